This design comes from an exercise in tuning for small area on the open sky130 flow, not from production work.
The RTL was checked by simulation tests, not by an equivalence proof against the original design.
The runs stand in the order in which they began. Some may have run side by side, so a run need not build on the results above it, and the first need not be the original design.
Some runs may be left out. An edit can pass the tests and still lose a function that they never use.
Power is estimated from default activity; no workload was simulated.

**design/flow/design.v**
```verilog
module alu (a, b, func, c_in, out, neg, zero, ovfl, c_out);
  input [31:0] a;
  input [31:0] b;
  input [3:0] func;
  input c_in;
  output reg c_out;
  output reg [31:0] out;
  output zero, neg, ovfl;
  wire [31:0] sum;
  wire [31:0] bn;
  wire unsigned_op, subtract, add_cout, sgn, unsgn;
  always @ (*) begin
  c_out = 1'b0;
  case(func)
    4'b0000,
    4'b0001,
    4'b0010,
    4'b0011: begin
      out = sum;
      c_out = add_cout;
    end
    4'b0100: begin
      c_out = 0;
      out = a & b;
    end
    4'b0101: begin
      c_out = 0;
      out = a | b;
    end
    4'b0110: begin
      c_out = 0;
      out = a ^ b;
    end
    4'b1010: begin
      {c_out,out} = a << b;
    end
    4'b1000: begin
      out = a >> b;
    end
    4'b1001: begin
      out = a >>> b;
    end
    4'b1011: begin
      out = {a[7:0],a[15:8],a[23:16],a[31:24]};
    end
    4'b1100: begin
      out = {{25{a[7]}}, a[6:0]};
    end
    4'b1101: begin
      out = {{17{a[15]}}, a[14:0]};
    end
    4'b1110: begin
      out = {24'b0, a[7:0]};
    end
    4'b1111: begin
      out = {16'b0, a[15:0]};
    end
    default: begin
      c_out = 0; out = a;
    end
  endcase
  end
  assign subtract = (func == 4'b0010) || (func == 4'b0011);
  assign unsigned_op = (func == 4'b0011) || (func == 4'b0001);
  assign bn = (subtract? ~b: b);
  assign {add_cout, sum} = a+bn+(subtract | c_in);
  assign zero = ~(|sum);
  assign sgn  = (sum[31]? (~a[31])&(~bn[31]): a[31]&bn[31] );
  assign unsgn = add_cout^subtract;
  assign ovfl = (unsigned_op ? unsgn : sgn);
  assign neg = (unsigned_op ? unsgn : sum[31]);
endmodule
module rf(a0, a1, write_reg, data_in, we,q0, q1, clk, rst);
  input [3:0] a0, a1, write_reg;
  input [31:0] data_in;
  output [31:0] q0, q1;
  input clk, rst, we;
  reg [31:0] r[0:14];
  always @ (posedge clk) begin
    if (rst) begin
      r[0] <= 31'b0;
      r[1] <= 31'b0;
      r[2] <= 31'b0;
      r[3] <= 31'b0;
      r[4] <= 31'b0;
      r[5] <= 31'b0;
      r[6] <= 31'b0;
      r[7] <= 31'b0;
      r[8] <= 31'b0;
      r[9] <= 31'b0;
      r[10] <= 31'b0;
      r[11] <= 31'b0;
      r[12] <= 31'b0;
      r[13] <= 31'b0;
      r[14] <= 31'b0;
    end else if (we && write_reg != 4'hf) begin
      r[write_reg] <= data_in;
    end
  end
  assign q0 = (a0 == 4'hf) ? 32'b0 : r[a0];
  assign q1 = (a1 == 4'hf) ? 32'b0 : r[a1];
endmodule
module conditional_branch(instruction_encoding, flags, taken) ;
  input [31:0] instruction_encoding;
  input [3:0] flags;
  output reg taken;
  wire n_flag = flags[3];
  wire z_flag = flags[2];
  wire c_flag = flags[1];
  wire v_flag = flags[0];
always @ (*)
  case (instruction_encoding[11:8])
    4'b0000: begin
      if (z_flag == 1'b1) begin  
        taken = 1;
      end else begin
        taken = 0;
      end
    end
    4'b0001: begin
      if (z_flag == 1'b0) begin  
        taken = 1;
      end else begin
        taken = 0;
      end
    end
    4'b0010: begin
      if (c_flag == 1'b1) begin  
        taken = 1;
      end else begin
        taken = 0;
      end
    end
    4'b0011: begin
      if (c_flag == 1'b0) begin  
        taken = 1;
      end else begin
        taken = 0;
      end
    end
    4'b0100: begin
      if (n_flag == 1'b1) begin  
        taken = 1;
      end else begin
        taken = 0;
      end
    end
    4'b0101: begin
      if (n_flag == 1'b0) begin  
        taken = 1;
      end else begin
        taken = 0;
      end
    end
    4'b0110: begin
      if (v_flag == 1'b1) begin  
        taken = 1;
      end else begin
        taken = 0;
      end
    end
    4'b0111: begin
      if (v_flag == 1'b0) begin  
        taken = 1;
      end else begin
        taken = 0;
      end
    end
    4'b1000: begin
      if ((c_flag == 1'b1) && (z_flag == 1'b0)) begin  
        taken = 1;
      end else begin
        taken = 0;
      end
    end
    4'b1001: begin
      if ((c_flag == 1'b0) || (z_flag == 1'b1)) begin  
        taken = 1;
      end else begin
        taken = 0;
      end
    end
    4'b1010: begin
      if (v_flag == n_flag) begin  
        taken = 1;
      end else begin
        taken = 0;
      end
    end
    4'b1011: begin
      if (v_flag != n_flag) begin  
        taken = 1;
      end else begin
        taken = 0;
      end
    end
    4'b1100: begin
      if ((z_flag == 1'b0) && (v_flag == n_flag)) begin  
        taken = 1;
      end else begin
        taken = 0;
      end
    end
    4'b1101: begin
      if ((z_flag == 1'b1) && (v_flag != n_flag)) begin  
        taken = 1;
      end else begin
        taken = 0;
      end
    end
    4'b1110: begin
        taken = 1;
    end
    4'b1111: begin
        taken = 1;
    end
    default: begin
        taken = 0;
    end
  endcase
endmodule
module push_fsm (clk, rst, active, register_list, base_register, dmem_write_enable, rf_read_0, rf_read_1, rf_write, rf_write_enable, alu_control, alu_input_0, alu_input_1, rf_data_in_select, dmem_byte_enable, done, push_pop, save_new_pc_from_dmem_out);
  parameter IDLE = 7'b0000001, INIT = 7'b0000010, SHIFT_PUSHLIST = 7'b0000100, DEC_SP = 7'b0001000, STOREREG = 7'b0010000,  DONE = 7'b0100000, INC_SP = 7'b1000000;
  input clk, rst, active, push_pop;
  input [15:0] register_list;
  input [3:0] base_register;
  output reg [3:0] rf_read_0, rf_read_1, rf_write;
  output reg [3:0] dmem_byte_enable;
  output reg [2:0] alu_control;
  output reg rf_write_enable, dmem_write_enable;
  output reg [31:0] alu_input_0, alu_input_1;
  output reg [1:0] rf_data_in_select;
  output reg done;
  output reg save_new_pc_from_dmem_out;
  reg [15:0] push_list, new_push_list;
  reg [3:0] reg_num, new_reg_num;
  reg [6:0] state, next_state;
  integer i;
  always @ (*) begin :FSM_COMBO
    case(state)
      IDLE: if(active == 1'b1) begin
              next_state = INIT;
            end else begin
              next_state = IDLE;
            end
      INIT: if (push_list == 16'b0) begin
              next_state = DONE;
            end else if (push_list[0] == 1'b0) begin
              next_state = SHIFT_PUSHLIST;
            end else if (push_list[0] == 1'b1 && push_pop ==1'b1) begin
              next_state = DEC_SP;
            end else begin
              next_state = STOREREG;
            end
      SHIFT_PUSHLIST: if (push_list == 16'b0) begin
                        next_state = DONE;
                      end else if (push_list[0] == 1'b0) begin
                        next_state = SHIFT_PUSHLIST;
                      end else if(push_list[0] == 1'b1 && push_pop == 1'b1) begin
                        next_state = DEC_SP;
                      end else begin
                        next_state = STOREREG;
                      end
      DEC_SP: next_state = STOREREG;
      INC_SP: next_state = SHIFT_PUSHLIST;
      STOREREG: if (push_pop == 1'b1) begin
                  next_state = SHIFT_PUSHLIST;
                end else begin
                  next_state = INC_SP;
                end
      DONE: next_state = IDLE;
      default: next_state = IDLE;
    endcase
  end
  always @ (posedge clk) begin: FSM_SEQ
    if(rst == 1'b1) begin
      state <= IDLE;
      push_list <= 16'b0;
    end else begin
      state <= next_state;
      push_list <= new_push_list;
      reg_num <= new_reg_num;
    end
  end
  always @ (*) begin : OUTPUT_LOGIC
    i = 0;
      case (state)
        IDLE: begin
          new_reg_num = push_pop ? -1 : 0;
          if (push_pop == 1'b1) begin
            new_push_list = register_list;
          end else begin
            for (i = 0; i < 16; i = i+1) begin
              new_push_list[i] = register_list[15-i];  
            end
          end
          dmem_byte_enable = 4'b0;
          rf_read_0 = 4'b0;
          rf_read_1 = 4'b0;
          rf_write = 4'b0;
          alu_control = 3'b0;
          rf_write_enable = 1'b0;
          dmem_write_enable = 1'b0;
          alu_input_0 = 32'b0;
          alu_input_1 = 32'b0;
          rf_data_in_select = 2'b0;
          done = 1'b0;
          save_new_pc_from_dmem_out = 1'b0;
        end
        INIT: begin
          new_reg_num = -1;
          new_push_list = register_list;
          dmem_byte_enable = 4'b0;
          rf_read_0 = 4'b0;
          rf_read_1 = 4'b0;
          rf_write = 4'b0;
          alu_control = 3'b0;
          rf_write_enable = 1'b0;
          dmem_write_enable = 1'b0;
          alu_input_0 = 32'b0;
          alu_input_1 = 32'b0;
          rf_data_in_select = 2'b0;
          done = 1'b0;
          save_new_pc_from_dmem_out = 1'b0;
        end
        SHIFT_PUSHLIST: begin
          new_reg_num = push_pop ? reg_num + 1 : reg_num - 1;
          new_push_list = {1'b0, push_list[15:1]};
          dmem_byte_enable = 4'b0;
          rf_read_0 = 4'b0;
          rf_read_1 = 4'b0;
          rf_write = 4'b0;
          alu_control = 3'b0;
          rf_write_enable = 1'b0;
          dmem_write_enable = 1'b0;
          alu_input_0 = 32'b0;
          alu_input_1 = 32'b0;
          rf_data_in_select = 2'b0;
          done = 1'b0;
          save_new_pc_from_dmem_out = 1'b0;
        end
        DEC_SP: begin
          new_reg_num = reg_num;
          new_push_list = push_list;
          dmem_byte_enable = 4'b0;
          rf_read_0 = base_register;
          rf_read_1 = 4'b0;
          rf_write = base_register;
          alu_control = 4'b0011;
          rf_write_enable = 1'b1;
          dmem_write_enable = 1'b0;
          alu_input_0 = 32'b0;
          alu_input_1 = 32'd4;
          rf_data_in_select = 2'b10;
          done = 1'b0;
          save_new_pc_from_dmem_out = 1'b0;
        end
        INC_SP: begin
          new_reg_num = reg_num;
          new_push_list = push_list;
          dmem_byte_enable = 4'b0;
          rf_read_0 = base_register;
          rf_read_1 = 4'b0;
          rf_write = base_register;
          alu_control = 4'b0001;
          rf_write_enable = 1'b1;
          dmem_write_enable = 1'b0;
          alu_input_0 = 32'b0;
          alu_input_1 = 32'd4;
          rf_data_in_select = 2'b10;
          done = 1'b0;
          save_new_pc_from_dmem_out = 1'b0;
        end
        STOREREG: begin
          new_reg_num = reg_num;
          new_push_list = push_list;
          dmem_byte_enable = 4'hf;
          rf_read_0 = base_register;
          rf_read_1 = reg_num;
          rf_write = push_pop ? 4'bx : reg_num;
          alu_control = 3'b0;
          rf_write_enable = ~push_pop ;  
          dmem_write_enable = push_pop;  
          alu_input_0 = 32'b0;
          alu_input_1 = 32'b0;
          rf_data_in_select = 2'b0;
          done = 1'b0;
          save_new_pc_from_dmem_out = (reg_num == 4'hf) & (push_pop == 1'b0) & (push_list != 0);
        end
        DONE: begin
          new_reg_num = reg_num;
          new_push_list = push_list;
          dmem_byte_enable = 4'b0;
          rf_read_0 = 4'b0;
          rf_read_1 = 4'b0;
          rf_write = 4'b0;
          alu_control = 3'b0;
          rf_write_enable = 1'b0;
          dmem_write_enable = 1'b0;
          alu_input_0 = 32'b0;
          alu_input_1 = 32'b0;
          rf_data_in_select = 2'b0;
          done = 1'b1;
          save_new_pc_from_dmem_out = 1'b0;
        end
        default: begin
          new_reg_num = -1;
          new_push_list = 16'b0;
          dmem_byte_enable = 4'b0;
          rf_read_0 = 4'b0;
          rf_read_1 = 4'b0;
          rf_write = 4'b0;
          alu_control = 3'b0;
          rf_write_enable = 1'b0;
          dmem_write_enable = 1'b0;
          alu_input_0 = 32'b0;
          alu_input_1 = 32'b0;
          rf_data_in_select = 2'b0;
          done = 1'b0;
          save_new_pc_from_dmem_out = 1'b0;
        end
      endcase
  end
endmodule
module control(clk, rst, instruction_encoding, rf_read_0, rf_read_1, rf_write, rf_write_enable, rf_data_in_select, alu_input_0, alu_input_1, alu_control, rf_out_0, rf_out_1, pc, new_pc_select, immediate, dmem_byte_enable, dmem_write_enable, dmem_create_dump, dmem_out_byte_select, force_stall_in_decode, flags, alu_carry_in, save_new_pc_from_dmem_out) ;
  input clk, rst;
  input [3:0] flags;
  input [31:0] instruction_encoding, rf_out_0, rf_out_1, pc;
  output reg [3:0] rf_read_0, rf_read_1, rf_write;
  output reg [3:0] alu_control;
  output reg rf_write_enable, dmem_write_enable, dmem_create_dump;
  output reg [31:0] alu_input_0, alu_input_1, immediate;
  output reg [2:0] new_pc_select;
  output reg [1:0] rf_data_in_select, dmem_out_byte_select;
  output reg [3:0] dmem_byte_enable;
  output reg force_stall_in_decode;
  output reg alu_carry_in;
  output save_new_pc_from_dmem_out;
  reg push_fsm_active, push_fsm_push_pop;
  reg [15:0] push_fsm_register_list;
  reg [3:0] push_fsm_base_register;
  wire push_fsm_dmem_write_enable, push_fsm_rf_write_enable, push_fsm_done, branch_taken;
  wire [3:0] push_fsm_rf_read_0, push_fsm_rf_read_1, push_fsm_rf_write;
  wire [2:0] push_fsm_alu_control;
  wire [31:0] push_fsm_alu_input_0, push_fsm_alu_input_1;
  wire [31:0] push_fsm_new_pc;
  wire [1:0] push_fsm_rf_data_in_select;
  wire [3:0] push_fsm_dmem_byte_enable;
push_fsm pfsm (.clk(clk), .rst(rst), .active(push_fsm_active),
               .register_list(push_fsm_register_list),
               .base_register(push_fsm_base_register),
               .dmem_write_enable(push_fsm_dmem_write_enable),
               .rf_read_0(push_fsm_rf_read_0),
               .rf_read_1(push_fsm_rf_read_1),
               .rf_write(push_fsm_rf_write),
               .rf_write_enable(push_fsm_rf_write_enable),
               .alu_control(push_fsm_alu_control),
               .alu_input_0(push_fsm_alu_input_0),
               .alu_input_1(push_fsm_alu_input_1),
               .rf_data_in_select(push_fsm_rf_data_in_select),
               .dmem_byte_enable(push_fsm_dmem_byte_enable),
               .done(push_fsm_done), 
               .push_pop(push_fsm_push_pop),
               .save_new_pc_from_dmem_out(save_new_pc_from_dmem_out));
conditional_branch branch_decision_logic(.instruction_encoding(instruction_encoding),
                                         .flags(flags), .taken(branch_taken)) ;
  always @ (*) begin
    rf_write = 4'b0;
    alu_control = 4'b0000;
    rf_write_enable = 1'b0;
    alu_input_1 = 32'b0;
    rf_data_in_select = 2'b0;
    casex(instruction_encoding)
      32'bxxxxxxxxxxxxxxxx011xxxxxxxxxxxxx: begin
        push_fsm_base_register = 4'b0;
        alu_carry_in = 1'b0;
        dmem_create_dump = 1'b0;
        push_fsm_register_list = 16'b0;
        push_fsm_active = 1'b0;
        force_stall_in_decode = 1'b0;
        dmem_write_enable = ~instruction_encoding[11];  
        new_pc_select = 3'b000;
        rf_read_0 = {1'b0, instruction_encoding[5:3]};
        rf_read_1 = {1'b0, instruction_encoding[2:0]};
        rf_write = {1'b0,instruction_encoding[2:0]};
        rf_write_enable = instruction_encoding[11];  
        alu_control = 4'b0000;
        alu_input_0 = rf_out_0;
        if(instruction_encoding[12] == 1'b0) begin
          alu_input_1 = {25'b0,instruction_encoding[10:6],2'b0};  
          dmem_byte_enable = 4'hf;
          dmem_out_byte_select = 2'b0;
        end else begin
          alu_input_1 = {27'b0,instruction_encoding[10:6]} & 32'hfffffffc;  
          dmem_byte_enable = (1<<instruction_encoding[7:6]);
          dmem_out_byte_select = instruction_encoding[7:6];
        end
        rf_data_in_select = 2'b0;
        immediate = 32'b0;
        push_fsm_push_pop = 1'b0;
      end
      32'bxxxxxxxxxxxxxxxx01001xxxxxxxxxxx: begin
        push_fsm_base_register = 4'b0;
        alu_carry_in = 1'b0;
        dmem_create_dump = 1'b0;
        push_fsm_register_list = 16'b0;
        push_fsm_active = 1'b0;
        force_stall_in_decode = 1'b0;
        dmem_out_byte_select = 2'b0;
        dmem_write_enable = 0;
        dmem_byte_enable = 4'hf;
        new_pc_select = 3'b000;
        rf_read_0 = 4'b0;
        rf_read_1 = 4'b0;
        rf_write = {1'b0,instruction_encoding[10:8]};
        rf_write_enable = 1;
        alu_control = 4'b0001;
        alu_input_0 = ((pc & 32'hfffffffc) + 32'h4);
        alu_input_1 = {22'b0,instruction_encoding[7:0],2'b0};
        rf_data_in_select = 2'b0;
        immediate = 32'b0;
        push_fsm_push_pop = 1'b0;
        end
      32'bxxxxxxxxxxxxxxxx1011010xxxxxxxxx: begin
        push_fsm_base_register = 4'd13;
        alu_carry_in = 1'b0;
        dmem_create_dump = 1'b0;
        push_fsm_register_list = {1'b0, instruction_encoding[8], 6'b0, instruction_encoding[7:0]};
        push_fsm_active = 1'b1;
        force_stall_in_decode = ~push_fsm_done;
        dmem_out_byte_select = 2'b0;
        dmem_write_enable = push_fsm_dmem_write_enable;
        dmem_byte_enable = push_fsm_dmem_byte_enable;
        new_pc_select = 3'b000;
        rf_read_0 = push_fsm_rf_read_0;
        rf_read_1 = push_fsm_rf_read_1;
        rf_write = push_fsm_rf_write;
        rf_write_enable = push_fsm_rf_write_enable;
        alu_control = push_fsm_alu_control;
        alu_input_0 = rf_out_0;
        alu_input_1 = push_fsm_alu_input_1;
        rf_data_in_select = push_fsm_rf_data_in_select;
        immediate = 32'b0;
        push_fsm_push_pop = 1'b1;
        end
      32'bxxxxxxxxxxxxxxxx1011110xxxxxxxxx: begin
        push_fsm_base_register = 4'd13;
        alu_carry_in = 1'b0;
        dmem_create_dump = 1'b0;
        push_fsm_register_list = {instruction_encoding[8], 7'b0, instruction_encoding[7:0]};
        push_fsm_active = 1'b1;
        force_stall_in_decode = ~push_fsm_done;
        dmem_out_byte_select = 2'b0;
        dmem_write_enable = push_fsm_dmem_write_enable;
        dmem_byte_enable = push_fsm_dmem_byte_enable;
        new_pc_select = instruction_encoding[8] ? 3'b110 :3'b000;
        rf_read_0 = push_fsm_rf_read_0;
        rf_read_1 = push_fsm_rf_read_1;
        rf_write = push_fsm_rf_write;
        rf_write_enable = push_fsm_rf_write_enable;
        alu_control = push_fsm_alu_control;
        alu_input_0 = rf_out_0;
        alu_input_1 = push_fsm_alu_input_1;
        rf_data_in_select = push_fsm_rf_data_in_select;
        immediate = 32'b0;
        push_fsm_push_pop = 1'b0;
        end
      32'bxxxxxxxxxxxxxxxx001xxxxxxxxxxxxx: begin
        push_fsm_base_register = 4'b0;
        alu_carry_in = 1'b0;
        dmem_create_dump = 1'b0;
        push_fsm_register_list = 16'b0;
        push_fsm_active = 1'b0;
        push_fsm_push_pop = 1'b0;
        force_stall_in_decode = 1'b0;
        dmem_out_byte_select = 2'b0;
        dmem_write_enable = 0;
        dmem_byte_enable = 4'b0;
        new_pc_select = 3'b000;
        rf_read_1 = {4'b0};
        rf_read_0 = {1'b0,instruction_encoding[10:8]};
        alu_input_0 = rf_out_0;
        immediate = {24'b0, instruction_encoding[7:0]};
        if (instruction_encoding[12:11] == 2'b00) begin  
          alu_input_1 = 32'b0;
          rf_data_in_select = 2'b11;  
          rf_write = {1'b0,instruction_encoding[10:8]};
          alu_control = 4'b0000;
          rf_write_enable = 1;
        end else if (instruction_encoding[12:11] == 2'b01) begin  
          alu_input_1 = immediate;
          rf_data_in_select = 2'b0;
          rf_write = {4'b0};
          alu_control = 4'b0010;
          rf_write_enable = 0;
        end else if (instruction_encoding[12:11] == 2'b10) begin  
          alu_input_1 = immediate;
          rf_data_in_select = 2'b10;
          rf_write = {1'b0,instruction_encoding[10:8]};
          alu_control = 4'b0000;
          rf_write_enable = 1;
        end else if (instruction_encoding[12:11] == 2'b11) begin  
          alu_input_1 = immediate;
          rf_data_in_select = 2'b10;
          rf_write = {1'b0,instruction_encoding[10:8]};
          alu_control = 4'b0010;
          rf_write_enable = 1;
        end
        end
      32'bxxxxxxxxxxxxxxxx000110xxxxxxxxxx: begin
        push_fsm_base_register = 4'b0;
        alu_carry_in = 1'b0;
        dmem_create_dump = 1'b0;
        push_fsm_register_list = 16'b0;
        push_fsm_active = 1'b0;
        push_fsm_push_pop = 1'b0;
        force_stall_in_decode = 1'b0;
        dmem_out_byte_select = 2'b0;
        dmem_write_enable = 0;
        dmem_byte_enable = 4'b0;
        new_pc_select = 3'b000;
        rf_write = {1'b0,instruction_encoding[2:0]};
        rf_read_1 = {1'b0,instruction_encoding[8:6]};
        rf_read_0 = {1'b0,instruction_encoding[5:3]};
        rf_write_enable = 1;
        alu_input_0 = rf_out_0;
        alu_input_1 = rf_out_1;
        rf_data_in_select = 2'b10;
        immediate = 32'b0;
        if (instruction_encoding[9] == 1'b0) begin  
          alu_control = 4'b0000;
        end else if (instruction_encoding[9] == 1'b1) begin  
          alu_control = 4'b0010;
        end
        end
      32'bxxxxxxxxxxxxxxxx1010xxxxxxxxxxxx: begin
        push_fsm_base_register = 4'b0;
        alu_carry_in = 1'b0;
        dmem_create_dump = 1'b0;
        push_fsm_register_list = 16'b0;
        push_fsm_active = 1'b0;
        push_fsm_push_pop = 1'b0;
        force_stall_in_decode = 1'b0;
        dmem_out_byte_select = 2'b0;
        dmem_write_enable = 0;
        dmem_byte_enable = 4'b0;
        new_pc_select = 3'b000;
        rf_write = {1'b0,instruction_encoding[10:8]};
        rf_read_1 = 4'b0;
        rf_read_0 = 13;
        rf_write_enable = 1;
        alu_input_0 = instruction_encoding[11] ? rf_out_0 : pc;
        alu_input_1 = {22'b0,instruction_encoding[7:0],2'b00};
        rf_data_in_select = 2'b10;
        immediate = 32'b0;
        alu_control = 4'b0000;
        end
      32'bxxxxxxxxxxxxxxxx1001xxxxxxxxxxxx: begin
        push_fsm_base_register = 4'b0;
        alu_carry_in = 1'b0;
        dmem_create_dump = 1'b0;
        push_fsm_register_list = 16'b0;
        push_fsm_active = 1'b0;
        push_fsm_push_pop = 1'b0;
        force_stall_in_decode = 1'b0;
        dmem_out_byte_select = 2'b0;
        dmem_write_enable = ~instruction_encoding[11];
        dmem_byte_enable = 4'hf;
        new_pc_select = 3'b000;
        rf_write = {1'b0,instruction_encoding[10:8]};
        rf_read_1 = {1'b0,instruction_encoding[10:8]};
        rf_read_0 = 13;  
        rf_write_enable = instruction_encoding[11];
        alu_input_0 = rf_out_0;
        alu_input_1 = {22'b0,instruction_encoding[7:0],2'b00};
        rf_data_in_select = 2'b00;
        immediate = 32'b0;
        alu_control = 4'b0001;
      end
      32'bxxxxxxxxxxxxxxxx000111xxxxxxxxxx: begin
        push_fsm_base_register = 4'b0;
        alu_carry_in = 1'b0;
        dmem_create_dump = 1'b0;
        push_fsm_register_list = 16'b0;
        push_fsm_active = 1'b0;
        push_fsm_push_pop = 1'b0;
        force_stall_in_decode = 1'b0;
        dmem_out_byte_select = 2'b0;
        dmem_write_enable = 0;
        dmem_byte_enable = 4'b0;
        new_pc_select = 3'b000;
        rf_write = {1'b0,instruction_encoding[2:0]};
        rf_read_1 = 4'b0;
        rf_read_0 = {1'b0,instruction_encoding[5:3]};
        rf_write_enable = 1;
        alu_input_0 = rf_out_0;
        alu_input_1 = { 29'b0, instruction_encoding[8:6]};
        rf_data_in_select = 2'b10;
        immediate = 32'b0;
        if (instruction_encoding[9] == 1'b0) begin  
          alu_control = 4'b0000;
        end else if (instruction_encoding[9] == 1'b1) begin  
          alu_control = 4'b0010;
        end
        end
      32'bxxxxxxxxxxxxxxxx000xxxxxxxxxxxxx: begin
        push_fsm_base_register = 4'b0;
        push_fsm_push_pop = 1'b0;
        alu_carry_in = 1'b0;
        if(instruction_encoding[12:11] == 2'b00) begin
          dmem_create_dump = 1'b0;
          push_fsm_register_list = 16'b0;
          push_fsm_active = 1'b0;
          force_stall_in_decode = 1'b0;
          dmem_out_byte_select = 2'b0;
          dmem_write_enable = 0;
          dmem_byte_enable = 4'b0;
          new_pc_select = 3'b000;
          rf_read_0 = {1'b0,instruction_encoding[5:3]};
          rf_read_1 = 4'b0;
          rf_write = {1'b0,instruction_encoding[2:0]};
          rf_write_enable = 1;
          alu_control = 4'b1010;
          alu_input_0 = rf_out_0;
          alu_input_1 = {27'b0,instruction_encoding[10:6]};
          rf_data_in_select = 2'b10;
          immediate = 32'b0;
        end else if (instruction_encoding[12:11] == 2'b01) begin
          dmem_create_dump = 1'b0;
          push_fsm_register_list = 16'b0;
          push_fsm_active = 1'b0;
          force_stall_in_decode = 1'b0;
          dmem_out_byte_select = 2'b0;
          dmem_write_enable = 0;
          dmem_byte_enable = 4'b0;
          new_pc_select = 3'b000;
          rf_read_0 = {1'b0,instruction_encoding[5:3]};
          rf_read_1 = 4'b0;
          rf_write = {1'b0,instruction_encoding[2:0]};
          rf_write_enable = 1;
          alu_control = 4'b1000;
          alu_input_0 = rf_out_0;
          alu_input_1 = {27'b0,instruction_encoding[10:6]};
          rf_data_in_select = 2'b10;
          immediate = 32'b0;
        end else if (instruction_encoding[12:11] == 2'b10) begin
          dmem_create_dump = 1'b0;
          push_fsm_register_list = 16'b0;
          push_fsm_active = 1'b0;
          force_stall_in_decode = 1'b0;
          dmem_out_byte_select = 2'b0;
          dmem_write_enable = 0;
          dmem_byte_enable = 4'b0;
          new_pc_select = 3'b000;
          rf_read_0 = {1'b0,instruction_encoding[5:3]};
          rf_read_1 = 4'b0;
          rf_write = {1'b0,instruction_encoding[2:0]};
          rf_write_enable = 1;
          alu_control = 4'b1001;
          alu_input_0 = rf_out_0;
          alu_input_1 = {27'b0,instruction_encoding[10:6]};
          rf_data_in_select = 2'b10;
          immediate = 32'b0;
        end else begin
          dmem_create_dump = 1'b0;
          push_fsm_register_list = 16'b0;
          push_fsm_active = 1'b0;
          force_stall_in_decode = 1'b0;
          dmem_out_byte_select = 2'b0;
          dmem_write_enable = 1'b0;
          dmem_byte_enable = 4'b0;
          new_pc_select = 3'b000;
          rf_read_0 = {1'b0,instruction_encoding[5:3]};
          rf_read_1 = 4'b0;
          rf_write = {1'b0,instruction_encoding[2:0]};
          rf_write_enable = 1'b0;
          alu_control = 4'b1001;
          alu_input_0 = 32'b0;
          alu_input_1 = 32'b0;
          rf_data_in_select = 2'b0;
          immediate = 32'b0;
        end
      end
      32'bxxxxxxxxxxxxxxxx010000xxxxxxxxxx: begin
        push_fsm_base_register = 4'b0;
        alu_carry_in = 1'b0;
        dmem_create_dump = 1'b0;
        push_fsm_register_list = 16'b0;
        push_fsm_active = 1'b0;
        push_fsm_push_pop = 1'b0;
        force_stall_in_decode = 1'b0;
        dmem_out_byte_select = 2'b0;
        dmem_write_enable = 1'b0;
        dmem_byte_enable = 4'b0;
        new_pc_select = 3'b000;
        rf_write = {1'b0,instruction_encoding[2:0]};
        rf_read_0 = {1'b0,instruction_encoding[2:0]};
        rf_read_1 = {1'b0,instruction_encoding[5:3]};
        rf_write_enable = 1'b1;
        alu_input_0 = rf_out_0;
        alu_input_1 = rf_out_1;
        rf_data_in_select = 2'b10;
        immediate = 32'b0;
        alu_control = 4'b0;
        if(instruction_encoding[9:6] == 4'b0000) begin
          alu_control = 4'b0100;
        end else if (instruction_encoding[9:6] == 4'b0001) begin
          alu_control = 4'b0110;
        end else if (instruction_encoding[9:6] == 4'b0010) begin
          alu_control = 4'b1010;
        end else if (instruction_encoding[9:6] == 4'b0011) begin
          alu_control = 4'b1000;
        end else if (instruction_encoding[9:6] == 4'b0100) begin
          alu_control = 4'b1001;
        end else if (instruction_encoding[9:6] == 4'b0101) begin
          alu_carry_in = flags[1];
          alu_control = 4'b0000;
        end else if (instruction_encoding[9:6] == 4'b0110) begin
        end else if (instruction_encoding[9:6] == 4'b0111) begin
        end else if (instruction_encoding[9:6] == 4'b1000) begin
        end else if (instruction_encoding[9:6] == 4'b1001) begin  
          alu_control = 4'b0010;
          alu_input_0 = 32'b0;
          alu_input_1 = rf_out_1;
        end else if (instruction_encoding[9:6] == 4'b1010) begin
          alu_control = 4'b0010;
          rf_write_enable = 1'b0;
        end else if (instruction_encoding[9:6] == 4'b1011) begin
        end else if (instruction_encoding[9:6] == 4'b1100) begin
          alu_control = 4'b0101;
        end else if (instruction_encoding[9:6] == 4'b1101) begin
        end else if (instruction_encoding[9:6] == 4'b1110) begin
        end else if (instruction_encoding[9:6] == 4'b1111) begin
        end
      end
      32'bxxxxxxxxxxxxxxxx01000111xxxxxxxx: begin
        push_fsm_base_register = 4'b0;
        push_fsm_push_pop = 1'b0;
        alu_carry_in = 1'b0;
        dmem_create_dump = 1'b0;
        push_fsm_register_list = 16'b0;
        push_fsm_active = 1'b0;
        force_stall_in_decode = 1'b0;
        dmem_out_byte_select = 2'b0;
        dmem_write_enable = 0;
        dmem_byte_enable = 4'b0;
        rf_read_0 = instruction_encoding[6:3];  
        rf_read_1 = 4'b0;
        rf_write = 4'b0;  
        rf_write_enable = 1'b0;
        alu_control = 4'b0;
        alu_input_0 = 32'b0;
        alu_input_1 = 32'b0;
        rf_data_in_select = 2'b11;
        immediate = (pc + 4) | 1 ;  
        new_pc_select = 3'b010;
      end
      32'bxxxxxxxxxxxxxxxx010001xxxxxxxxxx: begin
        push_fsm_base_register = 4'b0;
        alu_carry_in = 1'b0;
        dmem_create_dump = 1'b0;
        push_fsm_register_list = 16'b0;
        push_fsm_active = 1'b0;
        push_fsm_push_pop = 1'b0;
        force_stall_in_decode = 1'b0;
        dmem_out_byte_select = 2'b0;
        dmem_write_enable = 0;
        dmem_byte_enable = 4'b0;
        new_pc_select = 3'b000;
        rf_write = {instruction_encoding[7],instruction_encoding[2:0]};
        rf_read_0 = instruction_encoding[6:3];
        rf_read_1 = 4'b0;
        immediate = 32'b0;
        if (instruction_encoding[9:8] == 2'b10) begin  
          rf_write_enable = 1'b1;
          alu_control = 4'b0000;
          alu_input_0 = rf_out_0;
          alu_input_1 = rf_out_1;
          rf_data_in_select = 2'b01;
        end else if (instruction_encoding[9:8] == 2'b00) begin  
          rf_read_1 = {instruction_encoding[7],instruction_encoding[2:0]};
          rf_write_enable = 1'b1;
          alu_control = 4'b0000;
          alu_input_0 = rf_out_0;
          alu_input_1 = rf_out_1;
          rf_data_in_select = 2'b10;
        end else if (instruction_encoding[9:8] == 2'b01) begin  
          rf_read_1 = {instruction_encoding[7],instruction_encoding[2:0]};
          rf_write_enable = 1'b0;
          alu_control = 4'b0010;
          alu_input_0 = rf_out_0;
          alu_input_1 = rf_out_1;
          rf_data_in_select = 2'b0;
        end else begin
          rf_read_1 = 4'b0;
          rf_write_enable = 1'b0;
          alu_control = 4'b0010;
          alu_input_0 = 32'b0;
          alu_input_1 = 32'b0;
          rf_data_in_select = 2'b0;
        end
        end
      32'bxxxxxxxxxxxxxxxx10111010xxxxxxxx: begin
        push_fsm_base_register = 4'b0;
        alu_carry_in = 1'b0;
        dmem_create_dump = 1'b0;
        push_fsm_register_list = 16'b0;
        push_fsm_active = 1'b0;
        push_fsm_push_pop = 1'b0;
        force_stall_in_decode = 1'b0;
        dmem_out_byte_select = 2'b0;
        dmem_write_enable = 0;
        dmem_byte_enable = 4'h0;
        new_pc_select = 3'b000;
        rf_read_0 = {1'b0,instruction_encoding[5:3]};
        rf_read_1 = 4'b0;
        rf_write = {1'b0,instruction_encoding[2:0]};
        rf_write_enable = 1'b1;
        alu_control = 4'b1011;
        alu_input_0 = rf_out_0;
        alu_input_1 = 32'b0;
        rf_data_in_select = 2'b10;
        immediate = 32'b0;
      end
      32'bxxxxxxxxxxxxxxxx10110010xxxxxxxx: begin
        push_fsm_base_register = 4'b0;
        alu_carry_in = 1'b0;
        dmem_create_dump = 1'b0;
        push_fsm_register_list = 16'b0;
        push_fsm_active = 1'b0;
        push_fsm_push_pop = 1'b0;
        force_stall_in_decode = 1'b0;
        dmem_out_byte_select = 2'b0;
        dmem_write_enable = 0;
        dmem_byte_enable = 4'h0;
        new_pc_select = 3'b000;
        rf_read_0 = {1'b0,instruction_encoding[5:3]};
        rf_read_1 = 4'b0;
        rf_write = {1'b0,instruction_encoding[2:0]};
        rf_write_enable = 1'b1;
        alu_input_0 = rf_out_0;
        alu_input_1 = 32'b0;
        rf_data_in_select = 2'b10;
        immediate = 32'b0;
        if(instruction_encoding[7:6] == 2'b00) begin  
          alu_control = 4'b1101;
        end else if (instruction_encoding[7:6] == 2'b01) begin  
          alu_control = 4'b1100;
        end else if (instruction_encoding[7:6] == 2'b10) begin  
          alu_control = 4'b1111;
        end else if (instruction_encoding[7:6] == 2'b11) begin  
          alu_control = 4'b1110;
        end 
      end
      32'bxxxxxxxxxxxxxxxx10110000xxxxxxxx: begin
        push_fsm_base_register = 4'b0;
        alu_carry_in = 1'b0;
        dmem_create_dump = 1'b0;
        push_fsm_register_list = 16'b0;
        push_fsm_active = 1'b0;
        push_fsm_push_pop = 1'b0;
        force_stall_in_decode = 1'b0;
        dmem_out_byte_select = 2'b0;
        dmem_write_enable = 0;
        dmem_byte_enable = 4'b0;
        new_pc_select = 3'b000;
        rf_write = 4'd13;  
        rf_read_1 = 4'b0;
        rf_read_0 = 4'd13;
        rf_write_enable = 1;
        alu_input_0 = rf_out_0;
        alu_input_1 = {23'b0,instruction_encoding[6:0], 2'b0};
        rf_data_in_select = 2'b10;
        immediate = 32'b0;
        if (instruction_encoding[7] == 1'b1) begin  
          alu_control = 4'b0010;
        end else begin
          alu_control = 4'b0000;
        end
        end
      32'bxxxxxxxxxxxxxxxx1011111100100000: begin
        push_fsm_base_register = 4'b0;
        alu_carry_in = 1'b0;
        dmem_create_dump = 1'b1;
        push_fsm_register_list = 16'b0;
        push_fsm_active = 1'b0;
        push_fsm_push_pop = 1'b0;
        force_stall_in_decode = 1'b0;
        dmem_out_byte_select = 2'b0;
        dmem_write_enable = 0;
        dmem_byte_enable = 4'b0;
        new_pc_select = 3'b000;
        rf_read_0 = 4'b0000;
        rf_read_1 = 4'b0000;
        rf_write = 0000;
        rf_write_enable = 1'b0;
        alu_control = 4'b0000;
        alu_input_0 = rf_out_0;
        alu_input_1 = rf_out_1;
        rf_data_in_select = 2'b0;
        immediate = 32'b0;
        end
      32'bxxxxxxxxxxxxxxxx11100xxxxxxxxxxx: begin
        push_fsm_base_register = 4'b0;
        alu_carry_in = 1'b0;
        dmem_create_dump = 1'b0;
        push_fsm_register_list = 16'b0;
        push_fsm_active = 1'b0;
        push_fsm_push_pop = 1'b0;
        force_stall_in_decode = 1'b0;
        dmem_out_byte_select = 2'b0;
        dmem_write_enable = 0;
        dmem_byte_enable = 4'h0;
        new_pc_select = 3'b011;
        rf_read_0 = 4'b0;
        rf_read_1 = 4'b0;
        rf_write = 4'b0;
        rf_write_enable = 1'b0;
        alu_control = 4'b0000;
        alu_input_0 = 32'b0;
        alu_input_1 = 32'b0;
        rf_data_in_select = 2'b0;
        immediate = 32'b0;
      end
      32'bxxxxxxxxxxxxxxxx1101xxxxxxxxxxxx: begin
        push_fsm_base_register = 4'b0;
        alu_carry_in = 1'b0;
        dmem_create_dump = 1'b0;
        push_fsm_register_list = 16'b0;
        push_fsm_active = 1'b0;
        push_fsm_push_pop = 1'b0;
        force_stall_in_decode = 1'b0;
        dmem_out_byte_select = 2'b0;
        dmem_write_enable = 0;
        dmem_byte_enable = 4'h0;
        rf_read_0 = 4'b0;
        rf_read_1 = 4'b0;
        rf_write = 4'b0;
        rf_write_enable = 1'b0;
        alu_control = 4'b0000;
        alu_input_0 = 32'b0;
        alu_input_1 = 32'b0;
        rf_data_in_select = 2'b0;
        immediate = 32'b0;
        if(branch_taken == 1'b1) begin
          new_pc_select = 3'b100;
        end else begin
          new_pc_select = 3'b000;
        end
      end
      32'b11xxxxxxxxxxxxxx11110xxxxxxxxxxx: begin
        push_fsm_base_register = 4'b0;
        alu_carry_in = 1'b0;
        dmem_create_dump = 1'b0;
        push_fsm_register_list = 16'b0;
        push_fsm_active = 1'b0;
        push_fsm_push_pop = 1'b0;
        force_stall_in_decode = 1'b0;
        dmem_out_byte_select = 2'b0;
        dmem_write_enable = 0;
        dmem_byte_enable = 4'b0;
        rf_read_0 = 4'b0;
        rf_read_1 = 4'b0;
        rf_write = 4'd14;  
        rf_write_enable = 1'b1;
        alu_control = 4'b0;
        alu_input_0 = 32'b0;
        alu_input_1 = 32'b0;
        rf_data_in_select = 2'b11;
        immediate = (pc + 4) | 1 ;  
        new_pc_select = 3'b101;
        end
      default: begin
        push_fsm_base_register = 4'b0;
        alu_carry_in = 1'b0;
        dmem_create_dump = 1'b0;
        push_fsm_register_list = 16'b0;
        push_fsm_active = 1'b0;
        push_fsm_push_pop = 1'b0;
        force_stall_in_decode = 1'b0;
        dmem_out_byte_select = 2'b0;
        dmem_write_enable = 0;
        dmem_byte_enable = 4'b0;
        new_pc_select = 3'b000;
        rf_read_0 = 4'b0000;
        rf_read_1 = 4'b0000;
        rf_write = 4'b0000;
        rf_write_enable = 1'b0;
        alu_control = 4'b0000;
        alu_input_0 = rf_out_0;
        alu_input_1 = rf_out_1;
        rf_data_in_select = 2'b0;
        immediate = 32'b0;
        end
    endcase
  end
endmodule
module proc(clk, rst, imem_addr, imem_rdata, addr, data_out, dmem_be, dmem_we, dmem_rdata, io_en);
  input clk, rst;
  output wire [31:0] imem_addr;
  input  wire [31:0] imem_rdata;
  output wire [31:0] addr, data_out;
  output wire [3:0] dmem_be;
  output wire dmem_we;
  input  wire [31:0] dmem_rdata;
  output wire io_en;
  wire [31:0] instruction, dmem_out;
  wire [3:0] rf_read_0, rf_read_1, rf_write_reg;
  wire [31:0] rf_out_0, rf_out_1;
  wire rf_write_enable, alu_carry_in;
  wire [3:0] alu_ctrl;
  wire [31:0] alu_out, immediate;
  wire alu_c_out, alu_neg, alu_zero, alu_ovfl;
  wire [31:0] alu_input_0, alu_input_1;
  wire [1:0] rf_data_in_select;
  wire [3:0] newflags;
  wire [3:0] dmem_byte_enable;
  wire dmem_write_enable, dmem_create_dump;
  wire force_stall_in_decode;
  wire save_new_pc_from_dmem_out;
  reg [31:0] shifted_dmem_out;
  wire [1:0] dmem_out_byte_select;
  reg [31:0] new_pc;
  reg [31:0] new_pc_pop_register;
  wire [2:0] new_pc_select;
  reg [3:0] flags;  
  reg [31:0] pc;
  reg [31:0] rf_data_in;
  assign addr = alu_out;
  assign data_out = rf_out_1;
  assign io_en =  (|addr[31:24]) & dmem_write_enable;
  always @ (posedge clk) begin
    if(rst) begin
      pc <= 32'h0;
      new_pc_pop_register <= 32'b0;
      flags <= 0;
    end else if(force_stall_in_decode == 1'b0) begin
      pc <= new_pc;
      new_pc_pop_register <= save_new_pc_from_dmem_out ? shifted_dmem_out : new_pc_pop_register;
      flags <= newflags;
    end else begin
      pc <= pc;  
      new_pc_pop_register <= save_new_pc_from_dmem_out ? shifted_dmem_out : new_pc_pop_register;
    end
  end
  always @(*)
    case(new_pc_select)
    3'b000: begin
        new_pc = 2 + pc;
    end
    3'b001: begin
        new_pc = 4 + pc;
    end
    3'b010: begin
        new_pc = {rf_out_0[31:1] , 1'b0};  
    end
    3'b011: begin
        new_pc = pc + {{20{instruction[10]}}, instruction[10:0],1'b0} + 4;
    end
    3'b100: begin
        new_pc = pc + {{23{instruction[7]}}, instruction[7:0],1'b0} + 4;
    end
    3'b101: begin
        new_pc = 4 + pc + {{7{instruction[10]}}, instruction[10], ~(instruction[10] ^ instruction[29]),~(instruction[10] ^ instruction[27]), instruction[9:0], instruction[26:16], 1'b0};
    end
    3'b110: begin
        new_pc = {new_pc_pop_register[31:1], 1'b0};
    end
    default: begin
        new_pc = 32'b0;
    end
    endcase
  assign imem_addr = pc;
  assign instruction = imem_rdata;
  control decode_logic(.clk(clk),
                       .rst(rst),
                       .instruction_encoding(instruction),
                       .rf_read_0(rf_read_0),
                       .rf_read_1(rf_read_1),
                       .rf_write(rf_write_reg),
                       .rf_write_enable(rf_write_enable),
                       .rf_data_in_select(rf_data_in_select),
                       .alu_input_0(alu_input_0),
                       .alu_input_1(alu_input_1),
                       .alu_control(alu_ctrl),
                       .rf_out_0(rf_out_0),
                       .rf_out_1(rf_out_1),
                       .pc(pc),
                       .new_pc_select(new_pc_select),
                       .immediate(immediate),
                       .dmem_write_enable(dmem_write_enable),
                       .dmem_byte_enable(dmem_byte_enable),
                       .dmem_create_dump(dmem_create_dump),
                       .dmem_out_byte_select(dmem_out_byte_select),
                       .force_stall_in_decode(force_stall_in_decode),
                       .flags(flags), 
                       .alu_carry_in(alu_carry_in),
                       .save_new_pc_from_dmem_out(save_new_pc_from_dmem_out));
  rf register_file (.a0(rf_read_0), .a1(rf_read_1), .write_reg(rf_write_reg), .data_in(rf_data_in), .we(rf_write_enable), .q0(rf_out_0), .q1(rf_out_1), .clk(clk), .rst(rst));
  alu alu (.a(alu_input_0), .b(alu_input_1), .func(alu_ctrl), .c_in(alu_carry_in), .out(alu_out), .neg(alu_neg), .zero(alu_zero), .ovfl(alu_ovfl), .c_out(alu_c_out));
  assign newflags = {alu_neg, alu_zero, alu_c_out, alu_ovfl};
  assign dmem_out = dmem_rdata;
  assign dmem_be = dmem_byte_enable;
  assign dmem_we = dmem_write_enable;
  always @ (*)
    case(dmem_out_byte_select)
      2'b00: begin
        shifted_dmem_out = dmem_out;
      end
      2'b01: begin
        shifted_dmem_out = {8'b0, dmem_out[31:8]};
      end
      2'b10: begin
        shifted_dmem_out = {16'b0, dmem_out[31:16]};
      end
      2'b11: begin
        shifted_dmem_out = {24'b0,dmem_out[31:24]};
      end
      default: begin
        shifted_dmem_out = dmem_out;
      end
    endcase
  always @ (*)
    case(rf_data_in_select)
      2'b00: begin
        rf_data_in = shifted_dmem_out;
      end
      2'b01: begin
        rf_data_in = rf_out_0;
      end
      2'b10: begin
        rf_data_in = alu_out;
      end
      2'b11: begin
        rf_data_in = immediate;
      end
      default: begin
        rf_data_in = alu_out;
      end
    endcase
endmodule
```
**design/flow/run.sh**
```bash
#!/bin/bash
# synth_recipe.tcl (not shown) runs the flow's synth.tcl, then flattens the netlist and writes it again
# the make line also repeats each setting of config.mk as NAME=value (left out here)
make -C /OpenROAD-flow-scripts/flow DESIGN_CONFIG=/design/flow/config.mk WORK_HOME=/design/flow/orfs CLKGATE_MAP_FILE= SYNTH_SCRIPT=/design/flow/synth_recipe.tcl finish
```
**design/flow/constraint.sdc**
```tcl
create_clock -name core_clock -period 22.0 [get_ports {clk}]
set_input_delay 4.4000 -clock core_clock [delete_from_list [all_inputs] [get_ports {clk}]]
set_output_delay 4.4000 -clock core_clock [all_outputs]
set_load 0.01 [all_outputs]
```
**design/flow/config.mk**
```make
export PLATFORM = sky130hd
export DESIGN_NAME = proc
export DESIGN_NICKNAME = proc
export VERILOG_FILES = /design/flow/design.v
export SDC_FILE = /design/flow/constraint.sdc
export NUM_CORES = 4
export LEC_CHECK = 0
export CAP_MARGIN = 20
export CORE_MARGIN = 2
export CORE_UTILIZATION = 40
export SLEW_MARGIN = 20
```
==> impl_metrics.csv, run 1 <==
group,metric,value,unit
clock_network,cts_resized,0,
layout,fin_cells,7592,
clock_network,postCtsSetupBuffers,0,
yosys,ys_ff_latch,574,
detailed_routing,dr.pass1.iters,7,
yosys,yosys_warnings,6,
outcome,status,"timing/DRC/antenna clean",
yosys,synth_area_leaders,"edfxtp_1, ha_1, nor2_1",
sta,setup_viol,0,
clock_network,cts_sinks,574,
sta,fin_setup_tns,0,ns
pwr,powerDensity,82.0,nW/um2
pwr,switching_share,0.450,
sta,drv_slew,0,
layout,syn2layout_area_growth,11.6,%
yosys,syn_avg_cell_area,8.48,um2
yosys,netlist.area_leader.share,0.290,
placement,gp_congestion,1.09,
yosys,yosysMostFrequentCell,"nor2_1",
yosys,netlist_area,50100,um2
clock_network,clkTransAtPathRegs,0.05,ns
setup_path,required,17.60,ns
sta,slew_headroom,0.0932,
floorplanning,coreArea,124000,um2
pwr,pwr-share-comb,0.471,
layout,fillerInstances,12300,
clock_network,cts_hold_buf,0,
layout,ff_latch_area,16300,um2
floorplanning,io_pins,168,
sta,rsz0062_at_grt,"false",
setup_path,critPathArrivalTime,15.97,ns
setup_path,criticalPathCategory,"in2out",
pwr,intPower,2.52,mW
yosys,netlist_instances,5902,
pwr,pwr-share-seq,0.276,
floorplanning,num_rows,129,
detailed_routing,drc,0,
clock_network,htreeDepth,3,
setup_path,endpoint_kind,"output port",
placement,dp_hpwl,193,mm
pwr,power,4.58,mW
layout,layout-drive-gt1-share,0.104,
floorplanning,die_w,358,um
setup_path,slowest_stage,"clkdlybuf4s50_1",
yosys,yosysTopAreaCell,"edfxtp_1",
floorplanning,dieArea,128000,um2
layout,fin_nets,6202,
detailed_routing,vias_per_cell,7.01,
global_route,grt_overflow_total,0,
sta,hold_viol,0,
sta,tightest_slew,1.35,ns
clock_network,cts_tree,"done",
global_route,antenna_found_initial,11,
clock_network,clock_latency,0.68,ns
detailed_routing,drtIter0Drc,9385,
layout,multiInputGateArea,31100,um2
yosys,synth-edff-count,484,
pwr,irDropWorstVdd,0.0679,mV
setup_path,max_stage_delay,0.96,ns
pwr,power_switching,2.06,mW
clock_network,cts_root_buf,"clkbuf_16",
detailed_routing,ant_nets,0,
detailed_routing,wirelength,270,mm
clock_network,cts_max_path_buffers,3,
setup_path,cpMostUsedCell,"a21oi_1",
setup_path,critPathMaxFanout,72,
global_route,grt_pass1_vias,48400,
placement,postPlaceCellArea,53600,um2
yosys,ys_top_cells_by_count,"nor2_1, nand2_1, edfxtp_1, a21oi_1, o21ai_0",
yosys,synthFlopType,"edfxtp_1",
placement,placedCellCount,7464,
sta,hold_ws,0.454,ns
sta,min_period_over_period,0.926,
yosys,ys_seq_area_frac,0.326,
global_route,grt_usage,0.408,
sta,fmax,49.1,MHz
placement,portBuffers,166,
sta,finClkSkew,0.0399,ns
floorplanning,chipHeight,358,um
global_route,grt_pass1_wl,373,mm
yosys,ys_types,129,
detailed_routing,vias,53200,
pwr,p_clk_frac,0.253,
sta,layout_min_cycle_time,20.37,ns
layout,post-route-cell-area,55900,um2
clock_network,cts_buffers,68,
global_route,grt_max_degree,83,
setup_path,startpoint_type,"primary input",
hold_path,hold_path.class,"reg2reg",
pwr,power_leakage,20.9,nW
detailed_routing,wire_per_inst,35.5,um
job,cap_viol_max_count,0,
yosys,async_flop_share,0,
floorplanning,start_util,0.404,
[final timing paths]
path,from,end,slack [ns],depth (start not counted)
worst max-delay path,imem_rdata[13],io_en,1.63,28
worst min-delay path,new_pc_pop_register[30],new_pc_pop_register[30],0.45,2
worst max register to register,decode_logic.pfsm.state[4],register_file.r[11][25],11.56,25
worst min register to register,new_pc_pop_register[30],new_pc_pop_register[30],0.45,2
[flip-flops by register name, summed over array words and instances, names as in the netlist]
signal,flops
decode_logic.pfsm.state,7
new_pc_pop_register,31
decode_logic.pfsm.push_list,16
decode_logic.pfsm.reg_num,4
register_file.r,480
flags,4
pc,32
[routing by layer]
metal | wire, um | global-route usage
met1 | 101000 | 0.529
met2 | 110000 | 0.585
met3 | 36500 | 0.122
met4 | 22200 | 0.271
met5 | 41 | 0
[cell families after synthesis]
group	synth area share
flip-flops	0.326
adder cells (fa/ha/maj)	0.0602
AND/OR/NAND/NOR	0.197
AO/OA/AOI/OAI	0.249
multiplexers	0.0718
buffers and inverters	0.0625
XOR/XNOR	0.0338
[placed cells by master (no fill, tap or decap), drive strengths merged, types with 39 or more instances in the layout]
cell,netlist,final
or3,41,41
xor2,79,79
o21ai,389,389
o22ai,66,66
nor3,210,210
a22oi,75,75
clkdlybuf4s50,0,162
o221ai,48,48
nor4,63,63
nand2,503,503
a21oi,380,380
a21o,52,52
clkbuf,263,97
inv,187,194
a221oi,114,114
nand3,183,183
xnor2,114,114
dfxtp,90,90
nand2b,62,62
mux2i,262,262
o211ai,110,110
edfxtp,484,484
mux2,77,77
a211oi,106,106
buf,226,252
and2,76,76
nor2,749,749
ha,233,233
o31ai,39,39
nand4,54,54
[power groups by stage]
stage | combinational (mW) | sequential, mW | clock [mW]
3_3_place_gp | 2.02 | 1.28 | 0
6_report | 2.16 | 1.26 | 1.16
2_1_floorplan | 1.11 | 1.27 | 0
5_1_grt | 2.20 | 1.27 | 1.20
3_5_place_dp | 2.03 | 1.28 | 0
4_1_cts | 2.04 | 1.26 | 1.16
[worst max-delay path, delay by kind of cell]
kind,cells,cell delay (ns)
AOI/OAI and AO/OA,15,4.90
and+or+nand+nor,8,3.58
buffers and inverters,2,1.61
muxes,1,0.59
adders and majority gates,1,0.51
xor gates and xnor gates,1,0.29
[metrics by stage]
| stage | setup slack [ns] | utilization |
|---|---|---|
| 3_3_place_gp | 2.19 | 0.432 |
| 5_1_grt | 1.51 | 0.451 |
| 4_1_cts | 2.13 | 0.450 |
| 6_report | 1.63 | 0.451 |
| 2_1_floorplan | 5.22 | - |
| 3_5_place_dp | 2.21 | 0.432 |
[final cells by class]
type | instances | area share
multi-input combinational | 4649 | 0.556
tap | 1637 | 0.0366
timing repair buffer | 415 | 0.0632
sequential | 574 | 0.292
inverter | 190 | 0.0128
clock buffer | 96 | 0.0334
clock inverter | 23 | 0.00560
antenna | 8 | 0.000358
==> run 2, diff against run 1 <==
==> design/flow/design.v (replaced) <==
module proc(clk, rst, imem_addr, imem_rdata, addr, data_out, dmem_be, dmem_we, dmem_rdata, io_en);
  input clk, rst;
  output wire [31:0] imem_addr;
  input  wire [31:0] imem_rdata;
  output wire [31:0] addr, data_out;
  output wire [3:0] dmem_be;
  output wire dmem_we;
  input  wire [31:0] dmem_rdata;
  output wire io_en;
  wire [31:0] ins = imem_rdata;
  wire [15:0] h = ins[15:0];
  reg  [31:1] pc_q;
  wire [31:0] pc = {pc_q, 1'b0};
  reg  [31:1] pop_q;
  reg  [3:0]  flags;               
  reg  [2:0]  st;                  
  reg  [15:0] plist;
  reg  [3:0]  rnum;
  reg  [31:0] r [0:14];
  wire c_ldst  = h[15:13] == 3'b011;
  wire c_lit   = h[15:11] == 5'b01001;
  wire c_push  = h[15:9]  == 7'b1011010;
  wire c_pop   = h[15:9]  == 7'b1011110;
  wire c_imm8  = h[15:13] == 3'b001;
  wire c_asreg = h[15:10] == 6'b000110;
  wire c_adr   = h[15:12] == 4'b1010;
  wire c_ldsp  = h[15:12] == 4'b1001;
  wire c_asimm = h[15:10] == 6'b000111;
  wire c_shift = (h[15:13] == 3'b000) & ~(h[12] & h[11]);
  wire c_dp    = h[15:10] == 6'b010000;
  wire c_bx    = h[15:8]  == 8'b01000111;
  wire c_spec  = (h[15:10] == 6'b010001) & ~(h[9] & h[8]);
  wire c_rev   = h[15:8]  == 8'b10111010;
  wire c_ext   = h[15:8]  == 8'b10110010;
  wire c_adjsp = h[15:8]  == 8'b10110000;
  wire c_b     = h[15:11] == 5'b11100;
  wire c_bc    = h[15:12] == 4'b1101;
  wire c_bl    = (ins[31:30] == 2'b11) & (h[15:11] == 5'b11110);
  wire c_pp    = c_push | c_pop;
  wire c_br    = c_b | c_bc | c_bl | c_bx;
  wire [3:0] dop = h[9:6];
  wire dp_and = c_dp & (dop == 4'b0000);
  wire dp_eor = c_dp & (dop == 4'b0001);
  wire dp_lsl = c_dp & (dop == 4'b0010);
  wire dp_lsr = c_dp & ((dop == 4'b0011) | (dop == 4'b0100));
  wire dp_adc = c_dp & (dop == 4'b0101);
  wire dp_rsb = c_dp & (dop == 4'b1001);
  wire dp_cmp = c_dp & (dop == 4'b1010);
  wire dp_orr = c_dp & (dop == 4'b1100);
  wire dp_sum = c_dp & ~(dp_and | dp_eor | dp_lsl | dp_lsr | dp_orr);
  wire sh_lsl = c_shift & (h[12:11] == 2'b00);
  wire sh_lsr = c_shift & (h[12:11] != 2'b00);
  wire spec_mov = c_spec & (h[9:8] == 2'b10);
  wire spec_cmp = c_spec & (h[9:8] == 2'b01);
  wire imm8_mov = c_imm8 & (h[12:11] == 2'b00);
  localparam S_IDLE = 3'b000, S_INIT = 3'b001, S_SHIFT = 3'b010, S_DONE = 3'b011,
             S_STORE = 3'b100, S_DEC = 3'b110, S_INC = 3'b111;
  wire s_done  = st == S_DONE;
  wire s_store = st == S_STORE;
  wire s_decinc = st[2] & st[1];
  wire s_dec   = st == S_DEC;
  wire [15:0] rlist = c_push ? {1'b0, h[8], 6'b0, h[7:0]} :
                      c_pop  ? {h[8], 7'b0, h[7:0]} : 16'b0;
  wire [15:0] rlist_rev = c_pop ? {h[0], h[1], h[2], h[3], h[4], h[5], h[6], h[7], 7'b0, h[8]} : 16'b0;
  reg [2:0] st_n;
  always @(*) begin
    case (st)
      S_IDLE:  st_n = c_pp ? S_INIT : S_IDLE;
      S_INIT, S_SHIFT:
               st_n = (plist == 16'b0) ? S_DONE : ~plist[0] ? S_SHIFT : c_push ? S_DEC : S_STORE;
      S_DEC:   st_n = S_STORE;
      S_INC:   st_n = S_SHIFT;
      S_STORE: st_n = c_push ? S_SHIFT : S_INC;
      S_DONE:  st_n = S_IDLE;
      default: st_n = S_IDLE;
    endcase
  end
  always @(posedge clk) begin
    if (rst) begin
      st <= S_IDLE;
      plist <= 16'b0;
    end else begin
      st <= st_n;
      case (st)
        S_IDLE:  plist <= c_push ? rlist : rlist_rev;
        S_INIT:  plist <= rlist;
        S_SHIFT: plist <= {1'b0, plist[15:1]};
        default: plist <= plist;
      endcase
    end
  end
  always @(posedge clk) begin
    if (!rst) begin
      case (st)
        S_IDLE:  rnum <= c_push ? 4'hf : 4'h0;
        S_INIT:  rnum <= 4'hf;
        S_SHIFT: rnum <= c_push ? rnum + 4'h1 : rnum - 4'h1;
        default: rnum <= rnum;
      endcase
    end
  end
  wire save_pc = s_store & (rnum == 4'hf) & ~c_push & (plist != 16'b0);
  wire stall = c_pp & ~s_done;
  reg [3:0] ra, rb;
  always @(*) begin
    if (c_dp)                      ra = {1'b0, h[2:0]};
    else if (c_bx | c_spec)        ra = h[6:3];
    else if (c_imm8)               ra = {1'b0, h[10:8]};
    else if (c_adr | c_ldsp | c_adjsp | (c_pp & st[2])) ra = 4'd13;
    else if (c_ldst | c_asreg | c_asimm | c_shift | c_rev | c_ext) ra = {1'b0, h[5:3]};
    else                           ra = 4'd0;
  end
  always @(*) begin
    if (c_ldst)                    rb = {1'b0, h[2:0]};
    else if (c_asreg)              rb = {1'b0, h[8:6]};
    else if (c_dp)                 rb = {1'b0, h[5:3]};
    else if (c_spec & ~spec_mov)   rb = {h[7], h[2:0]};
    else if (c_ldsp)               rb = {1'b0, h[10:8]};
    else if (c_pp)                 rb = rnum;
    else                           rb = 4'd0;
  end
  wire [31:0] q0 = (ra == 4'hf) ? 32'b0 : r[ra];
  wire [31:0] q1 = (rb == 4'hf) ? 32'b0 : r[rb];
  wire [31:2] inc = pc[31:2] + 30'd1;
  wire [31:0] pc2 = pc[1] ? {inc, 2'b00} : {pc[31:2], 2'b10};
  wire a_pc  = c_adr & ~h[11];
  wire a_pc4 = c_lit | c_b | c_bc | c_bl;
  wire a_zero = dp_rsb | c_bx;
  wire [31:0] opa = a_pc  ? pc :
                    a_pc4 ? {inc, pc[1] & ~c_lit, 1'b0} :
                    a_zero ? 32'b0 : q0;
  wire b_reg = c_asreg | c_dp | c_spec | (~c_ldst & ~c_lit & ~c_pp & ~c_imm8 & ~c_adr & ~c_ldsp &
               ~c_asimm & ~c_shift & ~c_bx & ~c_rev & ~c_ext & ~c_adjsp & ~c_br);
  reg [31:0] bimm;
  always @(*) begin
    bimm = 32'b0;
    if (c_ldst)       bimm[6:2] = h[12] ? {2'b0, h[10:8]} : h[10:6];
    if (c_lit | c_adr | c_ldsp) bimm[9:2] = h[7:0];
    if (c_imm8 & ~imm8_mov) bimm[7:0] = h[7:0];
    if (c_asimm)      bimm[2:0] = h[8:6];
    if (c_shift)      bimm[4:0] = h[10:6];
    if (c_adjsp)      bimm[8:2] = h[6:0];
    if (c_pp & s_decinc) bimm[2] = 1'b1;
    if (c_b)          bimm = {{20{h[10]}}, h[10:0], 1'b0};
    if (c_bc)         bimm = {{23{h[7]}}, h[7:0], 1'b0};
    if (c_bl)         bimm = {{8{h[10]}}, ~(h[10] ^ ins[29]), ~(h[10] ^ ins[27]), h[9:0], ins[26:16], 1'b0};
  end
  wire [31:0] opb = b_reg ? q1 : bimm;
  wire sub = (c_imm8 & h[11]) | ((c_asreg | c_asimm) & h[9]) | dp_rsb | dp_cmp | spec_cmp |
             (c_adjsp & h[7]) | (c_pp & s_dec);
  wire cin = sub | (dp_adc & flags[1]);
  wire [31:0] bn = sub ? ~opb : opb;
  wire [32:0] sum33 = {1'b0, opa} + {1'b0, bn} + {32'b0, cin};
  wire [31:0] sum = sum33[31:0];
  wire cout = sum33[32];
  wire shl = sh_lsl | dp_lsl;
  wire shr = sh_lsr | dp_lsr;
  function [31:0] rev32(input [31:0] x);
    integer k;
    for (k = 0; k < 32; k = k + 1) rev32[k] = x[31-k];
  endfunction
  wire [31:0] shin = shr ? rev32(q0) : q0;
  wire [32:0] shz = (opb[31:6] != 26'b0) ? 33'b0 : ({1'b0, shin} << opb[5:0]);
  wire [31:0] sh_l = shz[31:0];
  wire [31:0] sh_r = rev32(shz[31:0]);
  wire sh_c = shz[32];
  wire t_sum = c_ldst | c_lit | c_imm8 | c_asreg | c_adr | c_ldsp | c_asimm | dp_sum | c_spec |
               c_adjsp | c_pp | ~(c_ldst | c_lit | c_pp | c_imm8 | c_asreg | c_adr | c_ldsp | c_asimm |
               c_shift | c_dp | c_bx | c_spec | c_rev | c_ext | c_adjsp | c_b | c_bc | c_bl);
  wire [31:0] extv = h[7] ? (h[6] ? {24'b0, q0[7:0]} : {16'b0, q0[15:0]})
                          : (h[6] ? {{24{q0[7]}}, q0[7:0]} : {{16{q0[15]}}, q0[15:0]});
  wire [31:0] alu_out = ({32{t_sum}} & sum) |
                        ({32{dp_and}} & (q0 & opb)) |
                        ({32{dp_orr}} & (q0 | opb)) |
                        ({32{dp_eor}} & (q0 ^ opb)) |
                        ({32{shl}} & sh_l) |
                        ({32{shr}} & sh_r) |
                        ({32{c_rev}} & {q0[7:0], q0[15:8], q0[23:16], q0[31:24]}) |
                        ({32{c_ext}} & extv);
  assign addr = alu_out;
  assign data_out = q1;
  assign dmem_we = ((c_ldst | c_ldsp) & ~h[11]) | (c_push & s_store);
  assign dmem_be = (c_ldst & h[12]) ? (4'b0001 << h[7:6]) : 4'hf;
  assign io_en = (|alu_out[31:24]) & dmem_we;
  wire [1:0] bsel = (c_ldst & h[12]) ? h[7:6] : 2'b00;
  wire [31:0] dmem_sh = dmem_rdata >> {bsel, 3'b000};
  wire w_dmem = c_ldst | c_lit | c_ldsp | (c_pp & ~s_decinc);
  wire w_imm8 = imm8_mov;
  wire w_lr   = c_bl;
  wire w_mov  = spec_mov;
  wire [31:0] wdata = w_dmem ? dmem_sh :
                      w_mov  ? q0 :
                      w_imm8 ? {24'b0, h[7:0]} :
                      w_lr   ? {inc, pc[1], 1'b1} : alu_out;
  reg [3:0] rw;
  always @(*) begin
    if (c_ldst | c_asreg | c_asimm | c_shift | c_dp | c_rev | c_ext) rw = {1'b0, h[2:0]};
    else if (c_spec)                    rw = {h[7], h[2:0]};
    else if (c_adjsp | c_pp & s_decinc) rw = 4'd13;
    else if (c_bl)                      rw = 4'd14;
    else if (c_pp)                      rw = rnum;
    else                                rw = {1'b0, h[10:8]};
  end
  wire we = (c_ldst & h[11]) | c_lit | (c_imm8 & (h[12:11] != 2'b01)) | c_asreg | c_adr |
            (c_ldsp & h[11]) | c_asimm | c_shift | (c_dp & ~dp_cmp) | (c_spec & ~spec_cmp) |
            c_rev | c_ext | c_adjsp | c_bl | (c_pp & (s_decinc | (s_store & ~c_push)));
  wire [31:0] wd = rst ? 32'b0 : wdata;
  genvar gi;
  generate for (gi = 0; gi < 15; gi = gi + 1) begin : RF
    wire en = rst | (we & (rw == gi));
    always @(posedge clk) if (en) r[gi] <= wd;
  end endgenerate
  wire uns = c_lit | c_ldsp;
  wire c_shcarry = shl;
  wire c_zero = shr | dp_and | dp_eor | dp_orr | c_rev | c_ext;
  wire ovf = sum[31] ? (~opa[31] & ~bn[31]) : (opa[31] & bn[31]);
  wire nf = c_br ? 1'b0 : uns ? cout : sum[31];
  wire zf = c_br ? 1'b1 : ~(|sum);
  wire cf = c_br ? 1'b0 : c_shcarry ? sh_c : c_zero ? 1'b0 : cout;
  wire vf = c_br ? 1'b0 : uns ? cout : ovf;
  wire fn = flags[3], fz = flags[2], fc = flags[1], fv = flags[0];
  reg taken;
  always @(*) begin
    case (h[11:8])
      4'h0: taken = fz;
      4'h1: taken = ~fz;
      4'h2: taken = fc;
      4'h3: taken = ~fc;
      4'h4: taken = fn;
      4'h5: taken = ~fn;
      4'h6: taken = fv;
      4'h7: taken = ~fv;
      4'h8: taken = fc & ~fz;
      4'h9: taken = ~fc | fz;
      4'ha: taken = fn == fv;
      4'hb: taken = fn != fv;
      4'hc: taken = ~fz & (fn == fv);
      4'hd: taken = fz & (fn != fv);
      default: taken = 1'b1;
    endcase
  end
  wire [31:0] npc = c_bx ? {q0[31:1], 1'b0} :
                    (c_b | c_bl | (c_bc & taken)) ? sum :
                    (c_pop & h[8]) ? {pop_q, 1'b0} : pc2;
  always @(posedge clk) begin
    if (rst) begin
      pc_q <= 31'b0;
      flags <= 4'b0;
    end else if (!stall) begin
      pc_q <= npc[31:1];
      flags <= {nf, zf, cf, vf};
    end
  end
  always @(posedge clk) begin
    if (rst) pop_q <= 31'b0;
    else if (save_pc) pop_q <= dmem_sh[31:1];
  end
  assign imem_addr = pc;
endmodule
==> impl_metrics.csv, run 2 <==
group,metric,value,unit
clock_network,cts_resized,0,
setup_path,critPathArrivalTime,15.67,ns
clock_network,clock_latency,0.67,ns
layout,post-route-util,0.465,
placement,placedCellCount,5786,
pwr,powerDensity,110,nW/um2
placement,postPlaceCellArea,44300,um2
sta,rsz0062_at_grt,"false",
clock_network,cts_sinks,569,
detailed_routing,vias_per_cell,7.45,
floorplanning,start_util,0.403,
yosys,synth-edff-count,484,
placement,dp_hpwl,160,mm
sta,fin_setup_tns,0,ns
setup_path,criticalPathCategory,"in2out",
sta,layout_min_cycle_time,20.07,ns
detailed_routing,dr.pass1.iters,7,
global_route,grt_usage,0.435,
sta,finClkSkew,0.0336,ns
sta,fmax,49.8,MHz
yosys,async_flop_share,0,
yosys,netlist_instances,4454,
clock_network,htreeDepth,3,
floorplanning,dieArea,103000,um2
job,cap_viol_max_count,0,
setup_path,critPathMaxFanout,27,
global_route,grt_overflow_total,0,
detailed_routing,drc,0,
global_route,antenna_found_initial,14,
outcome,status,"timing/DRC/antenna clean",
sta,min_period_over_period,0.912,
sta,setup_viol,0,
clock_network,clkTransAtPathRegs,0.06,ns
pwr,power_leakage,16.8,nW
layout,syn2layout_area_growth,15.4,%
placement,gp_congestion,1.07,
pwr,power,5.13,mW
sta,drv_slew,0,
clock_network,cts_max_path_buffers,3,
layout,top_register,"r",
layout,fin_cells,5917,
layout,largest_reg_flops,480,
setup_path,startpoint_type,"primary input",
placement,pre_cts_ws,2.43,ns
detailed_routing,wirelength,232,mm
detailed_routing,vias,44100,
clock_network,cts_tree,"done",
placement,portBuffers,165,
layout,largest_registers,"r (480), pc_q (31), pop_q (31)",
sta,hold_ws,0.461,ns
layout,fin_nets,4727,
clock_network,cts_root_buf,"clkbuf_16",
clock_network,postCtsSetupBuffers,0,
yosys,ys_seq_area_frac,0.403,
yosys,netlist_area,40300,um2
floorplanning,coreArea,100000,um2
layout,layout_common_cells,"edfxtp_1, nand2_1, nor2_1",
sta,setup_ws,1.93,ns
yosys,ys_top_cells_by_count,"edfxtp_1, nand2_1, nor2_1, a21oi_1, o21ai_0",
clock_network,cts_buffers,67,
yosys,netlist.area_leader.share,0.361,
setup_path,required,17.60,ns
sta,hold_viol,0,
global_route,grt_pass1_vias,39900,
clock_network,cts_hold_buf,0,
yosys,syn_avg_cell_area,9.04,um2
detailed_routing,drtIter0Drc,9400,
setup_path,endpoint_kind,"output port",
pwr,irDropWorstVdd,0.0735,mV
yosys,ys_ff_latch,569,
yosys,synthFlopType,"edfxtp_1",
sta,slew_headroom,0.180,
floorplanning,io_pins,168,
floorplanning,die_w,321,um
detailed_routing,ant_nets,0,
yosys,yosysMostFrequentCell,"edfxtp_1",
yosys,ys_types,119,
layout,fillerInstances,9525,
yosys,yosysTopAreaCell,"edfxtp_1",
global_route,grt_pass1_wl,318,mm
hold_path,hold_path.class,"reg2reg",
layout,final_common_cell,"edfxtp_1",
yosys,yosys_warnings,2,
sta,tightest_slew,1.23,ns
layout,post-route-cell-area,46500,um2
yosys,synth_area_leaders,"edfxtp_1, a21oi_1, dfxtp_1",
floorplanning,num_rows,116,
global_route,grt_max_degree,65,
layout,layout-drive-gt1-share,0.123,
floorplanning,chipHeight,321,um
detailed_routing,wire_per_inst,39.2,um
==> run 2: power by group <==
group          total, mW  internal (mW)  leakage (nW)  switching, mW
Clock               1.14          0.650          1.05          0.486
Combinational       2.34          0.727          10.1           1.61
Sequential          1.66           1.50          5.65          0.156
==> run 2: logic make-up (layout without fill, tap and decap cells) <==
group           count (synthesis)  in the layout  share of synthesized area
compound gates               1667           1667                      0.288
simple gates                 1400           1400                      0.168
flops                         569            569                      0.403
buf+inv                       486            640                     0.0519
mux                           131            131                     0.0353
fa+ha+maj                     102            102                     0.0322
xor+xnor                       98             98                     0.0213
other cells                     1             12                  0.0000931
==> run 2: final timing paths <==
path | start | endpoint | cells after the start | slack (ns)
worst max-delay path | imem_rdata[14] | io_en | 27 | 1.93
worst min-delay path | pop_q[22] | pop_q[22] | 2 | 0.46
worst max register to register | st[2] | r[11][31] | 29 | 11.54
worst min register to register | pop_q[22] | pop_q[22] | 2 | 0.46
==> run 2: final cells by class <==
cell class | count | area [um2] | share of cell area
diodes | 11 | 27.5 | 0.000592
well taps | 1298 | 1620 | 0.0349
clock buffers | 78 | 1740 | 0.0374
inverters | 106 | 398 | 0.00856
multi-input cells | 3399 | 22500 | 0.484
clock inverters | 40 | 415 | 0.00893
repair buffers | 416 | 3570 | 0.0769
flip-flops and latches | 569 | 16200 | 0.349
==> run 2: metal layers <==
layer | GRT usage | share of wire
met5 | 0 | 0.00076
met4 | 0.320 | 0.095
met3 | 0.187 | 0.16
met2 | 0.606 | 0.39
met1 | 0.533 | 0.35
==> run 2: critical path: stages <==
cell and delay [ns]:
clkdlybuf4s50_1 1.07, nor4b_2 0.99, and4b_1 0.38, a21o_2 0.59, buf_4 0.48, nor3_2 0.10
buf_4 0.29, nand3_1 0.20, buf_4 0.22, nand2_1 0.40, buf_4 0.44, a21o_1 0.38
a21oi_1 0.70, xor2_1 0.17, ha_1 0.46, or3b_2 0.48, o21ai_0 0.41, a211oi_1 0.22
o311ai_0 0.62, a21oi_1 0.30, o21ba_2 0.28, xnor2_1 0.46, a221oi_1 0.19, o21ai_1 0.48
nor2_1 0.11, a31oi_1 0.19, clkdlybuf4s50_1 0.59
==> run 3, diff against run 2 <==
--- a/design/flow/design.v
+++ b/design/flow/design.v
@@ -120,6 +120,15 @@
     else                           rb = 4'd0;
   end
-  wire [31:0] q0 = (ra == 4'hf) ? 32'b0 : r[ra];
-  wire [31:0] q1 = (rb == 4'hf) ? 32'b0 : r[rb];
+  wire [479:0] rflat;
+  wire [14:0] sel0, sel1;
+  genvar gr;
+  generate for (gr = 0; gr < 15; gr = gr + 1) begin : RSEL
+    assign rflat[gr*32 +: 32] = r[gr];
+    assign sel0[gr] = ra == gr;
+    assign sel1[gr] = rb == gr;
+  end endgenerate
+  wire [31:0] q0, q1;
+  rf_rdport rp0 (.rr(rflat), .s(sel0), .q(q0));
+  rf_rdport rp1 (.rr(rflat), .s(sel1), .q(q1));
   wire [31:2] inc = pc[31:2] + 30'd1;
   wire [31:0] pc2 = pc[1] ? {inc, 2'b00} : {pc[31:2], 2'b10};
@@ -258,2 +267,26 @@
   assign imem_addr = pc;
 endmodule
+module rf_rdport(rr, s, q);
+  input [479:0] rr;
+  input [14:0] s;
+  output [31:0] q;
+  genvar j, k;
+  generate for (j = 0; j < 32; j = j + 1) begin : B
+    wire [4:0] y;
+    for (k = 0; k < 5; k = k + 1) begin : G
+      rf_aoi222 u (.a1(rr[(3*k)*32+j]), .a2(s[3*k]), .b1(rr[(3*k+1)*32+j]), .b2(s[3*k+1]),
+                   .c1(rr[(3*k+2)*32+j]), .c2(s[3*k+2]), .y(y[k]));
+    end
+    rf_nand5 n (.a(y[0]), .b(y[1]), .c(y[2]), .d(y[3]), .e(y[4]), .y(q[j]));
+  end endgenerate
+endmodule
+module rf_aoi222(a1, a2, b1, b2, c1, c2, y);
+  input a1, a2, b1, b2, c1, c2;
+  output y;
+  assign y = ~((a1 & a2) | (b1 & b2) | (c1 & c2));
+endmodule
+module rf_nand5(a, b, c, d, e, y);
+  input a, b, c, d, e;
+  output y;
+  assign y = ~(a & b & c & d & e);
+endmodule
--- a/design/flow/config.mk
+++ b/design/flow/config.mk
@@ -8,4 +8,5 @@
 export CAP_MARGIN = 20
 export CORE_MARGIN = 2
-export CORE_UTILIZATION = 40
+export CORE_UTILIZATION = 65
 export SLEW_MARGIN = 20
+export SYNTH_HIERARCHICAL = 1
==> impl_metrics.csv, run 3 <==
group,metric,value,unit
outcome,status,"timing/DRC/antenna clean",
sta,drv_slew,0,
yosys,ys_ff_latch,569,
yosys,yosys.area_share.simple,0.129,
floorplanning,die_w,236,um
pwr,p_clk_frac,0.225,
pwr,pwr-share-comb,0.403,
pwr,power_leakage,14.7,nW
sta,fmax,50.4,MHz
setup_path,rr_worst_depth,25,
yosys,syn_avg_cell_area,10.4,um2
detailed_routing,wire_per_inst,38.1,um
yosys,netlist_instances,3362,
layout,largest_registers,"r (480), pc_q (31), pop_q (31)",
clock_network,cts_max_path_buffers,3,
yosys,yosysMostFrequentCell,"edfxtp_1",
hold_path,hold_path.class,"reg2reg",
yosys,synth_top_family_by_area,"compound AO/OA/AOI/OAI gates",
clock_network,clkTransAtPathRegs,0.06,ns
layout,fin_cells,4243,
layout,top_register,"r",
setup_path,critPathMaxFanout,39,
yosys,yosysTopAreaCell,"edfxtp_1",
layout,fillerInstances,3373,
setup_path,slowest_stage,"o31ai_1",
detailed_routing,drtIter0Drc,10600,
yosys,yosys.area_share.adder,0.0373,
setup_path,endpoint_kind,"output port",
yosys,synth-edff-count,484,
detailed_routing,wirelength,162,mm
yosys,yosys_warnings,8,
job,cap_viol_max_count,0,
setup_path,critPathCapture,"io_en",
layout,final_common_cell,"edfxtp_1",
global_route,grt_max_degree,91,
layout,fin_nets,3674,
sta,fin_setup_tns,0,ns
placement,pre_cts_ws,3.03,ns
setup_path,worstReg2RegStart,"st[2]",
global_route,grt_pass1_vias,34400,
placement,placedCellCount,4136,
global_route,grt_pass1_wl,233,mm
placement,portBuffers,165,
pwr,intPower,2.58,mW
clock_network,cts_hold_buf,0,
placement,postPlaceCellArea,37700,um2
sta,min_period_over_period,0.901,
yosys,netlist.area_leader.share,0.417,
setup_path,critPathArrivalTime,15.42,ns
floorplanning,coreArea,52800,um2
layout,layout_common_cells,"edfxtp_1, a222oi_1, nor2_1",
yosys,async_flop_share,0,
sta,hold_viol,0,
yosys,synthFlopType,"edfxtp_1",
yosys,ys_seq_area_frac,0.466,
clock_network,cts_tree,"done",
yosys,netlist_area,34800,um2
pwr,power_switching,1.85,mW
clock_network,cts_sinks,569,
yosys,ys_types,101,
global_route,grt_overflow_total,0,
placement,gp_congestion,1.13,
layout,syn2layout_area_growth,13.9,%
sta,layout_min_cycle_time,19.82,ns
sta,setup_viol,0,
layout,post-route-cell-area,39700,um2
global_route,grt_usage,0.564,
clock_network,cts_buffers,55,
clock_network,postCtsSetupBuffers,0,
placement,dp_hpwl,103,mm
yosys,synth_area_leaders,"edfxtp_1, a222oi_1, dfxtp_1",
sta,setup_ws,2.18,ns
clock_network,cts_resized,0,
clock_network,cts_root_buf,"clkbuf_16",
clock_network,htreeDepth,2,
sta,tightest_slew,1.26,ns
setup_path,r2r_slack,12.32,ns
floorplanning,dieArea,55500,um2
detailed_routing,vias,37000,
yosys,synth_xor_xnor_area_share,0.0231,
pwr,pwr-share-seq,0.372,
setup_path,r2r_end,"r[6][30]",
detailed_routing,dr.pass1.iters,21,
setup_path,required,17.60,ns
yosys,synth_compound_area_frac,0.256,
detailed_routing,drc,0,
floorplanning,start_util,0.660,
sta,slew_headroom,0.161,
setup_path,criticalPathCategory,"in2out",
floorplanning,num_rows,84,
floorplanning,io_pins,168,
layout,layout-drive-gt1-share,0.0930,
yosys,muxShareOfSynthArea,0.0507,
pwr,powerDensity,111,nW/um2
clock_network,clock_latency,0.68,ns
setup_path,crit_start,"imem_rdata[12]",
yosys,ys_top_cells_by_count,"edfxtp_1, a222oi_1, nor2_1, a21oi_1, nand2_1",
detailed_routing,vias_per_cell,8.71,
floorplanning,chipHeight,236,um
pwr,irDropWorstVdd,0.130,mV
sta,finClkSkew,0.0780,ns
layout,post-route-util,0.752,
pwr,switching_share,0.418,
setup_path,startpoint_type,"primary input",
sta,rsz0062_at_grt,"false",
detailed_routing,ant_nets,0,
setup_path,max_stage_delay,0.85,ns
layout,largest_reg_flops,480,
global_route,antenna_found_initial,7,
==> run 3: cell count changes in the layout (fill, tap and decap cells not counted), moves of 53 or more <==
cell	previous run	this run
a222oi_1	12	320
nand2_1	380	178
o21ai_0	255	99
buf_4	247	139
a21oi_1	346	250
nor2_1	370	280
mux2i_1	87	162
a31oi_1	78	19
nor3_1	103	48
nand3_1	192	138
a221oi_1	85	32
==> run 3: through the flow <==
| step | hold WS [ns] | total power [mW] |
|---|---|---|
| 2_1_floorplan | 0.454 | 2.47 |
| 6_report | 0.495 | 4.42 |
| 3_5_place_dp | 0.477 | 3.23 |
| 5_1_grt | 0.503 | 4.46 |
| 3_3_place_gp | 0.465 | 3.16 |
| 4_1_cts | 0.491 | 4.24 |
==> run 3: power by group through the flow <==
stage	logic (mW)	clock network [mW]	registers [mW]
floorplan	0.899	0	1.57
detailed placement	1.61	0	1.62
CTS	1.64	0.980	1.62
finish	1.78	0.996	1.64
global placement	1.57	0	1.58
global route	1.80	1.02	1.65
==> run 3: worst min-delay path by stage <==
stage / cells after the start / startpoint / endpoint
4_1_cts: 2 / pop_q[26] / pop_q[26]
3_3_place_gp: 2 / pop_q[27] / pop_q[27]
3_5_place_dp: 2 / pop_q[26] / pop_q[26]
5_1_grt: 2 / pop_q[26] / pop_q[26]
6_report: 2 / pop_q[26] / pop_q[26]
2_1_floorplan: 2 / pop_q[26] / pop_q[26]
==> run 3: kinds of logic after synthesis <==
logic type / after synthesis
xor gates and xnor gates: 92
and+or+nand+nor: 936
adders and majority gates: 102
other: 1
DFF: 569
muxes: 173
buffers and inverters: 318
AOI/OAI and AO/OA: 1171
==> run 3: modules after synthesis, one instance, submodules excluded, a selection <==
| module | cells | flip-flops and latches |
|---|---|---|
| rf_nand5 | 2 | 0 |
| proc | 2914 | 569 |
| rf_aoi222 | 1 | 0 |
==> run 3: area by class of cell <==
cell class,count,area (um2),area share
clock inverters,32,402,0.0101
diodes,6,15.0,0.000378
repair buffers,304,2710,0.0682
multi-input cells,2475,17700,0.445
well taps,688,861,0.0217
flip-flops and latches,569,16200,0.409
inverters,101,382,0.00962
clock buffers,68,1430,0.0359
==> run 3: layer usage <==
| metal | part of all wire | wire length (um) | vias to the layer above | global-route usage |
|---|---|---|---|---|
| met4 | 0.11 | 17200 | 6 | 0.414 |
| li1 | - | - | 14100 | - |
| met1 | 0.31 | 50100 | 16700 | 0.681 |
| met5 | 0.00038 | 62 | - | 0.00519 |
| met3 | 0.19 | 30300 | 1402 | 0.259 |
| met2 | 0.40 | 63900 | 4724 | 0.789 |
==> run 3: worst max-delay path: cells and delay by family <==
| family | cells | cell delay, ns |
|---|---|---|
| AND/OR/NAND/NOR | 10 | 3.11 |
| adder cells (fa/ha/maj) | 2 | 1.08 |
| buffers and inverters | 5 | 2.04 |
| XOR/XNOR | 2 | 0.38 |
| AO/OA/AOI/OAI | 11 | 4.34 |
==> run 4, diff against run 3 <==
--- a/design/flow/design.v
+++ b/design/flow/design.v
@@ -131,12 +131,23 @@
   rf_rdport rp0 (.rr(rflat), .s(sel0), .q(q0));
   rf_rdport rp1 (.rr(rflat), .s(sel1), .q(q1));
-  wire [31:2] inc = pc[31:2] + 30'd1;
-  wire [31:0] pc2 = pc[1] ? {inc, 2'b00} : {pc[31:2], 2'b10};
+  wire [31:2] inc;
+  wire [32:2] icy;
+  assign icy[2] = 1'b1;
+  genvar gc;
+  generate for (gc = 2; gc < 32; gc = gc + 1) begin : INC
+    assign inc[gc] = pc[gc] ^ icy[gc];
+    assign icy[gc+1] = pc[gc] & icy[gc];
+  end endgenerate
   wire a_pc  = c_adr & ~h[11];
-  wire a_pc4 = c_lit | c_b | c_bc | c_bl;
-  wire a_zero = dp_rsb | c_bx;
-  wire [31:0] opa = a_pc  ? pc :
-                    a_pc4 ? {inc, pc[1] & ~c_lit, 1'b0} :
-                    a_zero ? 32'b0 : q0;
+  wire a_inc = c_lit | c_b | c_bc | c_bl;
+  wire a_q0  = ~(a_pc | a_inc | dp_rsb | c_bx);
+  wire a_p1  = c_b | c_bc | c_bl;
+  wire [31:0] opa;
+  aor #(3) uopa1 (.d({q0[1], pc[1], pc[1]}), .s({a_q0, a_pc, a_p1}), .y(opa[1]));
+  aor #(1) uopa0 (.d(q0[0]), .s(a_q0), .y(opa[0]));
+  genvar ga;
+  generate for (ga = 2; ga < 32; ga = ga + 1) begin : OPA
+    aor #(3) u (.d({q0[ga], pc[ga], inc[ga]}), .s({a_q0, a_pc, a_inc}), .y(opa[ga]));
+  end endgenerate
   wire b_reg = c_asreg | c_dp | c_spec | (~c_ldst & ~c_lit & ~c_pp & ~c_imm8 & ~c_adr & ~c_ldsp &
                ~c_asimm & ~c_shift & ~c_bx & ~c_rev & ~c_ext & ~c_adjsp & ~c_br);
@@ -163,4 +174,6 @@
   wire [31:0] sum = sum33[31:0];
   wire cout = sum33[32];
+  wire [31:0] pg = opa ^ bn;
+  wire [31:0] gg = opa & bn;
   wire shl = sh_lsl | dp_lsl;
   wire shr = sh_lsr | dp_lsr;
@@ -171,20 +184,28 @@
   wire [31:0] shin = shr ? rev32(q0) : q0;
   wire [32:0] shz = (opb[31:6] != 26'b0) ? 33'b0 : ({1'b0, shin} << opb[5:0]);
-  wire [31:0] sh_l = shz[31:0];
-  wire [31:0] sh_r = rev32(shz[31:0]);
   wire sh_c = shz[32];
   wire t_sum = c_ldst | c_lit | c_imm8 | c_asreg | c_adr | c_ldsp | c_asimm | dp_sum | c_spec |
                c_adjsp | c_pp | ~(c_ldst | c_lit | c_pp | c_imm8 | c_asreg | c_adr | c_ldsp | c_asimm |
                c_shift | c_dp | c_bx | c_spec | c_rev | c_ext | c_adjsp | c_b | c_bc | c_bl);
-  wire [31:0] extv = h[7] ? (h[6] ? {24'b0, q0[7:0]} : {16'b0, q0[15:0]})
-                          : (h[6] ? {{24{q0[7]}}, q0[7:0]} : {{16{q0[15]}}, q0[15:0]});
-  wire [31:0] alu_out = ({32{t_sum}} & sum) |
-                        ({32{dp_and}} & (q0 & opb)) |
-                        ({32{dp_orr}} & (q0 | opb)) |
-                        ({32{dp_eor}} & (q0 ^ opb)) |
-                        ({32{shl}} & sh_l) |
-                        ({32{shr}} & sh_r) |
-                        ({32{c_rev}} & {q0[7:0], q0[15:8], q0[23:16], q0[31:24]}) |
-                        ({32{c_ext}} & extv);
+  wire t_g = dp_and | dp_orr;
+  wire t_p = dp_eor | dp_orr;
+  wire e_lo  = c_ext;                        
+  wire e_mid = c_ext & ~h[6];                
+  wire e_b   = c_ext & ~h[7] & h[6];         
+  wire e_h   = c_ext & ~h[7] & ~h[6];        
+  wire [31:0] alu_out;
+  genvar gb;
+  generate for (gb = 0; gb < 32; gb = gb + 1) begin : AO
+    if (gb < 8) begin : L
+      aor #(7) u (.d({sum[gb], gg[gb], pg[gb], shz[gb], shz[31-gb], q0[31-(gb/8)*8-7+(gb%8)], q0[gb]}),
+                  .s({t_sum, t_g, t_p, shl, shr, c_rev, e_lo}), .y(alu_out[gb]));
+    end else if (gb < 16) begin : M
+      aor #(8) u (.d({sum[gb], gg[gb], pg[gb], shz[gb], shz[31-gb], q0[31-(gb/8)*8-7+(gb%8)], q0[gb], q0[7]}),
+                  .s({t_sum, t_g, t_p, shl, shr, c_rev, e_mid, e_b}), .y(alu_out[gb]));
+    end else begin : H
+      aor #(8) u (.d({sum[gb], gg[gb], pg[gb], shz[gb], shz[31-gb], q0[31-(gb/8)*8-7+(gb%8)], q0[7], q0[15]}),
+                  .s({t_sum, t_g, t_p, shl, shr, c_rev, e_b, e_h}), .y(alu_out[gb]));
+    end
+  end endgenerate
   assign addr = alu_out;
   assign data_out = q1;
@@ -193,13 +214,34 @@
   assign io_en = (|alu_out[31:24]) & dmem_we;
   wire [1:0] bsel = (c_ldst & h[12]) ? h[7:6] : 2'b00;
-  wire [31:0] dmem_sh = dmem_rdata >> {bsel, 3'b000};
-  wire w_dmem = c_ldst | c_lit | c_ldsp | (c_pp & ~s_decinc);
-  wire w_imm8 = imm8_mov;
-  wire w_lr   = c_bl;
-  wire w_mov  = spec_mov;
-  wire [31:0] wdata = w_dmem ? dmem_sh :
-                      w_mov  ? q0 :
-                      w_imm8 ? {24'b0, h[7:0]} :
-                      w_lr   ? {inc, pc[1], 1'b1} : alu_out;
+  wire [3:0] bs = {4{~rst}} & {bsel == 2'd3, bsel == 2'd2, bsel == 2'd1, bsel == 2'd0};
+  wire [31:0] dsh;
+  genvar gd;
+  generate for (gd = 0; gd < 32; gd = gd + 1) begin : DS
+    if (gd < 8) begin : B0
+      aor #(4) u (.d({dmem_rdata[gd+24], dmem_rdata[gd+16], dmem_rdata[gd+8], dmem_rdata[gd]}), .s(bs), .y(dsh[gd]));
+    end else if (gd < 16) begin : B1
+      aor #(3) u (.d({dmem_rdata[gd+16], dmem_rdata[gd+8], dmem_rdata[gd]}), .s(bs[2:0]), .y(dsh[gd]));
+    end else if (gd < 24) begin : B2
+      aor #(2) u (.d({dmem_rdata[gd+8], dmem_rdata[gd]}), .s(bs[1:0]), .y(dsh[gd]));
+    end else begin : B3
+      aor #(1) u (.d(dmem_rdata[gd]), .s(bs[0]), .y(dsh[gd]));
+    end
+  end endgenerate
+  wire nr = ~rst;
+  wire w_dmem = nr & (c_ldst | c_lit | c_ldsp | (c_pp & ~s_decinc));
+  wire w_mov  = nr & spec_mov;
+  wire w_imm8 = nr & imm8_mov;
+  wire w_lr   = nr & c_bl;
+  wire w_alu  = nr & ~(c_ldst | c_lit | c_ldsp | (c_pp & ~s_decinc) | spec_mov | imm8_mov | c_bl);
+  wire [31:0] lr = {inc, pc[1], 1'b1};
+  wire [31:0] wd;
+  genvar gw;
+  generate for (gw = 0; gw < 32; gw = gw + 1) begin : WD
+    if (gw < 8) begin : L
+      aor #(5) u (.d({alu_out[gw], dsh[gw], q0[gw], h[gw], lr[gw]}), .s({w_alu, w_dmem, w_mov, w_imm8, w_lr}), .y(wd[gw]));
+    end else begin : H
+      aor #(4) u (.d({alu_out[gw], dsh[gw], q0[gw], lr[gw]}), .s({w_alu, w_dmem, w_mov, w_lr}), .y(wd[gw]));
+    end
+  end endgenerate
   reg [3:0] rw;
   always @(*) begin
@@ -214,5 +256,4 @@
             (c_ldsp & h[11]) | c_asimm | c_shift | (c_dp & ~dp_cmp) | (c_spec & ~spec_cmp) |
             c_rev | c_ext | c_adjsp | c_bl | (c_pp & (s_decinc | (s_store & ~c_push)));
-  wire [31:0] wd = rst ? 32'b0 : wdata;
   genvar gi;
   generate for (gi = 0; gi < 15; gi = gi + 1) begin : RF
@@ -249,19 +290,24 @@
     endcase
   end
-  wire [31:0] npc = c_bx ? {q0[31:1], 1'b0} :
-                    (c_b | c_bl | (c_bc & taken)) ? sum :
-                    (c_pop & h[8]) ? {pop_q, 1'b0} : pc2;
+  wire n_bx  = nr & c_bx;
+  wire n_br  = nr & (c_b | c_bl | (c_bc & taken));
+  wire n_pop = nr & c_pop & h[8];
+  wire n_seq = nr & ~(c_bx | c_b | c_bl | (c_bc & taken) | (c_pop & h[8]));
+  wire n_inc = n_seq & pc[1];
+  wire n_pc  = n_seq & ~pc[1];
+  wire [31:1] npc;
+  aor #(4) unpc1 (.d({q0[1], sum[1], pop_q[1], 1'b1}), .s({n_bx, n_br, n_pop, n_pc}), .y(npc[1]));
+  genvar gp;
+  generate for (gp = 2; gp < 32; gp = gp + 1) begin : NP
+    aor #(5) u (.d({q0[gp], sum[gp], pop_q[gp], inc[gp], pc[gp]}), .s({n_bx, n_br, n_pop, n_inc, n_pc}), .y(npc[gp]));
+  end endgenerate
   always @(posedge clk) begin
-    if (rst) begin
-      pc_q <= 31'b0;
-      flags <= 4'b0;
-    end else if (!stall) begin
-      pc_q <= npc[31:1];
-      flags <= {nf, zf, cf, vf};
+    if (rst | ~stall) begin
+      pc_q <= npc;
+      flags <= {nf, zf, cf, vf} & {4{nr}};
     end
   end
   always @(posedge clk) begin
-    if (rst) pop_q <= 31'b0;
-    else if (save_pc) pop_q <= dmem_sh[31:1];
+    if (rst | save_pc) pop_q <= dsh[31:1];
   end
   assign imem_addr = pc;
@@ -291,2 +337,46 @@
   assign y = ~(a & b & c & d & e);
 endmodule
+module aor #(parameter N = 3) (d, s, y);
+  input [N-1:0] d, s;
+  output y;
+  localparam N3 = N / 3;
+  localparam R = N % 3;
+  localparam G = N3 + R;
+  genvar k;
+  generate
+    if (N == 1) begin : A1
+      g_and2 u (.a(d[0]), .b(s[0]), .y(y));
+    end else if (N == 2) begin : A2
+      g_ao22 u (.a1(d[0]), .a2(s[0]), .b1(d[1]), .b2(s[1]), .y(y));
+    end else begin : AN
+      wire [G-1:0] gy;
+      for (k = 0; k < N3; k = k + 1) begin : T
+        rf_aoi222 u (.a1(d[3*k]), .a2(s[3*k]), .b1(d[3*k+1]), .b2(s[3*k+1]), .c1(d[3*k+2]), .c2(s[3*k+2]), .y(gy[k]));
+      end
+      for (k = 0; k < R; k = k + 1) begin : P
+        g_nand2 u (.a(d[3*N3+k]), .b(s[3*N3+k]), .y(gy[N3+k]));
+      end
+      g_nandn #(G) un (.a(gy), .y(y));
+    end
+  endgenerate
+endmodule
+module g_and2(a, b, y);
+  input a, b;
+  output y;
+  assign y = a & b;
+endmodule
+module g_ao22(a1, a2, b1, b2, y);
+  input a1, a2, b1, b2;
+  output y;
+  assign y = (a1 & a2) | (b1 & b2);
+endmodule
+module g_nand2(a, b, y);
+  input a, b;
+  output y;
+  assign y = ~(a & b);
+endmodule
+module g_nandn #(parameter G = 2) (a, y);
+  input [G-1:0] a;
+  output y;
+  assign y = ~(&a);
+endmodule
==> design/flow/flow/run.sh (new file) <==
#!/bin/bash
# The standard ORFS layout, with the port buffers made from a small buffer cell
# instead of the default delay-buffer choice. Everything else is the standard flow.
set -euo pipefail
bash standard.sh BUFFER_PORTS_ARGS="-buffer_cell sky130_fd_sc_hd__buf_1" finish > standard_flow.log 2>&1
==> design/flow/standard.sh (new file) <==
#!/bin/bash
# synth_recipe.tcl (not shown) runs the flow's synth.tcl, then flattens the netlist and writes it again
# the make line also repeats each setting of config.mk as NAME=value (left out here)
make -C /OpenROAD-flow-scripts/flow DESIGN_CONFIG=/design/flow/config.mk WORK_HOME=/design/flow/orfs CLKGATE_MAP_FILE= SYNTH_SCRIPT=/design/flow/synth_recipe.tcl "${@:-finish}"
--- a/design/flow/config.mk
+++ b/design/flow/config.mk
@@ -8,5 +8,5 @@
 export CAP_MARGIN = 20
 export CORE_MARGIN = 2
-export CORE_UTILIZATION = 65
+export CORE_UTILIZATION = 50
 export SLEW_MARGIN = 20
 export SYNTH_HIERARCHICAL = 1
removed: design/flow/run.sh
==> impl_metrics.csv, run 4 <==
group,metric,value,unit
outcome,status,"timing/DRC/antenna clean",
global_route,grt_usage,0.411,
setup_path,endpoint_kind,"output port",
pwr,power_leakage,13.3,nW
setup_path,rr_worst_depth,39,
detailed_routing,wire_per_inst,36.5,um
setup_path,cpMostUsedCell,"nand3_1",
sta,setup_viol,0,
placement,gp_congestion,1.01,
hold_path,whs_path_depth,2,
placement,portBuffers,165,
sta,slew_headroom,0.159,
sta,layout_min_cycle_time,17.60,ns
floorplanning,coreArea,64000,um2
detailed_routing,wirelength,142,mm
setup_path,critPathMaxFanout,35,
global_route,grt_overflow_total,0,
yosys,yosysMostFrequentCell,"edfxtp_1",
setup_path,crit_start,"imem_rdata[14]",
pwr,powerDensity,113,nW/um2
job,cap_viol_max_count,0,
detailed_routing,dr.pass1.iters,15,
global_route,grt_pass1_wl,200,mm
yosys,synth_area_leaders,"edfxtp_1, a222oi_1, nand2_1",
setup_path,criticalPathCategory,"in2out",
layout,largest_registers,"r (480), pc_q (31), pop_q (31)",
pwr,irDropWorstVdd,0.0888,mV
yosys,async_flop_share,0,
setup_path,r2r_end,"r[1][30]",
floorplanning,dieArea,66400,um2
layout,fin_nets,3118,
yosys,synth-edff-count,550,
detailed_routing,drc,0,
yosys,synthFlopType,"edfxtp_1",
clock_network,clock_latency,0.69,ns
sta,finClkSkew,0.0627,ns
layout,syn2layout_area_growth,13.7,%
yosys,ys_types,102,
layout,final_common_cell,"edfxtp_1",
sta,rsz0062_at_grt,"false",
floorplanning,start_util,0.503,
clock_network,cts_sinks,569,
global_route,grt_max_degree,55,
sta,drv_slew,0,
layout,post-route-util,0.572,
setup_path,max_stage_delay,0.53,ns
clock_network,cts_tree,"done",
layout,layout-drive-gt1-share,0.103,
clock_network,cts_hold_buf,0,
sta,fmax,56.8,MHz
layout,largest_reg_flops,480,
setup_path,r2r_slack,11.95,ns
layout,layout_common_cells,"edfxtp_1, a222oi_1, nand2_1",
floorplanning,die_w,258,um
yosys,netlist_instances,2739,
sta,hold_viol,0,
yosys,netlist_area,32200,um2
yosys,yosysTopAreaCell,"edfxtp_1",
placement,placedCellCount,3780,
setup_path,critPathCapture,"io_en",
hold_path,hold_path.class,"reg2reg",
yosys,netlist.area_leader.share,0.513,
detailed_routing,vias,30400,
clock_network,postCtsSetupBuffers,0,
setup_path,slowest_stage,"o311ai_0",
sta,min_period_over_period,0.800,
clock_network,cts_root_buf,"clkbuf_16",
floorplanning,chipHeight,258,um
detailed_routing,ant_nets,0,
clock_network,cts_resized,0,
global_route,antenna_found_initial,5,
layout,fin_cells,3889,
sta,tightest_slew,1.25,ns
setup_path,required,17.60,ns
layout,top_register,"r",
detailed_routing,vias_per_cell,7.81,
yosys,ys_ff_latch,569,
clock_network,cts_buffers,59,
clock_network,cts_max_path_buffers,3,
hold_path,hp-start,"plist[0]",
yosys,yosys_warnings,8,
yosys,ys_seq_area_frac,0.525,
detailed_routing,drtIter0Drc,8034,
setup_path,startpoint_type,"primary input",
floorplanning,num_rows,93,
clock_network,htreeDepth,2,
yosys,syn_avg_cell_area,11.8,um2
setup_path,critPathArrivalTime,13.20,ns
global_route,grt_pass1_vias,28500,
clock_network,clkTransAtPathRegs,0.06,ns
floorplanning,io_pins,168,
sta,fin_setup_tns,0,ns
placement,dp_hpwl,92.9,mm
yosys,ys_top_cells_by_count,"edfxtp_1, a222oi_1, nand2_1, nand3_1, nor2_1",
setup_path,worstReg2RegStart,"pc_q[2]",
[run 4: cell types whose count changed in the layout (fill, tap and decap cells not counted), sizes merged, moves of 46 or more]
| cell | previous run | this run |
|---|---|---|
| a211oi | 89 | 32 |
| a21oi | 254 | 118 |
| a222oi | 320 | 500 |
| a22oi | 72 | 25 |
| nand2 | 179 | 311 |
| buf | 141 | 275 |
| edfxtp | 484 | 550 |
| nor2 | 316 | 128 |
| clkdlybuf4s50 | 163 | 0 |
| mux2i | 162 | 116 |
| dfxtp | 85 | 19 |
[run 4: layout make-up]
type	count	area, um2
multi-input combinational	2013	15000
tap	855	1070
sequential	569	16900
clock buffer	75	1540
antenna	3	7.51
inverter	67	251
fill	5459	27400
timing repair buffer	276	1450
clock inverter	31	375
[run 4: worst min path at each step]
stage | endpoint | slack (ns)
2_1_floorplan | plist[15] | 0.46
3_3_place_gp | plist[15] | 0.48
3_5_place_dp | plist[15] | 0.49
4_1_cts | st[2] | 0.50
5_1_grt | st[2] | 0.52
6_report | st[2] | 0.51
[run 4: per-stage QoR]
stage / total power, mW / worst slack (ns) / area [um2] / hold WS [ns]
finish: 4.13 / 4.40 / 36600 / 0.506
global route: 4.26 / 4.18 / 36600 / 0.517
CTS: 4.06 / 4.77 / 36600 / 0.504
detailed placement: 3.07 / 4.79 / 34700 / 0.490
global placement: 3.04 / 4.82 / 34700 / 0.480
floorplan: 2.45 / 5.86 / 32200 / 0.456
[run 4: kinds of logic (layout without fill, tap and decap cells)]
group           after synthesis  after routing  synth area share
compound gates              887            887             0.235
xor+xnor                     69             69            0.0188
fa+ha+maj                    66             66            0.0264
buf+inv                     158            449            0.0218
flops                       569            569             0.525
mux                         121            121            0.0383
other cells                   2              6          0.000233
simple gates                867            867             0.135
[run 4: critical path, delay by kind of cell]
family	cells	cell delay [ns]
AND/OR/NAND/NOR	14	3.09
XOR/XNOR	1	0.25
AO/OA/AOI/OAI	11	3.10
buffers and inverters	5	1.33
adder cells (fa/ha/maj)	2	0.97
[run 4: Yosys stat by module, one instance, submodules excluded, a selection]
module	flops+latches	cell area, um2	cells	times used
g_ao22	0	8.76	1	8
proc	569	25100	1793	1
rf_nand5	0	11.3	2	64
rf_aoi222	0	10.0	1	494
g_and2	0	6.26	1	9
g_nand2	0	3.75	1	165
[run 4: routing by layer]
layer / GRT usage / routed length (um)
met1: 0.564 / 51500
met2: 0.617 / 62400
met3: 0.0995 / 20800
met4: 0.190 / 7380
met5: 0 / 26
[run 4: report_power, final]
group          switching, mW  leakage, nW  total, mW  internal (mW)
logic                   1.07         6.54       1.48          0.410
registers              0.128         5.88       1.64           1.52
clock network          0.439        0.926       1.00          0.565
total                   1.64         13.3       4.13           2.49
==> run 5, diff against run 4 <==
==> design/flow/flow/run.sh (replaced) <==
#!/bin/bash
# The standard ORFS layout, with the port buffers made from a small buffer cell
# instead of the default delay-buffer choice. Everything else is the standard flow.
set -euo pipefail
bash standard.sh BUFFER_PORTS_ARGS="-buffer_cell sky130_fd_sc_hd__buf_2" finish > standard_flow.log 2>&1
--- a/design/flow/config.mk
+++ b/design/flow/config.mk
@@ -9,4 +9,7 @@
 export CORE_MARGIN = 2
 export CORE_UTILIZATION = 50
+export CTS_BUF_LIST = sky130_fd_sc_hd__clkbuf_16
+export CTS_CLUSTER_DIAMETER = 60
+export CTS_CLUSTER_SIZE = 24
 export SLEW_MARGIN = 20
 export SYNTH_HIERARCHICAL = 1
==> impl_metrics.csv, run 5 <==
group,metric,value,unit
layout,post-route-util,0.567,
setup_path,critPathArrivalTime,13.28,ns
clock_network,postCtsSetupBuffers,0,
sta,slew_headroom,0.170,
placement,dp_hpwl,92.7,mm
floorplanning,die_w,258,um
setup_path,path_delay_family,"simple AND/OR/NAND/NOR gates",
yosys,synth_area_leaders,"edfxtp_1, a222oi_1, nand2_1",
floorplanning,num_rows,93,
clock_network,cts_resized,0,
setup_path,crit_start,"imem_rdata[13]",
placement,portBuffers,165,
clock_network,clock_latency,0.65,ns
placement,gp_congestion,1.01,
detailed_routing,drc,0,
detailed_routing,ant_nets,0,
clock_network,cts_sinks,569,
yosys,yosys_warnings,8,
detailed_routing,wirelength,141,mm
setup_path,startpoint_type,"primary input",
layout,fillerInstances,5482,
setup_path,worstReg2RegStart,"pc_q[3]",
detailed_routing,wire_per_inst,36.8,um
pwr,powerDensity,110,nW/um2
setup_path,required,17.60,ns
layout,layout-drive-gt1-share,0.152,
layout,ff_latch_area,16900,um2
floorplanning,start_util,0.503,
sta,fin_setup_tns,0,ns
layout,fin_cells,3845,
layout,top_register,"r",
sta,hold_ws,0.508,ns
layout,multiInputGateArea,15000,um2
global_route,grt_max_degree,55,
floorplanning,io_pins,168,
clock_network,cts_tree,"done",
clock_network,cts_root_buf,"clkbuf_16",
outcome,status,"timing/DRC/antenna clean",
hold_path,hp-start,"plist[15]",
sta,hold_viol,0,
sta,setup_viol,0,
detailed_routing,vias,30300,
setup_path,critPathMaxFanout,32,
floorplanning,coreArea,64000,um2
sta,rsz0062_at_grt,"false",
floorplanning,dieArea,66400,um2
layout,layout_common_cells,"edfxtp_1, a222oi_1, nand2_1",
global_route,antenna_found_initial,6,
yosys,netlist_area,32200,um2
layout,syn2layout_area_growth,12.7,%
yosys,async_flop_share,0,
layout,largest_reg_flops,480,
global_route,grt_pass1_vias,28200,
detailed_routing,drtIter0Drc,8008,
sta,fmax,56.6,MHz
global_route,grt_pass1_wl,198,mm
sta,finClkSkew,0.0628,ns
pwr,power_leakage,13.6,nW
sta,layout_min_cycle_time,17.68,ns
setup_path,critical_path_buf_inv_count,3,
yosys,yosysTopAreaCell,"edfxtp_1",
layout,fin_nets,3088,
clock_network,cts_buffers,44,
yosys,synthFlopType,"edfxtp_1",
yosys,yosysMostFrequentCell,"edfxtp_1",
yosys,netlist_instances,2739,
job,cap_viol_max_count,0,
sta,min_period_over_period,0.803,
yosys,ys_ff_latch,569,
yosys,synth-edff-count,550,
global_route,grt_overflow_total,0,
yosys,ys_top_cells_by_count,"edfxtp_1, a222oi_1, nand2_1, nand3_1, nor2_1",
setup_path,criticalPathCategory,"in2out",
global_route,grt_usage,0.408,
setup_path,slowest_stage,"o311ai_0",
yosys,ys_seq_area_frac,0.525,
setup_path,max_stage_delay,0.71,ns
placement,placedCellCount,3765,
clock_network,clkTransAtPathRegs,0.06,ns
clock_network,cts_max_path_buffers,3,
yosys,syn_avg_cell_area,11.8,um2
sta,drv_slew,0,
floorplanning,chipHeight,258,um
layout,final_common_cell,"edfxtp_1",
hold_path,hold_path.class,"reg2reg",
yosys,netlist.area_leader.share,0.513,
clock_network,htreeDepth,2,
layout,largest_registers,"r (480), pc_q (31), pop_q (31)",
setup_path,endpoint_kind,"output port",
pwr,irDropWorstVdd,0.0805,mV
yosys,ys_types,102,
detailed_routing,vias_per_cell,7.87,
detailed_routing,dr.pass1.iters,19,
sta,tightest_slew,1.23,ns
clock_network,cts_hold_buf,0,
run 5: cell counts after synthesis:
Identical to the previous run, type by type.
run 5: power breakdown:
part	switching [mW]	internal (mW)	total [mW]
Sequential	0.128	1.51	1.64
Clock	0.445	0.404	0.850
Combinational	1.07	0.426	1.50
Total	1.64	2.34	3.99
run 5: final timing paths:
check / depth (start not counted) / slack [ns] / to
worst max-delay path: 28 / 4.32 / io_en
worst max register to register: 39 / 12.01 / r[0][30]
worst min-delay path: 2 / 0.51 / plist[15]
worst min register to register: 2 / 0.51 / plist[15]
run 5: kinds of logic after synthesis:
group	synth area share
other	0.000233
and+or+nand+nor	0.135
buffers and inverters	0.0218
DFF	0.525
AOI/OAI and AO/OA	0.235
xor gates and xnor gates	0.0188
muxes	0.0383
adders and majority gates	0.0264
run 5: final cells by class:
class,count,share of cell area
diodes,2,0.000138
inverters,67,0.00693
repair buffers,261,0.0430
multi-input cells,2013,0.414
flip-flops and latches,569,0.466
clock buffers,44,0.0304
well taps,855,0.0295
clock inverters,34,0.0108
run 5: worst min-delay path: cells and delay by family, from the launching register on:
| family | cells | cell delay (ns) |
|---|---|---|
| DFF | 1 | 0.33 |
| AOI/OAI and AO/OA | 1 | 0.06 |
| and+or+nand+nor | 1 | 0.08 |
run 5: per-module statistics from Yosys, one instance, submodules excluded, a selection:
module     cells  flip-flops and latches
proc        1793                     569
rf_nand5       2                       0
g_ao22         1                       0
g_and2         1                       0
g_nand2        1                       0
rf_aoi222      1                       0
run 5: per-stage QoR:
step                      area, um2  total power, mW  worst slack, ns
after floorplan               32200             2.45             5.86
after global placement        34800             3.05             4.75
after detailed placement      34800             3.08             4.64
after CTS                     36300             3.91             4.61
after global routing          36300             4.10             4.10
final                         36300             3.99             4.32
run 5: per-layer routing:
layer	global-route usage	share of wire	up-vias
met5	0	0	-
met4	0.181	0.051	0
met3	0.112	0.15	371
met2	0.618	0.44	2727
met1	0.549	0.36	14800
li1	-	-	12300
==> run 6, diff against run 5 <==
--- a/design/flow/design.v
+++ b/design/flow/design.v
@@ -132,14 +132,8 @@
   rf_rdport rp1 (.rr(rflat), .s(sel1), .q(q1));
   wire [31:2] inc;
-  wire [32:2] icy;
-  assign icy[2] = 1'b1;
-  genvar gc;
-  generate for (gc = 2; gc < 32; gc = gc + 1) begin : INC
-    assign inc[gc] = pc[gc] ^ icy[gc];
-    assign icy[gc+1] = pc[gc] & icy[gc];
-  end endgenerate
+  inc30 uinc (.a(pc[31:2]), .y(inc));
   wire a_pc  = c_adr & ~h[11];
   wire a_inc = c_lit | c_b | c_bc | c_bl;
-  wire a_q0  = ~(a_pc | a_inc | dp_rsb | c_bx);
+  wire a_q0  = ~(a_pc | a_inc | dp_rsb);       
   wire a_p1  = c_b | c_bc | c_bl;
   wire [31:0] opa;
@@ -171,21 +165,19 @@
   wire cin = sub | (dp_adc & flags[1]);
   wire [31:0] bn = sub ? ~opb : opb;
-  wire [32:0] sum33 = {1'b0, opa} + {1'b0, bn} + {32'b0, cin};
-  wire [31:0] sum = sum33[31:0];
-  wire cout = sum33[32];
-  wire [31:0] pg = opa ^ bn;
-  wire [31:0] gg = opa & bn;
+  wire [31:0] sum, pg, gg;
+  wire cout;
+  padd uadd (.a(opa), .b(bn), .c(cin), .s(sum), .co(cout), .p(pg), .g(gg));
   wire shl = sh_lsl | dp_lsl;
   wire shr = sh_lsr | dp_lsr;
-  function [31:0] rev32(input [31:0] x);
-    integer k;
-    for (k = 0; k < 32; k = k + 1) rev32[k] = x[31-k];
-  endfunction
-  wire [31:0] shin = shr ? rev32(q0) : q0;
-  wire [32:0] shz = (opb[31:6] != 26'b0) ? 33'b0 : ({1'b0, shin} << opb[5:0]);
-  wire sh_c = shz[32];
+  wire [32:0] shz;                                  
+  shl33 ushl (.q(q0), .rev(shr), .b(opb[4:0]), .z(shz));
+  wire sh_big = opb[31:6] != 26'b0;
+  wire sh_ok  = ~sh_big & ~opb[5];                  
+  wire sh_c = ~sh_big & (opb[5] ? shz[0] : shz[32]);
   wire t_sum = c_ldst | c_lit | c_imm8 | c_asreg | c_adr | c_ldsp | c_asimm | dp_sum | c_spec |
                c_adjsp | c_pp | ~(c_ldst | c_lit | c_pp | c_imm8 | c_asreg | c_adr | c_ldsp | c_asimm |
                c_shift | c_dp | c_bx | c_spec | c_rev | c_ext | c_adjsp | c_b | c_bc | c_bl);
+  wire t_shl = shl & sh_ok;
+  wire t_shr = shr & sh_ok;
   wire t_g = dp_and | dp_orr;
   wire t_p = dp_eor | dp_orr;
@@ -199,11 +191,11 @@
     if (gb < 8) begin : L
       aor #(7) u (.d({sum[gb], gg[gb], pg[gb], shz[gb], shz[31-gb], q0[31-(gb/8)*8-7+(gb%8)], q0[gb]}),
-                  .s({t_sum, t_g, t_p, shl, shr, c_rev, e_lo}), .y(alu_out[gb]));
+                  .s({t_sum, t_g, t_p, t_shl, t_shr, c_rev, e_lo}), .y(alu_out[gb]));
     end else if (gb < 16) begin : M
       aor #(8) u (.d({sum[gb], gg[gb], pg[gb], shz[gb], shz[31-gb], q0[31-(gb/8)*8-7+(gb%8)], q0[gb], q0[7]}),
-                  .s({t_sum, t_g, t_p, shl, shr, c_rev, e_mid, e_b}), .y(alu_out[gb]));
+                  .s({t_sum, t_g, t_p, t_shl, t_shr, c_rev, e_mid, e_b}), .y(alu_out[gb]));
     end else begin : H
       aor #(8) u (.d({sum[gb], gg[gb], pg[gb], shz[gb], shz[31-gb], q0[31-(gb/8)*8-7+(gb%8)], q0[7], q0[15]}),
-                  .s({t_sum, t_g, t_p, shl, shr, c_rev, e_b, e_h}), .y(alu_out[gb]));
+                  .s({t_sum, t_g, t_p, t_shl, t_shr, c_rev, e_b, e_h}), .y(alu_out[gb]));
     end
   end endgenerate
@@ -290,6 +282,5 @@
     endcase
   end
-  wire n_bx  = nr & c_bx;
-  wire n_br  = nr & (c_b | c_bl | (c_bc & taken));
+  wire n_br  = nr & (c_bx | c_b | c_bl | (c_bc & taken));
   wire n_pop = nr & c_pop & h[8];
   wire n_seq = nr & ~(c_bx | c_b | c_bl | (c_bc & taken) | (c_pop & h[8]));
@@ -297,8 +288,8 @@
   wire n_pc  = n_seq & ~pc[1];
   wire [31:1] npc;
-  aor #(4) unpc1 (.d({q0[1], sum[1], pop_q[1], 1'b1}), .s({n_bx, n_br, n_pop, n_pc}), .y(npc[1]));
+  aor #(3) unpc1 (.d({sum[1], pop_q[1], 1'b1}), .s({n_br, n_pop, n_pc}), .y(npc[1]));
   genvar gp;
   generate for (gp = 2; gp < 32; gp = gp + 1) begin : NP
-    aor #(5) u (.d({q0[gp], sum[gp], pop_q[gp], inc[gp], pc[gp]}), .s({n_bx, n_br, n_pop, n_inc, n_pc}), .y(npc[gp]));
+    aor #(4) u (.d({sum[gp], pop_q[gp], inc[gp], pc[gp]}), .s({n_br, n_pop, n_inc, n_pc}), .y(npc[gp]));
   end endgenerate
   always @(posedge clk) begin
@@ -381,2 +372,467 @@
   assign y = ~(&a);
 endmodule
+module inc30(a, y);
+  input [29:0] a;
+  output [29:0] y;
+  wire [30:0] c;
+  assign c[0] = 1'b1;
+  genvar i;
+  generate for (i = 0; i < 30; i = i + 1) begin : H
+    assign y[i] = a[i] ^ c[i];
+    assign c[i+1] = a[i] & c[i];
+  end endgenerate
+endmodule
+module padd(a, b, c, s, co, p, g);
+  input [31:0] a, b;
+  input c;
+  output [31:0] s, p, g;
+  output co;
+  assign p = a ^ b;
+  assign g = a & b;
+  wire G0_0 = g[0] | (p[0] & c);
+  wire G1_1 = g[1];
+  wire P1_1 = p[1];
+  wire G2_2 = g[2];
+  wire P2_2 = p[2];
+  wire G3_3 = g[3];
+  wire P3_3 = p[3];
+  wire G4_4 = g[4];
+  wire P4_4 = p[4];
+  wire G5_5 = g[5];
+  wire P5_5 = p[5];
+  wire G6_6 = g[6];
+  wire P6_6 = p[6];
+  wire G7_7 = g[7];
+  wire P7_7 = p[7];
+  wire G8_8 = g[8];
+  wire P8_8 = p[8];
+  wire G9_9 = g[9];
+  wire P9_9 = p[9];
+  wire G10_10 = g[10];
+  wire P10_10 = p[10];
+  wire G11_11 = g[11];
+  wire P11_11 = p[11];
+  wire G12_12 = g[12];
+  wire P12_12 = p[12];
+  wire G13_13 = g[13];
+  wire P13_13 = p[13];
+  wire G14_14 = g[14];
+  wire P14_14 = p[14];
+  wire G15_15 = g[15];
+  wire P15_15 = p[15];
+  wire G16_16 = g[16];
+  wire P16_16 = p[16];
+  wire G17_17 = g[17];
+  wire P17_17 = p[17];
+  wire G18_18 = g[18];
+  wire P18_18 = p[18];
+  wire G19_19 = g[19];
+  wire P19_19 = p[19];
+  wire G20_20 = g[20];
+  wire P20_20 = p[20];
+  wire G21_21 = g[21];
+  wire P21_21 = p[21];
+  wire G22_22 = g[22];
+  wire P22_22 = p[22];
+  wire G23_23 = g[23];
+  wire P23_23 = p[23];
+  wire G24_24 = g[24];
+  wire P24_24 = p[24];
+  wire G25_25 = g[25];
+  wire P25_25 = p[25];
+  wire G26_26 = g[26];
+  wire P26_26 = p[26];
+  wire G27_27 = g[27];
+  wire P27_27 = p[27];
+  wire G28_28 = g[28];
+  wire P28_28 = p[28];
+  wire G29_29 = g[29];
+  wire P29_29 = p[29];
+  wire G30_30 = g[30];
+  wire P30_30 = p[30];
+  wire G31_31 = g[31];
+  wire P31_31 = p[31];
+  wire G1_0 = G1_1 | (P1_1 & G0_0);
+  wire G3_2 = G3_3 | (P3_3 & G2_2);
+  wire P3_2 = P3_3 & P2_2;
+  wire G5_4 = G5_5 | (P5_5 & G4_4);
+  wire P5_4 = P5_5 & P4_4;
+  wire G7_6 = G7_7 | (P7_7 & G6_6);
+  wire P7_6 = P7_7 & P6_6;
+  wire G9_8 = G9_9 | (P9_9 & G8_8);
+  wire P9_8 = P9_9 & P8_8;
+  wire G11_10 = G11_11 | (P11_11 & G10_10);
+  wire P11_10 = P11_11 & P10_10;
+  wire G13_12 = G13_13 | (P13_13 & G12_12);
+  wire P13_12 = P13_13 & P12_12;
+  wire G15_14 = G15_15 | (P15_15 & G14_14);
+  wire P15_14 = P15_15 & P14_14;
+  wire G17_16 = G17_17 | (P17_17 & G16_16);
+  wire P17_16 = P17_17 & P16_16;
+  wire G19_18 = G19_19 | (P19_19 & G18_18);
+  wire P19_18 = P19_19 & P18_18;
+  wire G21_20 = G21_21 | (P21_21 & G20_20);
+  wire P21_20 = P21_21 & P20_20;
+  wire G23_22 = G23_23 | (P23_23 & G22_22);
+  wire P23_22 = P23_23 & P22_22;
+  wire G25_24 = G25_25 | (P25_25 & G24_24);
+  wire P25_24 = P25_25 & P24_24;
+  wire G27_26 = G27_27 | (P27_27 & G26_26);
+  wire P27_26 = P27_27 & P26_26;
+  wire G29_28 = G29_29 | (P29_29 & G28_28);
+  wire P29_28 = P29_29 & P28_28;
+  wire G31_30 = G31_31 | (P31_31 & G30_30);
+  wire P31_30 = P31_31 & P30_30;
+  wire G2_0 = G2_2 | (P2_2 & G1_0);
+  wire G3_0 = G3_2 | (P3_2 & G1_0);
+  wire G6_4 = G6_6 | (P6_6 & G5_4);
+  wire P6_4 = P6_6 & P5_4;
+  wire G7_4 = G7_6 | (P7_6 & G5_4);
+  wire P7_4 = P7_6 & P5_4;
+  wire G10_8 = G10_10 | (P10_10 & G9_8);
+  wire P10_8 = P10_10 & P9_8;
+  wire G11_8 = G11_10 | (P11_10 & G9_8);
+  wire P11_8 = P11_10 & P9_8;
+  wire G14_12 = G14_14 | (P14_14 & G13_12);
+  wire P14_12 = P14_14 & P13_12;
+  wire G15_12 = G15_14 | (P15_14 & G13_12);
+  wire P15_12 = P15_14 & P13_12;
+  wire G18_16 = G18_18 | (P18_18 & G17_16);
+  wire P18_16 = P18_18 & P17_16;
+  wire G19_16 = G19_18 | (P19_18 & G17_16);
+  wire P19_16 = P19_18 & P17_16;
+  wire G22_20 = G22_22 | (P22_22 & G21_20);
+  wire P22_20 = P22_22 & P21_20;
+  wire G23_20 = G23_22 | (P23_22 & G21_20);
+  wire P23_20 = P23_22 & P21_20;
+  wire G26_24 = G26_26 | (P26_26 & G25_24);
+  wire P26_24 = P26_26 & P25_24;
+  wire G27_24 = G27_26 | (P27_26 & G25_24);
+  wire P27_24 = P27_26 & P25_24;
+  wire G30_28 = G30_30 | (P30_30 & G29_28);
+  wire P30_28 = P30_30 & P29_28;
+  wire G31_28 = G31_30 | (P31_30 & G29_28);
+  wire P31_28 = P31_30 & P29_28;
+  wire G4_0 = G4_4 | (P4_4 & G3_0);
+  wire G5_0 = G5_4 | (P5_4 & G3_0);
+  wire G6_0 = G6_4 | (P6_4 & G3_0);
+  wire G7_0 = G7_4 | (P7_4 & G3_0);
+  wire G12_8 = G12_12 | (P12_12 & G11_8);
+  wire P12_8 = P12_12 & P11_8;
+  wire G13_8 = G13_12 | (P13_12 & G11_8);
+  wire P13_8 = P13_12 & P11_8;
+  wire G14_8 = G14_12 | (P14_12 & G11_8);
+  wire P14_8 = P14_12 & P11_8;
+  wire G15_8 = G15_12 | (P15_12 & G11_8);
+  wire P15_8 = P15_12 & P11_8;
+  wire G20_16 = G20_20 | (P20_20 & G19_16);
+  wire P20_16 = P20_20 & P19_16;
+  wire G21_16 = G21_20 | (P21_20 & G19_16);
+  wire P21_16 = P21_20 & P19_16;
+  wire G22_16 = G22_20 | (P22_20 & G19_16);
+  wire P22_16 = P22_20 & P19_16;
+  wire G23_16 = G23_20 | (P23_20 & G19_16);
+  wire P23_16 = P23_20 & P19_16;
+  wire G28_24 = G28_28 | (P28_28 & G27_24);
+  wire P28_24 = P28_28 & P27_24;
+  wire G29_24 = G29_28 | (P29_28 & G27_24);
+  wire P29_24 = P29_28 & P27_24;
+  wire G30_24 = G30_28 | (P30_28 & G27_24);
+  wire P30_24 = P30_28 & P27_24;
+  wire G31_24 = G31_28 | (P31_28 & G27_24);
+  wire P31_24 = P31_28 & P27_24;
+  wire G8_0 = G8_8 | (P8_8 & G7_0);
+  wire G9_0 = G9_8 | (P9_8 & G7_0);
+  wire G10_0 = G10_8 | (P10_8 & G7_0);
+  wire G11_0 = G11_8 | (P11_8 & G7_0);
+  wire G12_0 = G12_8 | (P12_8 & G7_0);
+  wire G13_0 = G13_8 | (P13_8 & G7_0);
+  wire G14_0 = G14_8 | (P14_8 & G7_0);
+  wire G15_0 = G15_8 | (P15_8 & G7_0);
+  wire G24_16 = G24_24 | (P24_24 & G23_16);
+  wire P24_16 = P24_24 & P23_16;
+  wire G25_16 = G25_24 | (P25_24 & G23_16);
+  wire P25_16 = P25_24 & P23_16;
+  wire G26_16 = G26_24 | (P26_24 & G23_16);
+  wire P26_16 = P26_24 & P23_16;
+  wire G27_16 = G27_24 | (P27_24 & G23_16);
+  wire P27_16 = P27_24 & P23_16;
+  wire G28_16 = G28_24 | (P28_24 & G23_16);
+  wire P28_16 = P28_24 & P23_16;
+  wire G29_16 = G29_24 | (P29_24 & G23_16);
+  wire P29_16 = P29_24 & P23_16;
+  wire G30_16 = G30_24 | (P30_24 & G23_16);
+  wire P30_16 = P30_24 & P23_16;
+  wire G31_16 = G31_24 | (P31_24 & G23_16);
+  wire P31_16 = P31_24 & P23_16;
+  wire G16_0 = G16_16 | (P16_16 & G15_0);
+  wire G17_0 = G17_16 | (P17_16 & G15_0);
+  wire G18_0 = G18_16 | (P18_16 & G15_0);
+  wire G19_0 = G19_16 | (P19_16 & G15_0);
+  wire G20_0 = G20_16 | (P20_16 & G15_0);
+  wire G21_0 = G21_16 | (P21_16 & G15_0);
+  wire G22_0 = G22_16 | (P22_16 & G15_0);
+  wire G23_0 = G23_16 | (P23_16 & G15_0);
+  wire G24_0 = G24_16 | (P24_16 & G15_0);
+  wire G25_0 = G25_16 | (P25_16 & G15_0);
+  wire G26_0 = G26_16 | (P26_16 & G15_0);
+  wire G27_0 = G27_16 | (P27_16 & G15_0);
+  wire G28_0 = G28_16 | (P28_16 & G15_0);
+  wire G29_0 = G29_16 | (P29_16 & G15_0);
+  wire G30_0 = G30_16 | (P30_16 & G15_0);
+  wire G31_0 = G31_16 | (P31_16 & G15_0);
+  assign s[0] = p[0] ^ c;
+  assign s[1] = p[1] ^ G0_0;
+  assign s[2] = p[2] ^ G1_0;
+  assign s[3] = p[3] ^ G2_0;
+  assign s[4] = p[4] ^ G3_0;
+  assign s[5] = p[5] ^ G4_0;
+  assign s[6] = p[6] ^ G5_0;
+  assign s[7] = p[7] ^ G6_0;
+  assign s[8] = p[8] ^ G7_0;
+  assign s[9] = p[9] ^ G8_0;
+  assign s[10] = p[10] ^ G9_0;
+  assign s[11] = p[11] ^ G10_0;
+  assign s[12] = p[12] ^ G11_0;
+  assign s[13] = p[13] ^ G12_0;
+  assign s[14] = p[14] ^ G13_0;
+  assign s[15] = p[15] ^ G14_0;
+  assign s[16] = p[16] ^ G15_0;
+  assign s[17] = p[17] ^ G16_0;
+  assign s[18] = p[18] ^ G17_0;
+  assign s[19] = p[19] ^ G18_0;
+  assign s[20] = p[20] ^ G19_0;
+  assign s[21] = p[21] ^ G20_0;
+  assign s[22] = p[22] ^ G21_0;
+  assign s[23] = p[23] ^ G22_0;
+  assign s[24] = p[24] ^ G23_0;
+  assign s[25] = p[25] ^ G24_0;
+  assign s[26] = p[26] ^ G25_0;
+  assign s[27] = p[27] ^ G26_0;
+  assign s[28] = p[28] ^ G27_0;
+  assign s[29] = p[29] ^ G28_0;
+  assign s[30] = p[30] ^ G29_0;
+  assign s[31] = p[31] ^ G30_0;
+  assign co = G31_0;
+endmodule
+module shl33(q, rev, b, z);
+  input [31:0] q;
+  input rev;
+  input [4:0] b;
+  output [32:0] z;
+  wire [4:0] nb = ~b;
+  wire [31:0] t0;   
+  g_mux2i m0_0 (.a0(q[0]), .a1(q[31]), .s(rev), .y(t0[0]));
+  g_mux2i m0_1 (.a0(q[1]), .a1(q[30]), .s(rev), .y(t0[1]));
+  g_mux2i m0_2 (.a0(q[2]), .a1(q[29]), .s(rev), .y(t0[2]));
+  g_mux2i m0_3 (.a0(q[3]), .a1(q[28]), .s(rev), .y(t0[3]));
+  g_mux2i m0_4 (.a0(q[4]), .a1(q[27]), .s(rev), .y(t0[4]));
+  g_mux2i m0_5 (.a0(q[5]), .a1(q[26]), .s(rev), .y(t0[5]));
+  g_mux2i m0_6 (.a0(q[6]), .a1(q[25]), .s(rev), .y(t0[6]));
+  g_mux2i m0_7 (.a0(q[7]), .a1(q[24]), .s(rev), .y(t0[7]));
+  g_mux2i m0_8 (.a0(q[8]), .a1(q[23]), .s(rev), .y(t0[8]));
+  g_mux2i m0_9 (.a0(q[9]), .a1(q[22]), .s(rev), .y(t0[9]));
+  g_mux2i m0_10 (.a0(q[10]), .a1(q[21]), .s(rev), .y(t0[10]));
+  g_mux2i m0_11 (.a0(q[11]), .a1(q[20]), .s(rev), .y(t0[11]));
+  g_mux2i m0_12 (.a0(q[12]), .a1(q[19]), .s(rev), .y(t0[12]));
+  g_mux2i m0_13 (.a0(q[13]), .a1(q[18]), .s(rev), .y(t0[13]));
+  g_mux2i m0_14 (.a0(q[14]), .a1(q[17]), .s(rev), .y(t0[14]));
+  g_mux2i m0_15 (.a0(q[15]), .a1(q[16]), .s(rev), .y(t0[15]));
+  g_mux2i m0_16 (.a0(q[16]), .a1(q[15]), .s(rev), .y(t0[16]));
+  g_mux2i m0_17 (.a0(q[17]), .a1(q[14]), .s(rev), .y(t0[17]));
+  g_mux2i m0_18 (.a0(q[18]), .a1(q[13]), .s(rev), .y(t0[18]));
+  g_mux2i m0_19 (.a0(q[19]), .a1(q[12]), .s(rev), .y(t0[19]));
+  g_mux2i m0_20 (.a0(q[20]), .a1(q[11]), .s(rev), .y(t0[20]));
+  g_mux2i m0_21 (.a0(q[21]), .a1(q[10]), .s(rev), .y(t0[21]));
+  g_mux2i m0_22 (.a0(q[22]), .a1(q[9]), .s(rev), .y(t0[22]));
+  g_mux2i m0_23 (.a0(q[23]), .a1(q[8]), .s(rev), .y(t0[23]));
+  g_mux2i m0_24 (.a0(q[24]), .a1(q[7]), .s(rev), .y(t0[24]));
+  g_mux2i m0_25 (.a0(q[25]), .a1(q[6]), .s(rev), .y(t0[25]));
+  g_mux2i m0_26 (.a0(q[26]), .a1(q[5]), .s(rev), .y(t0[26]));
+  g_mux2i m0_27 (.a0(q[27]), .a1(q[4]), .s(rev), .y(t0[27]));
+  g_mux2i m0_28 (.a0(q[28]), .a1(q[3]), .s(rev), .y(t0[28]));
+  g_mux2i m0_29 (.a0(q[29]), .a1(q[2]), .s(rev), .y(t0[29]));
+  g_mux2i m0_30 (.a0(q[30]), .a1(q[1]), .s(rev), .y(t0[30]));
+  g_mux2i m0_31 (.a0(q[31]), .a1(q[0]), .s(rev), .y(t0[31]));
+  wire [32:0] t1;   
+  g_nor2 s0_0 (.a(b[0]), .b(t0[0]), .y(t1[0]));
+  g_mux2i s0_1 (.a0(t0[1]), .a1(t0[0]), .s(b[0]), .y(t1[1]));
+  g_mux2i s0_2 (.a0(t0[2]), .a1(t0[1]), .s(b[0]), .y(t1[2]));
+  g_mux2i s0_3 (.a0(t0[3]), .a1(t0[2]), .s(b[0]), .y(t1[3]));
+  g_mux2i s0_4 (.a0(t0[4]), .a1(t0[3]), .s(b[0]), .y(t1[4]));
+  g_mux2i s0_5 (.a0(t0[5]), .a1(t0[4]), .s(b[0]), .y(t1[5]));
+  g_mux2i s0_6 (.a0(t0[6]), .a1(t0[5]), .s(b[0]), .y(t1[6]));
+  g_mux2i s0_7 (.a0(t0[7]), .a1(t0[6]), .s(b[0]), .y(t1[7]));
+  g_mux2i s0_8 (.a0(t0[8]), .a1(t0[7]), .s(b[0]), .y(t1[8]));
+  g_mux2i s0_9 (.a0(t0[9]), .a1(t0[8]), .s(b[0]), .y(t1[9]));
+  g_mux2i s0_10 (.a0(t0[10]), .a1(t0[9]), .s(b[0]), .y(t1[10]));
+  g_mux2i s0_11 (.a0(t0[11]), .a1(t0[10]), .s(b[0]), .y(t1[11]));
+  g_mux2i s0_12 (.a0(t0[12]), .a1(t0[11]), .s(b[0]), .y(t1[12]));
+  g_mux2i s0_13 (.a0(t0[13]), .a1(t0[12]), .s(b[0]), .y(t1[13]));
+  g_mux2i s0_14 (.a0(t0[14]), .a1(t0[13]), .s(b[0]), .y(t1[14]));
+  g_mux2i s0_15 (.a0(t0[15]), .a1(t0[14]), .s(b[0]), .y(t1[15]));
+  g_mux2i s0_16 (.a0(t0[16]), .a1(t0[15]), .s(b[0]), .y(t1[16]));
+  g_mux2i s0_17 (.a0(t0[17]), .a1(t0[16]), .s(b[0]), .y(t1[17]));
+  g_mux2i s0_18 (.a0(t0[18]), .a1(t0[17]), .s(b[0]), .y(t1[18]));
+  g_mux2i s0_19 (.a0(t0[19]), .a1(t0[18]), .s(b[0]), .y(t1[19]));
+  g_mux2i s0_20 (.a0(t0[20]), .a1(t0[19]), .s(b[0]), .y(t1[20]));
+  g_mux2i s0_21 (.a0(t0[21]), .a1(t0[20]), .s(b[0]), .y(t1[21]));
+  g_mux2i s0_22 (.a0(t0[22]), .a1(t0[21]), .s(b[0]), .y(t1[22]));
+  g_mux2i s0_23 (.a0(t0[23]), .a1(t0[22]), .s(b[0]), .y(t1[23]));
+  g_mux2i s0_24 (.a0(t0[24]), .a1(t0[23]), .s(b[0]), .y(t1[24]));
+  g_mux2i s0_25 (.a0(t0[25]), .a1(t0[24]), .s(b[0]), .y(t1[25]));
+  g_mux2i s0_26 (.a0(t0[26]), .a1(t0[25]), .s(b[0]), .y(t1[26]));
+  g_mux2i s0_27 (.a0(t0[27]), .a1(t0[26]), .s(b[0]), .y(t1[27]));
+  g_mux2i s0_28 (.a0(t0[28]), .a1(t0[27]), .s(b[0]), .y(t1[28]));
+  g_mux2i s0_29 (.a0(t0[29]), .a1(t0[28]), .s(b[0]), .y(t1[29]));
+  g_mux2i s0_30 (.a0(t0[30]), .a1(t0[29]), .s(b[0]), .y(t1[30]));
+  g_mux2i s0_31 (.a0(t0[31]), .a1(t0[30]), .s(b[0]), .y(t1[31]));
+  g_nor2 s0_32 (.a(nb[0]), .b(t0[31]), .y(t1[32]));
+  wire [32:0] t2;   
+  g_nand2 s1_0 (.a(nb[1]), .b(t1[0]), .y(t2[0]));
+  g_nand2 s1_1 (.a(nb[1]), .b(t1[1]), .y(t2[1]));
+  g_mux2i s1_2 (.a0(t1[2]), .a1(t1[0]), .s(b[1]), .y(t2[2]));
+  g_mux2i s1_3 (.a0(t1[3]), .a1(t1[1]), .s(b[1]), .y(t2[3]));
+  g_mux2i s1_4 (.a0(t1[4]), .a1(t1[2]), .s(b[1]), .y(t2[4]));
+  g_mux2i s1_5 (.a0(t1[5]), .a1(t1[3]), .s(b[1]), .y(t2[5]));
+  g_mux2i s1_6 (.a0(t1[6]), .a1(t1[4]), .s(b[1]), .y(t2[6]));
+  g_mux2i s1_7 (.a0(t1[7]), .a1(t1[5]), .s(b[1]), .y(t2[7]));
+  g_mux2i s1_8 (.a0(t1[8]), .a1(t1[6]), .s(b[1]), .y(t2[8]));
+  g_mux2i s1_9 (.a0(t1[9]), .a1(t1[7]), .s(b[1]), .y(t2[9]));
+  g_mux2i s1_10 (.a0(t1[10]), .a1(t1[8]), .s(b[1]), .y(t2[10]));
+  g_mux2i s1_11 (.a0(t1[11]), .a1(t1[9]), .s(b[1]), .y(t2[11]));
+  g_mux2i s1_12 (.a0(t1[12]), .a1(t1[10]), .s(b[1]), .y(t2[12]));
+  g_mux2i s1_13 (.a0(t1[13]), .a1(t1[11]), .s(b[1]), .y(t2[13]));
+  g_mux2i s1_14 (.a0(t1[14]), .a1(t1[12]), .s(b[1]), .y(t2[14]));
+  g_mux2i s1_15 (.a0(t1[15]), .a1(t1[13]), .s(b[1]), .y(t2[15]));
+  g_mux2i s1_16 (.a0(t1[16]), .a1(t1[14]), .s(b[1]), .y(t2[16]));
+  g_mux2i s1_17 (.a0(t1[17]), .a1(t1[15]), .s(b[1]), .y(t2[17]));
+  g_mux2i s1_18 (.a0(t1[18]), .a1(t1[16]), .s(b[1]), .y(t2[18]));
+  g_mux2i s1_19 (.a0(t1[19]), .a1(t1[17]), .s(b[1]), .y(t2[19]));
+  g_mux2i s1_20 (.a0(t1[20]), .a1(t1[18]), .s(b[1]), .y(t2[20]));
+  g_mux2i s1_21 (.a0(t1[21]), .a1(t1[19]), .s(b[1]), .y(t2[21]));
+  g_mux2i s1_22 (.a0(t1[22]), .a1(t1[20]), .s(b[1]), .y(t2[22]));
+  g_mux2i s1_23 (.a0(t1[23]), .a1(t1[21]), .s(b[1]), .y(t2[23]));
+  g_mux2i s1_24 (.a0(t1[24]), .a1(t1[22]), .s(b[1]), .y(t2[24]));
+  g_mux2i s1_25 (.a0(t1[25]), .a1(t1[23]), .s(b[1]), .y(t2[25]));
+  g_mux2i s1_26 (.a0(t1[26]), .a1(t1[24]), .s(b[1]), .y(t2[26]));
+  g_mux2i s1_27 (.a0(t1[27]), .a1(t1[25]), .s(b[1]), .y(t2[27]));
+  g_mux2i s1_28 (.a0(t1[28]), .a1(t1[26]), .s(b[1]), .y(t2[28]));
+  g_mux2i s1_29 (.a0(t1[29]), .a1(t1[27]), .s(b[1]), .y(t2[29]));
+  g_mux2i s1_30 (.a0(t1[30]), .a1(t1[28]), .s(b[1]), .y(t2[30]));
+  g_mux2i s1_31 (.a0(t1[31]), .a1(t1[29]), .s(b[1]), .y(t2[31]));
+  g_mux2i s1_32 (.a0(t1[32]), .a1(t1[30]), .s(b[1]), .y(t2[32]));
+  wire [32:0] t3;   
+  g_nor2 s2_0 (.a(b[2]), .b(t2[0]), .y(t3[0]));
+  g_nor2 s2_1 (.a(b[2]), .b(t2[1]), .y(t3[1]));
+  g_nor2 s2_2 (.a(b[2]), .b(t2[2]), .y(t3[2]));
+  g_nor2 s2_3 (.a(b[2]), .b(t2[3]), .y(t3[3]));
+  g_mux2i s2_4 (.a0(t2[4]), .a1(t2[0]), .s(b[2]), .y(t3[4]));
+  g_mux2i s2_5 (.a0(t2[5]), .a1(t2[1]), .s(b[2]), .y(t3[5]));
+  g_mux2i s2_6 (.a0(t2[6]), .a1(t2[2]), .s(b[2]), .y(t3[6]));
+  g_mux2i s2_7 (.a0(t2[7]), .a1(t2[3]), .s(b[2]), .y(t3[7]));
+  g_mux2i s2_8 (.a0(t2[8]), .a1(t2[4]), .s(b[2]), .y(t3[8]));
+  g_mux2i s2_9 (.a0(t2[9]), .a1(t2[5]), .s(b[2]), .y(t3[9]));
+  g_mux2i s2_10 (.a0(t2[10]), .a1(t2[6]), .s(b[2]), .y(t3[10]));
+  g_mux2i s2_11 (.a0(t2[11]), .a1(t2[7]), .s(b[2]), .y(t3[11]));
+  g_mux2i s2_12 (.a0(t2[12]), .a1(t2[8]), .s(b[2]), .y(t3[12]));
+  g_mux2i s2_13 (.a0(t2[13]), .a1(t2[9]), .s(b[2]), .y(t3[13]));
+  g_mux2i s2_14 (.a0(t2[14]), .a1(t2[10]), .s(b[2]), .y(t3[14]));
+  g_mux2i s2_15 (.a0(t2[15]), .a1(t2[11]), .s(b[2]), .y(t3[15]));
+  g_mux2i s2_16 (.a0(t2[16]), .a1(t2[12]), .s(b[2]), .y(t3[16]));
+  g_mux2i s2_17 (.a0(t2[17]), .a1(t2[13]), .s(b[2]), .y(t3[17]));
+  g_mux2i s2_18 (.a0(t2[18]), .a1(t2[14]), .s(b[2]), .y(t3[18]));
+  g_mux2i s2_19 (.a0(t2[19]), .a1(t2[15]), .s(b[2]), .y(t3[19]));
+  g_mux2i s2_20 (.a0(t2[20]), .a1(t2[16]), .s(b[2]), .y(t3[20]));
+  g_mux2i s2_21 (.a0(t2[21]), .a1(t2[17]), .s(b[2]), .y(t3[21]));
+  g_mux2i s2_22 (.a0(t2[22]), .a1(t2[18]), .s(b[2]), .y(t3[22]));
+  g_mux2i s2_23 (.a0(t2[23]), .a1(t2[19]), .s(b[2]), .y(t3[23]));
+  g_mux2i s2_24 (.a0(t2[24]), .a1(t2[20]), .s(b[2]), .y(t3[24]));
+  g_mux2i s2_25 (.a0(t2[25]), .a1(t2[21]), .s(b[2]), .y(t3[25]));
+  g_mux2i s2_26 (.a0(t2[26]), .a1(t2[22]), .s(b[2]), .y(t3[26]));
+  g_mux2i s2_27 (.a0(t2[27]), .a1(t2[23]), .s(b[2]), .y(t3[27]));
+  g_mux2i s2_28 (.a0(t2[28]), .a1(t2[24]), .s(b[2]), .y(t3[28]));
+  g_mux2i s2_29 (.a0(t2[29]), .a1(t2[25]), .s(b[2]), .y(t3[29]));
+  g_mux2i s2_30 (.a0(t2[30]), .a1(t2[26]), .s(b[2]), .y(t3[30]));
+  g_mux2i s2_31 (.a0(t2[31]), .a1(t2[27]), .s(b[2]), .y(t3[31]));
+  g_mux2i s2_32 (.a0(t2[32]), .a1(t2[28]), .s(b[2]), .y(t3[32]));
+  wire [32:0] t4;   
+  g_nand2 s3_0 (.a(nb[3]), .b(t3[0]), .y(t4[0]));
+  g_nand2 s3_1 (.a(nb[3]), .b(t3[1]), .y(t4[1]));
+  g_nand2 s3_2 (.a(nb[3]), .b(t3[2]), .y(t4[2]));
+  g_nand2 s3_3 (.a(nb[3]), .b(t3[3]), .y(t4[3]));
+  g_nand2 s3_4 (.a(nb[3]), .b(t3[4]), .y(t4[4]));
+  g_nand2 s3_5 (.a(nb[3]), .b(t3[5]), .y(t4[5]));
+  g_nand2 s3_6 (.a(nb[3]), .b(t3[6]), .y(t4[6]));
+  g_nand2 s3_7 (.a(nb[3]), .b(t3[7]), .y(t4[7]));
+  g_mux2i s3_8 (.a0(t3[8]), .a1(t3[0]), .s(b[3]), .y(t4[8]));
+  g_mux2i s3_9 (.a0(t3[9]), .a1(t3[1]), .s(b[3]), .y(t4[9]));
+  g_mux2i s3_10 (.a0(t3[10]), .a1(t3[2]), .s(b[3]), .y(t4[10]));
+  g_mux2i s3_11 (.a0(t3[11]), .a1(t3[3]), .s(b[3]), .y(t4[11]));
+  g_mux2i s3_12 (.a0(t3[12]), .a1(t3[4]), .s(b[3]), .y(t4[12]));
+  g_mux2i s3_13 (.a0(t3[13]), .a1(t3[5]), .s(b[3]), .y(t4[13]));
+  g_mux2i s3_14 (.a0(t3[14]), .a1(t3[6]), .s(b[3]), .y(t4[14]));
+  g_mux2i s3_15 (.a0(t3[15]), .a1(t3[7]), .s(b[3]), .y(t4[15]));
+  g_mux2i s3_16 (.a0(t3[16]), .a1(t3[8]), .s(b[3]), .y(t4[16]));
+  g_mux2i s3_17 (.a0(t3[17]), .a1(t3[9]), .s(b[3]), .y(t4[17]));
+  g_mux2i s3_18 (.a0(t3[18]), .a1(t3[10]), .s(b[3]), .y(t4[18]));
+  g_mux2i s3_19 (.a0(t3[19]), .a1(t3[11]), .s(b[3]), .y(t4[19]));
+  g_mux2i s3_20 (.a0(t3[20]), .a1(t3[12]), .s(b[3]), .y(t4[20]));
+  g_mux2i s3_21 (.a0(t3[21]), .a1(t3[13]), .s(b[3]), .y(t4[21]));
+  g_mux2i s3_22 (.a0(t3[22]), .a1(t3[14]), .s(b[3]), .y(t4[22]));
+  g_mux2i s3_23 (.a0(t3[23]), .a1(t3[15]), .s(b[3]), .y(t4[23]));
+  g_mux2i s3_24 (.a0(t3[24]), .a1(t3[16]), .s(b[3]), .y(t4[24]));
+  g_mux2i s3_25 (.a0(t3[25]), .a1(t3[17]), .s(b[3]), .y(t4[25]));
+  g_mux2i s3_26 (.a0(t3[26]), .a1(t3[18]), .s(b[3]), .y(t4[26]));
+  g_mux2i s3_27 (.a0(t3[27]), .a1(t3[19]), .s(b[3]), .y(t4[27]));
+  g_mux2i s3_28 (.a0(t3[28]), .a1(t3[20]), .s(b[3]), .y(t4[28]));
+  g_mux2i s3_29 (.a0(t3[29]), .a1(t3[21]), .s(b[3]), .y(t4[29]));
+  g_mux2i s3_30 (.a0(t3[30]), .a1(t3[22]), .s(b[3]), .y(t4[30]));
+  g_mux2i s3_31 (.a0(t3[31]), .a1(t3[23]), .s(b[3]), .y(t4[31]));
+  g_mux2i s3_32 (.a0(t3[32]), .a1(t3[24]), .s(b[3]), .y(t4[32]));
+  wire [32:0] t5;   
+  g_nor2 s4_0 (.a(b[4]), .b(t4[0]), .y(t5[0]));
+  g_nor2 s4_1 (.a(b[4]), .b(t4[1]), .y(t5[1]));
+  g_nor2 s4_2 (.a(b[4]), .b(t4[2]), .y(t5[2]));
+  g_nor2 s4_3 (.a(b[4]), .b(t4[3]), .y(t5[3]));
+  g_nor2 s4_4 (.a(b[4]), .b(t4[4]), .y(t5[4]));
+  g_nor2 s4_5 (.a(b[4]), .b(t4[5]), .y(t5[5]));
+  g_nor2 s4_6 (.a(b[4]), .b(t4[6]), .y(t5[6]));
+  g_nor2 s4_7 (.a(b[4]), .b(t4[7]), .y(t5[7]));
+  g_nor2 s4_8 (.a(b[4]), .b(t4[8]), .y(t5[8]));
+  g_nor2 s4_9 (.a(b[4]), .b(t4[9]), .y(t5[9]));
+  g_nor2 s4_10 (.a(b[4]), .b(t4[10]), .y(t5[10]));
+  g_nor2 s4_11 (.a(b[4]), .b(t4[11]), .y(t5[11]));
+  g_nor2 s4_12 (.a(b[4]), .b(t4[12]), .y(t5[12]));
+  g_nor2 s4_13 (.a(b[4]), .b(t4[13]), .y(t5[13]));
+  g_nor2 s4_14 (.a(b[4]), .b(t4[14]), .y(t5[14]));
+  g_nor2 s4_15 (.a(b[4]), .b(t4[15]), .y(t5[15]));
+  g_mux2i s4_16 (.a0(t4[16]), .a1(t4[0]), .s(b[4]), .y(t5[16]));
+  g_mux2i s4_17 (.a0(t4[17]), .a1(t4[1]), .s(b[4]), .y(t5[17]));
+  g_mux2i s4_18 (.a0(t4[18]), .a1(t4[2]), .s(b[4]), .y(t5[18]));
+  g_mux2i s4_19 (.a0(t4[19]), .a1(t4[3]), .s(b[4]), .y(t5[19]));
+  g_mux2i s4_20 (.a0(t4[20]), .a1(t4[4]), .s(b[4]), .y(t5[20]));
+  g_mux2i s4_21 (.a0(t4[21]), .a1(t4[5]), .s(b[4]), .y(t5[21]));
+  g_mux2i s4_22 (.a0(t4[22]), .a1(t4[6]), .s(b[4]), .y(t5[22]));
+  g_mux2i s4_23 (.a0(t4[23]), .a1(t4[7]), .s(b[4]), .y(t5[23]));
+  g_mux2i s4_24 (.a0(t4[24]), .a1(t4[8]), .s(b[4]), .y(t5[24]));
+  g_mux2i s4_25 (.a0(t4[25]), .a1(t4[9]), .s(b[4]), .y(t5[25]));
+  g_mux2i s4_26 (.a0(t4[26]), .a1(t4[10]), .s(b[4]), .y(t5[26]));
+  g_mux2i s4_27 (.a0(t4[27]), .a1(t4[11]), .s(b[4]), .y(t5[27]));
+  g_mux2i s4_28 (.a0(t4[28]), .a1(t4[12]), .s(b[4]), .y(t5[28]));
+  g_mux2i s4_29 (.a0(t4[29]), .a1(t4[13]), .s(b[4]), .y(t5[29]));
+  g_mux2i s4_30 (.a0(t4[30]), .a1(t4[14]), .s(b[4]), .y(t5[30]));
+  g_mux2i s4_31 (.a0(t4[31]), .a1(t4[15]), .s(b[4]), .y(t5[31]));
+  g_mux2i s4_32 (.a0(t4[32]), .a1(t4[16]), .s(b[4]), .y(t5[32]));
+  assign z = t5;
+endmodule
+module g_mux2i(a0, a1, s, y);
+  input a0, a1, s;
+  output y;
+  assign y = ~(s ? a1 : a0);
+endmodule
+module g_nor2(a, b, y);
+  input a, b;
+  output y;
+  assign y = ~(a | b);
+endmodule
==> design/flow/flow/run.sh (replaced) <==
#!/bin/bash
# The standard ORFS layout with two changes: the port buffers use a small buffer cell
# (sky130_fd_sc_hd__buf_2) instead of the default delay-buffer choice, and clock tree synthesis
# runs without dummy loads (same clock buffer list and clustering as config.mk).
set -euo pipefail
CTS="-sink_clustering_enable -repair_clock_nets -dont_use_dummy_load"
CTS="$CTS -buf_list sky130_fd_sc_hd__clkbuf_16 -sink_clustering_size 24 -sink_clustering_max_diameter 60"
bash standard.sh BUFFER_PORTS_ARGS="-buffer_cell sky130_fd_sc_hd__buf_2" CTS_ARGS="$CTS" finish > standard_flow.log 2>&1
--- a/design/flow/config.mk
+++ b/design/flow/config.mk
@@ -8,5 +8,5 @@
 export CAP_MARGIN = 20
 export CORE_MARGIN = 2
-export CORE_UTILIZATION = 50
+export CORE_UTILIZATION = 45
 export CTS_BUF_LIST = sky130_fd_sc_hd__clkbuf_16
 export CTS_CLUSTER_DIAMETER = 60
==> impl_metrics.csv, run 6 <==
group,metric,value,unit
clock_network,cts_max_path_buffers,3,
detailed_routing,vias_per_cell,7.58,
yosys,ys_top_cells_by_count,"edfxtp_1, a222oi_1, nand2_1, mux2i_1, nor2_1",
yosys,ys_ff_latch,569,
setup_path,max_stage_delay,0.90,ns
sta,finClkSkew,0.0937,ns
layout,layout_common_cells,"edfxtp_1, a222oi_1, nand2_1",
yosys,netlist_instances,2574,
global_route,grt_pass1_vias,26200,
yosys,synthFlopType,"edfxtp_1",
clock_network,cts_root_buf,"clkbuf_16",
setup_path,path_delay_family,"compound AO/OA/AOI/OAI gates",
detailed_routing,drtIter0Drc,7172,
placement,dp_hpwl,91.4,mm
setup_path,slowest_stage,"a221o_2",
floorplanning,die_w,269,um
clock_network,cts_buffers,47,
layout,top_register,"r",
clock_network,htreeDepth,2,
yosys,syn_avg_cell_area,12.3,um2
yosys,yosysMostFrequentCell,"edfxtp_1",
clock_network,cts_sinks,569,
global_route,antenna_found_initial,6,
floorplanning,chipHeight,269,um
clock_network,cts_tree,"done",
sta,fmax,59.4,MHz
global_route,grt_overflow_total,0,
pwr,irDropWorstVdd,0.0782,mV
yosys,netlist.area_leader.share,0.524,
floorplanning,io_pins,168,
sta,setup_viol,0,
layout,fin_nets,2946,
detailed_routing,dr.pass1.iters,14,
setup_path,startpoint_type,"primary input",
clock_network,cts_resized,0,
yosys,ys_seq_area_frac,0.536,
sta,min_period_over_period,0.765,
hold_path,hold_path.class,"reg2reg",
sta,fin_setup_tns,0,ns
sta,rsz0062_at_grt,"false",
setup_path,required,17.60,ns
outcome,status,"timing/DRC/antenna clean",
job,cap_viol_max_count,0,
floorplanning,dieArea,72200,um2
pwr,power,3.73,mW
global_route,grt_max_degree,39,
yosys,synth_area_leaders,"edfxtp_1, a222oi_1, mux2i_1",
pwr,powerDensity,105,nW/um2
yosys,netlist_area,31500,um2
global_route,grt_pass1_wl,193,mm
layout,final_common_cell,"edfxtp_1",
yosys,async_flop_share,0,
sta,slew_headroom,0.239,
clock_network,postCtsSetupBuffers,0,
sta,drv_slew,0,
setup_path,critical_path_buf_inv_count,4,
sta,hold_viol,0,
sta,layout_min_cycle_time,16.84,ns
clock_network,clkTransAtPathRegs,0.05,ns
layout,syn2layout_area_growth,12.8,%
sta,tightest_slew,1.14,ns
yosys,synth-edff-count,550,
setup_path,critPathMaxFanout,34,
yosys,yosysTopAreaCell,"edfxtp_1",
layout,antenna_cells,0,
detailed_routing,vias,28400,
yosys,yosys_warnings,8,
layout,layout-drive-gt1-share,0.146,
setup_path,critPathArrivalTime,12.44,ns
layout,largest_registers,"r (480), pc_q (31), pop_q (31)",
yosys,ys_types,100,
layout,largest_reg_flops,480,
detailed_routing,wire_per_inst,37.1,um
sta,setup_ws,5.16,ns
detailed_routing,ant_nets,0,
setup_path,endpoint_kind,"output port",
placement,pre_cts_ws,5.11,ns
floorplanning,start_util,0.453,
setup_path,criticalPathCategory,"in2out",
clock_network,cts_hold_buf,0,
setup_path,r2r_slack,12.42,ns
placement,gp_congestion,1.02,
placement,portBuffers,165,
detailed_routing,drc,0,
floorplanning,num_rows,97,
clock_network,clock_latency,0.65,ns
detailed_routing,wirelength,139,mm
pwr,power_leakage,13.1,nW
floorplanning,coreArea,69700,um2
global_route,grt_usage,0.373,
==> run 6: cell types whose count changed after synthesis, sizes merged, moves of 17 or more <==
cell    delta
nand3     -44
a22oi     -22
a21oi     -45
nand2     -26
a221oi    +23
a211oi    -17
mux2i     +59
o21ai     -25
==> run 6: report_power, final <==
part,internal (mW),switching [mW],total [mW]
clock network,0.374,0.373,0.747
logic,0.390,0.984,1.37
registers,1.49,0.120,1.61
total,2.25,1.48,3.73
==> run 6: per-stage QoR <==
step	util	hold WS, ns	instance area, um2	std cells
global placement	0.493	0.498	34300	3699
finish	0.511	0.514	35600	3749
global route	0.511	0.542	35600	3749
detailed placement	0.493	0.509	34400	3701
floorplan	-	0.463	31500	2575
CTS	0.510	0.517	35500	3748
==> run 6: layout make-up <==
cell class | count | area [um2]
flip-flops and latches | 569 | 16900
repair buffers | 252 | 1500
multi-input cells | 1866 | 14500
well taps | 940 | 1180
fillers | 6227 | 34100
clock buffers | 47 | 1180
inverters | 75 | 282
==> run 6: worst min-delay path: cells and delay by family (launching register included) <==
family / cells / cell delay (ns)
DFF: 1 / 0.32
and+or+nand+nor: 2 / 0.15
==> run 6: logic make-up (layout without fill, tap and decap cells) <==
kind of cell / count (synthesis) / in the layout / share of synthesized area
AO/OA/AOI/OAI: 772 / 772 / 0.220
XOR/XNOR: 62 / 62 / 0.0175
adder cells (fa/ha/maj): 69 / 69 / 0.0290
buffers and inverters: 140 / 374 / 0.0203
flip-flops: 569 / 569 / 0.536
multiplexers: 176 / 176 / 0.0559
other: 2 / 3 / 0.000238
AND/OR/NAND/NOR: 784 / 784 / 0.121
==> run 6: Yosys stat by module (local to each module, per instance), a selection <==
module,flops+latches,cells,area (um2)
proc,569,1255,21000
padd,0,174,1430
rf_nand5,0,2,11.3
shl33,0,3,11.3
rf_aoi222,0,1,10.0
g_mux2i,0,1,10.0
g_ao22,0,1,8.76
g_and2,0,1,6.26
g_nand2,0,1,3.75
g_nor2,0,1,3.75
==> run 6: worst paths after layout <==
| kind | endpoint | startpoint | cells past startpoint |
|---|---|---|---|
| max reg2reg | r[14][31] | pc_q[2] | 38 |
| max | io_en | imem_rdata[11] | 27 |
| min reg2reg | plist[11] | plist[11] | 2 |
| min | plist[11] | plist[11] | 2 |
==> run 6: metal layers <==
layer	vias up	wire [um]	track usage
li1	11800	-	-
met1	14100	52400	0.509
met2	2187	61200	0.568
met3	331	18100	0.0798
met4	4	7490	0.173
met5	-	23	0.00135
==> run 7, diff against run 6 <==
==> design/flow/flow/run.sh (replaced) <==
#!/bin/bash
# The standard ORFS layout with two changes: the port buffers use a small buffer cell
# (sky130_fd_sc_hd__buf_1) instead of the default delay-buffer choice, and clock tree synthesis
# runs without dummy loads (same clock buffer list and clustering as config.mk).
set -euo pipefail
CTS="-sink_clustering_enable -repair_clock_nets -dont_use_dummy_load"
CTS="$CTS -buf_list sky130_fd_sc_hd__clkbuf_16 -sink_clustering_size 24 -sink_clustering_max_diameter 60"
bash standard.sh BUFFER_PORTS_ARGS="-buffer_cell sky130_fd_sc_hd__buf_1" CTS_ARGS="$CTS" finish > standard_flow.log 2>&1
--- a/design/flow/config.mk
+++ b/design/flow/config.mk
@@ -6,5 +6,5 @@
 export NUM_CORES = 4
 export LEC_CHECK = 0
-export CAP_MARGIN = 20
+export CAP_MARGIN = 10
 export CORE_MARGIN = 2
 export CORE_UTILIZATION = 45
@@ -12,4 +12,4 @@
 export CTS_CLUSTER_DIAMETER = 60
 export CTS_CLUSTER_SIZE = 24
-export SLEW_MARGIN = 20
+export SLEW_MARGIN = 10
 export SYNTH_HIERARCHICAL = 1
==> impl_metrics.csv, run 7 <==
group,metric,value,unit
pwr,power_leakage,12.7,nW
clock_network,cts_buffers,47,
setup_path,rr_worst_depth,37,
layout,top_register,"r",
setup_path,critPathMaxFanout,33,
clock_network,cts_hold_buf,0,
yosys,synthFlopType,"edfxtp_1",
sta,layout_min_cycle_time,17.34,ns
layout,layout-drive-gt1-share,0.0931,
layout,final_common_cell,"edfxtp_1",
clock_network,cts_max_path_buffers,3,
hold_path,hp-start,"plist[13]",
setup_path,cpMostUsedCell,"nand2_1",
detailed_routing,dr.pass1.iters,14,
yosys,syn_avg_cell_area,12.3,um2
global_route,grt_max_degree,39,
sta,hold_ws,0.512,ns
job,cap_viol_max_count,0,
detailed_routing,drc,0,
yosys,ys_types,100,
detailed_routing,vias,28600,
clock_network,postCtsSetupBuffers,0,
sta,drv_slew,0,
hold_path,hold_path.class,"reg2reg",
floorplanning,num_rows,97,
sta,slew_headroom,0.0999,
yosys,async_flop_share,0,
clock_network,clkTransAtPathRegs,0.06,ns
floorplanning,coreArea,69700,um2
sta,tightest_slew,1.34,ns
floorplanning,chipHeight,269,um
global_route,grt_usage,0.371,
pwr,irDropWorstVdd,0.0915,mV
layout,fin_nets,2961,
global_route,grt_overflow_total,0,
yosys,synth-edff-count,550,
setup_path,worstReg2RegStart,"pc_q[2]",
sta,setup_viol,0,
placement,dp_hpwl,91.4,mm
yosys,synth_area_leaders,"edfxtp_1, a222oi_1, mux2i_1",
detailed_routing,ant_nets,0,
floorplanning,io_pins,168,
sta,fmax,57.7,MHz
clock_network,cts_sinks,569,
yosys,netlist_instances,2574,
sta,fin_setup_tns,0,ns
yosys,ys_seq_area_frac,0.536,
floorplanning,start_util,0.453,
pwr,powerDensity,104,nW/um2
setup_path,endpoint_kind,"output port",
clock_network,cts_root_buf,"clkbuf_16",
floorplanning,die_w,269,um
global_route,grt_pass1_wl,192,mm
layout,largest_registers,"r (480), pc_q (31), pop_q (31)",
setup_path,critPathArrivalTime,12.94,ns
outcome,status,"timing/DRC/antenna clean",
clock_network,htreeDepth,2,
yosys,ys_ff_latch,569,
yosys,netlist_area,31500,um2
yosys,ys_top_cells_by_count,"edfxtp_1, a222oi_1, nand2_1, mux2i_1, nor2_1",
yosys,netlist.area_leader.share,0.524,
placement,gp_congestion,1.01,
setup_path,startpoint_type,"primary input",
detailed_routing,vias_per_cell,7.59,
global_route,grt_pass1_vias,26200,
global_route,antenna_found_initial,4,
detailed_routing,drtIter0Drc,6409,
clock_network,cts_tree,"done",
placement,portBuffers,165,
sta,hold_viol,0,
clock_network,cts_resized,0,
layout,syn2layout_area_growth,12.4,%
setup_path,slowest_stage,"nand3_2",
floorplanning,dieArea,72200,um2
setup_path,r2r_end,"r[6][31]",
setup_path,required,17.60,ns
yosys,yosysTopAreaCell,"edfxtp_1",
setup_path,r2r_slack,12.15,ns
sta,min_period_over_period,0.788,
hold_path,hold_end,"plist[13]",
layout,layout_common_cells,"edfxtp_1, a222oi_1, nand2_1",
layout,largest_reg_flops,480,
hold_path,whs_path_depth,2,
yosys,yosys_warnings,8,
sta,finClkSkew,0.0819,ns
clock_network,clock_latency,0.64,ns
detailed_routing,wire_per_inst,36.9,um
detailed_routing,wirelength,139,mm
setup_path,max_stage_delay,0.84,ns
setup_path,criticalPathCategory,"in2out",
sta,rsz0062_at_grt,"false",
yosys,yosysMostFrequentCell,"edfxtp_1",
==> run 7: cell counts after synthesis <==
Identical to the previous run, type by type.
==> run 7: final cells by class <==
type	instances	area, um2
fill	6239	34200
sequential	569	16900
multi-input combinational	1866	14500
timing repair buffer	267	1390
clock buffer	47	1180
tap	940	1180
inverter	75	282
antenna	2	5.00
==> run 7: Yosys stat by module (local to each module, per instance), excerpt <==
module / area [um2] / flip-flops and latches / cells
inc30: 363 / 0 / 30
padd: 1430 / 0 / 174
rf_aoi222: 10.0 / 0 / 1
g_and2: 6.26 / 0 / 1
proc: 21000 / 569 / 1255
rf_nand5: 11.3 / 0 / 2
g_nor2: 3.75 / 0 / 1
g_mux2i: 10.0 / 0 / 1
==> run 7: layer usage <==
metal / track usage / share of wire / vias up / routed length, um
met4: 0.175 / 0.053 / 4 / 7410
met2: 0.554 / 0.44 / 2303 / 60700
li1: - / - / 11800 / -
met3: 0.0864 / 0.13 / 335 / 18200
met5: 0.00338 / 0.00022 / - / 31
met1: 0.511 / 0.38 / 14200 / 52600
==> run 7: worst max-delay path, delay by kind of cell <==
kind,cells,cell delay [ns]
buf+inv,4,0.95
simple gates,12,2.83
fa+ha+maj,1,0.36
xor+xnor,2,1.40
compound gates,10,2.92
==> run 7: cells by family after synthesis <==
family	share of synthesized area
AOI/OAI and AO/OA	0.220
DFF	0.536
and+or+nand+nor	0.121
xor gates and xnor gates	0.0175
adders and majority gates	0.0290
other	0.000238
muxes	0.0559
buffers and inverters	0.0203
==> run 7: worst max-delay path by stage <==
stage | start | endpoint | slack, ns
floorplan | imem_rdata[14] | io_en | 5.45
global placement | imem_rdata[11] | io_en | 4.86
detailed placement | imem_rdata[11] | io_en | 4.93
CTS | imem_rdata[11] | io_en | 4.88
global route | imem_rdata[9] | io_en | 4.18
finish | imem_rdata[11] | io_en | 4.66
==> run 7: report_power, final <==
| group | internal [mW] | leakage (nW) | switching (mW) | total, mW |
|---|---|---|---|---|
| clock network | 0.374 | 0.579 | 0.372 | 0.746 |
| logic | 0.372 | 6.18 | 0.979 | 1.35 |
| registers | 1.49 | 5.89 | 0.119 | 1.61 |
| total | 2.23 | 12.7 | 1.47 | 3.70 |
==> run 7: through the flow <==
stage	area, um2	std cells	power (mW)	utilization	setup WS, ns
2_1_floorplan	31500	2575	2.34	-	5.45
3_3_place_gp	34300	3717	2.89	0.492	4.86
3_5_place_dp	34300	3717	2.91	0.492	4.93
4_1_cts	35400	3764	3.64	0.509	4.88
5_1_grt	35400	3764	3.82	0.509	4.18
6_report	35400	3766	3.70	0.509	4.66
==> run 8, diff against run 7 <==
--- a/design/flow/design.v
+++ b/design/flow/design.v
@@ -52,4 +52,7 @@
   wire sh_lsr = c_shift & (h[12:11] != 2'b00);
   wire spec_mov = c_spec & (h[9:8] == 2'b10);
+  wire a_pc  = c_adr & ~h[11];                   
+  wire a_inc = c_lit | c_b | c_bc | c_bl;        
+  wire a_p1  = c_b | c_bc | c_bl;                
   wire spec_cmp = c_spec & (h[9:8] == 2'b01);
   wire imm8_mov = c_imm8 & (h[12:11] == 2'b00);
@@ -104,5 +107,6 @@
   reg [3:0] ra, rb;
   always @(*) begin
-    if (c_dp)                      ra = {1'b0, h[2:0]};
+    if (dp_rsb | a_pc | a_inc)     ra = 4'hf;       
+    else if (c_dp)                 ra = {1'b0, h[2:0]};
     else if (c_bx | c_spec)        ra = h[6:3];
     else if (c_imm8)               ra = {1'b0, h[10:8]};
@@ -129,19 +133,10 @@
   end endgenerate
   wire [31:0] q0, q1;
-  rf_rdport rp0 (.rr(rflat), .s(sel0), .q(q0));
   rf_rdport rp1 (.rr(rflat), .s(sel1), .q(q1));
   wire [31:2] inc;
   inc30 uinc (.a(pc[31:2]), .y(inc));
-  wire a_pc  = c_adr & ~h[11];
-  wire a_inc = c_lit | c_b | c_bc | c_bl;
-  wire a_q0  = ~(a_pc | a_inc | dp_rsb);       
-  wire a_p1  = c_b | c_bc | c_bl;
-  wire [31:0] opa;
-  aor #(3) uopa1 (.d({q0[1], pc[1], pc[1]}), .s({a_q0, a_pc, a_p1}), .y(opa[1]));
-  aor #(1) uopa0 (.d(q0[0]), .s(a_q0), .y(opa[0]));
-  genvar ga;
-  generate for (ga = 2; ga < 32; ga = ga + 1) begin : OPA
-    aor #(3) u (.d({q0[ga], pc[ga], inc[ga]}), .s({a_q0, a_pc, a_inc}), .y(opa[ga]));
-  end endgenerate
+  rf_rdport_a rp0 (.rr(rflat), .s(sel0), .xa(a_pc), .da(pc[31:1]), .xb(a_inc), .db(inc),
+                   .xc(a_p1), .q(q0));
+  wire [31:0] opa = q0;
   wire b_reg = c_asreg | c_dp | c_spec | (~c_ldst & ~c_lit & ~c_pp & ~c_imm8 & ~c_adr & ~c_ldsp &
                ~c_asimm & ~c_shift & ~c_bx & ~c_rev & ~c_ext & ~c_adjsp & ~c_br);
@@ -837,2 +832,37 @@
   assign y = ~(a | b);
 endmodule
+module rf_rdport_a(rr, s, xa, da, xb, db, xc, q);
+  input [479:0] rr;
+  input [14:0] s;
+  input xa, xb, xc;
+  input [31:1] da;
+  input [31:2] db;
+  output [31:0] q;
+  wire xac = xa | xc;
+  genvar j, k;
+  generate for (j = 0; j < 32; j = j + 1) begin : B
+    wire [4:0] y;
+    for (k = 0; k < 5; k = k + 1) begin : G
+      rf_aoi222 u (.a1(rr[(3*k)*32+j]), .a2(s[3*k]), .b1(rr[(3*k+1)*32+j]), .b2(s[3*k+1]),
+                   .c1(rr[(3*k+2)*32+j]), .c2(s[3*k+2]), .y(y[k]));
+    end
+    if (j == 0) begin : N0
+      rf_nand5 n (.a(y[0]), .b(y[1]), .c(y[2]), .d(y[3]), .e(y[4]), .y(q[j]));
+    end else if (j == 1) begin : N1
+      rf_nand5o1 n (.a(y[0]), .b(y[1]), .c(y[2]), .d(y[3]), .e(y[4]), .f1(xac), .f2(da[1]), .y(q[j]));
+    end else begin : N2
+      rf_nand5o2 n (.a(y[0]), .b(y[1]), .c(y[2]), .d(y[3]), .e(y[4]), .f1(xa), .f2(da[j]),
+                    .g1(xb), .g2(db[j]), .y(q[j]));
+    end
+  end endgenerate
+endmodule
+module rf_nand5o1(a, b, c, d, e, f1, f2, y);
+  input a, b, c, d, e, f1, f2;
+  output y;
+  assign y = ~(a & b & c & d & e) | (f1 & f2);
+endmodule
+module rf_nand5o2(a, b, c, d, e, f1, f2, g1, g2, y);
+  input a, b, c, d, e, f1, f2, g1, g2;
+  output y;
+  assign y = ~(a & b & c & d & e) | (f1 & f2) | (g1 & g2);
+endmodule
--- a/design/flow/flow/run.sh
+++ b/design/flow/flow/run.sh
@@ -5,4 +5,4 @@
 set -euo pipefail
 CTS="-sink_clustering_enable -repair_clock_nets -dont_use_dummy_load"
-CTS="$CTS -buf_list sky130_fd_sc_hd__clkbuf_16 -sink_clustering_size 24 -sink_clustering_max_diameter 60"
+CTS="$CTS -buf_list sky130_fd_sc_hd__clkbuf_16 -sink_clustering_size 24 -sink_clustering_max_diameter 80"
 bash standard.sh BUFFER_PORTS_ARGS="-buffer_cell sky130_fd_sc_hd__buf_1" CTS_ARGS="$CTS" finish > standard_flow.log 2>&1
--- a/design/flow/config.mk
+++ b/design/flow/config.mk
@@ -10,5 +10,5 @@
 export CORE_UTILIZATION = 45
 export CTS_BUF_LIST = sky130_fd_sc_hd__clkbuf_16
-export CTS_CLUSTER_DIAMETER = 60
+export CTS_CLUSTER_DIAMETER = 80
 export CTS_CLUSTER_SIZE = 24
 export SLEW_MARGIN = 10
==> impl_metrics.csv, run 8 <==
group,metric,value,unit
setup_path,max_stage_delay,0.91,ns
detailed_routing,wl_met3,22.8,mm
layout,fin_nets,2950,
yosys,syn_avg_cell_area,12.2,um2
layout,layout-drive-gt1-share,0.0882,
clock_network,clkTransAtPathRegs,0.06,ns
clock_network,postCtsSetupBuffers,0,
detailed_routing,dr.pass1.iters,14,
floorplanning,chipHeight,268,um
sta,min_period_over_period,0.803,
sta,finClkSkew,0.0925,ns
placement,placedCellCount,3710,
hold_path,hold_path.class,"reg2reg",
global_route,grt_overflow_total,0,
yosys,netlist_area,31400,um2
layout,post-route-util,0.510,
detailed_routing,drtIter0Drc,7965,
sta,tightest_slew,1.26,ns
yosys,netlist.area_leader.share,0.525,
pwr,power_leakage,12.6,nW
clock_network,cts_tree,"done",
floorplanning,io_pins,168,
global_route,grt_pass1_vias,27300,
yosys,yosys_warnings,8,
yosys,synth_area_leaders,"edfxtp_1, a222oi_1, mux2i_1",
yosys,yosysTopAreaCell,"edfxtp_1",
yosys,ys_top_cells_by_count,"edfxtp_1, a222oi_1, nand2_1, mux2i_1, nor2_1",
sta,slew_headroom,0.153,
floorplanning,dieArea,72000,um2
setup_path,endpoint_kind,"output port",
yosys,yosysMostFrequentCell,"edfxtp_1",
outcome,status,"timing/DRC/antenna clean",
setup_path,path_delay_family,"simple AND/OR/NAND/NOR gates",
global_route,grt_usage,0.389,
yosys,synth-edff-count,550,
pwr,irDropWorstVdd,0.0761,mV
clock_network,cts_buffers,34,
detailed_routing,drt-met1-wl,51.8,mm
sta,layout_min_cycle_time,17.67,ns
global_route,grt_pass1_wl,200,mm
setup_path,required,17.60,ns
detailed_routing,wire_per_inst,38.4,um
placement,dp_hpwl,94.5,mm
sta,hold_viol,0,
layout,syn2layout_area_growth,11.7,%
clock_network,cts_resized,0,
clock_network,htreeDepth,2,
setup_path,slowest_stage,"a221o_2",
setup_path,critical_path_buf_inv_count,5,
clock_network,cts_max_path_buffers,3,
detailed_routing,wl_met2,61.3,mm
yosys,ys_seq_area_frac,0.537,
detailed_routing,vias_per_cell,7.75,
layout,layout_common_cells,"edfxtp_1, a222oi_1, nand2_1",
detailed_routing,vias,29100,
floorplanning,die_w,268,um
setup_path,critPathArrivalTime,13.27,ns
sta,rsz0062_at_grt,"false",
pwr,power,4.01,mW
pwr,powerDensity,114,nW/um2
setup_path,startpoint_type,"primary input",
sta,setup_viol,0,
yosys,ys_ff_latch,569,
yosys,async_flop_share,0,
layout,final_common_cell,"edfxtp_1",
layout,fin_cells,3749,
setup_path,criticalPathCategory,"in2out",
placement,portBuffers,165,
detailed_routing,top_layer,"met5",
detailed_routing,wirelength,144,mm
floorplanning,start_util,0.457,
yosys,synthFlopType,"edfxtp_1",
detailed_routing,drc,0,
detailed_routing,ant_nets,0,
global_route,antenna_found_initial,10,
layout,largest_reg_flops,480,
clock_network,cts_sinks,569,
clock_network,clock_latency,0.61,ns
layout,largest_registers,"r (480), pc_q (31), pop_q (31)",
clock_network,cts_root_buf,"clkbuf_16",
yosys,ys_types,100,
sta,fmax,56.6,MHz
setup_path,cpMostUsedCell,"buf_4",
sta,fin_setup_tns,0,ns
floorplanning,num_rows,96,
yosys,netlist_instances,2568,
floorplanning,coreArea,68800,um2
placement,gp_congestion,1.01,
setup_path,critPathMaxFanout,34,
job,cap_viol_max_count,0,
layout,top_register,"r",
clock_network,cts_hold_buf,0,
sta,drv_slew,0,
global_route,grt_max_degree,38,
[run 8: layout make-up]
class | instances | area, um2
diodes | 5 | 12.5
clock buffers | 34 | 851
fillers | 6070 | 33700
inverters | 41 | 154
multi-input cells | 1894 | 14600
flip-flops and latches | 569 | 16900
well taps | 931 | 1160
repair buffers | 275 | 1450
[run 8: worst paths after layout]
| check | startpoint | endpoint | slack [ns] | cells after the start |
|---|---|---|---|---|
| hold reg to reg | plist[6] | plist[6] | 0.52 | 2 |
| setup reg to reg | pc_q[3] | r[14][0] | 11.35 | 40 |
| hold / removal | plist[6] | plist[6] | 0.52 | 2 |
| setup / recovery | imem_rdata[12] | io_en | 4.33 | 28 |
[run 8: per-layer routing]
layer | vias up | global-route usage
met5 | - | 0
met4 | 4 | 0.185
met3 | 445 | 0.118
met2 | 2612 | 0.576
met1 | 14200 | 0.523
li1 | 11800 | -
[run 8: cell families (layout without fill, tap and decap cells)]
kind of cell / Yosys count / after routing / share of synthesized area
buf+inv: 106 / 350 / 0.0148
compound gates: 775 / 775 / 0.221
simple gates: 808 / 808 / 0.124
xor+xnor: 63 / 63 / 0.0178
other cells: 2 / 8 / 0.000239
mux: 175 / 175 / 0.0559
flops: 569 / 569 / 0.537
fa+ha+maj: 70 / 70 / 0.0295
[run 8: through the flow]
stage                     hold WS [ns]  instance area, um2  setup WS, ns
after floorplan                  0.488               31400          6.00
after global routing             0.548               35100          4.12
after detailed placement         0.505               34300          4.71
after CTS                        0.516               35100          4.69
after global placement           0.500               34300          4.84
final                            0.519               35100          4.33
[run 8: where the power goes]
part / leakage, nW / switching, mW / internal, mW
logic: 6.28 / 1.25 / 0.450
registers: 5.89 / 0.144 / 1.55
clock network: 0.419 / 0.348 / 0.275
total: 12.6 / 1.74 / 2.28
[run 8: modules after synthesis (local to each module, per instance), a selection]
module / area, um2 / flops+latches / cells inside
g_mux2i: 10.0 / 0 / 1
rf_aoi222: 10.0 / 0 / 1
g_nand2: 3.75 / 0 / 1
rf_nand5o2: 23.8 / 0 / 4
inc30: 363 / 0 / 30
g_ao22: 8.76 / 0 / 1
rf_rdport_a: 6.26 / 0 / 1
g_nor2: 3.75 / 0 / 1
proc: 21000 / 569 / 1250
shl33: 11.3 / 0 / 3
g_and2: 6.26 / 0 / 1
[run 8: worst register-to-register path, delay by kind of cell (launching register included)]
family | cells | cell delay [ns]
adders and majority gates | 28 | 5.79
AOI/OAI and AO/OA | 2 | 0.75
and+or+nand+nor | 4 | 1.61
DFF | 1 | 0.52
muxes | 6 | 1.58
==> run 9, diff against run 8 <==
--- a/design/flow/design.v
+++ b/design/flow/design.v
@@ -80,16 +80,14 @@
   end
   always @(posedge clk) begin
-    if (rst) begin
-      st <= S_IDLE;
-      plist <= 16'b0;
-    end else begin
-      st <= st_n;
-      case (st)
-        S_IDLE:  plist <= c_push ? rlist : rlist_rev;
-        S_INIT:  plist <= rlist;
-        S_SHIFT: plist <= {1'b0, plist[15:1]};
-        default: plist <= plist;
-      endcase
-    end
+    if (rst) st <= S_IDLE;
+    else     st <= st_n;
+  end
+  always @(posedge clk) begin
+    case (st)
+      S_IDLE:  plist <= c_push ? rlist : rlist_rev;
+      S_INIT:  plist <= rlist;
+      S_SHIFT: plist <= {1'b0, plist[15:1]};
+      default: plist <= plist;
+    endcase
   end
   always @(posedge clk) begin
@@ -479,102 +477,56 @@
   wire G31_30 = G31_31 | (P31_31 & G30_30);
   wire P31_30 = P31_31 & P30_30;
-  wire G2_0 = G2_2 | (P2_2 & G1_0);
   wire G3_0 = G3_2 | (P3_2 & G1_0);
-  wire G6_4 = G6_6 | (P6_6 & G5_4);
-  wire P6_4 = P6_6 & P5_4;
   wire G7_4 = G7_6 | (P7_6 & G5_4);
   wire P7_4 = P7_6 & P5_4;
-  wire G10_8 = G10_10 | (P10_10 & G9_8);
-  wire P10_8 = P10_10 & P9_8;
   wire G11_8 = G11_10 | (P11_10 & G9_8);
   wire P11_8 = P11_10 & P9_8;
-  wire G14_12 = G14_14 | (P14_14 & G13_12);
-  wire P14_12 = P14_14 & P13_12;
   wire G15_12 = G15_14 | (P15_14 & G13_12);
   wire P15_12 = P15_14 & P13_12;
-  wire G18_16 = G18_18 | (P18_18 & G17_16);
-  wire P18_16 = P18_18 & P17_16;
   wire G19_16 = G19_18 | (P19_18 & G17_16);
   wire P19_16 = P19_18 & P17_16;
-  wire G22_20 = G22_22 | (P22_22 & G21_20);
-  wire P22_20 = P22_22 & P21_20;
   wire G23_20 = G23_22 | (P23_22 & G21_20);
   wire P23_20 = P23_22 & P21_20;
-  wire G26_24 = G26_26 | (P26_26 & G25_24);
-  wire P26_24 = P26_26 & P25_24;
   wire G27_24 = G27_26 | (P27_26 & G25_24);
   wire P27_24 = P27_26 & P25_24;
-  wire G30_28 = G30_30 | (P30_30 & G29_28);
-  wire P30_28 = P30_30 & P29_28;
   wire G31_28 = G31_30 | (P31_30 & G29_28);
   wire P31_28 = P31_30 & P29_28;
-  wire G4_0 = G4_4 | (P4_4 & G3_0);
-  wire G5_0 = G5_4 | (P5_4 & G3_0);
-  wire G6_0 = G6_4 | (P6_4 & G3_0);
   wire G7_0 = G7_4 | (P7_4 & G3_0);
-  wire G12_8 = G12_12 | (P12_12 & G11_8);
-  wire P12_8 = P12_12 & P11_8;
-  wire G13_8 = G13_12 | (P13_12 & G11_8);
-  wire P13_8 = P13_12 & P11_8;
-  wire G14_8 = G14_12 | (P14_12 & G11_8);
-  wire P14_8 = P14_12 & P11_8;
   wire G15_8 = G15_12 | (P15_12 & G11_8);
   wire P15_8 = P15_12 & P11_8;
-  wire G20_16 = G20_20 | (P20_20 & G19_16);
-  wire P20_16 = P20_20 & P19_16;
-  wire G21_16 = G21_20 | (P21_20 & G19_16);
-  wire P21_16 = P21_20 & P19_16;
-  wire G22_16 = G22_20 | (P22_20 & G19_16);
-  wire P22_16 = P22_20 & P19_16;
   wire G23_16 = G23_20 | (P23_20 & G19_16);
   wire P23_16 = P23_20 & P19_16;
-  wire G28_24 = G28_28 | (P28_28 & G27_24);
-  wire P28_24 = P28_28 & P27_24;
-  wire G29_24 = G29_28 | (P29_28 & G27_24);
-  wire P29_24 = P29_28 & P27_24;
-  wire G30_24 = G30_28 | (P30_28 & G27_24);
-  wire P30_24 = P30_28 & P27_24;
   wire G31_24 = G31_28 | (P31_28 & G27_24);
   wire P31_24 = P31_28 & P27_24;
-  wire G8_0 = G8_8 | (P8_8 & G7_0);
-  wire G9_0 = G9_8 | (P9_8 & G7_0);
-  wire G10_0 = G10_8 | (P10_8 & G7_0);
-  wire G11_0 = G11_8 | (P11_8 & G7_0);
-  wire G12_0 = G12_8 | (P12_8 & G7_0);
-  wire G13_0 = G13_8 | (P13_8 & G7_0);
-  wire G14_0 = G14_8 | (P14_8 & G7_0);
   wire G15_0 = G15_8 | (P15_8 & G7_0);
-  wire G24_16 = G24_24 | (P24_24 & G23_16);
-  wire P24_16 = P24_24 & P23_16;
-  wire G25_16 = G25_24 | (P25_24 & G23_16);
-  wire P25_16 = P25_24 & P23_16;
-  wire G26_16 = G26_24 | (P26_24 & G23_16);
-  wire P26_16 = P26_24 & P23_16;
-  wire G27_16 = G27_24 | (P27_24 & G23_16);
-  wire P27_16 = P27_24 & P23_16;
-  wire G28_16 = G28_24 | (P28_24 & G23_16);
-  wire P28_16 = P28_24 & P23_16;
-  wire G29_16 = G29_24 | (P29_24 & G23_16);
-  wire P29_16 = P29_24 & P23_16;
-  wire G30_16 = G30_24 | (P30_24 & G23_16);
-  wire P30_16 = P30_24 & P23_16;
   wire G31_16 = G31_24 | (P31_24 & G23_16);
   wire P31_16 = P31_24 & P23_16;
-  wire G16_0 = G16_16 | (P16_16 & G15_0);
-  wire G17_0 = G17_16 | (P17_16 & G15_0);
-  wire G18_0 = G18_16 | (P18_16 & G15_0);
-  wire G19_0 = G19_16 | (P19_16 & G15_0);
-  wire G20_0 = G20_16 | (P20_16 & G15_0);
-  wire G21_0 = G21_16 | (P21_16 & G15_0);
-  wire G22_0 = G22_16 | (P22_16 & G15_0);
-  wire G23_0 = G23_16 | (P23_16 & G15_0);
-  wire G24_0 = G24_16 | (P24_16 & G15_0);
-  wire G25_0 = G25_16 | (P25_16 & G15_0);
-  wire G26_0 = G26_16 | (P26_16 & G15_0);
-  wire G27_0 = G27_16 | (P27_16 & G15_0);
-  wire G28_0 = G28_16 | (P28_16 & G15_0);
-  wire G29_0 = G29_16 | (P29_16 & G15_0);
-  wire G30_0 = G30_16 | (P30_16 & G15_0);
   wire G31_0 = G31_16 | (P31_16 & G15_0);
+  wire G23_0 = G23_16 | (P23_16 & G15_0);
+  wire G11_0 = G11_8 | (P11_8 & G7_0);
+  wire G19_0 = G19_16 | (P19_16 & G15_0);
+  wire G27_0 = G27_24 | (P27_24 & G23_0);
+  wire G5_0 = G5_4 | (P5_4 & G3_0);
+  wire G9_0 = G9_8 | (P9_8 & G7_0);
+  wire G13_0 = G13_12 | (P13_12 & G11_0);
+  wire G17_0 = G17_16 | (P17_16 & G15_0);
+  wire G21_0 = G21_20 | (P21_20 & G19_0);
+  wire G25_0 = G25_24 | (P25_24 & G23_0);
+  wire G29_0 = G29_28 | (P29_28 & G27_0);
+  wire G2_0 = G2_2 | (P2_2 & G1_0);
+  wire G4_0 = G4_4 | (P4_4 & G3_0);
+  wire G6_0 = G6_6 | (P6_6 & G5_0);
+  wire G8_0 = G8_8 | (P8_8 & G7_0);
+  wire G10_0 = G10_10 | (P10_10 & G9_0);
+  wire G12_0 = G12_12 | (P12_12 & G11_0);
+  wire G14_0 = G14_14 | (P14_14 & G13_0);
+  wire G16_0 = G16_16 | (P16_16 & G15_0);
+  wire G18_0 = G18_18 | (P18_18 & G17_0);
+  wire G20_0 = G20_20 | (P20_20 & G19_0);
+  wire G22_0 = G22_22 | (P22_22 & G21_0);
+  wire G24_0 = G24_24 | (P24_24 & G23_0);
+  wire G26_0 = G26_26 | (P26_26 & G25_0);
+  wire G28_0 = G28_28 | (P28_28 & G27_0);
+  wire G30_0 = G30_30 | (P30_30 & G29_0);
   assign s[0] = p[0] ^ c;
   assign s[1] = p[1] ^ G0_0;
==> impl_metrics.csv, run 9 <==
group,metric,value,unit
sta,hold_ws,0.547,ns
detailed_routing,dr.pass1.iters,14,
setup_path,r2r_slack,11.31,ns
sta,setup_ws,3.61,ns
detailed_routing,vias_per_cell,7.96,
pwr,power_switching,1.59,mW
setup_path,required,17.60,ns
yosys,yosysMostFrequentCell,"edfxtp_1",
pwr,power,3.81,mW
pwr,power_leakage,12.5,nW
floorplanning,chipHeight,267,um
layout,layout_common_cells,"edfxtp_1, a222oi_1, nand2_1",
setup_path,max_stage_delay,0.94,ns
sta,hold_viol,0,
pwr,switching_share,0.417,
clock_network,cts_hold_buf,0,
clock_network,cts_buffers,35,
layout,syn2layout_area_growth,11.3,%
layout,top_register,"r",
layout,final_common_cell,"edfxtp_1",
clock_network,clock_latency,0.60,ns
layout,fillerInstances,6164,
pwr,powerDensity,110,nW/um2
pwr,pwr-share-comb,0.396,
global_route,grt_max_degree,38,
detailed_routing,wirelength,153,mm
layout,largest_reg_flops,480,
placement,gp_congestion,1.09,
detailed_routing,drtIter0Drc,7384,
clock_network,cts_sinks,569,
clock_network,cts_resized,0,
pwr,irDropWorstVdd,0.0640,mV
job,cap_viol_max_count,0,
pwr,intPower,2.22,mW
yosys,ys_seq_area_frac,0.546,
clock_network,cts_root_buf,"clkbuf_16",
yosys,yosysTopAreaCell,"edfxtp_1",
pwr,pwr-share-seq,0.438,
yosys,async_flop_share,0,
floorplanning,dieArea,71500,um2
outcome,status,"timing/DRC/antenna clean",
setup_path,endpoint_kind,"output port",
yosys,yosys_warnings,8,
layout,antenna_cells,0,
sta,fmax,54.4,MHz
yosys,netlist.area_leader.share,0.544,
yosys,ys_types,90,
global_route,grt_overflow_total,0,
floorplanning,num_rows,96,
global_route,antenna_found_initial,6,
floorplanning,io_pins,168,
pwr,p_clk_frac,0.166,
clock_network,postCtsSetupBuffers,0,
yosys,synth-edff-count,566,
sta,rsz0062_at_grt,"false",
sta,tightest_slew,1.22,ns
setup_path,critical_path_buf_inv_count,4,
layout,post-route-util,0.506,
layout,layout-drive-gt1-share,0.0851,
yosys,netlist_instances,2470,
global_route,grt_pass1_wl,208,mm
detailed_routing,ant_nets,0,
setup_path,criticalPathCategory,"in2out",
layout,largest_registers,"r (480), pc_q (31), pop_q (31)",
setup_path,critPathArrivalTime,13.99,ns
detailed_routing,vias,28900,
floorplanning,start_util,0.455,
clock_network,cts_max_path_buffers,3,
sta,min_period_over_period,0.836,
layout,fin_nets,2852,
sta,drv_slew,0,
clock_network,clkTransAtPathRegs,0.10,ns
yosys,synth_area_leaders,"edfxtp_1, a222oi_1, mux2i_1",
placement,portBuffers,165,
yosys,synthFlopType,"edfxtp_1",
yosys,syn_avg_cell_area,12.6,um2
placement,pre_cts_ws,4.08,ns
placement,dp_hpwl,96.7,mm
setup_path,path_delay_family,"compound AO/OA/AOI/OAI gates",
detailed_routing,wire_per_inst,42.2,um
hold_path,hold_path.class,"reg2reg",
clock_network,cts_tree,"done",
global_route,grt_usage,0.417,
floorplanning,coreArea,68700,um2
sta,slew_headroom,0.189,
floorplanning,die_w,267,um
sta,fin_setup_tns,0,ns
setup_path,critPathMaxFanout,34,
clock_network,htreeDepth,2,
yosys,ys_top_cells_by_count,"edfxtp_1, a222oi_1, nand2_1, mux2i_1, nor2_1",
detailed_routing,drc,0,
sta,finClkSkew,0.0979,ns
yosys,ys_ff_latch,569,
global_route,grt_pass1_vias,27300,
setup_path,slowest_stage,"a221o_2",
setup_path,startpoint_type,"primary input",
yosys,netlist_area,31200,um2
sta,setup_viol,0,
sta,layout_min_cycle_time,18.39,ns
run 9: changes by cell type in the layout (fill, tap and decap cells not counted), sizes merged, moves of 12 or more:
| cell | previous run | this run |
|---|---|---|
| a221oi | 26 | 12 |
| a31o | 0 | 12 |
| buf | 274 | 253 |
| dfxtp | 19 | 3 |
| edfxtp | 550 | 566 |
| nor2 | 136 | 102 |
| o21ai | 51 | 35 |
run 9: final timing paths:
check,startpoint,end,cells after the start
setup / recovery,imem_rdata[12],io_en,28
hold / removal,pop_q[1],pc_q[1],2
setup reg to reg,pc_q[2],r[7][2],39
hold reg to reg,pop_q[1],pc_q[1],2
run 9: power by group through the flow:
stage          Clock (mW)  Combinational, mW  Sequential, mW
4_1_cts             0.631               1.45            1.66
3_5_place_dp            0               1.44            1.68
3_3_place_gp            0               1.43            1.66
6_report            0.631               1.51            1.67
2_1_floorplan           0              0.818            1.64
5_1_grt             0.666               1.56            1.69
run 9: cell type report:
| class | count | area, um2 | area share |
|---|---|---|---|
| flip-flops and latches | 569 | 17100 | 0.491 |
| multi-input cells | 1803 | 14200 | 0.409 |
| repair buffers | 254 | 1290 | 0.0371 |
| well taps | 931 | 1160 | 0.0335 |
| clock buffers | 35 | 876 | 0.0252 |
| inverters | 43 | 161 | 0.00465 |
run 9: cells by family after synthesis:
| family | count (synthesis) | share of synthesized area |
|---|---|---|
| other cells | 2 | 0.000240 |
| flops | 569 | 0.546 |
| buf+inv | 99 | 0.0129 |
| mux | 178 | 0.0572 |
| xor+xnor | 59 | 0.0165 |
| compound gates | 742 | 0.215 |
| simple gates | 741 | 0.115 |
| fa+ha+maj | 80 | 0.0364 |
run 9: tightest hold or removal path, cell delays in order, from the launching register on:
cell	delay, ns
edfxtp_1	0.34
a222oi_1	0.06
inv_1	0.05
run 9: metrics by stage:
step,instance area [um2],instances
after floorplan,31200,2471
after global placement,33900,3600
after detailed placement,33900,3600
after CTS,34700,3635
after global routing,34700,3635
final,34700,3635
run 9: layer usage:
layer / global-route usage / wire length [um]
met1: 0.553 / 55700
met2: 0.592 / 62800
met3: 0.135 / 24000
met4: 0.253 / 10800
met5: 0 / 31
run 9: per-module statistics from Yosys, one instance, submodules excluded, a selection:
module / cells inside / cell area [um2] / flip-flops and latches
proc: 1181 / 20900 / 569
rf_rdport_a: 1 / 6.26 / 0
g_and2: 1 / 6.26 / 0
g_nor2: 1 / 3.75 / 0
g_nand2: 1 / 3.75 / 0
g_mux2i: 1 / 10.0 / 0
padd: 145 / 1340 / 0
rf_nand5o1: 3 / 16.3 / 0
inc30: 30 / 363 / 0
==> run 10, diff against run 9 <==
--- a/design/flow/flow/run.sh
+++ b/design/flow/flow/run.sh
@@ -5,4 +5,4 @@
 set -euo pipefail
 CTS="-sink_clustering_enable -repair_clock_nets -dont_use_dummy_load"
-CTS="$CTS -buf_list sky130_fd_sc_hd__clkbuf_16 -sink_clustering_size 24 -sink_clustering_max_diameter 80"
+CTS="$CTS -buf_list sky130_fd_sc_hd__clkbuf_16 -sink_clustering_size 28 -sink_clustering_max_diameter 100"
 bash standard.sh BUFFER_PORTS_ARGS="-buffer_cell sky130_fd_sc_hd__buf_1" CTS_ARGS="$CTS" finish > standard_flow.log 2>&1
--- a/design/flow/config.mk
+++ b/design/flow/config.mk
@@ -10,6 +10,6 @@
 export CORE_UTILIZATION = 45
 export CTS_BUF_LIST = sky130_fd_sc_hd__clkbuf_16
-export CTS_CLUSTER_DIAMETER = 80
-export CTS_CLUSTER_SIZE = 24
+export CTS_CLUSTER_DIAMETER = 100
+export CTS_CLUSTER_SIZE = 28
 export SLEW_MARGIN = 10
 export SYNTH_HIERARCHICAL = 1
==> impl_metrics.csv, run 10 <==
group,metric,value,unit
outcome,status,"timing/DRC/antenna clean",
yosys,netlist_instances,2470,
global_route,grt_max_degree,38,
detailed_routing,drc,0,
pwr,power_leakage,12.3,nW
sta,hold_viol,0,
hold_path,whs_path_depth,2,
detailed_routing,ant_nets,0,
setup_path,critPathArrivalTime,13.86,ns
detailed_routing,wirelength,153,mm
yosys,netlist.area_leader.share,0.544,
setup_path,endpoint_kind,"output port",
setup_path,startpoint_type,"primary input",
detailed_routing,dr.pass1.iters,13,
floorplanning,io_pins,168,
floorplanning,coreArea,68700,um2
sta,setup_viol,0,
layout,layout_common_cells,"edfxtp_1, a222oi_1, nand2_1",
clock_network,cts_sinks,569,
sta,min_period_over_period,0.830,
yosys,netlist_area,31200,um2
yosys,yosysMostFrequentCell,"edfxtp_1",
placement,placedCellCount,3600,
placement,portBuffers,165,
detailed_routing,vias_per_cell,7.98,
layout,layout-drive-gt1-share,0.0820,
sta,layout_min_cycle_time,18.26,ns
pwr,intPower,2.14,mW
placement,gp_congestion,1.09,
setup_path,worstReg2RegStart,"pc_q[2]",
global_route,grt_usage,0.415,
setup_path,critPathMaxFanout,34,
global_route,antenna_found_initial,3,
pwr,powerDensity,107,nW/um2
global_route,grt_overflow_total,0,
clock_network,postCtsSetupBuffers,0,
setup_path,r2r_slack,11.30,ns
setup_path,required,17.60,ns
detailed_routing,vias,28900,
sta,rsz0062_at_grt,"false",
floorplanning,chipHeight,267,um
sta,tightest_slew,1.12,ns
clock_network,clkTransAtPathRegs,0.11,ns
clock_network,htreeDepth,1,
pwr,pwr-share-comb,0.407,
clock_network,cts_max_path_buffers,3,
layout,fin_cells,3627,
placement,dp_hpwl,96.7,mm
yosys,async_flop_share,0,
layout,ff_latch_area,17100,um2
clock_network,cts_buffers,25,
setup_path,rr_worst_depth,39,
layout,largest_registers,"r (480), pc_q (31), pop_q (31)",
pwr,power,3.70,mW
detailed_routing,wire_per_inst,42.2,um
clock_network,cts_tree,"done",
floorplanning,die_w,267,um
yosys,ys_types,90,
yosys,ys_seq_area_frac,0.546,
layout,fillerInstances,6172,
pwr,irDropWorstVdd,0.0678,mV
floorplanning,start_util,0.455,
global_route,grt_pass1_vias,27100,
yosys,ys_ff_latch,569,
yosys,synth_area_leaders,"edfxtp_1, a222oi_1, mux2i_1",
layout,multiInputGateArea,14200,um2
hold_path,hold_end,"pc_q[1]",
yosys,synth-edff-count,566,
layout,syn2layout_area_growth,10.5,%
sta,fmax,54.7,MHz
clock_network,clock_latency,0.62,ns
clock_network,cts_root_buf,"clkbuf_16",
global_route,grt_pass1_wl,208,mm
job,cap_viol_max_count,0,
setup_path,criticalPathCategory,"in2out",
setup_path,r2r_end,"r[3][2]",
yosys,synthFlopType,"edfxtp_1",
sta,fin_setup_tns,0,ns
clock_network,cts_resized,0,
hold_path,hp-start,"pop_q[1]",
floorplanning,num_rows,96,
yosys,yosysTopAreaCell,"edfxtp_1",
layout,largest_reg_flops,480,
floorplanning,dieArea,71500,um2
pwr,p_clk_frac,0.143,
pwr,switching_share,0.423,
pwr,pwr-share-seq,0.450,
detailed_routing,drtIter0Drc,7636,
layout,final_common_cell,"edfxtp_1",
layout,fin_nets,2843,
sta,finClkSkew,0.0446,ns
yosys,syn_avg_cell_area,12.6,um2
sta,slew_headroom,0.243,
sta,drv_slew,0,
clock_network,cts_hold_buf,0,
hold_path,hold_path.class,"reg2reg",
layout,top_register,"r",
yosys,ys_top_cells_by_count,"edfxtp_1, a222oi_1, nand2_1, mux2i_1, nor2_1",
pwr,power_switching,1.57,mW
yosys,yosys_warnings,8,
==> run 10: cell counts after synthesis <==
Identical to the previous run, type by type.
==> run 10: power groups by stage <==
| stage | clock network, mW | logic [mW] | registers (mW) |
|---|---|---|---|
| 6_report | 0.530 | 1.51 | 1.67 |
| 5_1_grt | 0.563 | 1.56 | 1.69 |
| 4_1_cts | 0.531 | 1.45 | 1.66 |
| 3_5_place_dp | 0 | 1.44 | 1.68 |
| 3_3_place_gp | 0 | 1.43 | 1.66 |
| 2_1_floorplan | 0 | 0.818 | 1.64 |
==> run 10: routing by layer <==
metal  routed length [um]  GRT usage  vias up
met1                55900      0.556    14300
met4                11400      0.260        4
li1                     -          -    11300
met5                   27          0        -
met3                23200      0.120      496
met2                62600      0.592     2787
==> run 10: per-stage QoR <==
stage	util	instance area (um2)	hold WS, ns	setup WS (ns)
floorplan	-	31200	0.505	5.68
global placement	0.493	33900	0.518	4.17
detailed placement	0.493	33900	0.526	4.08
CTS	0.502	34500	0.554	4.05
global route	0.502	34500	0.577	3.54
finish	0.502	34500	0.555	3.74
==> run 10: cell type report <==
type | instances | area share
clock buffers | 25 | 0.0181
repair buffers | 255 | 0.0375
diodes | 1 | 0.0000725
flip-flops and latches | 569 | 0.494
inverters | 43 | 0.00468
well taps | 931 | 0.0338
multi-input cells | 1803 | 0.412
==> run 10: cell families after synthesis <==
| logic type | Yosys count | synth area share |
|---|---|---|
| muxes | 178 | 0.0572 |
| DFF | 569 | 0.546 |
| AOI/OAI and AO/OA | 742 | 0.215 |
| other | 2 | 0.000240 |
| buffers and inverters | 99 | 0.0129 |
| and+or+nand+nor | 741 | 0.115 |
| adders and majority gates | 80 | 0.0364 |
| xor gates and xnor gates | 59 | 0.0165 |
==> run 10: how the worst max path moves through the flow <==
stage,startpoint,endpoint,slack [ns],cells past startpoint
final,imem_rdata[12],io_en,3.74,28
after global routing,imem_rdata[12],io_en,3.54,28
after CTS,imem_rdata[11],io_en,4.05,28
after detailed placement,imem_rdata[11],io_en,4.08,28
after global placement,imem_rdata[11],io_en,4.17,28
after floorplan,imem_rdata[15],io_en,5.68,27
==> run 10: worst max-delay path: stages <==
cell and delay [ns]:
buf_1 0.07, buf_4 0.31, nand4b_2 0.30, nor2_1 0.71
nand2_1 0.22, o211ai_1 0.14, a221o_1 0.23, nand2b_1 0.27
nor2b_4 0.65, buf_4 0.58, a222oi_1 0.21, nand3_1 0.33
a221o_2 0.93, xor2_1 0.31, ha_1 0.42, a211oi_2 0.26
o21ai_2 0.15, o2111ai_2 0.31, o211ai_1 0.30, o21ai_0 0.53
a21boi_0 0.23, fa_1 0.42, xor2_1 0.56, nand2_1 0.11
nand4_1 0.22, nor4_1 0.08, a21boi_0 0.39, buf_1 0.20
==> run 10: modules after synthesis, one instance, submodules excluded, a selection <==
| module | times used | cell area, um2 | flip-flops and latches |
|---|---|---|---|
| g_nor2 | 22 | 3.75 | 0 |
| rf_nand5o1 | 1 | 16.3 | 0 |
| g_mux2i | 165 | 10.0 | 0 |
| g_ao22 | 8 | 8.76 | 0 |
| rf_aoi222 | 463 | 10.0 | 0 |
| inc30 | 1 | 363 | 0 |
| proc | 1 | 20900 | 569 |
| g_and2 | 8 | 6.26 | 0 |
| shl33 | 1 | 11.3 | 0 |
| padd | 1 | 1340 | 0 |
| g_nand2 | 144 | 3.75 | 0 |
==> run 11, diff against run 10 <==
--- a/design/flow/config.mk
+++ b/design/flow/config.mk
@@ -8,5 +8,5 @@
 export CAP_MARGIN = 10
 export CORE_MARGIN = 2
-export CORE_UTILIZATION = 45
+export CORE_UTILIZATION = 52
 export CTS_BUF_LIST = sky130_fd_sc_hd__clkbuf_16
 export CTS_CLUSTER_DIAMETER = 100
==> impl_metrics.csv, run 11 <==
group,metric,value,unit
yosys,yosysMostFrequentCell,"edfxtp_1",
yosys,netlist_instances,2470,
floorplanning,die_w,249,um
floorplanning,io_pins,168,
sta,hold_viol,0,
hold_path,whs_path_depth,2,
hold_path,hp-start,"pop_q[1]",
sta,min_period_over_period,0.828,
floorplanning,num_rows,89,
sta,fmax,54.9,MHz
detailed_routing,drc,0,
layout,final_common_cell,"edfxtp_1",
sta,finClkSkew,0.110,ns
layout,top_register,"r",
sta,setup_viol,0,
sta,drv_slew,0,
layout,multiInputGateArea,14100,um2
global_route,grt_pass1_wl,199,mm
detailed_routing,ant_nets,0,
layout,fin_nets,2851,
detailed_routing,dr.pass1.iters,15,
layout,ff_latch_area,17100,um2
setup_path,critPathArrivalTime,13.82,ns
clock_network,clkTransAtPathRegs,0.11,ns
yosys,ys_ff_latch,569,
setup_path,endpoint_kind,"output port",
clock_network,cts_sinks,569,
detailed_routing,vias_per_cell,8.28,
global_route,grt_pass1_vias,26700,
layout,largest_registers,"r (480), pc_q (31), pop_q (31)",
setup_path,worstReg2RegStart,"pc_q[2]",
clock_network,cts_resized,0,
setup_path,rr_worst_depth,41,
floorplanning,chipHeight,249,um
setup_path,r2r_end,"r[12][1]",
floorplanning,start_util,0.527,
job,cap_viol_max_count,0,
clock_network,clock_latency,0.66,ns
placement,portBuffers,165,
yosys,ys_types,90,
pwr,power,3.73,mW
setup_path,criticalPathCategory,"in2out",
layout,fillerInstances,4911,
clock_network,cts_buffers,26,
layout,layout_common_cells,"edfxtp_1, a222oi_1, nand2_1",
setup_path,max_stage_delay,0.75,ns
layout,post-route-util,0.580,
sta,tightest_slew,1.23,ns
yosys,netlist.area_leader.share,0.544,
placement,gp_congestion,1.01,
detailed_routing,drtIter0Drc,7647,
global_route,grt_overflow_total,0,
setup_path,r2r_slack,10.87,ns
yosys,synth_area_leaders,"edfxtp_1, a222oi_1, mux2i_1",
clock_network,cts_max_path_buffers,3,
pwr,irDropWorstVdd,0.0707,mV
global_route,antenna_found_initial,10,
placement,dp_hpwl,95.7,mm
global_route,grt_max_degree,38,
clock_network,htreeDepth,1,
detailed_routing,wire_per_inst,41.3,um
clock_network,cts_root_buf,"clkbuf_16",
setup_path,startpoint_type,"primary input",
clock_network,cts_tree,"done",
detailed_routing,vias,28900,
setup_path,required,17.60,ns
floorplanning,coreArea,59200,um2
clock_network,cts_hold_buf,0,
setup_path,cpMostUsedCell,"fa_1",
sta,layout_min_cycle_time,18.22,ns
hold_path,hold_end,"pc_q[1]",
setup_path,critPathMaxFanout,34,
setup_path,slowest_stage,"nor2_1",
outcome,status,"timing/DRC/antenna clean",
yosys,async_flop_share,0,
detailed_routing,wirelength,144,mm
sta,rsz0062_at_grt,"false",
pwr,power_leakage,12.4,nW
yosys,synth-edff-count,566,
layout,layout-drive-gt1-share,0.0847,
yosys,yosys_warnings,8,
yosys,ys_seq_area_frac,0.546,
clock_network,postCtsSetupBuffers,0,
sta,slew_headroom,0.180,
yosys,netlist_area,31200,um2
floorplanning,dieArea,62000,um2
yosys,syn_avg_cell_area,12.6,um2
yosys,ys_top_cells_by_count,"edfxtp_1, a222oi_1, nand2_1, mux2i_1, nor2_1",
global_route,grt_usage,0.447,
hold_path,hold_path.class,"reg2reg",
layout,syn2layout_area_growth,10.0,%
sta,fin_setup_tns,0,ns
yosys,yosysTopAreaCell,"edfxtp_1",
layout,largest_reg_flops,480,
yosys,synthFlopType,"edfxtp_1",
pwr,powerDensity,109,nW/um2
[run 11: cell counts after synthesis]
Identical to the previous run, type by type.
[run 11: critical path: cells and delay by family]
kind                     cells  cell delay, ns
AND/OR/NAND/NOR              8            2.32
adder cells (fa/ha/maj)      3            1.02
XOR/XNOR                     2            0.78
buffers and inverters        6            1.17
AO/OA/AOI/OAI               12            4.04
[run 11: power breakdown]
part / switching (mW) / leakage (nW) / internal [mW]
combinational: 1.13 / 6.10 / 0.401
clock: 0.331 / 0.320 / 0.211
sequential: 0.130 / 5.95 / 1.54
[run 11: modules after synthesis, one instance, submodules excluded, excerpt]
module,times used,area [um2],cells inside
g_mux2i,165,10.0,1
rf_nand5o2,30,23.8,4
g_and2,8,6.26,1
rf_rdport_a,1,6.26,1
g_nand2,144,3.75,1
padd,1,1340,145
g_nor2,22,3.75,1
inc30,1,363,30
g_ao22,8,8.76,1
rf_nand5,33,11.3,2
[run 11: worst max-delay path by stage]
stage / startpoint / end / slack [ns] / depth (start not counted)
CTS: imem_rdata[12] / io_en / 4.04 / 32
floorplan: imem_rdata[15] / io_en / 5.68 / 27
global placement: imem_rdata[12] / io_en / 4.19 / 32
detailed placement: imem_rdata[12] / io_en / 4.08 / 32
finish: imem_rdata[12] / io_en / 3.78 / 31
global route: imem_rdata[12] / io_en / 3.42 / 32
[run 11: cell families after synthesis]
group / after synthesis / share of synthesized area
xor gates and xnor gates: 59 / 0.0165
AOI/OAI and AO/OA: 742 / 0.215
DFF: 569 / 0.546
and+or+nand+nor: 741 / 0.115
adders and majority gates: 80 / 0.0364
other: 2 / 0.000240
muxes: 178 / 0.0572
buffers and inverters: 99 / 0.0129
[run 11: per-stage QoR]
step / hold slack [ns] / setup slack (ns) / instances / instance area, um2
CTS: 0.550 / 4.04 / 3476 / 34300
floorplan: 0.505 / 5.68 / 2471 / 31200
global route: 0.582 / 3.42 / 3481 / 34300
detailed placement: 0.526 / 4.08 / 3450 / 33700
finish: 0.550 / 3.78 / 3485 / 34400
global placement: 0.526 / 4.19 / 3450 / 33700
[run 11: final cells by class]
cell class,instances,share of cell area
clock buffer,26,0.0189
timing repair buffer,262,0.0393
inverter,43,0.00470
multi-input combinational,1803,0.412
antenna,9,0.000656
sequential,569,0.496
tap,773,0.0282
[run 11: metal layers]
metal / part of all wire / GRT usage / up-vias
li1: - / - / 11400
met1: 0.34 / 0.587 / 14000
met2: 0.42 / 0.648 / 2959
met3: 0.16 / 0.128 / 502
met4: 0.080 / 0.296 / 6
met5: 0.00024 / 0 / -

-- afterwards: timing with drivers on the ports --
No port has a modelled driver above. Below, the same layouts with a new extraction and two added sets of constraints. Step 1 sets driving cells, clkbuf_16 on the clock port and buf_2 on the other inputs (assumed; they add their load-dependent delay and slew). Step 2 also shifts input and output timing later by t, the mid clock arrival at the registers, as if the neighbouring blocks saw the same clock. Slacks: ideal ports / drivers / drivers and shift; pairs: ideal ports / drivers.
| run | shift t [ns] | setup slack, ns | slew at the worst register clock pin (ns) | worst slew at a driven data input, ns | pins driven straight from the clock port |
|---|---|---|---|---|---|
| run 1 | 0.736 | 1.632 / 1.580 / 1.580 | 0.08 / 0.08 | 0.14 | 1 |
| run 2 | 0.732 | 1.933 / 1.884 / 1.884 | 0.07 / 0.07 | 0.08 | 1 |
| run 3 | 0.707 | 2.178 / 2.149 / 2.149 | 0.08 / 0.08 | 0.06 | 1 |
| run 4 | 0.721 | 4.399 / 4.372 / 4.372 | 0.07 / 0.07 | 0.06 | 1 |
| run 5 | 0.692 | 4.323 / 4.301 / 4.301 | 0.10 / 0.10 | 0.05 | 1 |
| run 6 | 0.666 | 5.160 / 5.131 / 5.131 | 0.10 / 0.10 | 0.08 | 1 |
| run 7 | 0.664 | 4.662 / 4.640 / 4.640 | 0.10 / 0.10 | 0.05 | 1 |
| run 8 | 0.629 | 4.333 / 4.307 / 4.307 | 0.10 / 0.10 | 0.14 | 1 |
| run 9 | 0.619 | 3.615 / 3.586 / 3.586 | 0.10 / 0.10 | 0.05 | 1 |
| run 10 | 0.665 | 3.735 / 3.707 / 3.707 | 0.11 / 0.11 | 0.05 | 1 |
| run 11 | 0.679 | 3.778 / 3.745 / 3.745 | 0.12 / 0.12 | 0.16 | 1 |
After both steps setup and hold are still met in every run listed. The setup slack of run 1, which loses most, moves by -0.052 ns with the drivers and by -0.052 ns with both steps.
